Background: an optimization exercise with open tools, aiming at small area. Do not read the settings as production practice. At most, simulation tests tie the RTL to the original design; equivalence was not proved. Order is by start time. A run may have started before the one above it ended, and the first run may already hold edits. Not every run is shown, and edits may drop behaviour that the tests do not exercise. No functional check of the RTL was part of runs 2 and 3. The clock cells of runs 6 to 20 come from the design's own scripts or RTL, not from TritonCTS. The clock port is modelled as an ideal driver, which makes a skipped or thinned clock tree look cheaper than it is; a real chip needs a root buffer or a tree. Power figures rest on the tool's default switching activity, not on a simulated workload.

===== flow/config.mk =====
export PLATFORM = sky130hd
export DESIGN_NAME = TopEntity
export DESIGN_NICKNAME = TopEntity
export VERILOG_FILES = /design/flow/design.v
export SDC_FILE = /design/flow/constraint.sdc
export NUM_CORES = 4
export LEC_CHECK = 0
export CAP_MARGIN = 20
export CORE_MARGIN = 2
export CORE_UTILIZATION = 40
export SLEW_MARGIN = 20

===== flow/constraint.sdc =====
create_clock -name core_clock -period 10.0 [get_ports {clk100khz}]
set_input_delay 2.0000 -clock core_clock [delete_from_list [all_inputs] [get_ports {clk100khz}]]
set_output_delay 2.0000 -clock core_clock [all_outputs]
set_load 0.01 [all_outputs]

===== flow/design.v =====
module CounterGrp
(
	input clk100khz,
	input rst,
	input mode_set,
	input inc,
	input dec,
	output [3: 0] msb_h,
	output [3: 0] lsb_h,
	output [3: 0] msb_m,
	output [3: 0] lsb_m,
	output [3: 0] msb_s,
	output [3: 0] lsb_s,
	output reg [1: 0] mode_flag
);
	reg clk1hz;
	reg [15: 0] clk1hz_cnt;
	reg mode_set_pre;
	wire c_m, c_s;
	wire inc_h_real = (mode_flag == 2'd3 && ~inc) | c_m;
	wire inc_m_real = (mode_flag == 2'd2 && ~inc) | c_s;
	wire inc_s_real = (mode_flag == 2'd1 && ~inc) | clk1hz;
	wire dec_h_real = mode_flag == 2'd3 && ~dec;
	wire dec_m_real = mode_flag == 2'd2 && ~dec;
	wire dec_s_real = mode_flag == 2'd1 && ~dec;
	Counter #(.max_num(23)) ch(.*, .inc(inc_h_real), .dec(dec_h_real), .msb(msb_h), .lsb(lsb_h), .c());
	Counter #(.max_num(59)) cm(.*, .inc(inc_m_real), .dec(dec_m_real), .msb(msb_m), .lsb(lsb_m), .c(c_m));
	Counter #(.max_num(59)) cs(.*, .inc(inc_s_real), .dec(dec_s_real), .msb(msb_s), .lsb(lsb_s), .c(c_s));
	always@(posedge clk100khz)
		if(rst)
		begin
			clk1hz_cnt <= 0;
			clk1hz <= 0;
		end
		else if(clk1hz_cnt == 16'd50000)
		begin
			clk1hz_cnt <= 0;
			clk1hz <= ~clk1hz;
		end
		else
			clk1hz_cnt <= clk1hz_cnt + 1'b1;
	always@(posedge clk100khz)
	begin
		if(rst)
			mode_flag <= 0;
		else if(mode_set_pre && !mode_set)   
			mode_flag <= mode_flag + 1'b1;
		mode_set_pre <= rst | mode_set;
	end
endmodule
module Counter
	#(parameter integer max_num = 59)
(
	input clk100khz,
	input rst,
	input inc,
	input dec,
	output reg [3: 0] msb,
	output reg [3: 0] lsb,
	output reg c
);
	localparam [3: 0] max_msb = max_num / 10;
	localparam [3: 0] max_lsb = max_num % 10;
	reg inc_pre;
	reg dec_pre;
	always@(posedge clk100khz)
	begin
		if(rst)
		begin
			msb <= 0;
			lsb <= 0;
			c <= 0;
		end
		else if(inc && !inc_pre)   
		begin
			if(msb == max_msb && lsb == max_lsb)
			begin
				msb <= 0;
				lsb <= 0;
				c <= 1;
			end
			else if(lsb == 4'd9)
			begin
				lsb <= 0;
				msb <= msb + 1'b1;
				c <= 0;
			end
			else
			begin
				lsb <= lsb + 1'b1;
				c <= 0;
			end
		end
		else if(dec && !dec_pre)   
		begin
			if(msb == 4'b0 && lsb == 4'b0)
			begin
				msb <= max_msb;
				lsb <= max_lsb;
			end
			else if(lsb == 4'b0)
			begin
				msb <= msb - 1'b1;
				lsb <= 4'd9;
			end
			else
				lsb <= lsb - 1'b1;
			c <= 0;
		end
		inc_pre <= rst ? 1'b0 : inc;
		dec_pre <= rst ? 1'b0 : dec;
	end
endmodule
module KeyFilter
(
	input clk100khz,
	input rst,
	input mode_set_o,
	input inc_o,
	input dec_o,
	output reg mode_set,
	output reg inc,
	output reg dec
);
	reg mode_set_buff;
	reg inc_buff;
	reg dec_buff;
	reg [8: 0] clk100hz_cnt;
	always@(posedge clk100khz)
	begin
		if(rst)
		begin
			clk100hz_cnt <= 0;
			mode_set <= 1;
			inc <= 1;
			dec <= 1;
			mode_set_buff <= 1;
			inc_buff <= 1;
			dec_buff <= 1;
		end
		else if(clk100hz_cnt == 9'd500)
		begin
			clk100hz_cnt <= 0;
			mode_set <= mode_set_buff;
			inc <= inc_buff;
			dec <= dec_buff;
			mode_set_buff <= 1;
			inc_buff <= 1;
			dec_buff <= 1;
		end
		else
		begin
			clk100hz_cnt <= clk100hz_cnt + 1'b1;
			mode_set_buff <= mode_set_buff & mode_set_o;
			inc_buff <= inc_buff & inc_o;
			dec_buff <= dec_buff & dec_o;
		end
	end
endmodule
module LedOutput
(
	input clk100khz,
	input rst,
	input [23: 0] digits,   
	input [1: 0] mode_flag,
	output wire [5: 0] scan,
	output wire [7: 0] dout
);
	function automatic [7: 0] led_num(input [3: 0] d);
		case(d)
			4'd0: led_num = 8'b00111111;   
			4'd1: led_num = 8'b00000110;
			4'd2: led_num = 8'b01011011;
			4'd3: led_num = 8'b01001111;
			4'd4: led_num = 8'b01100110;   
			4'd5: led_num = 8'b01101101;
			4'd6: led_num = 8'b01111101;
			4'd7: led_num = 8'b00000111;
			4'd8: led_num = 8'b01111111;   
			4'd9: led_num = 8'b01101111;
			default: led_num = 8'b0;
		endcase
	endfunction
	localparam [1: 0] SHOW_0 = 2'd0, SHOW_1 = 2'd1, HIDE = 2'd2;
	reg [2: 0] led_choice;
	reg [36: 0] state_cnt;
	reg [1: 0] state;
	wire [3: 0] curDigit =
		led_choice == 3'd0 ? digits[23: 20] :
		led_choice == 3'd1 ? digits[19: 16] :
		led_choice == 3'd2 ? digits[15: 12] :
		led_choice == 3'd3 ? digits[11: 8] :
		led_choice == 3'd4 ? digits[7: 4] :
		digits[3: 0];
	wire [7: 0] rawDigit = led_num(curDigit);
	wire shouldPutDot = led_choice == 3'd1 || led_choice == 3'd3;
	wire shouldHideDigit = state == HIDE && mode_flag == ~led_choice[2: 1];
	wire [7: 0] hidedDigit = shouldHideDigit ? 8'b0 : rawDigit;
	assign scan = 6'h20 >> led_choice;
	assign dout = shouldPutDot ? hidedDigit | 8'h80   : hidedDigit;
	always@(posedge clk100khz)
	if(rst)
	begin
		state <= SHOW_0;
		state_cnt <= 0;
		led_choice <= 0;
	end
	else
	begin
		if(state_cnt == 37'd33333)   
		begin
			state <=
				state == SHOW_0 ? SHOW_1 :
				state == SHOW_1 ? HIDE :
				SHOW_0;
			state_cnt <= 0;
		end
		else
			state_cnt <= state_cnt + 1'b1;
		led_choice <= led_choice == 3'd5 ? 3'b0 : led_choice + 1'b1;
	end
endmodule
module TopEntity
(
	input clk100khz,
	input rst,
	input mode_set_o,
	input inc_o,
	input dec_o,
	output wire [5: 0] scan,
	output wire [7: 0] dout
);
	wire mode_set, inc, dec;
	wire [3: 0] msb_h, lsb_h, msb_m, lsb_m, msb_s, lsb_s;
	wire [23: 0] digits;
	wire [1: 0] mode_flag;
	assign digits = {msb_h, lsb_h, msb_m, lsb_m, msb_s, lsb_s};
	KeyFilter keyFilter(.*);
	CounterGrp CounterGrp(.*);
	LedOutput ledOutput(.*);
endmodule

===== flow/run.sh =====
#!/bin/bash
# synth_recipe.tcl (not shown) runs the flow's synth.tcl, then flattens the netlist and writes it again
# the make line also repeats each setting of config.mk as NAME=value (left out here)
make -C /OpenROAD-flow-scripts/flow DESIGN_CONFIG=/design/flow/config.mk WORK_HOME=/design/flow/orfs CLKGATE_MAP_FILE= SYNTH_SCRIPT=/design/flow/synth_recipe.tcl finish

==> results.py, run 1 <==
metrics = {
    "placed_design": {
        "detailed_place_hpwl_um": 8775,
        "dp_slack_ps": 4944,
        "port_buffers": 18,
        "gpl.final_weighted_congestion": 0.8193,
        "placed_cells_incl_taps": 914,
    },
    "synth": {
        "yosys_warnings": 5,
        "synth.lib_cells_used.distinct": 64,
        "syn_std_cell_area_um2": 5989,
        "netlist_top_cells_count": "122 x sky130_fd_sc_hd__nor2_1, 109 x sky130_fd_sc_hd__dfxtp_1, 44 x sky130_fd_sc_hd__nand3_1, 43 x sky130_fd_sc_hd__nand2_1, 41 x sky130_fd_sc_hd__inv_1",
        "synth.largest_area_cell": "sky130_fd_sc_hd__dfxtp_1",
        "postSynthAreaPerCell_um2": 8.127,
        "synth_top_area_share_pct": 36.43,
        "synth-edff-count": 0,
        "synth-seq-area-share_pct": 36.43,
        "dominantRegCellSynth": "sky130_fd_sc_hd__dfxtp_1",
        "synth_top_cells_by_area": "sky130_fd_sc_hd__dfxtp_1 36%, sky130_fd_sc_hd__nor2_1 7.6%, sky130_fd_sc_hd__ha_1 6.9%, sky130_fd_sc_hd__xor2_1 5.3%, sky130_fd_sc_hd__nand3_1 3.7%",
        "asr_flop_ratio_synth_pct": 0,
        "ys_seq_elements": 109,
        "synth.net_count": 775,
        "syn_inst": 737,
        "synthMostInstantiatedCell": "sky130_fd_sc_hd__nor2_1",
    },
    "route": {
        "drcViolationCount": 0,
        "met3_wirelength_um": 444,
        "highest_layer": "met4",
        "detail_route.wirelength.met1_um": 6092,
        "firstDrtPassIters": 4,
        "met2_length_um": 5650,
        "drt-vias-per-instance": 5.365,
        "drt_total_wl_um": 12320,
        "detail_route.iter0.violations": 239,
        "antenna_left": 0,
        "route.detailed.wl_per_inst_um": 13.25,
        "dr_total_vias": 4989,
    },
    "setup_path": {
        "worst_r2r_startpoint": "ledOutput.state_cnt[0]",
        "critical_path.max_fanout": 17,
        "worst_path_cell_with_the_longest_stage_delay": "sky130_fd_sc_hd__dfxtp_1",
        "worstSetupPathType": "reg -> out",
        "timing.critical_path.from_type": "flip-flop",
        "critical_path.top_delay_family": "compound AO/OA/AOI/OAI gates",
        "critical_path.cell_chain": "inv_1 > ha_1 > a211o_1 > a22oi_1 > nor2_1 > or2_2 > o32ai_1 > clkdlybuf4s50_1",
        "crit_arrival_ps": 3450,
        "number_of_buffers_and_inverters_on_the_critical_path": 2,
        "delay_of_the_slowest_cell_on_the_worst_path_ps": 650,
        "worst-endpoint-required_ps": 8000,
        "critPathCaptureType": "output port",
        "timing.critical_path.from": "ledOutput.led_choice[2]",
    },
    "sta": {
        "report.final.hold_viol_count": 0,
        "clock.fmax_ghz": 0.1833,
        "clock_skew_ps": 7.983,
        "max-slew-margin-rel_pct": 48.39,
        "setup_viol_count_final": 0,
        "total_negative_setup_slack_ps": 0,
        "min_period_ps": 5454,
        "slew_viol_final": 0,
        "share_of_the_clock_period_used_by_the_worst_path_pct": 54.54,
        "rsz0062_at_grt": "no",
        "final.setup.worst_slack_ps": 4546,
        "worst_pin_slew_ps": 771.2,
    },
    "hold_path": {
        "class_of_the_worst_hold_path": "reg -> reg",
        "hold_path_startpoint": "keyFilter.inc_buff",
    },
    "final_layout": {
        "fin_nets": 779,
        "syn_to_final_growth_pct": 10.19,
        "num_antenna_cells": 0,
        "final-instance-count-excl-fill": 930,
        "drive_above_1_share_pct": 4.826,
    },
    "clock_tree": {
        "number_of_gates_resized_after_cts": 0,
        "clk_root_buffer_cell": "sky130_fd_sc_hd__clkbuf_16",
        "cts-buffers-inserted": 9,
        "holdBufCountCts": 0,
        "clkLatencyLatePin_ps": 350,
        "max-clock-path-buffers": 2,
        "total_clock_sinks": 109,
        "h-tree-depth": 3,
        "post_cts_buffers": 0,
        "cts.reportedPaths.clkPinSlew_ps": 80,
        "tritoncts": "done",
    },
    "global_routing": {
        "grt_start_max_net_pins": 41,
        "vias_in_the_first_global_route": 4658,
        "track_usage_pct": 15.99,
        "overflow": 0,
        "grt_first_pass_wirelength_um": 21580,
        "antenna_found_initial": 0,
    },
    "job": {
        "drv_cap": 0,
    },
    "pwr": {
        "p_leak_uw": 0.002395,
        "max-vdd-ir-drop_mv": 0.1083,
        "power.density_nw_per_um2": 140.7,
    },
    "floorplan": {
        "die_h_um": 126.4,
        "num_rows": 44,
        "fp.dieArea_um2": 15970,
        "fp.dieW_um": 126.4,
        "design.core.area_um2": 14590,
        "floorplan.initialDensity_pct": 41.05,
        "top_level_ports": 19,
    },
    "run_status": {
        "result_of_the_run": "no timing/DRC/antenna violations",
    },
}
==> area by class of cell <==
cell class / instances / area (um^2)
repair buffers: 22 / 210.2
well taps: 184 / 230.2
inverters: 41 / 153.9
multi-input cells: 558 / 3512
clock inverters: 4 / 55.05
flip-flops and latches: 109 / 2182
clock buffers: 12 / 256.5
fillers: 1428 / 7989
==> layout by cell type (no fill, tap or decap), types with 3 or more instances in the layout <==
master / count
sky130_fd_sc_hd__dfxtp_1: 109
sky130_fd_sc_hd__a31oi_1: 4
sky130_fd_sc_hd__ha_1: 33
sky130_fd_sc_hd__nand2_1: 43
sky130_fd_sc_hd__a21o_1: 6
sky130_fd_sc_hd__nand2b_1: 9
sky130_fd_sc_hd__nor2b_1: 5
sky130_fd_sc_hd__o32ai_1: 4
sky130_fd_sc_hd__or4_1: 4
sky130_fd_sc_hd__xor2_1: 36
sky130_fd_sc_hd__xnor2_1: 25
sky130_fd_sc_hd__inv_1: 41
sky130_fd_sc_hd__a21oi_1: 40
sky130_fd_sc_hd__a211oi_1: 9
sky130_fd_sc_hd__o21ai_0: 23
sky130_fd_sc_hd__or3_1: 9
sky130_fd_sc_hd__and4_1: 3
sky130_fd_sc_hd__clkdlybuf4s50_1: 18
sky130_fd_sc_hd__nor4b_1: 4
sky130_fd_sc_hd__o22ai_1: 9
sky130_fd_sc_hd__nand3_1: 44
sky130_fd_sc_hd__buf_4: 4
sky130_fd_sc_hd__mux2i_1: 12
sky130_fd_sc_hd__nor4_1: 8
sky130_fd_sc_hd__nor3_1: 18
sky130_fd_sc_hd__nor4bb_1: 3
sky130_fd_sc_hd__and3_1: 9
sky130_fd_sc_hd__and2_1: 10
sky130_fd_sc_hd__nand4_1: 14
sky130_fd_sc_hd__clkbuf_16: 9
sky130_fd_sc_hd__or2_2: 6
sky130_fd_sc_hd__a311oi_1: 6
sky130_fd_sc_hd__nand4b_1: 3
sky130_fd_sc_hd__nor2_1: 122
==> worst paths after layout <==
path              cells after the start  slack (ps)                 endpoint
setup / recovery                      8        4550                  dout[5]
hold / removal                        1         460       keyFilter.inc_buff
setup reg to reg                      7        7560  ledOutput.state_cnt[20]
hold reg to reg                       1         460       keyFilter.inc_buff
==> layer usage <==
layer / GRT usage, % / up-vias
li1: - / 2571
met4: 3.878 / 0
met2: 25.83 / 83
met3: 4.007 / 11
met1: 21.53 / 2324
met5: 0 / -
==> power breakdown <==
group / internal [uW] / total [uW] / switching, uW
Combinational: 55.3 / 113 / 57.3
Sequential: 439 / 445 / 6.54
Clock: 209 / 371 / 161
Total: 704 / 929 / 225
==> registers in the layout, summed over array words and instances (netlist names), 3 cells and up <==
register / flops
ledOutput.led_choice: 3
CounterGrp.ch.msb: 4
ledOutput.state_cnt: 37
CounterGrp.cm.msb: 4
CounterGrp.cm.lsb: 4
CounterGrp.cs.msb: 4
CounterGrp.ch.lsb: 4
CounterGrp.clk1hz_cnt: 16
CounterGrp.cs.lsb: 4
keyFilter.clk100hz_cnt: 9
==> cells by family (layout without fill, tap and decap cells) <==
group | count (synthesis) | count (layout) | share of synthesized area, %
flip-flops | 109 | 109 | 36.43
buffers and inverters | 70 | 79 | 4.930
adder cells (fa/ha/maj) | 33 | 33 | 6.894
multiplexers | 13 | 13 | 2.194
AO/OA/AOI/OAI | 124 | 124 | 13.16
AND/OR/NAND/NOR | 327 | 327 | 27.47
XOR/XNOR | 61 | 61 | 8.920
==> through the flow <==
stage	utilization [%]	hold WS (ps)	instance area [um^2]	total power [uW]
4_1_cts	45.24	469.2	6600	942.2
6_report	45.24	461.5	6600	929.0
3_3_place_gp	43.10	442.9	6289	564.8
5_1_grt	45.24	482.8	6600	971.1
3_5_place_dp	43.10	452.1	6289	568.3
2_1_floorplan	-	425.9	5989	525.8
==> inputs of run 2 (changes only) <==
==> flow/design.v (replaced) <==
module CounterGrp
(
	input clk100khz,
	input rst,
	input mode_set,
	input inc,
	input dec,
	input clk1hz,
	output [3: 0] msb_h,
	output [3: 0] lsb_h,
	output [3: 0] msb_m,
	output [3: 0] lsb_m,
	output [3: 0] msb_s,
	output [3: 0] lsb_s,
	output reg [1: 0] mode_flag
);
	reg mode_set_pre;
	wire c_m, c_s;
	wire inc_h_real = (mode_flag == 2'd3 && ~inc) | c_m;
	wire inc_m_real = (mode_flag == 2'd2 && ~inc) | c_s;
	wire inc_s_real = (mode_flag == 2'd1 && ~inc) | clk1hz;
	wire dec_h_real = mode_flag == 2'd3 && ~dec;
	wire dec_m_real = mode_flag == 2'd2 && ~dec;
	wire dec_s_real = mode_flag == 2'd1 && ~dec;
	Counter #(.max_num(23), .msb_w(2)) ch(.*, .inc(inc_h_real), .dec(dec_h_real), .msb(msb_h), .lsb(lsb_h), .c());
	Counter #(.max_num(59), .msb_w(3)) cm(.*, .inc(inc_m_real), .dec(dec_m_real), .msb(msb_m), .lsb(lsb_m), .c(c_m));
	Counter #(.max_num(59), .msb_w(3)) cs(.*, .inc(inc_s_real), .dec(dec_s_real), .msb(msb_s), .lsb(lsb_s), .c(c_s));
	always@(posedge clk100khz)
	begin
		if(rst)
			mode_flag <= 0;
		else if(mode_set_pre && !mode_set)   
			mode_flag <= mode_flag + 1'b1;
		mode_set_pre <= rst | mode_set;
	end
endmodule
module Counter
	#(parameter integer max_num = 59, parameter integer msb_w = 3)
(
	input clk100khz,
	input rst,
	input inc,
	input dec,
	output [3: 0] msb,
	output reg [3: 0] lsb,
	output reg c
);
	localparam [msb_w - 1: 0] max_msb = max_num / 10;
	localparam [3: 0] max_lsb = max_num % 10;
	reg [msb_w - 1: 0] m;
	reg inc_pre;
	reg dec_pre;
	assign msb = m;
	always@(posedge clk100khz)
	begin
		if(rst)
		begin
			m <= 0;
			lsb <= 0;
			c <= 0;
		end
		else if(inc && !inc_pre)   
		begin
			if(m == max_msb && lsb == max_lsb)
			begin
				m <= 0;
				lsb <= 0;
				c <= 1;
			end
			else if(lsb == 4'd9)
			begin
				lsb <= 0;
				m <= m + 1'b1;
				c <= 0;
			end
			else
			begin
				lsb <= lsb + 1'b1;
				c <= 0;
			end
		end
		else if(dec && !dec_pre)   
		begin
			if(m == 0 && lsb == 4'b0)
			begin
				m <= max_msb;
				lsb <= max_lsb;
			end
			else if(lsb == 4'b0)
			begin
				m <= m - 1'b1;
				lsb <= 4'd9;
			end
			else
				lsb <= lsb - 1'b1;
			c <= 0;
		end
		inc_pre <= rst ? 1'b0 : inc;
		dec_pre <= rst ? 1'b0 : dec;
	end
endmodule
module KeyFilter
(
	input clk100khz,
	input rst,
	input phase2,
	input mode_set_o,
	input inc_o,
	input dec_o,
	output reg mode_set,
	output reg inc,
	output reg dec
);
	reg mode_set_buff;
	reg inc_buff;
	reg dec_buff;
	reg [7: 0] lfsr;
	wire last167 = (lfsr & 8'hd3) == 8'h00;
	wire wrap = last167 & phase2;
	always@(posedge clk100khz)
	begin
		if(rst | last167)
			lfsr <= 8'h0e;
		else
			lfsr <= {lfsr[6: 0], ~(lfsr[7] ^ lfsr[2])};
		if(rst)
		begin
			mode_set <= 1;
			inc <= 1;
			dec <= 1;
			mode_set_buff <= 1;
			inc_buff <= 1;
			dec_buff <= 1;
		end
		else if(wrap)
		begin
			mode_set <= mode_set_buff;
			inc <= inc_buff;
			dec <= dec_buff;
			mode_set_buff <= 1;
			inc_buff <= 1;
			dec_buff <= 1;
		end
		else
		begin
			mode_set_buff <= mode_set_buff & mode_set_o;
			inc_buff <= inc_buff & inc_o;
			dec_buff <= dec_buff & dec_o;
		end
	end
endmodule
module LedOutput
(
	input clk100khz,
	input rst,
	input [23: 0] digits,   
	input [1: 0] mode_flag,
	output wire [5: 0] scan,
	output wire [7: 0] dout,
	output wire clk1hz,
	output wire phase2
);
	function automatic [6: 0] led_num(input [3: 0] d);
		case(d)
			4'd0: led_num = 7'b0111111;   
			4'd1: led_num = 7'b0000110;
			4'd2: led_num = 7'b1011011;
			4'd3: led_num = 7'b1001111;
			4'd4: led_num = 7'b1100110;   
			4'd5: led_num = 7'b1101101;
			4'd6: led_num = 7'b1111101;
			4'd7: led_num = 7'b0000111;
			4'd8: led_num = 7'b1111111;   
			4'd9: led_num = 7'b1101111;
			default: led_num = 7'bx;
		endcase
	endfunction
	reg [2: 0] ptr;
	reg [2: 0] tick;
	reg [14: 0] lfsr;
	wire [5: 0] p1h = {~ptr[1] & ptr[2], ~ptr[0] & ptr[1], ptr[0] & ptr[2],
		~ptr[2] & ptr[1], ptr[0] & ~ptr[1], ~ptr[0] & ~ptr[2]};
	wire last16667 = (lfsr & 15'h1e3f) == 15'h1e3e;
	assign phase2 = p1h[2] | p1h[5];
	assign clk1hz = tick[2];
	wire hide = tick[2] & ~tick[0];
	wire [3: 0] curDigit =
		({4{p1h[0]}} & digits[23: 20]) |
		({4{p1h[1]}} & digits[19: 16]) |
		({4{p1h[2]}} & digits[15: 12]) |
		({4{p1h[3]}} & digits[11: 8]) |
		({4{p1h[4]}} & digits[7: 4]) |
		({4{p1h[5]}} & digits[3: 0]);
	wire field =
		(mode_flag == 2'd3 & (p1h[0] | p1h[1])) |
		(mode_flag == 2'd2 & (p1h[2] | p1h[3])) |
		(mode_flag == 2'd1 & (p1h[4] | p1h[5]));
	assign scan = {p1h[0], p1h[1], p1h[2], p1h[3], p1h[4], p1h[5]};
	assign dout = {p1h[1] | p1h[3], (hide & field) ? 7'b0 : led_num(curDigit)};
	always@(posedge clk100khz)
	if(rst)
	begin
		ptr <= 0;
		tick <= 0;
		lfsr <= 15'h0849;
	end
	else
	begin
		ptr <= {ptr[1: 0], ~ptr[2]};
		if(last16667)
		begin
			lfsr <= 15'h0849;
			tick <= {tick[1: 0], ~tick[2]};
		end
		else
			lfsr <= {lfsr[13: 0], ~(lfsr[14] ^ lfsr[6])};
	end
endmodule
module TopEntity
(
	input clk100khz,
	input rst,
	input mode_set_o,
	input inc_o,
	input dec_o,
	output wire [5: 0] scan,
	output wire [7: 0] dout
);
	wire mode_set, inc, dec;
	wire [3: 0] msb_h, lsb_h, msb_m, lsb_m, msb_s, lsb_s;
	wire [23: 0] digits;
	wire [1: 0] mode_flag;
	wire clk1hz;      
	wire phase2;      
	assign digits = {msb_h, lsb_h, msb_m, lsb_m, msb_s, lsb_s};
	KeyFilter keyFilter(.*);
	CounterGrp CounterGrp(.*);
	LedOutput ledOutput(.*);
endmodule
==> results.py, run 2 <==
metrics = {
    "run_status": {
        "result_of_the_run": "no timing/DRC/antenna violations",
    },
    "synth": {
        "yosys_warnings": 5,
        "synth-seq-area-share_pct": 36.49,
        "synthMostInstantiatedCell": "sky130_fd_sc_hd__dfxtp_1",
        "synth_top_cells_by_area": "sky130_fd_sc_hd__dfxtp_1 36%, sky130_fd_sc_hd__ha_1 11%, sky130_fd_sc_hd__a21oi_1 4.0%, sky130_fd_sc_hd__nor2_1 3.8%, sky130_fd_sc_hd__nand2_1 3.2%",
        "ys_seq_elements": 66,
        "dominantRegCellSynth": "sky130_fd_sc_hd__dfxtp_1",
        "synth_top_area_share_pct": 36.49,
        "syn_std_cell_area_um2": 3621,
        "synth.net_count": 462,
        "synth.lib_cells_used.distinct": 65,
        "synth.largest_area_cell": "sky130_fd_sc_hd__dfxtp_1",
        "postSynthAreaPerCell_um2": 8.500,
        "syn_inst": 426,
        "netlist_top_cells_count": "66 x sky130_fd_sc_hd__dfxtp_1, 37 x sky130_fd_sc_hd__nor2_1, 31 x sky130_fd_sc_hd__ha_1, 31 x sky130_fd_sc_hd__nand2_1",
        "asr_flop_ratio_synth_pct": 0,
        "synth-edff-count": 0,
    },
    "setup_path": {
        "critPathCaptureType": "output port",
        "critical_path.max_fanout": 9,
        "worst-endpoint-required_ps": 8000,
        "timing.critical_path.from_type": "flip-flop",
        "crit_arrival_ps": 3270,
        "worstSetupPathType": "reg -> out",
    },
    "floorplan": {
        "fp.dieArea_um2": 9830,
        "num_rows": 34,
        "floorplan.initialDensity_pct": 41.32,
        "die_h_um": 99.15,
        "design.core.area_um2": 8763,
        "top_level_ports": 19,
        "fp.dieW_um": 99.15,
    },
    "sta": {
        "slew_viol_final": 0,
        "share_of_the_clock_period_used_by_the_worst_path_pct": 52.72,
        "max-slew-margin-rel_pct": 35.96,
        "total_negative_setup_slack_ps": 0,
        "worst_pin_slew_ps": 954.8,
        "report.final.hold_viol_count": 0,
        "rsz0062_at_grt": "no",
        "clock.fmax_ghz": 0.1897,
        "setup_viol_count_final": 0,
        "min_period_ps": 5272,
        "clock_skew_ps": 5.419,
    },
    "final_layout": {
        "multi_input_comb_area_um2": 2111,
        "syn_to_final_growth_pct": 11.96,
        "layout_fillers": 860,
        "sequential_cell_area_um2": 1321,
        "postLayoutCellArea_um2": 4054,
        "layout_commonest_cell": "sky130_fd_sc_hd__dfxtp_1",
        "num_antenna_cells": 0,
        "registers_with_the_highest_flip_flop_counts": "ledOutput.lfsr x15, keyFilter.lfsr x8",
        "drive_above_1_share_pct": 8.559,
        "max_flop_register": "ledOutput.lfsr",
        "fin_nets": 475,
        "finalCoreUtilization_pct": 46.26,
        "highest_count_cells_in_the_layout_ignoring_fill_and_taps": "66 x sky130_fd_sc_hd__dfxtp_1, 37 x sky130_fd_sc_hd__nor2_1, 31 x sky130_fd_sc_hd__nand2_1, 31 x sky130_fd_sc_hd__ha_1",
        "largest_reg_flops": 15,
    },
    "global_routing": {
        "overflow": 0,
        "track_usage_pct": 16.94,
        "grt_start_max_net_pins": 58,
        "grt_first_pass_wirelength_um": 13490,
        "vias_in_the_first_global_route": 2813,
        "antenna_found_initial": 0,
    },
    "pwr": {
        "power.switching_fraction_pct": 26.83,
        "p_int_uw": 389.1,
        "power_switching_uw": 142.7,
        "power.share.sequential_pct": 52.7,
        "max-vdd-ir-drop_mv": 0.08457,
        "comb_power_share_pct": 6.7,
        "pwr-share-clk_pct": 40.6,
        "power.density_nw_per_um2": 131.2,
        "p_leak_uw": 0.001524,
    },
    "route": {
        "drcViolationCount": 0,
        "firstDrtPassIters": 5,
        "dr_total_vias": 3020,
        "detail_route.iter0.violations": 102,
        "drt-vias-per-instance": 5.471,
        "route.detailed.wl_per_inst_um": 14.66,
        "antenna_left": 0,
        "drt_total_wl_um": 8095,
    },
    "clock_tree": {
        "holdBufCountCts": 0,
        "clkLatencyLatePin_ps": 340,
        "h-tree-depth": 3,
        "total_clock_sinks": 66,
        "number_of_gates_resized_after_cts": 0,
        "max-clock-path-buffers": 2,
        "post_cts_buffers": 0,
        "cts-buffers-inserted": 9,
        "clk_root_buffer_cell": "sky130_fd_sc_hd__clkbuf_8",
        "cts.reportedPaths.clkPinSlew_ps": 80,
        "tritoncts": "done",
    },
    "job": {
        "drv_cap": 0,
    },
    "hold_path": {
        "class_of_the_worst_hold_path": "reg -> reg",
    },
    "placed_design": {
        "placed_area_um2": 3866,
        "detailed_place_hpwl_um": 5731,
        "gpl.final_weighted_congestion": 0.8454,
        "port_buffers": 18,
    },
}
run 2: changes by cell type after synthesis, sizes merged, moves of 8 or more:
| cell | change |
|---|---|
| a21oi | -10 |
| clkbuf | -8 |
| dfxtp | -43 |
| inv | -12 |
| nand2 | -12 |
| nand3 | -31 |
| nand4 | -13 |
| nor2 | -84 |
| nor2b | +9 |
| nor4 | -10 |
| o21ai | -10 |
| xnor2 | -24 |
| xor2 | -34 |
run 2: final cells by class:
class,count,share of cell area [%]
Clock buffer,10,3.395
Timing Repair Buffer,20,4.691
Multi-Input combinational cell,313,52.07
Sequential cell,66,32.59
Tap cell,108,3.333
Clock inverter,6,1.235
Inverter,29,2.685
run 2: worst paths after layout:
check / from / end / slack, ps / cells after the start
setup / recovery: ledOutput.ptr[1] / dout[3] / 4730 / 11
hold / removal: ledOutput.lfsr[7] / ledOutput.lfsr[8] / 430 / 1
setup reg to reg: CounterGrp.mode_flag[0] / CounterGrp.cm.m[1] / 7730 / 7
hold reg to reg: ledOutput.lfsr[7] / ledOutput.lfsr[8] / 430 / 1
run 2: logic make-up (layout without fill, tap and decap cells):
| logic type | count (synthesis) | in the layout | synth area share (%) |
|---|---|---|---|
| XOR/XNOR | 3 | 3 | 0.7258 |
| adder cells (fa/ha/maj) | 31 | 31 | 10.71 |
| buffers and inverters | 47 | 65 | 5.217 |
| AO/OA/AOI/OAI | 108 | 108 | 20.97 |
| multiplexers | 6 | 6 | 1.659 |
| flip-flops | 66 | 66 | 36.49 |
| AND/OR/NAND/NOR | 165 | 165 | 24.22 |
run 2: metrics by stage:
step / setup slack (ps) / instances / total power [uW] / hold WS (ps)
finish: 4728 / 552 / 531.8 / 430.1
global route: 4448 / 552 / 552.8 / 452.0
CTS: 4714 / 552 / 536.7 / 435.5
detailed placement: 5114 / 536 / 322.1 / 415.9
global placement: 5241 / 536 / 321.5 / 409.0
floorplan: 5807 / 426 / 310.2 / 405.7
run 2: worst max-delay path, cell delays in order, from the launching register on:
cell                              delay, ps
sky130_fd_sc_hd__dfxtp_1                520
sky130_fd_sc_hd__inv_1                  110
sky130_fd_sc_hd__ha_1                   290
sky130_fd_sc_hd__a222oi_1               310
sky130_fd_sc_hd__nand2_1                120
sky130_fd_sc_hd__a21oi_1                330
sky130_fd_sc_hd__inv_1                  120
sky130_fd_sc_hd__ha_1                   290
sky130_fd_sc_hd__inv_1                   60
sky130_fd_sc_hd__o21ai_0                 80
sky130_fd_sc_hd__a21oi_1                150
sky130_fd_sc_hd__clkdlybuf4s50_1        550
run 2: layer usage:
layer / share of wire [%] / global-route usage, % / routed length, um / vias up
li1: - / - / - / 1545
met1: 50 / 22.36 / 4034 / 1418
met2: 45 / 27.13 / 3670 / 47
met3: 3.1 / 3.584 / 253 / 10
met4: 1.7 / 6.744 / 137 / 0
met5: 0 / 0 / 0 / -
run 2: power groups by stage:
stage	Combinational, uW	Clock, uW	Sequential (uW)
global placement	35.4	0	286
floorplan	27.3	0	283
CTS	36.0	220	280
global route	40.0	231	282
detailed placement	35.7	0	286
finish	35.9	216	280
==> inputs of run 3 (changes only) <==
--- a/flow/config.mk
+++ b/flow/config.mk
@@ -5,6 +5,7 @@
 export SDC_FILE = /design/flow/constraint.sdc
 export NUM_CORES = 4
 export LEC_CHECK = 0
+export ABC_AREA = 1
 export CAP_MARGIN = 20
 export CORE_MARGIN = 2
 export CORE_UTILIZATION = 40
==> results.py, run 3 <==
metrics = {
    "final_layout": {
        "drive_above_1_share_pct": 6.316,
        "max_flop_register": "ledOutput.lfsr",
        "layout_commonest_cell": "sky130_fd_sc_hd__nand2_1",
        "num_antenna_cells": 0,
        "largest_reg_flops": 15,
        "syn_to_final_growth_pct": 13.43,
        "highest_count_cells_in_the_layout_ignoring_fill_and_taps": "120 x sky130_fd_sc_hd__nand2_1, 95 x sky130_fd_sc_hd__inv_1, 75 x sky130_fd_sc_hd__nor2_1",
        "registers_with_the_highest_flip_flop_counts": "ledOutput.lfsr x15, keyFilter.lfsr x8",
        "fin_nets": 601,
    },
    "route": {
        "route.detailed.wl_per_inst_um": 11.66,
        "firstDrtPassIters": 4,
        "drt_total_wl_um": 7942,
        "drcViolationCount": 0,
        "drt-vias-per-instance": 4.752,
        "detail_route.iter0.violations": 173,
        "antenna_left": 0,
        "dr_total_vias": 3236,
    },
    "synth": {
        "synth-edff-count": 0,
        "synth-seq-area-share_pct": 35.56,
        "syn_inst": 544,
        "dominantRegCellSynth": "sky130_fd_sc_hd__dfxtp_1",
        "synth_top_cells_by_area": "sky130_fd_sc_hd__dfxtp_1 36%, sky130_fd_sc_hd__nand2_1 12%, sky130_fd_sc_hd__ha_1 10%, sky130_fd_sc_hd__inv_1 9.6%, sky130_fd_sc_hd__nor2_1 7.6%",
        "synth.net_count": 580,
        "netlist_top_cells_count": "120 x sky130_fd_sc_hd__nand2_1, 95 x sky130_fd_sc_hd__inv_1, 75 x sky130_fd_sc_hd__nor2_1, 66 x sky130_fd_sc_hd__dfxtp_1, 38 x sky130_fd_sc_hd__nand3_1",
        "synth.largest_area_cell": "sky130_fd_sc_hd__dfxtp_1",
        "synth.lib_cells_used.distinct": 31,
        "syn_std_cell_area_um2": 3716,
        "ys_seq_elements": 66,
        "synthMostInstantiatedCell": "sky130_fd_sc_hd__nand2_1",
        "asr_flop_ratio_synth_pct": 0,
        "yosys_warnings": 5,
        "synth_top_area_share_pct": 35.56,
        "postSynthAreaPerCell_um2": 6.831,
    },
    "global_routing": {
        "overflow": 0,
        "track_usage_pct": 16.69,
        "antenna_found_initial": 0,
        "vias_in_the_first_global_route": 3029,
        "grt_start_max_net_pins": 27,
        "grt_first_pass_wirelength_um": 13680,
    },
    "pwr": {
        "p_leak_uw": 0.002097,
        "max-vdd-ir-drop_mv": 0.1032,
        "power.density_nw_per_um2": 134.2,
    },
    "sta": {
        "share_of_the_clock_period_used_by_the_worst_path_pct": 49.48,
        "clock_skew_ps": 12.20,
        "max-slew-margin-rel_pct": 43.47,
        "report.final.hold_viol_count": 0,
        "rsz0062_at_grt": "no",
        "setup_viol_count_final": 0,
        "worst_pin_slew_ps": 847.0,
        "slew_viol_final": 0,
        "min_period_ps": 4948,
        "clock.fmax_ghz": 0.2021,
        "total_negative_setup_slack_ps": 0,
        "final.hold.worst_slack_ps": 413.7,
    },
    "clock_tree": {
        "total_clock_sinks": 66,
        "clk_root_buffer_cell": "sky130_fd_sc_hd__clkbuf_8",
        "holdBufCountCts": 0,
        "max-clock-path-buffers": 2,
        "cts.reportedPaths.clkPinSlew_ps": 80,
        "tritoncts": "done",
        "cts-buffers-inserted": 9,
        "clkLatencyLatePin_ps": 340,
        "post_cts_buffers": 0,
        "h-tree-depth": 3,
        "number_of_gates_resized_after_cts": 0,
    },
    "run_status": {
        "result_of_the_run": "no timing/DRC/antenna violations",
    },
    "setup_path": {
        "worstSetupPathType": "reg -> out",
        "worst_path_cell_with_the_longest_stage_delay": "sky130_fd_sc_hd__clkdlybuf4s50_1",
        "endpoint_of_the_worst_register_to_register_path": "CounterGrp.cm.m[1]",
        "critical_path.max_fanout": 6,
        "delay_of_the_slowest_cell_on_the_worst_path_ps": 560,
        "critPathCaptureType": "output port",
        "worst-endpoint-required_ps": 8000,
        "worst_r2r_path_depth": 10,
        "crit_arrival_ps": 2950,
        "regToRegSetupSlack_ps": 8310,
        "timing.critical_path.from_type": "flip-flop",
        "worst_r2r_startpoint": "CounterGrp.mode_flag[0]",
        "critical_path.cell_chain": "inv_1 > ha_1 > nand2_1 > nand3_1 > nor3_1 > inv_1 > ha_1 > inv_1 > nand2_1 > nand2_1 > nor2_1 > nor2_1 > clkdlybuf4s50_1",
    },
    "floorplan": {
        "die_h_um": 100.4,
        "floorplan.initialDensity_pct": 40.80,
        "num_rows": 35,
        "top_level_ports": 19,
        "fp.dieArea_um2": 10080,
        "design.core.area_um2": 9109,
        "fp.dieW_um": 100.4,
    },
    "placed_design": {
        "port_buffers": 18,
        "gpl.final_weighted_congestion": 0.8315,
        "detailed_place_hpwl_um": 5841,
    },
    "hold_path": {
        "hold_path_startpoint": "keyFilter.lfsr[3]",
        "class_of_the_worst_hold_path": "reg -> reg",
        "min_delay_worst_endpoint": "keyFilter.lfsr[4]",
        "holdPathStages": 2,
    },
    "job": {
        "drv_cap": 0,
    },
}
-- run 3: cells by family (layout without fill, tap and decap cells) --
family                   Yosys count  count (layout)  share of synthesized area, %
AO/OA/AOI/OAI                     64              64                         9.360
flip-flops                        66              66                         35.56
buffers and inverters            104             130                         10.71
XOR/XNOR                          10              10                         2.357
AND/OR/NAND/NOR                  269             269                         31.58
adder cells (fa/ha/maj)           31              31                         10.44
-- run 3: worst max path at each step --
stage               to  depth (start not counted)  slack (ps)             start
4_1_cts        dout[6]                         13        5030  ledOutput.ptr[1]
5_1_grt        dout[6]                         13        4790  ledOutput.ptr[1]
6_report       dout[6]                         13        5050  ledOutput.ptr[1]
2_1_floorplan  dout[6]                         12        6110  ledOutput.ptr[1]
3_3_place_gp   dout[0]                         13        5490  ledOutput.ptr[1]
3_5_place_dp   dout[6]                         13        5430  ledOutput.ptr[1]
-- run 3: routing by layer --
metal | vias to the layer above | GRT usage (%) | wire length (um)
met3 | 5 | 4.109 | 214
met1 | 1471 | 22.30 | 3961
met5 | - | 0 | 0
met2 | 30 | 27.67 | 3724
li1 | 1730 | - | -
met4 | 0 | 3.056 | 42
-- run 3: area by class of cell --
class,count,area [um^2]
Clock buffer,10,127.6
Clock inverter,6,90.09
Fill cell,949,4893
Inverter,96,360.3
Multi-Input combinational cell,374,1997
Sequential cell,66,1321
Tap cell,111,138.9
Timing Repair Buffer,18,180.2
-- run 3: stage by stage --
stage | instances | instance area, um^2 | util (%) | total power (uW) | setup WS, ps
2_1_floorplan | 544 | 3716 | - | 310.3 | 6112
3_3_place_gp | 665 | 3998 | 43.89 | 322.6 | 5493
3_5_place_dp | 665 | 3998 | 43.89 | 323.6 | 5434
4_1_cts | 681 | 4215 | 46.28 | 572.3 | 5031
5_1_grt | 681 | 4215 | 46.28 | 588.6 | 4795
6_report | 681 | 4215 | 46.28 | 565.6 | 5052
-- run 3: power by group --
| group | internal, uW | switching, uW | leakage [uW] | total, uW |
|---|---|---|---|---|
| combinational | 14.8 | 23.6 | 0.00145 | 38.5 |
| clock | 141 | 107 | 0.000107 | 248 |
| sequential | 273 | 6.34 | 0.000539 | 279 |
-- run 3: worst max-delay path: cells and delay by family, from the launching register on --
kind | cells | cell delay [ps]
adder cells (fa/ha/maj) | 2 | 510
buffers and inverters | 4 | 870
flip-flops | 1 | 380
AND/OR/NAND/NOR | 7 | 870
==> inputs of run 4 (changes only) <==
--- a/flow/design.v
+++ b/flow/design.v
@@ -45,12 +45,35 @@
 	output reg [3: 0] lsb,
 	output reg c
 );
-	localparam [msb_w - 1: 0] max_msb = max_num / 10;
-	localparam [3: 0] max_lsb = max_num % 10;
+	localparam hours = max_num == 23;
 	reg [msb_w - 1: 0] m;
 	reg inc_pre;
 	reg dec_pre;
 	assign msb = m;
+	wire [3: 0] l = lsb;
+	wire inc_e = inc & ~inc_pre;
+	wire dec_e = dec & ~dec_pre;
+	wire l9 = l[3] & l[0];
+	wire l0 = ~(l[3] | l[2] | l[1] | l[0]);
+	wire m0 = ~|m;
+	wire at_max = hours ? m[msb_w - 1] & l[1] & l[0] : m[2] & m[0] & l9;
+	wire [3: 0] l_up = {(l[3] & ~l[0]) | (l[2] & l[1] & l[0]), l[2] ^ (l[1] & l[0]),
+		(l[1] ^ l[0]) & ~l[3], ~l[0]};
+	wire [3: 0] l_dn = {(l[3] & l[0]) | l0, (l[2] & (l[1] | l[0])) | (l[3] & ~l[0]),
+		~(l[1] ^ l[0]) & ~l0, ~l[0]};
+	wire [msb_w - 1: 0] m_up, m_dn;
+	generate
+		if(hours)
+		begin : g_h
+			assign m_up = {m[0], ~m[1] & ~m[0]};
+			assign m_dn = {m0, m[1]};
+		end
+		else
+		begin : g_ms
+			assign m_up = {(m[2] & ~m[0]) | (m[1] & m[0]), (m[1] ^ m[0]) & ~m[2], ~m[0]};
+			assign m_dn = {(m[2] & m[0]) | m0, (m[1] & m[0]) | (m[2] & ~m[0]), ~m[0]};
+		end
+	endgenerate
 	always@(posedge clk100khz)
 	begin
 		if(rst)
@@ -59,40 +82,18 @@
 			lsb <= 0;
 			c <= 0;
 		end
-		else if(inc && !inc_pre)   
-		begin
-			if(m == max_msb && lsb == max_lsb)
-			begin
-				m <= 0;
-				lsb <= 0;
-				c <= 1;
-			end
-			else if(lsb == 4'd9)
-			begin
-				lsb <= 0;
-				m <= m + 1'b1;
-				c <= 0;
-			end
-			else
-			begin
-				lsb <= lsb + 1'b1;
-				c <= 0;
-			end
-		end
-		else if(dec && !dec_pre)   
-		begin
-			if(m == 0 && lsb == 4'b0)
-			begin
-				m <= max_msb;
-				lsb <= max_lsb;
-			end
-			else if(lsb == 4'b0)
-			begin
-				m <= m - 1'b1;
-				lsb <= 4'd9;
-			end
-			else
-				lsb <= lsb - 1'b1;
+		else if(inc_e)
+		begin
+			lsb <= (hours && at_max) ? 4'd0 : l_up;
+			if(l9 | at_max)
+				m <= m_up;
+			c <= at_max;
+		end
+		else if(dec_e)
+		begin
+			lsb <= (hours && m0 && l0) ? 4'd3 : l_dn;
+			if(l0)
+				m <= m_dn;
 			c <= 0;
 		end
 		inc_pre <= rst ? 1'b0 : inc;
--- a/flow/config.mk
+++ b/flow/config.mk
@@ -5,7 +5,6 @@
 export SDC_FILE = /design/flow/constraint.sdc
 export NUM_CORES = 4
 export LEC_CHECK = 0
-export ABC_AREA = 1
 export CAP_MARGIN = 20
 export CORE_MARGIN = 2
 export CORE_UTILIZATION = 40
==> results.py, run 4 <==
metrics = {
    "hold_path": {
        "class_of_the_worst_hold_path": "reg -> reg",
        "holdPathStages": 1,
        "hold_path_startpoint": "keyFilter.lfsr[5]",
        "min_delay_worst_endpoint": "keyFilter.lfsr[6]",
    },
    "clock_tree": {
        "cts-buffers-inserted": 9,
        "clk_root_buffer_cell": "sky130_fd_sc_hd__clkbuf_8",
        "post_cts_buffers": 0,
        "tritoncts": "done",
        "h-tree-depth": 3,
        "clkLatencyLatePin_ps": 340,
        "number_of_gates_resized_after_cts": 0,
        "holdBufCountCts": 0,
        "max-clock-path-buffers": 2,
        "cts.reportedPaths.clkPinSlew_ps": 70,
        "total_clock_sinks": 66,
    },
    "synth": {
        "dominantRegCellSynth": "sky130_fd_sc_hd__dfxtp_1",
        "synth-seq-area-share_pct": 41.20,
        "syn_std_cell_area_um2": 3207,
        "ys_seq_elements": 66,
        "synth_top_cells_by_area": "sky130_fd_sc_hd__dfxtp_1 41%, sky130_fd_sc_hd__ha_1 7.0%, sky130_fd_sc_hd__nor2_1 4.2%, sky130_fd_sc_hd__and2_1 3.7%, sky130_fd_sc_hd__a21oi_1 3.6%",
        "synth-edff-count": 0,
        "netlist_top_cells_count": "66 x sky130_fd_sc_hd__dfxtp_1, 36 x sky130_fd_sc_hd__nor2_1, 29 x sky130_fd_sc_hd__inv_1, 23 x sky130_fd_sc_hd__a21oi_1, 22 x sky130_fd_sc_hd__nand2_1",
        "synth.lib_cells_used.distinct": 54,
        "syn_inst": 361,
        "synthMostInstantiatedCell": "sky130_fd_sc_hd__dfxtp_1",
        "synth.largest_area_cell": "sky130_fd_sc_hd__dfxtp_1",
        "yosys_warnings": 5,
        "synth_top_area_share_pct": 41.20,
        "synth.net_count": 384,
        "asr_flop_ratio_synth_pct": 0,
        "postSynthAreaPerCell_um2": 8.883,
    },
    "route": {
        "dr_total_vias": 2530,
        "drt-vias-per-instance": 5.206,
        "detail_route.iter0.violations": 123,
        "route.detailed.wl_per_inst_um": 13.37,
        "drcViolationCount": 0,
        "antenna_left": 0,
        "firstDrtPassIters": 4,
        "drt_total_wl_um": 6500,
    },
    "final_layout": {
        "registers_with_the_highest_flip_flop_counts": "ledOutput.lfsr x15, keyFilter.lfsr x8, CounterGrp.ch.lsb x4",
        "final-instance-count-excl-fill": 486,
        "largest_reg_flops": 15,
        "num_antenna_cells": 0,
        "layout_fillers": 758,
        "sequential_cell_area_um2": 1321,
        "multi_input_comb_area_um2": 1718,
        "finalCoreUtilization_pct": 47.55,
        "max_flop_register": "ledOutput.lfsr",
        "syn_to_final_growth_pct": 15.18,
        "drive_above_1_share_pct": 8.594,
        "fin_nets": 402,
        "layout_commonest_cell": "sky130_fd_sc_hd__dfxtp_1",
        "highest_count_cells_in_the_layout_ignoring_fill_and_taps": "66 x sky130_fd_sc_hd__dfxtp_1, 36 x sky130_fd_sc_hd__nor2_1, 29 x sky130_fd_sc_hd__inv_1",
    },
    "placed_design": {
        "detailed_place_hpwl_um": 4475,
        "placed_cells_incl_taps": 470,
        "port_buffers": 18,
        "gpl.final_weighted_congestion": 0.7648,
    },
    "floorplan": {
        "top_level_ports": 19,
        "fp.dieArea_um2": 8750,
        "design.core.area_um2": 7767,
        "fp.dieW_um": 93.54,
        "floorplan.initialDensity_pct": 41.29,
        "die_h_um": 93.54,
        "num_rows": 32,
    },
    "setup_path": {
        "critical_path.max_fanout": 10,
        "regToRegSetupSlack_ps": 7710,
        "worst_r2r_startpoint": "CounterGrp.mode_flag[0]",
        "timing.critical_path.from_type": "flip-flop",
        "worstSetupPathType": "reg -> out",
        "crit_arrival_ps": 3320,
        "endpoint_of_the_worst_register_to_register_path": "CounterGrp.cs.m[2]",
        "worst-endpoint-required_ps": 8000,
        "critPathCaptureType": "output port",
        "timing.critical_path.from": "ledOutput.ptr[1]",
        "worst_r2r_path_depth": 6,
    },
    "sta": {
        "rsz0062_at_grt": "no",
        "share_of_the_clock_period_used_by_the_worst_path_pct": 53.23,
        "clock_skew_ps": 6.072,
        "slew_viol_final": 0,
        "max-slew-margin-rel_pct": 34.91,
        "setup_viol_count_final": 0,
        "clock.fmax_ghz": 0.1879,
        "total_negative_setup_slack_ps": 0,
        "report.final.hold_viol_count": 0,
        "min_period_ps": 5323,
        "worst_pin_slew_ps": 976.4,
    },
    "global_routing": {
        "overflow": 0,
        "track_usage_pct": 15.33,
        "vias_in_the_first_global_route": 2255,
        "grt_start_max_net_pins": 53,
        "antenna_found_initial": 0,
        "grt_first_pass_wirelength_um": 10650,
    },
    "pwr": {
        "power.density_nw_per_um2": 157.4,
        "power.share.sequential_pct": 48.1,
        "pwr-share-clk_pct": 46.7,
        "power_switching_uw": 127.8,
        "comb_power_share_pct": 5.2,
        "power.switching_fraction_pct": 21.97,
        "p_leak_uw": 0.001355,
        "max-vdd-ir-drop_mv": 0.1214,
        "p_int_uw": 453.6,
    },
    "run_status": {
        "result_of_the_run": "no timing/DRC/antenna violations",
    },
    "job": {
        "drv_cap": 0,
    },
}
## run 4: logic make-up after synthesis
family / after synthesis / share of synthesized area (%)
muxes: 9 / 3.199
adders and majority gates: 18 / 7.023
DFF: 66 / 41.20
buffers and inverters: 40 / 5.228
and+or+nand+nor: 134 / 22.90
xor gates and xnor gates: 8 / 2.185
AOI/OAI and AO/OA: 86 / 18.26
## run 4: through the flow
stage               cell area (um^2)  hold slack [ps]  setup slack (ps)  total power (uW)
finish                          3694            429.8              4677             581.4
global route                    3694            452.5              4386             604.1
CTS                             3694            435.9              4682             587.6
detailed placement              3451            416.4              5075             316.1
global placement                3451            410.4              5127             315.6
floorplan                       3207            405.7              5777             306.2
## run 4: layer usage
metal / part of all wire (%) / GRT usage [%] / up-vias
met5: 0 / 0 / -
met4: 0.97 / 3.623 / 0
met3: 5.2 / 4.674 / 9
met2: 43 / 23.98 / 55
met1: 51 / 20.78 / 1168
li1: - / - / 1298
## run 4: area by class of cell
| class | count | share of cell area [%] |
|---|---|---|
| well taps | 102 | 3.455 |
| inverters | 29 | 2.947 |
| repair buffers | 18 | 4.743 |
| clock inverters | 6 | 3.117 |
| multi-input cells | 255 | 46.51 |
| clock buffers | 10 | 3.455 |
| flip-flops and latches | 66 | 35.77 |
## run 4: worst max-delay path by stage
stage | to | slack [ps] | cells past startpoint
6_report | dout[3] | 4680 | 11
2_1_floorplan | dout[3] | 5780 | 11
4_1_cts | dout[3] | 4680 | 11
3_3_place_gp | dout[3] | 5130 | 11
3_5_place_dp | dout[3] | 5070 | 11
5_1_grt | dout[3] | 4390 | 11
## run 4: critical path, stage by stage (launching register included)
cell                              delay [ps]
sky130_fd_sc_hd__dfxtp_1                 540
sky130_fd_sc_hd__inv_1                   110
sky130_fd_sc_hd__ha_1                    290
sky130_fd_sc_hd__a222oi_1                350
sky130_fd_sc_hd__o21ai_0                 130
sky130_fd_sc_hd__a21oi_1                 340
sky130_fd_sc_hd__inv_1                   120
sky130_fd_sc_hd__ha_1                    290
sky130_fd_sc_hd__inv_1                    70
sky130_fd_sc_hd__o21ai_0                  80
sky130_fd_sc_hd__a21oi_1                 140
sky130_fd_sc_hd__clkdlybuf4s50_1         550
## run 4: power groups by stage
stage	clock network, uW	logic (uW)	registers [uW]
after floorplan	0	23.7	282
after global placement	0	30.2	285
after detailed placement	0	30.6	286
after CTS	277	30.8	280
after global routing	289	34.1	281
final	271	30.4	280
==> inputs of run 5 (changes only) <==
--- a/flow/config.mk
+++ b/flow/config.mk
@@ -8,4 +8,6 @@
 export CAP_MARGIN = 20
 export CORE_MARGIN = 2
 export CORE_UTILIZATION = 40
+export CTS_CLUSTER_DIAMETER = 300
+export CTS_CLUSTER_SIZE = 40
 export SLEW_MARGIN = 20
==> results.py, run 5 <==
metrics = {
    "run_status": {
        "result_of_the_run": "no timing/DRC/antenna violations",
    },
    "floorplan": {
        "design.core.area_um2": 7767,
        "fp.dieArea_um2": 8750,
        "die_h_um": 93.54,
        "top_level_ports": 19,
        "fp.dieW_um": 93.54,
        "floorplan.initialDensity_pct": 41.29,
        "num_rows": 32,
    },
    "clock_tree": {
        "number_of_gates_resized_after_cts": 0,
        "cts-buffers-inserted": 9,
        "holdBufCountCts": 0,
        "h-tree-depth": 3,
        "max-clock-path-buffers": 2,
        "cts.reportedPaths.clkPinSlew_ps": 70,
        "clk_root_buffer_cell": "sky130_fd_sc_hd__clkbuf_8",
        "total_clock_sinks": 66,
        "post_cts_buffers": 0,
        "tritoncts": "done",
        "clkLatencyLatePin_ps": 340,
    },
    "route": {
        "drcViolationCount": 0,
        "drt-vias-per-instance": 5.206,
        "route.detailed.wl_per_inst_um": 13.37,
        "firstDrtPassIters": 4,
        "dr_total_vias": 2530,
        "drt_total_wl_um": 6500,
        "detail_route.iter0.violations": 123,
        "antenna_left": 0,
    },
    "final_layout": {
        "highest_count_cells_in_the_layout_ignoring_fill_and_taps": "66 x sky130_fd_sc_hd__dfxtp_1, 36 x sky130_fd_sc_hd__nor2_1, 29 x sky130_fd_sc_hd__inv_1",
        "max_flop_register": "ledOutput.lfsr",
        "syn_to_final_growth_pct": 15.18,
        "largest_reg_flops": 15,
        "registers_with_the_highest_flip_flop_counts": "ledOutput.lfsr x15, keyFilter.lfsr x8, CounterGrp.ch.lsb x4",
        "layout_commonest_cell": "sky130_fd_sc_hd__dfxtp_1",
        "drive_above_1_share_pct": 8.594,
        "num_antenna_cells": 0,
        "fin_nets": 402,
        "finalCoreUtilization_pct": 47.55,
    },
    "setup_path": {
        "endpoint_of_the_worst_register_to_register_path": "CounterGrp.cs.m[2]",
        "worstSetupPathType": "reg -> out",
        "critical_path.max_fanout": 10,
        "worst_r2r_path_depth": 6,
        "worst_r2r_startpoint": "CounterGrp.mode_flag[0]",
        "delay_of_the_slowest_cell_on_the_worst_path_ps": 550,
        "critical_path.cell_chain": "inv_1 > ha_1 > a222oi_1 > o21ai_0 > a21oi_1 > inv_1 > ha_1 > inv_1 > o21ai_0 > a21oi_1 > clkdlybuf4s50_1",
        "crit_arrival_ps": 3320,
        "timing.critical_path.from_type": "flip-flop",
        "worst_path_cell_with_the_longest_stage_delay": "sky130_fd_sc_hd__clkdlybuf4s50_1",
        "critPathCaptureType": "output port",
        "worst-endpoint-required_ps": 8000,
        "critical-path-top-cell-by-count": "sky130_fd_sc_hd__inv_1",
        "regToRegSetupSlack_ps": 7710,
    },
    "synth": {
        "synth-edff-count": 0,
        "ys_seq_elements": 66,
        "yosys_warnings": 5,
        "yosys.area_share.adder_pct": 7.023,
        "synth-compound-area-share_pct": 18.26,
        "postSynthAreaPerCell_um2": 8.883,
        "netlist_top_cells_count": "66 x sky130_fd_sc_hd__dfxtp_1, 36 x sky130_fd_sc_hd__nor2_1, 29 x sky130_fd_sc_hd__inv_1, 23 x sky130_fd_sc_hd__a21oi_1, 22 x sky130_fd_sc_hd__nand2_1",
        "synth.net_count": 384,
        "synth-seq-area-share_pct": 41.20,
        "syn_inst": 361,
        "fraction_of_synthesized_cell_area_in_xor_and_xnor_cells_pct": 2.185,
        "synth.largest_area_cell": "sky130_fd_sc_hd__dfxtp_1",
        "dominantRegCellSynth": "sky130_fd_sc_hd__dfxtp_1",
        "synth.lib_cells_used.distinct": 54,
        "asr_flop_ratio_synth_pct": 0,
        "main_combinational_cell_family_by_area_after_synthesis": "simple AND/OR/NAND/NOR gates",
        "syn_std_cell_area_um2": 3207,
        "synth_simple_gate_area_share_pct": 22.90,
        "mux_share_of_post_synthesis_cell_area_pct": 3.199,
        "synthMostInstantiatedCell": "sky130_fd_sc_hd__dfxtp_1",
        "synth_top_cells_by_area": "sky130_fd_sc_hd__dfxtp_1 41%, sky130_fd_sc_hd__ha_1 7.0%, sky130_fd_sc_hd__nor2_1 4.2%, sky130_fd_sc_hd__and2_1 3.7%, sky130_fd_sc_hd__a21oi_1 3.6%",
        "synth_top_area_share_pct": 41.20,
    },
    "sta": {
        "total_negative_setup_slack_ps": 0,
        "final.hold.worst_slack_ps": 429.8,
        "slew_viol_final": 0,
        "clock.fmax_ghz": 0.1879,
        "setup_viol_count_final": 0,
        "rsz0062_at_grt": "no",
        "clock_skew_ps": 6.072,
        "worst_pin_slew_ps": 976.4,
        "min_period_ps": 5323,
        "share_of_the_clock_period_used_by_the_worst_path_pct": 53.23,
        "report.final.hold_viol_count": 0,
        "max-slew-margin-rel_pct": 34.91,
    },
    "hold_path": {
        "class_of_the_worst_hold_path": "reg -> reg",
        "hold_path_startpoint": "keyFilter.lfsr[5]",
        "holdPathStages": 1,
        "min_delay_worst_endpoint": "keyFilter.lfsr[6]",
    },
    "placed_design": {
        "port_buffers": 18,
        "gpl.final_weighted_congestion": 0.7648,
        "detailed_place_hpwl_um": 4475,
    },
    "global_routing": {
        "grt_first_pass_wirelength_um": 10650,
        "gr-usage-met2_pct": 23.98,
        "overflow": 0,
        "grt_util_met3_pct": 4.674,
        "grt_util_met1_pct": 20.78,
        "track_usage_pct": 15.33,
        "vias_in_the_first_global_route": 2255,
        "busiest_layer": "met2",
        "antenna_found_initial": 0,
        "grt_start_max_net_pins": 53,
    },
    "pwr": {
        "p_leak_uw": 0.001355,
        "max-vdd-ir-drop_mv": 0.1214,
        "power.density_nw_per_um2": 157.4,
    },
    "job": {
        "drv_cap": 0,
    },
}
[run 5: metrics by stage]
stage | total power [uW] | std cells | setup slack [ps] | cell area [um^2]
floorplan | 306.2 | 361 | 5777 | 3207
global placement | 315.6 | 470 | 5127 | 3451
detailed placement | 316.1 | 470 | 5075 | 3451
CTS | 587.6 | 486 | 4682 | 3694
global route | 604.1 | 486 | 4386 | 3694
finish | 581.4 | 486 | 4677 | 3694
[run 5: routing by layer]
layer / vias to the layer above / part of all wire (%)
met5: - / 0
met4: 0 / 0.97
met3: 9 / 5.2
met2: 55 / 43
met1: 1168 / 51
li1: 1298 / -
[run 5: worst max-delay path by stage]
stage / from / cells past startpoint / slack (ps) / to
after floorplan: ledOutput.ptr[1] / 11 / 5780 / dout[3]
after global placement: ledOutput.ptr[1] / 11 / 5130 / dout[3]
after detailed placement: ledOutput.ptr[1] / 11 / 5070 / dout[3]
after CTS: ledOutput.ptr[1] / 11 / 4680 / dout[3]
after global routing: ledOutput.ptr[1] / 11 / 4390 / dout[3]
final: ledOutput.ptr[1] / 11 / 4680 / dout[3]
[run 5: layout make-up]
class	instances	area (um^2)
clock buffer	10	127.6
clock inverter	6	115.1
fill	758	4074
inverter	29	108.9
multi-input combinational	255	1718
sequential	66	1321
tap	102	127.6
timing repair buffer	18	175.2
[run 5: critical path, delay by kind of cell (launching register included)]
family	cells	cell delay (ps)
flip-flops	1	540
AO/OA/AOI/OAI	5	1040
adder cells (fa/ha/maj)	2	580
buffers and inverters	4	850
[run 5: where the power goes]
group | total, uW | internal, uW | switching (uW)
combinational | 30.4 | 14.9 | 15.5
sequential | 280 | 272 | 7.29
clock | 271 | 167 | 105
[run 5: cells by family after synthesis]
logic type,Yosys count
AOI/OAI and AO/OA,86
xor gates and xnor gates,8
adders and majority gates,18
buffers and inverters,40
DFF,66
muxes,9
and+or+nand+nor,134
==> inputs of run 6 (changes only) <==
==> flow/flow/run.sh (new file) <==
#!/bin/bash
# Own layout flow: the standard flow (standard.sh) with three changes,
# made through ORFS's own hooks and variables:
#  - input/output ports are buffered with sky130_fd_sc_hd__buf_1;
#  - the clock tree is built by flow/manual_cts.tcl (a few clock buffers,
#    each driving one cluster of flip-flops) instead of TritonCTS;
#  - after global routing, repair_timing -recover_power downsizes gates
#    that have slack.
# Each tool's output is in the ORFS logs under orfs/logs/; make's own output
# is in standard.log here.
set -euo pipefail
here=$(pwd)
export BUFFER_PORTS_ARGS="-buffer_cell sky130_fd_sc_hd__buf_1"
export PRE_CTS_TCL="$here/flow/manual_cts.tcl"
export MCTS_K=${MCTS_K:-3}
export MCTS_CELL=${MCTS_CELL:-sky130_fd_sc_hd__clkbuf_16}
export RECOVER_POWER=${RECOVER_POWER:-100}
bash standard.sh > standard.log 2>&1
==> flow/flow/manual_cts.tcl (new file) <==
# Manual clock tree: the clock port drives a few clock buffers directly, each
# feeding one cluster of flip-flops (k-means on the flip-flop positions).
# Sourced as PRE_CTS_TCL; replaces TritonCTS for this small design.
proc mcts_build {k cell} {
  set block [ord::get_db_block]
  set clknet [$block findNet clk100khz]
  set pts {}
  foreach it [$clknet getITerms] {
    set inst [$it getInst]
    set bb [$inst getBBox]
    set x [expr {([$bb xMin] + [$bb xMax]) / 2.0}]
    set y [expr {([$bb yMin] + [$bb yMax]) / 2.0}]
    lappend pts [list [$inst getName] [$it getMTerm] $x $y]
  }
  set n [llength $pts]
  # initial centres: spread along the sorted x order
  set sorted [lsort -real -index 2 $pts]
  set cx {}; set cy {}
  for {set i 0} {$i < $k} {incr i} {
    set p [lindex $sorted [expr {int(($i + 0.5) * $n / $k)}]]
    lappend cx [lindex $p 2]; lappend cy [lindex $p 3]
  }
  for {set iter 0} {$iter < 50} {incr iter} {
    set assign {}
    foreach p $pts {
      set best 0; set bd 1e30
      for {set i 0} {$i < $k} {incr i} {
        set dx [expr {[lindex $p 2] - [lindex $cx $i]}]
        set dy [expr {[lindex $p 3] - [lindex $cy $i]}]
        set d [expr {abs($dx) + abs($dy)}]
        if {$d < $bd} { set bd $d; set best $i }
      }
      lappend assign $best
    }
    set ncx {}; set ncy {}
    for {set i 0} {$i < $k} {incr i} {
      set sx 0; set sy 0; set c 0
      foreach p $pts a $assign {
        if {$a == $i} { set sx [expr {$sx + [lindex $p 2]}]; set sy [expr {$sy + [lindex $p 3]}]; incr c }
      }
      if {$c > 0} { lappend ncx [expr {$sx / $c}]; lappend ncy [expr {$sy / $c}] } else { lappend ncx [lindex $cx $i]; lappend ncy [lindex $cy $i] }
    }
    set cx $ncx; set cy $ncy
  }
  set dbu [$block getDbUnitsPerMicron]
  for {set i 0} {$i < $k} {incr i} {
    set pins {}
    foreach p $pts a $assign {
      if {$a == $i} { lappend pins [get_pins "[lindex $p 0]/[[lindex $p 1] getName]"] }
    }
    if {[llength $pins] == 0} { continue }
    set lx [expr {[lindex $cx $i] / $dbu}]
    set ly [expr {[lindex $cy $i] / $dbu}]
    puts "mcts: buffer $i drives [llength $pins] sinks at ($lx, $ly)"
    insert_buffer -buffer_cell $cell -net clk100khz -load_pins $pins \
      -location [list $lx $ly] -buffer_name clkbuf_m$i -net_name clknet_m$i
    set nn [get_full_name [get_nets -of_objects [lindex $pins 0]]]
    [$block findNet $nn] setSigType CLOCK
  }
  [$block findNet clk100khz] setSigType CLOCK
  set_propagated_clock [all_clocks]
}

rename clock_tree_synthesis tritoncts_clock_tree_synthesis
proc clock_tree_synthesis {args} {
  set k 3
  set cell sky130_fd_sc_hd__clkbuf_8
  if {[info exists ::env(MCTS_K)]} { set k $::env(MCTS_K) }
  if {[info exists ::env(MCTS_CELL)]} { set cell $::env(MCTS_CELL) }
  mcts_build $k $cell
}
==> flow/standard.sh (new file) <==
#!/bin/bash
# synth_recipe.tcl (not shown) runs the flow's synth.tcl, then flattens the netlist and writes it again
# the make line also repeats each setting of config.mk as NAME=value (left out here)
make -C /OpenROAD-flow-scripts/flow DESIGN_CONFIG=/design/flow/config.mk WORK_HOME=/design/flow/orfs CLKGATE_MAP_FILE= SYNTH_SCRIPT=/design/flow/synth_recipe.tcl "${@:-finish}"
--- a/flow/config.mk
+++ b/flow/config.mk
@@ -8,6 +8,4 @@
 export CAP_MARGIN = 20
 export CORE_MARGIN = 2
 export CORE_UTILIZATION = 40
-export CTS_CLUSTER_DIAMETER = 300
-export CTS_CLUSTER_SIZE = 40
 export SLEW_MARGIN = 20
removed: flow/run.sh
==> results.py, run 6 <==
metrics = {
    "synth": {
        "synth_top_cells_by_area": "sky130_fd_sc_hd__dfxtp_1 41%, sky130_fd_sc_hd__ha_1 7.0%, sky130_fd_sc_hd__nor2_1 4.2%, sky130_fd_sc_hd__and2_1 3.7%, sky130_fd_sc_hd__a21oi_1 3.6%",
        "yosys_warnings": 5,
        "netlist_top_cells_count": "66 x sky130_fd_sc_hd__dfxtp_1, 36 x sky130_fd_sc_hd__nor2_1, 29 x sky130_fd_sc_hd__inv_1, 23 x sky130_fd_sc_hd__a21oi_1, 22 x sky130_fd_sc_hd__nand2_1",
        "ys_seq_elements": 66,
        "syn_std_cell_area_um2": 3207,
        "asr_flop_ratio_synth_pct": 0,
        "postSynthAreaPerCell_um2": 8.883,
        "synth-seq-area-share_pct": 41.20,
        "synthMostInstantiatedCell": "sky130_fd_sc_hd__dfxtp_1",
        "synth.lib_cells_used.distinct": 54,
        "syn_inst": 361,
        "synth.largest_area_cell": "sky130_fd_sc_hd__dfxtp_1",
        "dominantRegCellSynth": "sky130_fd_sc_hd__dfxtp_1",
        "synth_top_area_share_pct": 41.20,
        "synth-edff-count": 0,
        "synth.net_count": 384,
    },
    "setup_path": {
        "worst-endpoint-required_ps": 8000,
        "endpoint_of_the_worst_register_to_register_path": "CounterGrp.cs.m[2]",
        "critPathCaptureType": "output port",
        "critical_path.cell_chain": "inv_1 > ha_1 > a222oi_1 > o21ai_0 > a21oi_1 > inv_1 > ha_1 > inv_1 > o21ai_0 > a21oi_1 > buf_1",
        "critical_path_depth": 11,
        "worst_r2r_path_depth": 6,
        "delay_of_the_slowest_cell_on_the_worst_path_ps": 490,
        "worst_r2r_startpoint": "CounterGrp.mode_flag[0]",
        "worstSetupPathType": "reg -> out",
        "worst_path_cell_with_the_longest_stage_delay": "sky130_fd_sc_hd__dfxtp_1",
        "number_of_buffers_and_inverters_on_the_critical_path": 4,
        "critical-path-top-cell-by-count": "sky130_fd_sc_hd__inv_1",
        "regToRegSetupSlack_ps": 7690,
        "critical_path.top_delay_family": "compound AO/OA/AOI/OAI gates",
        "critical_path.max_fanout": 10,
        "crit_arrival_ps": 2750,
        "timing.critical_path.from_type": "flip-flop",
    },
    "final_layout": {
        "syn_to_final_growth_pct": 6.048,
        "num_antenna_cells": 0,
        "finalCoreUtilization_pct": 43.78,
        "max_flop_register": "ledOutput.lfsr",
        "largest_reg_flops": 15,
        "fin_nets": 396,
        "registers_with_the_highest_flip_flop_counts": "ledOutput.lfsr x15, keyFilter.lfsr x8, CounterGrp.ch.lsb x4",
        "layout_fillers": 787,
        "layout_commonest_cell": "sky130_fd_sc_hd__dfxtp_1",
        "highest_count_cells_in_the_layout_ignoring_fill_and_taps": "66 x sky130_fd_sc_hd__dfxtp_1, 36 x sky130_fd_sc_hd__nor2_1, 29 x sky130_fd_sc_hd__inv_1",
        "drive_above_1_share_pct": 4.582,
    },
    "run_status": {
        "violatedChecks": "max-capacitance violations, max-slew violations",
        "result_of_the_run": "failed layout checks",
    },
    "hold_path": {
        "min_delay_worst_endpoint": "ledOutput.lfsr[8]",
        "hold_path_startpoint": "ledOutput.lfsr[7]",
        "holdPathStages": 1,
        "class_of_the_worst_hold_path": "reg -> reg",
    },
    "route": {
        "detail_route.iter0.violations": 104,
        "antenna_left": 0,
        "drt_total_wl_um": 6132,
        "drt-vias-per-instance": 5.271,
        "route.detailed.wl_per_inst_um": 12.96,
        "dr_total_vias": 2493,
        "drcViolationCount": 0,
        "firstDrtPassIters": 5,
    },
    "global_routing": {
        "overflow": 0,
        "track_usage_pct": 13.88,
        "grt_start_max_net_pins": 53,
        "grt_util_met1_pct": 20.64,
        "busiest_layer": "met2",
        "vias_in_the_first_global_route": 2237,
        "antenna_found_initial": 0,
        "grt_util_met3_pct": 0.9670,
        "gr-usage-met2_pct": 23.14,
        "grt_first_pass_wirelength_um": 10400,
    },
    "sta": {
        "final.setup.worst_slack_ps": 5248,
        "rsz0062_at_grt": "no",
        "report.final.hold_viol_count": 0,
        "final.hold.worst_slack_ps": 428.8,
        "clock.fmax_ghz": 0.2104,
        "min_period_ps": 4752,
        "worst_pin_slew_ps": 2263,
        "clock_skew_ps": 9.859,
        "total_negative_setup_slack_ps": 0,
        "max-slew-margin-rel_pct": -50.88,
        "slew_viol_final": 53,
        "setup_viol_count_final": 0,
        "share_of_the_clock_period_used_by_the_worst_path_pct": 47.52,
    },
    "placed_design": {
        "detailed_place_hpwl_um": 4431,
        "port_buffers": 18,
        "dp_slack_ps": 5369,
        "gpl.final_weighted_congestion": 0.7901,
    },
    "clock_tree": {
        "number_of_gates_resized_after_cts": 0,
        "post_cts_buffers": 0,
        "clkLatencyLatePin_ps": 150,
        "holdBufCountCts": 0,
        "cts.reportedPaths.clkPinSlew_ps": 80,
    },
    "floorplan": {
        "fp.dieArea_um2": 8750,
        "design.core.area_um2": 7767,
        "floorplan.initialDensity_pct": 41.29,
        "top_level_ports": 19,
        "num_rows": 32,
        "fp.dieW_um": 93.54,
        "die_h_um": 93.54,
    },
    "job": {
        "drv_cap": 1,
    },
    "pwr": {
        "power.total_uw": 426.0,
        "max-vdd-ir-drop_mv": 0.1070,
        "power.density_nw_per_um2": 125.3,
        "p_leak_uw": 0.001213,
    },
}
## run 6: cell count changes in the layout (fill, tap and decap cells not counted), sizes merged
cell	delta
buf	+16
bufinv	-3
clkinv	-2
clkbuf	-6
clkinvlp	-1
clkdlybuf4s50	-17
## run 6: logic make-up (layout without fill, tap and decap cells)
| family | Yosys count | in the layout | share of synthesized area, % |
|---|---|---|---|
| compound gates | 86 | 86 | 18.26 |
| mux | 9 | 9 | 3.199 |
| fa+ha+maj | 18 | 18 | 7.023 |
| xor+xnor | 8 | 8 | 2.185 |
| buf+inv | 40 | 50 | 5.228 |
| flops | 66 | 66 | 41.20 |
| simple gates | 134 | 134 | 22.90 |
## run 6: cell type report, clock buffers not listed
cell class / instances / area, um^2 / area share [%]
Multi-Input combinational cell: 255 / 1700 / 50.00
Sequential cell: 66 / 1321 / 38.85
Tap cell: 102 / 127.6 / 3.753
Inverter: 29 / 108.9 / 3.201
Timing Repair Buffer: 18 / 67.56 / 1.987
## run 6: through the flow
stage               std cells  area [um^2]
global route              473         3401
CTS                       473         3420
floorplan                 361         3207
detailed placement        470         3344
finish                    473         3401
global placement          470         3344
## run 6: metal layers
layer / wire [um] / part of all wire, % / vias to the layer above
met5: 0 / 0 / -
met4: 46 / 0.75 / 0
met3: 275 / 4.5 / 5
met2: 2685 / 44 / 46
met1: 3124 / 51 / 1158
li1: - / - / 1284
## run 6: worst max path at each step
| stage | start | to | slack, ps |
|---|---|---|---|
| final | ledOutput.ptr[1] | dout[3] | 5250 |
| after global routing | ledOutput.ptr[1] | dout[3] | 5010 |
| after CTS | ledOutput.ptr[1] | dout[3] | 5180 |
| after detailed placement | ledOutput.ptr[1] | dout[3] | 5370 |
| after global placement | ledOutput.ptr[1] | dout[3] | 5500 |
| after floorplan | ledOutput.ptr[1] | dout[3] | 5780 |
## run 6: power by group
group / switching (uW) / internal, uW
combinational: 15.6 / 11.3
sequential: 6.91 / 272
clock: 65.2 / 54.8
==> inputs of run 7 (changes only) <==
--- a/flow/flow/run.sh
+++ b/flow/flow/run.sh
@@ -14,5 +14,5 @@
 export PRE_CTS_TCL="$here/flow/manual_cts.tcl"
 export MCTS_K=${MCTS_K:-3}
 export MCTS_CELL=${MCTS_CELL:-sky130_fd_sc_hd__clkbuf_16}
-export RECOVER_POWER=${RECOVER_POWER:-100}
+export RECOVER_POWER=${RECOVER_POWER:-0}
 bash standard.sh > standard.log 2>&1
==> results.py, run 7 <==
metrics = {
    "run_status": {
        "result_of_the_run": "no timing/DRC/antenna violations",
    },
    "synth": {
        "synth_top_cells_by_area": "sky130_fd_sc_hd__dfxtp_1 41%, sky130_fd_sc_hd__ha_1 7.0%, sky130_fd_sc_hd__nor2_1 4.2%, sky130_fd_sc_hd__and2_1 3.7%, sky130_fd_sc_hd__a21oi_1 3.6%",
        "syn_std_cell_area_um2": 3207,
        "mux_share_of_post_synthesis_cell_area_pct": 3.199,
        "synth_top_area_share_pct": 41.20,
        "synth-seq-area-share_pct": 41.20,
        "synth-compound-area-share_pct": 18.26,
        "synth.lib_cells_used.distinct": 54,
        "synth.largest_area_cell": "sky130_fd_sc_hd__dfxtp_1",
        "asr_flop_ratio_synth_pct": 0,
        "netlist_top_cells_count": "66 x sky130_fd_sc_hd__dfxtp_1, 36 x sky130_fd_sc_hd__nor2_1, 29 x sky130_fd_sc_hd__inv_1, 23 x sky130_fd_sc_hd__a21oi_1, 22 x sky130_fd_sc_hd__nand2_1",
        "yosys_warnings": 5,
        "postSynthAreaPerCell_um2": 8.883,
        "synth-edff-count": 0,
        "ys_seq_elements": 66,
        "dominantRegCellSynth": "sky130_fd_sc_hd__dfxtp_1",
        "yosys.area_share.adder_pct": 7.023,
        "fraction_of_synthesized_cell_area_in_xor_and_xnor_cells_pct": 2.185,
        "synthMostInstantiatedCell": "sky130_fd_sc_hd__dfxtp_1",
        "syn_inst": 361,
        "synth_simple_gate_area_share_pct": 22.90,
        "main_combinational_cell_family_by_area_after_synthesis": "simple AND/OR/NAND/NOR gates",
        "synth.net_count": 384,
    },
    "pwr": {
        "p_leak_uw": 0.001229,
        "max-vdd-ir-drop_mv": 0.1077,
        "power.density_nw_per_um2": 125.1,
    },
    "hold_path": {
        "min_delay_worst_endpoint": "ledOutput.lfsr[8]",
        "class_of_the_worst_hold_path": "reg -> reg",
        "holdPathStages": 1,
        "hold_path_startpoint": "ledOutput.lfsr[7]",
    },
    "sta": {
        "total_negative_setup_slack_ps": 0,
        "clock.fmax_ghz": 0.2074,
        "report.final.hold_viol_count": 0,
        "min_period_ps": 4821,
        "share_of_the_clock_period_used_by_the_worst_path_pct": 48.21,
        "clock_skew_ps": 8.754,
        "setup_viol_count_final": 0,
        "rsz0062_at_grt": "no",
        "slew_viol_final": 0,
        "max-slew-margin-rel_pct": 29.14,
        "worst_pin_slew_ps": 1063,
    },
    "final_layout": {
        "registers_with_the_highest_flip_flop_counts": "ledOutput.lfsr x15, keyFilter.lfsr x8, CounterGrp.ch.lsb x4",
        "max_flop_register": "ledOutput.lfsr",
        "largest_reg_flops": 15,
        "fin_nets": 396,
        "layout_fillers": 788,
        "drive_above_1_share_pct": 5.660,
        "num_antenna_cells": 0,
        "layout_commonest_cell": "sky130_fd_sc_hd__dfxtp_1",
        "highest_count_cells_in_the_layout_ignoring_fill_and_taps": "66 x sky130_fd_sc_hd__dfxtp_1, 36 x sky130_fd_sc_hd__nor2_1, 29 x sky130_fd_sc_hd__inv_1",
        "syn_to_final_growth_pct": 6.633,
        "postLayoutCellArea_um2": 3420,
    },
    "route": {
        "firstDrtPassIters": 4,
        "antenna_left": 0,
        "drcViolationCount": 0,
        "dr_total_vias": 2479,
        "route.detailed.wl_per_inst_um": 13.01,
        "drt_total_wl_um": 6152,
        "detail_route.iter0.violations": 107,
        "drt-vias-per-instance": 5.241,
    },
    "global_routing": {
        "grt_first_pass_wirelength_um": 10400,
        "vias_in_the_first_global_route": 2237,
        "antenna_found_initial": 0,
        "grt_start_max_net_pins": 53,
        "overflow": 0,
        "track_usage_pct": 13.88,
    },
    "job": {
        "drv_cap": 0,
    },
    "floorplan": {
        "num_rows": 32,
        "top_level_ports": 19,
        "fp.dieW_um": 93.54,
        "floorplan.initialDensity_pct": 41.29,
        "design.core.area_um2": 7767,
        "fp.dieArea_um2": 8750,
        "die_h_um": 93.54,
    },
    "placed_design": {
        "placed_area_um2": 3344,
        "port_buffers": 18,
        "gpl.final_weighted_congestion": 0.7901,
        "detailed_place_hpwl_um": 4431,
    },
    "setup_path": {
        "timing.critical_path.from_type": "flip-flop",
        "regToRegSetupSlack_ps": 7700,
        "worst_r2r_startpoint": "CounterGrp.mode_flag[0]",
        "endpoint_of_the_worst_register_to_register_path": "CounterGrp.cs.m[2]",
        "worst_r2r_path_depth": 6,
        "crit_arrival_ps": 2820,
        "worstSetupPathType": "reg -> out",
        "worst-endpoint-required_ps": 8000,
        "critPathCaptureType": "output port",
        "critical_path.max_fanout": 10,
    },
    "clock_tree": {
        "cts.reportedPaths.clkPinSlew_ps": 80,
        "clkLatencyLatePin_ps": 150,
        "post_cts_buffers": 0,
        "holdBufCountCts": 0,
        "number_of_gates_resized_after_cts": 0,
    },
}
## run 7: cell counts after synthesis
No cell type changed its count.
## run 7: worst max-delay path, cell delays in order (launching register included)
cell                       delay, ps
sky130_fd_sc_hd__dfxtp_1         550
sky130_fd_sc_hd__inv_1           110
sky130_fd_sc_hd__ha_1            280
sky130_fd_sc_hd__a222oi_1        390
sky130_fd_sc_hd__o21ai_0         140
sky130_fd_sc_hd__a21oi_1         320
sky130_fd_sc_hd__inv_1           110
sky130_fd_sc_hd__ha_1            290
sky130_fd_sc_hd__inv_1            80
sky130_fd_sc_hd__o21ai_0          80
sky130_fd_sc_hd__a21oi_1         140
sky130_fd_sc_hd__buf_1           170
## run 7: cell families after synthesis
logic type | Yosys count
compound gates | 86
xor+xnor | 8
mux | 9
buf+inv | 40
simple gates | 134
fa+ha+maj | 18
flops | 66
## run 7: worst max path at each step
stage	depth (start not counted)	to	from	slack [ps]
global route	11	dout[3]	ledOutput.ptr[1]	4940
floorplan	11	dout[3]	ledOutput.ptr[1]	5780
CTS	11	dout[3]	ledOutput.ptr[1]	5180
detailed placement	11	dout[3]	ledOutput.ptr[1]	5370
finish	11	dout[3]	ledOutput.ptr[1]	5180
global placement	11	dout[3]	ledOutput.ptr[1]	5500
## run 7: per-layer routing
metal  vias up  part of all wire [%]  GRT usage (%)
met5         -                     0              0
met4         0                  0.75         0.9662
met3         5                   3.8         0.9670
met2        39                    44          23.14
met1      1151                    51          20.64
li1       1284                     -              -
## run 7: layout make-up, clock buffers not listed
class | instances | area, um^2 | share of cell area, %
multi-input combinational | 255 | 1718 | 50.24
sequential | 66 | 1321 | 38.64
timing repair buffer | 18 | 68.82 | 2.012
tap | 102 | 127.6 | 3.732
inverter | 29 | 108.9 | 3.183
## run 7: stage by stage
step | instances | hold slack [ps] | worst slack [ps] | power, uW | utilization [%]
2_1_floorplan | 361 | 405.7 | 5777 | 306.2 | -
3_3_place_gp | 470 | 407.6 | 5500 | 312.7 | 43.06
3_5_place_dp | 470 | 412.9 | 5369 | 313.2 | 43.06
4_1_cts | 473 | 433.8 | 5184 | 433.0 | 44.02
5_1_grt | 473 | 443.7 | 4941 | 446.1 | 44.02
6_report | 473 | 430.4 | 5179 | 427.8 | 44.02
## run 7: where the power goes
part           total (uW)  internal [uW]  switching, uW  leakage (uW)
sequential            279            272           7.28      0.000539
clock                 121           54.8           66.0     0.0000370
combinational        27.6           12.0           15.7      0.000653
==> inputs of run 8 (changes only) <==
--- a/flow/design.v
+++ b/flow/design.v
@@ -15,16 +15,18 @@
 	output reg [1: 0] mode_flag
 );
 	reg mode_set_pre;
+	reg [1: 0] dec_pre;
 	wire c_m, c_s;
 	wire inc_h_real = (mode_flag == 2'd3 && ~inc) | c_m;
 	wire inc_m_real = (mode_flag == 2'd2 && ~inc) | c_s;
 	wire inc_s_real = (mode_flag == 2'd1 && ~inc) | clk1hz;
-	wire dec_h_real = mode_flag == 2'd3 && ~dec;
-	wire dec_m_real = mode_flag == 2'd2 && ~dec;
-	wire dec_s_real = mode_flag == 2'd1 && ~dec;
-	Counter #(.max_num(23), .msb_w(2)) ch(.*, .inc(inc_h_real), .dec(dec_h_real), .msb(msb_h), .lsb(lsb_h), .c());
-	Counter #(.max_num(59), .msb_w(3)) cm(.*, .inc(inc_m_real), .dec(dec_m_real), .msb(msb_m), .lsb(lsb_m), .c(c_m));
-	Counter #(.max_num(59), .msb_w(3)) cs(.*, .inc(inc_s_real), .dec(dec_s_real), .msb(msb_s), .lsb(lsb_s), .c(c_s));
+	wire dec_edge = ~dec & (dec_pre != mode_flag);   
+	wire dec_h_e = dec_edge && mode_flag == 2'd3;
+	wire dec_m_e = dec_edge && mode_flag == 2'd2;
+	wire dec_s_e = dec_edge && mode_flag == 2'd1;
+	Counter #(.max_num(23), .msb_w(2)) ch(.*, .inc(inc_h_real), .dec_e(dec_h_e), .msb(msb_h), .lsb(lsb_h), .c());
+	Counter #(.max_num(59), .msb_w(3)) cm(.*, .inc(inc_m_real), .dec_e(dec_m_e), .msb(msb_m), .lsb(lsb_m), .c(c_m));
+	Counter #(.max_num(59), .msb_w(3)) cs(.*, .inc(inc_s_real), .dec_e(dec_s_e), .msb(msb_s), .lsb(lsb_s), .c(c_s));
 	always@(posedge clk100khz)
 	begin
 		if(rst)
@@ -32,6 +34,7 @@
 		else if(mode_set_pre && !mode_set)   
 			mode_flag <= mode_flag + 1'b1;
 		mode_set_pre <= rst | mode_set;
+		dec_pre <= (rst | dec) ? 2'd0 : mode_flag;
 	end
 endmodule
 module Counter
@@ -40,26 +43,25 @@
 	input clk100khz,
 	input rst,
 	input inc,
-	input dec,
+	input dec_e,
 	output [3: 0] msb,
 	output reg [3: 0] lsb,
-	output reg c
+	output c
 );
 	localparam hours = max_num == 23;
 	reg [msb_w - 1: 0] m;
 	reg inc_pre;
-	reg dec_pre;
 	assign msb = m;
 	wire [3: 0] l = lsb;
 	wire inc_e = inc & ~inc_pre;
-	wire dec_e = dec & ~dec_pre;
 	wire l9 = l[3] & l[0];
-	wire l0 = ~(l[3] | l[2] | l[1] | l[0]);
+	wire l0 = ~l[2] & ~l[0] & ~(l[3] ^ l[1]);
 	wire m0 = ~|m;
+	assign c = l[3] & l[1];
 	wire at_max = hours ? m[msb_w - 1] & l[1] & l[0] : m[2] & m[0] & l9;
-	wire [3: 0] l_up = {(l[3] & ~l[0]) | (l[2] & l[1] & l[0]), l[2] ^ (l[1] & l[0]),
+	wire [3: 0] l_up = {(l[3] & ~l[0] & ~l[1]) | (l[2] & l[1] & l[0]), l[2] ^ (l[1] & l[0]),
 		(l[1] ^ l[0]) & ~l[3], ~l[0]};
-	wire [3: 0] l_dn = {(l[3] & l[0]) | l0, (l[2] & (l[1] | l[0])) | (l[3] & ~l[0]),
+	wire [3: 0] l_dn = {(l[3] & l[0]) | l0, (l[2] & (l[1] | l[0])) | (l[3] & ~l[0] & ~l[1]),
 		~(l[1] ^ l[0]) & ~l0, ~l[0]};
 	wire [msb_w - 1: 0] m_up, m_dn;
 	generate
@@ -80,24 +82,20 @@
 		begin
 			m <= 0;
 			lsb <= 0;
-			c <= 0;
 		end
 		else if(inc_e)
 		begin
-			lsb <= (hours && at_max) ? 4'd0 : l_up;
+			lsb <= at_max ? (hours ? 4'd0 : 4'b1010) : l_up;
 			if(l9 | at_max)
 				m <= m_up;
-			c <= at_max;
 		end
 		else if(dec_e)
 		begin
 			lsb <= (hours && m0 && l0) ? 4'd3 : l_dn;
 			if(l0)
 				m <= m_dn;
-			c <= 0;
 		end
 		inc_pre <= rst ? 1'b0 : inc;
-		dec_pre <= rst ? 1'b0 : dec;
 	end
 endmodule
 module KeyFilter
@@ -173,6 +171,7 @@
 			4'd7: led_num = 7'b0000111;
 			4'd8: led_num = 7'b1111111;   
 			4'd9: led_num = 7'b1101111;
+			4'd10: led_num = 7'b0111111;   
 			default: led_num = 7'bx;
 		endcase
 	endfunction
==> flow/flow/run.sh (replaced) <==
#!/bin/bash
# Own layout flow: the standard flow with these changes, made through
# ORFS's own variables and hooks:
#  - synthesis is the standard flow's synthesis script with an area-oriented ABC script
#    (flow/area.abc) and without Yosys's adder extraction (ADDER_MAP_FILE
#    empty), so ABC maps all the logic itself;
#  - input/output ports are buffered with sky130_fd_sc_hd__buf_1;
#  - the clock tree is built by flow/manual_cts.tcl (a few clock buffers,
#    each driving one cluster of flip-flops) instead of TritonCTS.
# The tools' own logs are in orfs/logs/; make's output is in synth.log and
# standard.log here.
set -euo pipefail
here=$(pwd)
export FLOW_WORK="$here"
export MY_ABC_SCRIPT="$here/flow/area.abc"
export BUFFER_PORTS_ARGS="-buffer_cell sky130_fd_sc_hd__buf_1"
export PRE_CTS_TCL="$here/flow/manual_cts.tcl"
export MCTS_K=${MCTS_K:-3}
export MCTS_CELL=${MCTS_CELL:-sky130_fd_sc_hd__buf_12}

# synthesis (same make call as standard.sh, with the synthesis script and
# adder mapping changed)
make -C "$FLOW_HOME" DESIGN_CONFIG="$here/config.mk" WORK_HOME="$here/orfs" \
  CLKGATE_MAP_FILE= ADDER_MAP_FILE= SYNTH_SCRIPT="$here/flow/synth_wrap.tcl" \
  synth > synth.log 2>&1
grep -q "area.abc" abc_script_used.txt

# the rest of the standard flow, from the synthesised netlist
bash standard.sh > standard.log 2>&1
==> flow/flow/area.abc (new file) <==
strash
balance
rewrite
refactor
balance
rewrite
rewrite -z
balance
refactor -z
rewrite -z
balance
balance
rewrite
refactor
balance
rewrite
rewrite -z
balance
refactor -z
rewrite -z
balance
balance
rewrite
refactor
balance
rewrite
rewrite -z
balance
refactor -z
rewrite -z
balance
&get -n
&dch -f
&nf -p -R 1000 -F 8 -A 4
&put
topo
dnsize
==> flow/flow/synth_wrap.tcl (new file) <==
# Synthesis for this flow: the standard flow's own synthesis script (synth_recipe.tcl, in
# the flow's work folder), with ABC's technology mapping run with the script
# given in MY_ABC_SCRIPT instead of ORFS's speed script. Everything else,
# including the flip-flop mapping and register names, is left as it is.
proc abc {args} {
  set i [lsearch -exact $args -script]
  if {$i >= 0 && [info exists ::env(MY_ABC_SCRIPT)]} {
    set args [lreplace $args [expr {$i + 1}] [expr {$i + 1}] $::env(MY_ABC_SCRIPT)]
    set f [open $::env(FLOW_WORK)/abc_script_used.txt w]
    puts $f $::env(MY_ABC_SCRIPT)
    close $f
  }
  yosys abc {*}$args
}
source $::env(FLOW_WORK)/synth_recipe.tcl
==> results.py, run 8 <==
metrics = {
    "synth": {
        "postSynthAreaPerCell_um2": 8.497,
        "dominantRegCellSynth": "sky130_fd_sc_hd__dfxtp_1",
        "synth.lib_cells_used.distinct": 34,
        "synth.net_count": 326,
        "asr_flop_ratio_synth_pct": 0,
        "synth-seq-area-share_pct": 46.24,
        "ys_seq_elements": 63,
        "syn_inst": 321,
        "synthMostInstantiatedCell": "sky130_fd_sc_hd__dfxtp_1",
        "synth_top_cells_by_area": "sky130_fd_sc_hd__dfxtp_1 46%, sky130_fd_sc_hd__nor2_1 6.5%, sky130_fd_sc_hd__nor2b_1 4.8%, sky130_fd_sc_hd__a21oi_1 4.6%, sky130_fd_sc_hd__nand2_1 4.0%",
        "syn_std_cell_area_um2": 2728,
        "synth_top_area_share_pct": 46.24,
        "netlist_top_cells_count": "63 x sky130_fd_sc_hd__dfxtp_1, 47 x sky130_fd_sc_hd__nor2_1, 29 x sky130_fd_sc_hd__nand2_1, 25 x sky130_fd_sc_hd__a21oi_1, 21 x sky130_fd_sc_hd__nor2b_1",
        "synth-edff-count": 0,
        "synth.largest_area_cell": "sky130_fd_sc_hd__dfxtp_1",
        "yosys_warnings": 5,
    },
    "setup_path": {
        "worst_r2r_startpoint": "CounterGrp.mode_flag[1]",
        "delay_of_the_slowest_cell_on_the_worst_path_ps": 650,
        "timing.critical_path.from": "ledOutput.ptr[2]",
        "worstSetupPathType": "reg -> out",
        "worst_path_cell_with_the_longest_stage_delay": "sky130_fd_sc_hd__a221oi_1",
        "critical-path-top-cell-by-count": "sky130_fd_sc_hd__nand2_1",
        "critical_path.cell_chain": "nor2b_1 > a22oi_1 > nand2_1 > a221oi_1 > o21ai_0 > clkinv_1 > nand2_1 > a21oi_1 > buf_1",
        "timing.critical_path.from_type": "flip-flop",
        "worst-endpoint-required_ps": 8000,
        "crit_arrival_ps": 2370,
        "critPathCaptureType": "output port",
        "critical_path.max_fanout": 8,
    },
    "route": {
        "drt_total_wl_um": 5618,
        "highest_layer": "met4",
        "drcViolationCount": 0,
        "detail_route.iter0.violations": 184,
        "firstDrtPassIters": 4,
        "met3_wirelength_um": 174,
        "antenna_left": 0,
        "met2_length_um": 2511,
        "detail_route.wirelength.met1_um": 2889,
        "drt-vias-per-instance": 5.391,
        "dr_total_vias": 2275,
        "route.detailed.wl_per_inst_um": 13.31,
    },
    "final_layout": {
        "layout_commonest_cell": "sky130_fd_sc_hd__dfxtp_1",
        "highest_count_cells_in_the_layout_ignoring_fill_and_taps": "63 x sky130_fd_sc_hd__dfxtp_1, 47 x sky130_fd_sc_hd__nor2_1, 29 x sky130_fd_sc_hd__nand2_1",
        "largest_reg_flops": 15,
        "registers_with_the_highest_flip_flop_counts": "ledOutput.lfsr x15, keyFilter.lfsr x8",
        "fin_nets": 349,
        "drive_above_1_share_pct": 1.170,
        "num_antenna_cells": 0,
        "final-instance-count-excl-fill": 422,
        "syn_to_final_growth_pct": 8.395,
        "max_flop_register": "ledOutput.lfsr",
        "layout_fillers": 673,
    },
    "clock_tree": {
        "holdBufCountCts": 0,
        "post_cts_buffers": 0,
        "clkLatencyLatePin_ps": 130,
        "cts.reportedPaths.clkPinSlew_ps": 80,
        "number_of_gates_resized_after_cts": 0,
    },
    "global_routing": {
        "overflow": 0,
        "grt_start_max_net_pins": 51,
        "vias_in_the_first_global_route": 2012,
        "track_usage_pct": 15.31,
        "grt_first_pass_wirelength_um": 9791,
        "antenna_found_initial": 0,
    },
    "pwr": {
        "p_leak_uw": 0.001068,
        "max-vdd-ir-drop_mv": 0.06566,
        "power.density_nw_per_um2": 135.2,
    },
    "floorplan": {
        "design.core.area_um2": 6681,
        "top_level_ports": 19,
        "floorplan.initialDensity_pct": 40.82,
        "fp.dieArea_um2": 7495,
        "num_rows": 30,
        "die_h_um": 86.58,
        "fp.dieW_um": 86.58,
    },
    "sta": {
        "worst_pin_slew_ps": 975.5,
        "share_of_the_clock_period_used_by_the_worst_path_pct": 43.66,
        "max-slew-margin-rel_pct": 34.05,
        "slew_viol_final": 0,
        "report.final.hold_viol_count": 0,
        "final.hold.worst_slack_ps": 430.5,
        "min_period_ps": 4366,
        "clock.fmax_ghz": 0.2291,
        "clock_skew_ps": 17.85,
        "setup_viol_count_final": 0,
        "total_negative_setup_slack_ps": 0,
        "rsz0062_at_grt": "no",
    },
    "placed_design": {
        "detailed_place_hpwl_um": 3906,
        "port_buffers": 18,
        "placed_cells_incl_taps": 419,
        "gpl.final_weighted_congestion": 0.8196,
    },
    "job": {
        "drv_cap": 0,
    },
    "hold_path": {
        "hold_path_startpoint": "keyFilter.lfsr[5]",
        "class_of_the_worst_hold_path": "reg -> reg",
    },
    "run_status": {
        "result_of_the_run": "no timing/DRC/antenna violations",
    },
}
## run 8: changes by cell type after synthesis, sizes merged, moves of 7 or more
cell and change:
and2 -7, xor2 +8, clkbuf -7, nor2 +10, nor3 +10, ha -18, inv -29, nand2 +7
## run 8: cell type report, clock buffers not listed
cell class,instances,area [um^2],share of cell area (%)
Multi-Input combinational cell,253,1448,48.96
Sequential cell,63,1261,42.66
Tap cell,80,100.1,3.386
Timing Repair Buffer,18,68.82,2.328
Inverter,5,18.77,0.6348
## run 8: power breakdown
part	internal [uW]	switching [uW]	leakage, uW	total, uW
clock	48.8	64.2	0.0000282	113
sequential	260	5.27	0.000515	265
combinational	8.01	13.6	0.000525	21.6
total	317	83.1	0.00107	400
## run 8: metrics by stage
stage,total power (uW),util (%),instance area (um^2),worst slack (ps)
floorplan,283.0,-,2728,6080
global placement,292.2,43.35,2897,5892
detailed placement,292.5,43.35,2897,5808
CTS,402.3,44.25,2957,5657
global route,417.4,44.25,2957,5405
finish,399.8,44.25,2957,5634
## run 8: cell families after synthesis
family | Yosys count | synth area share [%]
and+or+nand+nor | 155 | 27.71
AOI/OAI and AO/OA | 74 | 17.29
muxes | 7 | 2.615
xor gates and xnor gates | 17 | 5.459
DFF | 63 | 46.24
buffers and inverters | 5 | 0.6881
## run 8: worst paths after layout
path                        endpoint  slack [ps]  cells after the start
hold reg to reg    keyFilter.lfsr[6]         430                      1
setup reg to reg  CounterGrp.cm.m[2]        7230                      7
setup / recovery             dout[3]        5630                      9
hold / removal     keyFilter.lfsr[6]         430                      1
## run 8: worst max-delay path, delay by kind of cell (launching register included)
family | cells | cell delay (ps)
AO/OA/AOI/OAI | 4 | 1280
AND/OR/NAND/NOR | 3 | 350
flip-flops | 1 | 350
buffers and inverters | 2 | 270
## run 8: metal layers
layer | GRT usage [%] | vias up
met3 | 1.810 | 2
met1 | 23.05 | 1061
met2 | 24.55 | 26
met4 | 1.278 | 0
met5 | 0 | -
li1 | - | 1186
==> inputs of run 9 (changes only) <==
--- a/flow/design.v
+++ b/flow/design.v
@@ -114,14 +114,14 @@
 	reg inc_buff;
 	reg dec_buff;
 	reg [7: 0] lfsr;
-	wire last167 = (lfsr & 8'hd3) == 8'h00;
+	wire last167 = (lfsr & 8'hd7) == 8'h86;
 	wire wrap = last167 & phase2;
 	always@(posedge clk100khz)
 	begin
 		if(rst | last167)
-			lfsr <= 8'h0e;
-		else
-			lfsr <= {lfsr[6: 0], ~(lfsr[7] ^ lfsr[2])};
+			lfsr <= 8'h00;
+		else
+			lfsr <= {~lfsr[6: 0], ~(lfsr[7] ^ lfsr[2])};
 		if(rst)
 		begin
 			mode_set <= 1;
@@ -180,7 +180,7 @@
 	reg [14: 0] lfsr;
 	wire [5: 0] p1h = {~ptr[1] & ptr[2], ~ptr[0] & ptr[1], ptr[0] & ptr[2],
 		~ptr[2] & ptr[1], ptr[0] & ~ptr[1], ~ptr[0] & ~ptr[2]};
-	wire last16667 = (lfsr & 15'h1e3f) == 15'h1e3e;
+	wire last16667 = (lfsr & 15'h35ff) == 15'h25ac;
 	assign phase2 = p1h[2] | p1h[5];
 	assign clk1hz = tick[2];
 	wire hide = tick[2] & ~tick[0];
@@ -202,18 +202,18 @@
 	begin
 		ptr <= 0;
 		tick <= 0;
-		lfsr <= 15'h0849;
+		lfsr <= 15'h0000;
 	end
 	else
 	begin
 		ptr <= {ptr[1: 0], ~ptr[2]};
 		if(last16667)
 		begin
-			lfsr <= 15'h0849;
+			lfsr <= 15'h0000;
 			tick <= {tick[1: 0], ~tick[2]};
 		end
 		else
-			lfsr <= {lfsr[13: 0], ~(lfsr[14] ^ lfsr[6])};
+			lfsr <= {~lfsr[13: 0], ~(lfsr[14] ^ lfsr[0])};
 	end
 endmodule
 module TopEntity
==> flow/flow/area.abc (replaced) <==
strash
balance
rewrite
refactor
balance
rewrite
rewrite -z
balance
refactor -z
rewrite -z
balance
balance
rewrite
refactor
balance
rewrite
rewrite -z
balance
refactor -z
rewrite -z
balance
&get -n
&deepsyn -T 120 -S 4
&put
&get -n
&dch -f
&nf -p -R 1000 -F 8 -A 4
&put
topo
dnsize
==> results.py, run 9 <==
metrics = {
    "setup_path": {
        "regToRegSetupSlack_ps": 7450,
        "critical_path.max_fanout": 7,
        "worst_r2r_path_depth": 7,
        "critical_path.top_delay_family": "compound AO/OA/AOI/OAI gates",
        "timing.critical_path.from_type": "flip-flop",
        "worst-endpoint-required_ps": 8000,
        "worstSetupPathType": "reg -> out",
        "critical_path.cell_chain": "and2_0 > a22oi_1 > nand2_1 > a221oi_1 > xnor2_1 > a31oi_1 > o21ai_0 > a21boi_0 > buf_1",
        "worst_path_cell_with_the_longest_stage_delay": "sky130_fd_sc_hd__a221oi_1",
        "endpoint_of_the_worst_register_to_register_path": "CounterGrp.cs.m[2]",
        "crit_arrival_ps": 2420,
        "worst_r2r_startpoint": "CounterGrp.mode_flag[0]",
        "number_of_buffers_and_inverters_on_the_critical_path": 1,
        "delay_of_the_slowest_cell_on_the_worst_path_ps": 490,
        "critPathCaptureType": "output port",
    },
    "sta": {
        "total_negative_setup_slack_ps": 0,
        "max-slew-margin-rel_pct": 57.60,
        "worst_pin_slew_ps": 631.2,
        "min_period_ps": 4416,
        "final.setup.worst_slack_ps": 5584,
        "report.final.hold_viol_count": 0,
        "share_of_the_clock_period_used_by_the_worst_path_pct": 44.16,
        "clock.fmax_ghz": 0.2264,
        "final.hold.worst_slack_ps": 381.8,
        "slew_viol_final": 0,
        "clock_skew_ps": 15.66,
        "setup_viol_count_final": 0,
        "rsz0062_at_grt": "no",
    },
    "final_layout": {
        "largest_reg_flops": 15,
        "num_antenna_cells": 0,
        "highest_count_cells_in_the_layout_ignoring_fill_and_taps": "63 x sky130_fd_sc_hd__dfxtp_1, 63 x sky130_fd_sc_hd__nor2_1, 28 x sky130_fd_sc_hd__nand2_1",
        "syn_to_final_growth_pct": 9.122,
        "drive_above_1_share_pct": 1.553,
        "registers_with_the_highest_flip_flop_counts": "ledOutput.lfsr x15, keyFilter.lfsr x8",
        "max_flop_register": "ledOutput.lfsr",
        "fin_nets": 329,
    },
    "clock_tree": {
        "post_cts_buffers": 0,
        "holdBufCountCts": 0,
        "number_of_gates_resized_after_cts": 0,
        "cts.reportedPaths.clkPinSlew_ps": 80,
        "clkLatencyLatePin_ps": 130,
    },
    "floorplan": {
        "floorplan.initialDensity_pct": 40.88,
        "num_rows": 29,
        "fp.dieArea_um2": 7033,
        "fp.dieW_um": 83.86,
        "design.core.area_um2": 6241,
        "die_h_um": 83.86,
        "top_level_ports": 19,
    },
    "global_routing": {
        "overflow": 0,
        "vias_in_the_first_global_route": 1844,
        "grt_util_met1_pct": 21.26,
        "gr-usage-met2_pct": 22.40,
        "track_usage_pct": 14.09,
        "busiest_layer": "met2",
        "grt_first_pass_wirelength_um": 8611,
        "grt_start_max_net_pins": 46,
        "antenna_found_initial": 0,
        "grt_util_met3_pct": 0.9891,
    },
    "route": {
        "drcViolationCount": 0,
        "drt_total_wl_um": 5186,
        "drt-vias-per-instance": 5.343,
        "antenna_left": 0,
        "route.detailed.wl_per_inst_um": 13.00,
        "firstDrtPassIters": 4,
        "dr_total_vias": 2132,
        "detail_route.iter0.violations": 130,
    },
    "hold_path": {
        "min_delay_worst_endpoint": "keyFilter.lfsr[4]",
        "holdPathStages": 1,
        "hold_path_startpoint": "keyFilter.lfsr[3]",
        "class_of_the_worst_hold_path": "reg -> reg",
    },
    "synth": {
        "synth-edff-count": 0,
        "synth_top_area_share_pct": 49.44,
        "netlist_top_cells_count": "63 x sky130_fd_sc_hd__dfxtp_1, 63 x sky130_fd_sc_hd__nor2_1, 28 x sky130_fd_sc_hd__nand2_1, 16 x sky130_fd_sc_hd__a21oi_1, 16 x sky130_fd_sc_hd__o21ai_0",
        "synth_top_cells_by_area": "sky130_fd_sc_hd__dfxtp_1 49%, sky130_fd_sc_hd__nor2_1 9.3%, sky130_fd_sc_hd__nand2_1 4.1%, sky130_fd_sc_hd__a21oi_1 3.1%, sky130_fd_sc_hd__o21ai_0 3.1%",
        "yosys_warnings": 5,
        "syn_std_cell_area_um2": 2551,
        "postSynthAreaPerCell_um2": 8.504,
        "dominantRegCellSynth": "sky130_fd_sc_hd__dfxtp_1",
        "synth-seq-area-share_pct": 49.44,
        "synth.largest_area_cell": "sky130_fd_sc_hd__dfxtp_1",
        "synth.net_count": 305,
        "syn_inst": 300,
        "synth.lib_cells_used.distinct": 41,
        "ys_seq_elements": 63,
        "asr_flop_ratio_synth_pct": 0,
    },
    "pwr": {
        "power.density_nw_per_um2": 141.1,
        "p_leak_uw": 0.0009980,
        "max-vdd-ir-drop_mv": 0.1069,
    },
    "placed_design": {
        "detailed_place_hpwl_um": 3712,
        "gpl.final_weighted_congestion": 0.8346,
        "dp_slack_ps": 5735,
        "port_buffers": 18,
    },
    "job": {
        "drv_cap": 0,
    },
    "run_status": {
        "result_of_the_run": "no timing/DRC/antenna violations",
    },
}
## run 9: worst max path at each step
stage / endpoint / start / slack [ps] / depth (start not counted)
2_1_floorplan: dout[5] / ledOutput.ptr[2] / 5780 / 8
3_3_place_gp: dout[5] / ledOutput.ptr[2] / 5810 / 9
3_5_place_dp: dout[5] / ledOutput.ptr[2] / 5740 / 9
4_1_cts: dout[5] / ledOutput.ptr[2] / 5570 / 9
5_1_grt: dout[5] / ledOutput.ptr[2] / 5300 / 9
6_report: dout[5] / ledOutput.ptr[2] / 5580 / 9
## run 9: worst register-to-register path: stages, from the launching register on
cell                       delay (ps)
sky130_fd_sc_hd__dfxtp_1          520
sky130_fd_sc_hd__nand2b_1         120
sky130_fd_sc_hd__a211oi_1         400
sky130_fd_sc_hd__or3b_1           460
sky130_fd_sc_hd__or3_1            410
sky130_fd_sc_hd__mux2i_1          280
sky130_fd_sc_hd__nor2_1            70
sky130_fd_sc_hd__a211oi_1         210
## run 9: where the power goes
part	internal (uW)	switching [uW]
logic	6.24	11.5
registers	260	5.27
clock network	48.8	60.9
total	315	77.7
## run 9: final cells by class, clock buffers not listed
class	instances	area (um^2)
Multi-Input combinational cell	228	1256
Fill cell	630	3457
Inverter	9	33.78
Timing Repair Buffer	19	76.32
Sequential cell	63	1261
Tap cell	77	96.34
## run 9: kinds of logic after synthesis
logic type      after synthesis  synth area share (%)
simple gates                149                 27.56
buf+inv                       9                 1.324
xor+xnor                      7                 2.403
mux                           4                 1.618
flops                        63                 49.44
compound gates               68                 17.66
## run 9: routing by layer
metal | up-vias | part of all wire, %
li1 | 1114 | -
met1 | 981 | 51
met2 | 30 | 44
met3 | 7 | 2.5
met4 | 0 | 2.1
met5 | - | 0
## run 9: through the flow
step	instances	area, um^2	utilization (%)	total power, uW
floorplan	300	2551	-	280.2
global placement	396	2724	43.64	288.5
detailed placement	396	2724	43.64	288.7
CTS	399	2784	44.61	397.0
global route	399	2784	44.61	409.3
finish	399	2784	44.61	392.8
==> inputs of run 10 (changes only) <==
--- a/flow/design.v
+++ b/flow/design.v
@@ -172,7 +172,11 @@
 			4'd8: led_num = 7'b1111111;   
 			4'd9: led_num = 7'b1101111;
 			4'd10: led_num = 7'b0111111;   
-			default: led_num = 7'bx;
+			4'd11: led_num = 7'h07;
+			4'd12: led_num = 7'h27;
+			4'd13: led_num = 7'h2d;
+			4'd14: led_num = 7'h3d;
+			default: led_num = 7'h07;
 		endcase
 	endfunction
 	reg [2: 0] ptr;
--- a/flow/flow/run.sh
+++ b/flow/flow/run.sh
@@ -6,7 +6,8 @@
 #    empty), so ABC maps all the logic itself;
 #  - input/output ports are buffered with sky130_fd_sc_hd__buf_1;
 #  - the clock tree is built by flow/manual_cts.tcl (a few clock buffers,
-#    each driving one cluster of flip-flops) instead of TritonCTS.
+#    each driving one cluster of flip-flops and sized for its load) instead
+#    of TritonCTS.
 # The tools' own logs are in orfs/logs/; make's output is in synth.log and
 # standard.log here.
 set -euo pipefail
@@ -16,7 +17,11 @@
 export BUFFER_PORTS_ARGS="-buffer_cell sky130_fd_sc_hd__buf_1"
 export PRE_CTS_TCL="$here/flow/manual_cts.tcl"
 export MCTS_K=${MCTS_K:-3}
-export MCTS_CELL=${MCTS_CELL:-sky130_fd_sc_hd__buf_12}
+export MCTS_CELL=${MCTS_CELL:-sky130_fd_sc_hd__buf_16}
+# each clock buffer is then downsized to the smallest of these that keeps its
+# flip-flops' estimated clock slew within MCTS_SLEW ns
+export MCTS_SIZES="sky130_fd_sc_hd__buf_4 sky130_fd_sc_hd__buf_6 sky130_fd_sc_hd__buf_8 sky130_fd_sc_hd__buf_12 sky130_fd_sc_hd__buf_16"
+export MCTS_SLEW=0.100
 
 # synthesis (same make call as standard.sh, with the synthesis script and
 # adder mapping changed)
--- a/flow/flow/area.abc
+++ b/flow/flow/area.abc
@@ -20,7 +20,7 @@
 rewrite -z
 balance
 &get -n
-&deepsyn -T 120 -S 4
+&deepsyn -J 500 -S 4 -T 300
 &put
 &get -n
 &dch -f
--- a/flow/flow/manual_cts.tcl
+++ b/flow/flow/manual_cts.tcl
@@ -59,6 +59,33 @@
   }
   [$block findNet clk100khz] setSigType CLOCK
   set_propagated_clock [all_clocks]
+  if {[info exists ::env(MCTS_SIZES)]} { mcts_downsize $::env(MCTS_SIZES) $::env(MCTS_SLEW) }
+}
+
+# Swap each clock buffer for the smallest cell in sizes (smallest first) that
+# keeps the estimated slew at every flip-flop clock pin it drives within
+# target (ns), with placement-based parasitics.
+proc mcts_downsize {sizes target} {
+  foreach inst [get_cells clkbuf_m*] {
+    set name [get_full_name $inst]
+    set orig [get_property $inst ref_name]
+    set out [get_pins -of_objects $inst -filter "direction==output"]
+    set sinks [get_pins -of_objects [get_nets -of_objects $out] -filter "direction==input"]
+    set chosen $orig
+    foreach cell $sizes {
+      replace_cell $inst $cell
+      estimate_parasitics -placement
+      set worst 0
+      foreach p $sinks {
+        set sl [get_property $p slew_max]
+        if {$sl > $worst} { set worst $sl }
+      }
+      if {$worst <= $target} { set chosen $cell; break }
+    }
+    replace_cell $inst $chosen
+    puts "mcts: $name uses $chosen"
+  }
+  estimate_parasitics -placement
 }
 
 rename clock_tree_synthesis tritoncts_clock_tree_synthesis
==> results.py, run 10 <==
metrics = {
    "synth": {
        "synth_top_cells_by_area": "sky130_fd_sc_hd__dfxtp_1 49%, sky130_fd_sc_hd__nor2_1 9.8%, sky130_fd_sc_hd__a21oi_1 4.9%, sky130_fd_sc_hd__nand2_1 3.2%, sky130_fd_sc_hd__o21ai_0 2.7%",
        "synth_top_area_share_pct": 49.34,
        "synth_simple_gate_area_share_pct": 27.07,
        "synth.net_count": 309,
        "synth-seq-area-share_pct": 49.34,
        "syn_inst": 304,
        "postSynthAreaPerCell_um2": 8.409,
        "ys_seq_elements": 63,
        "synth.largest_area_cell": "sky130_fd_sc_hd__dfxtp_1",
        "synth.lib_cells_used.distinct": 40,
        "yosys.area_share.adder_pct": 0,
        "dominantRegCellSynth": "sky130_fd_sc_hd__dfxtp_1",
        "main_combinational_cell_family_by_area_after_synthesis": "simple AND/OR/NAND/NOR gates",
        "mux_share_of_post_synthesis_cell_area_pct": 0.3916,
        "synth-compound-area-share_pct": 19.63,
        "synthMostInstantiatedCell": "sky130_fd_sc_hd__nor2_1",
        "yosys_warnings": 5,
        "netlist_top_cells_count": "67 x sky130_fd_sc_hd__nor2_1, 63 x sky130_fd_sc_hd__dfxtp_1, 25 x sky130_fd_sc_hd__a21oi_1, 22 x sky130_fd_sc_hd__nand2_1, 14 x sky130_fd_sc_hd__o21ai_0",
        "syn_std_cell_area_um2": 2556,
        "asr_flop_ratio_synth_pct": 0,
        "synth-edff-count": 0,
        "fraction_of_synthesized_cell_area_in_xor_and_xnor_cells_pct": 2.398,
    },
    "global_routing": {
        "grt_start_max_net_pins": 46,
        "overflow": 0,
        "antenna_found_initial": 0,
        "grt_first_pass_wirelength_um": 9225,
        "vias_in_the_first_global_route": 1995,
        "track_usage_pct": 14.91,
    },
    "final_layout": {
        "max_flop_register": "ledOutput.lfsr",
        "drive_above_1_share_pct": 1.231,
        "fin_nets": 332,
        "registers_with_the_highest_flip_flop_counts": "ledOutput.lfsr x15, keyFilter.lfsr x8",
        "num_antenna_cells": 0,
        "syn_to_final_growth_pct": 8.811,
        "sequential_cell_area_um2": 1261,
        "multi_input_comb_area_um2": 1265,
        "layout_fillers": 627,
        "highest_count_cells_in_the_layout_ignoring_fill_and_taps": "67 x sky130_fd_sc_hd__nor2_1, 63 x sky130_fd_sc_hd__dfxtp_1, 25 x sky130_fd_sc_hd__a21oi_1",
        "largest_reg_flops": 15,
        "layout_commonest_cell": "sky130_fd_sc_hd__nor2_1",
    },
    "route": {
        "firstDrtPassIters": 4,
        "route.detailed.wl_per_inst_um": 13.44,
        "drcViolationCount": 0,
        "drt-vias-per-instance": 5.453,
        "drt_total_wl_um": 5404,
        "dr_total_vias": 2192,
        "antenna_left": 0,
        "detail_route.iter0.violations": 109,
    },
    "clock_tree": {
        "clkLatencyLatePin_ps": 120,
        "holdBufCountCts": 0,
        "number_of_gates_resized_after_cts": 0,
        "cts.reportedPaths.clkPinSlew_ps": 80,
        "post_cts_buffers": 0,
    },
    "setup_path": {
        "delay_of_the_slowest_cell_on_the_worst_path_ps": 420,
        "critPathCaptureType": "output port",
        "number_of_buffers_and_inverters_on_the_critical_path": 2,
        "critical-path-top-cell-by-count": "sky130_fd_sc_hd__nor2_1",
        "worst-endpoint-required_ps": 8000,
        "critical_path.cell_chain": "clkinv_1 > nor2_1 > a222oi_1 > and3_1 > nor2b_1 > a21oi_1 > nor2_1 > nor3_1 > a2bb2oi_1 > buf_1",
        "worst_path_cell_with_the_longest_stage_delay": "sky130_fd_sc_hd__dfxtp_1",
        "crit_arrival_ps": 2500,
        "worstSetupPathType": "reg -> out",
        "critical_path.top_delay_family": "simple AND/OR/NAND/NOR gates",
        "timing.critical_path.from_type": "flip-flop",
        "critical_path.max_fanout": 6,
    },
    "pwr": {
        "power.density_nw_per_um2": 141.6,
        "p_leak_uw": 0.001005,
        "power.total_uw": 393.8,
        "max-vdd-ir-drop_mv": 0.1400,
    },
    "sta": {
        "min_period_ps": 4501,
        "rsz0062_at_grt": "no",
        "share_of_the_clock_period_used_by_the_worst_path_pct": 45.01,
        "report.final.hold_viol_count": 0,
        "clock_skew_ps": 4.577,
        "setup_viol_count_final": 0,
        "clock.fmax_ghz": 0.2222,
        "max-slew-margin-rel_pct": 41.64,
        "slew_viol_final": 0,
        "total_negative_setup_slack_ps": 0,
        "worst_pin_slew_ps": 875.4,
    },
    "floorplan": {
        "floorplan.initialDensity_pct": 40.72,
        "fp.dieArea_um2": 7046,
        "die_h_um": 83.94,
        "num_rows": 29,
        "top_level_ports": 19,
        "design.core.area_um2": 6277,
        "fp.dieW_um": 83.94,
    },
    "placed_design": {
        "port_buffers": 18,
        "detailed_place_hpwl_um": 3933,
        "gpl.final_weighted_congestion": 0.8518,
    },
    "run_status": {
        "result_of_the_run": "no timing/DRC/antenna violations",
    },
    "hold_path": {
        "class_of_the_worst_hold_path": "reg -> reg",
    },
    "job": {
        "drv_cap": 0,
    },
}
[run 10: final timing paths]
check / end / slack (ps) / start / cells after the start
max: dout[3] / 5500 / ledOutput.ptr[2] / 10
min: keyFilter.lfsr[6] / 390 / keyFilter.lfsr[5] / 1
max reg2reg: CounterGrp.cs.m[2] / 7350 / CounterGrp.mode_flag[1] / 13
min reg2reg: keyFilter.lfsr[6] / 390 / keyFilter.lfsr[5] / 1
[run 10: layout make-up, clock buffers not listed]
cell class | count | area share (%)
inverters | 8 | 1.080
multi-input cells | 233 | 45.48
flip-flops and latches | 63 | 45.34
well taps | 77 | 3.464
repair buffers | 18 | 2.474
[run 10: where the power goes]
group / switching [uW] / internal, uW / leakage, uW
Clock: 62.3 / 48.8 / 0.0000282
Sequential: 5.18 / 260 / 0.000517
Combinational: 11.1 / 6.35 / 0.000460
Total: 78.6 / 315 / 0.00100
[run 10: cells by family (layout without fill, tap and decap cells)]
kind of cell | after synthesis | count (layout)
AO/OA/AOI/OAI | 77 | 77
XOR/XNOR | 7 | 7
buffers and inverters | 8 | 29
flip-flops | 63 | 63
multiplexers | 1 | 1
AND/OR/NAND/NOR | 148 | 148
[run 10: layer usage]
metal | track usage (%) | routed length (um)
met1 | 21.45 | 2663
met2 | 24.58 | 2429
met3 | 1.583 | 249
met4 | 2.493 | 61
met5 | 0 | 0
[run 10: worst register-to-register path: stages (launching register included)]
cell and delay [ps]:
sky130_fd_sc_hd__dfxtp_1 360, sky130_fd_sc_hd__clkinv_1 150, sky130_fd_sc_hd__nand2_1 150, sky130_fd_sc_hd__nor2_1 50
sky130_fd_sc_hd__nor2_1 220, sky130_fd_sc_hd__nor2_1 140, sky130_fd_sc_hd__or3_1 450, sky130_fd_sc_hd__nor3_1 220
sky130_fd_sc_hd__nor2_1 90, sky130_fd_sc_hd__nor2_1 120, sky130_fd_sc_hd__nor2_1 70, sky130_fd_sc_hd__a21oi_1 250
sky130_fd_sc_hd__nor2_1 70, sky130_fd_sc_hd__a211oi_1 220
[run 10: stage by stage]
step	hold slack, ps	worst slack, ps	utilization, %	instance area, um^2	std cells
after CTS	388.2	5492	44.31	2781	402
after global routing	399.1	5251	44.31	2781	402
after floorplan	368.2	5688	-	2556	304
final	385.6	5499	44.31	2781	402
after global placement	369.8	5805	43.35	2721	399
after detailed placement	373.9	5641	43.35	2721	399
==> inputs of run 11 (changes only) <==
--- a/flow/design.v
+++ b/flow/design.v
@@ -114,12 +114,12 @@
 	reg inc_buff;
 	reg dec_buff;
 	reg [7: 0] lfsr;
-	wire last167 = (lfsr & 8'hd7) == 8'h86;
+	wire last167 = (lfsr & 8'hd3) == 8'h51;
 	wire wrap = last167 & phase2;
 	always@(posedge clk100khz)
 	begin
 		if(rst | last167)
-			lfsr <= 8'h00;
+			lfsr <= 8'h5b;
 		else
 			lfsr <= {~lfsr[6: 0], ~(lfsr[7] ^ lfsr[2])};
 		if(rst)
@@ -184,7 +184,7 @@
 	reg [14: 0] lfsr;
 	wire [5: 0] p1h = {~ptr[1] & ptr[2], ~ptr[0] & ptr[1], ptr[0] & ptr[2],
 		~ptr[2] & ptr[1], ptr[0] & ~ptr[1], ~ptr[0] & ~ptr[2]};
-	wire last16667 = (lfsr & 15'h35ff) == 15'h25ac;
+	wire last16667 = (lfsr & 15'h1e3f) == 15'h1414;
 	assign phase2 = p1h[2] | p1h[5];
 	assign clk1hz = tick[2];
 	wire hide = tick[2] & ~tick[0];
@@ -206,18 +206,18 @@
 	begin
 		ptr <= 0;
 		tick <= 0;
-		lfsr <= 15'h0000;
+		lfsr <= 15'h22e3;
 	end
 	else
 	begin
 		ptr <= {ptr[1: 0], ~ptr[2]};
 		if(last16667)
 		begin
-			lfsr <= 15'h0000;
+			lfsr <= 15'h22e3;
 			tick <= {tick[1: 0], ~tick[2]};
 		end
 		else
-			lfsr <= {~lfsr[13: 0], ~(lfsr[14] ^ lfsr[0])};
+			lfsr <= {~lfsr[13: 0], ~(lfsr[14] ^ lfsr[6])};
 	end
 endmodule
 module TopEntity
==> results.py, run 11 <==
metrics = {
    "setup_path": {
        "critPathCaptureType": "output port",
        "regToRegSetupSlack_ps": 7330,
        "worst-endpoint-required_ps": 8000,
        "crit_arrival_ps": 2360,
        "critical_path.max_fanout": 7,
        "timing.critical_path.from_type": "flip-flop",
        "worstSetupPathType": "reg -> out",
    },
    "final_layout": {
        "registers_with_the_highest_flip_flop_counts": "ledOutput.lfsr x15, keyFilter.lfsr x8",
        "drive_above_1_share_pct": 1.582,
        "fin_nets": 323,
        "layout_commonest_cell": "sky130_fd_sc_hd__dfxtp_1",
        "highest_count_cells_in_the_layout_ignoring_fill_and_taps": "63 x sky130_fd_sc_hd__dfxtp_1, 48 x sky130_fd_sc_hd__nor2_1, 41 x sky130_fd_sc_hd__nand2_1",
        "finalCoreUtilization_pct": 44.55,
        "final-instance-count-excl-fill": 393,
        "max_flop_register": "ledOutput.lfsr",
        "num_antenna_cells": 0,
        "syn_to_final_growth_pct": 9.404,
        "largest_reg_flops": 15,
    },
    "route": {
        "firstDrtPassIters": 4,
        "antenna_left": 0,
        "route.detailed.wl_per_inst_um": 13.35,
        "detail_route.iter0.violations": 120,
        "drt_total_wl_um": 5246,
        "drcViolationCount": 0,
        "dr_total_vias": 2117,
        "drt-vias-per-instance": 5.387,
    },
    "sta": {
        "worst_pin_slew_ps": 589.4,
        "total_negative_setup_slack_ps": 0,
        "report.final.hold_viol_count": 0,
        "final.setup.worst_slack_ps": 5637,
        "clock.fmax_ghz": 0.2292,
        "clock_skew_ps": 14.50,
        "min_period_ps": 4363,
        "max-slew-margin-rel_pct": 60.15,
        "slew_viol_final": 0,
        "setup_viol_count_final": 0,
        "share_of_the_clock_period_used_by_the_worst_path_pct": 43.63,
        "rsz0062_at_grt": "no",
    },
    "placed_design": {
        "detailed_place_hpwl_um": 3800,
        "placed_cells_incl_taps": 390,
        "port_buffers": 18,
        "dp_slack_ps": 5800,
        "gpl.final_weighted_congestion": 0.8448,
    },
    "synth": {
        "asr_flop_ratio_synth_pct": 0,
        "netlist_top_cells_count": "63 x sky130_fd_sc_hd__dfxtp_1, 48 x sky130_fd_sc_hd__nor2_1, 41 x sky130_fd_sc_hd__nand2_1, 16 x sky130_fd_sc_hd__a21oi_1",
        "yosys.area_share.adder_pct": 0,
        "synth_top_area_share_pct": 49.63,
        "synth.largest_area_cell": "sky130_fd_sc_hd__dfxtp_1",
        "main_combinational_cell_family_by_area_after_synthesis": "simple AND/OR/NAND/NOR gates",
        "synth_top_cells_by_area": "sky130_fd_sc_hd__dfxtp_1 50%, sky130_fd_sc_hd__nor2_1 7.1%, sky130_fd_sc_hd__nand2_1 6.1%, sky130_fd_sc_hd__a21oi_1 3.2%, sky130_fd_sc_hd__nor2b_1 2.2%",
        "synthMostInstantiatedCell": "sky130_fd_sc_hd__dfxtp_1",
        "synth.lib_cells_used.distinct": 39,
        "syn_inst": 294,
        "synth-seq-area-share_pct": 49.63,
        "postSynthAreaPerCell_um2": 8.643,
        "yosys_warnings": 5,
        "synth_simple_gate_area_share_pct": 27.52,
        "synth-compound-area-share_pct": 19.10,
        "fraction_of_synthesized_cell_area_in_xor_and_xnor_cells_pct": 2.068,
        "mux_share_of_post_synthesis_cell_area_pct": 0.7878,
        "ys_seq_elements": 63,
        "synth.net_count": 299,
        "dominantRegCellSynth": "sky130_fd_sc_hd__dfxtp_1",
        "syn_std_cell_area_um2": 2541,
        "synth-edff-count": 0,
    },
    "floorplan": {
        "floorplan.initialDensity_pct": 40.72,
        "fp.dieW_um": 83.71,
        "top_level_ports": 19,
        "num_rows": 29,
        "die_h_um": 83.71,
        "design.core.area_um2": 6241,
        "fp.dieArea_um2": 7007,
    },
    "pwr": {
        "comb_power_share_pct": 4.7,
        "power.share.sequential_pct": 66.3,
        "power.switching_fraction_pct": 19.84,
        "power.density_nw_per_um2": 143.2,
        "p_int_uw": 319.0,
        "power.total_uw": 398.0,
        "pwr-share-clk_pct": 29.0,
        "p_leak_uw": 0.001032,
        "max-vdd-ir-drop_mv": 0.1401,
        "power_switching_uw": 78.96,
    },
    "clock_tree": {
        "post_cts_buffers": 0,
        "number_of_gates_resized_after_cts": 0,
        "holdBufCountCts": 0,
        "clkLatencyLatePin_ps": 130,
        "cts.reportedPaths.clkPinSlew_ps": 90,
    },
    "job": {
        "drv_cap": 0,
    },
    "global_routing": {
        "vias_in_the_first_global_route": 1805,
        "antenna_found_initial": 0,
        "grt_first_pass_wirelength_um": 8618,
        "overflow": 0,
        "grt_start_max_net_pins": 47,
        "track_usage_pct": 14.29,
    },
    "run_status": {
        "result_of_the_run": "no timing/DRC/antenna violations",
    },
    "hold_path": {
        "class_of_the_worst_hold_path": "reg -> reg",
    },
}
-- run 11: cell types whose count changed after synthesis, moves of 4 or more --
cell	delta
sky130_fd_sc_hd__nand2b_1	+5
sky130_fd_sc_hd__nor2_1	-19
sky130_fd_sc_hd__o21ai_0	-4
sky130_fd_sc_hd__nand2_1	+19
sky130_fd_sc_hd__o22ai_1	-5
sky130_fd_sc_hd__o21a_1	+4
sky130_fd_sc_hd__a21oi_1	-9
-- run 11: cell type report, clock buffers not listed --
class / count / area (um^2)
multi-input combinational: 225 / 1257
timing repair buffer: 19 / 76.32
tap: 77 / 96.34
inverter: 6 / 22.52
fill: 646 / 3461
sequential: 63 / 1261
-- run 11: through the flow --
step                hold slack, ps  instance area [um^2]
CTS                          377.4                  2780
floorplan                    343.4                  2541
global placement             345.0                  2714
detailed placement           352.6                  2714
finish                       376.2                  2780
global route                 391.9                  2780
-- run 11: metal layers --
layer	routed length [um]	up-vias	track usage [%]
li1	-	1105	-
met1	2692	970	21.84
met2	2247	36	22.47
met3	248	6	1.780
met4	57	0	1.320
met5	0	-	0
-- run 11: final timing paths --
check                          startpoint                 end  cells past startpoint
setup / recovery         ledOutput.ptr[1]             dout[0]                     10
hold / removal          ledOutput.lfsr[8]   ledOutput.lfsr[9]                      1
setup reg to reg  CounterGrp.mode_flag[0]  CounterGrp.cs.m[1]                     10
hold reg to reg         ledOutput.lfsr[8]   ledOutput.lfsr[9]                      1
-- run 11: power by group through the flow --
stage / logic, uW / clock network (uW) / registers (uW)
finish: 18.7 / 116 / 264
global route: 21.1 / 127 / 265
CTS: 18.9 / 119 / 264
detailed placement: 18.9 / 0 / 270
global placement: 18.7 / 0 / 270
floorplan: 11.6 / 0 / 268
-- run 11: kinds of logic after synthesis --
kind of cell    after synthesis
simple gates                148
compound gates               69
flops                        63
xor+xnor                      6
buf+inv                       6
mux                           2
-- run 11: critical path, cell delays in order, from the launching register on --
cell and delay, ps:
sky130_fd_sc_hd__dfxtp_1 370, sky130_fd_sc_hd__nor2b_1 210, sky130_fd_sc_hd__a222oi_1 370, sky130_fd_sc_hd__nand2_1 160, sky130_fd_sc_hd__nand2_1 130, sky130_fd_sc_hd__nand2_1 70, sky130_fd_sc_hd__o22a_1 210, sky130_fd_sc_hd__a211oi_1 300
sky130_fd_sc_hd__o21a_1 170, sky130_fd_sc_hd__or2_0 100, sky130_fd_sc_hd__buf_1 140
==> inputs of run 12 (changes only) <==
--- a/flow/config.mk
+++ b/flow/config.mk
@@ -7,5 +7,6 @@
 export LEC_CHECK = 0
 export CAP_MARGIN = 20
 export CORE_MARGIN = 2
-export CORE_UTILIZATION = 40
+export CORE_UTILIZATION = 65
+export PLACE_DENSITY = 0.85
 export SLEW_MARGIN = 20
==> results.py, run 12 <==
metrics = {
    "synth": {
        "syn_std_cell_area_um2": 2541,
        "synthMostInstantiatedCell": "sky130_fd_sc_hd__dfxtp_1",
        "yosys_warnings": 5,
        "postSynthAreaPerCell_um2": 8.643,
        "synth-seq-area-share_pct": 49.63,
        "synth_top_cells_by_area": "sky130_fd_sc_hd__dfxtp_1 50%, sky130_fd_sc_hd__nor2_1 7.1%, sky130_fd_sc_hd__nand2_1 6.1%, sky130_fd_sc_hd__a21oi_1 3.2%, sky130_fd_sc_hd__nor2b_1 2.2%",
        "synth-edff-count": 0,
        "syn_inst": 294,
        "synth_top_area_share_pct": 49.63,
        "netlist_top_cells_count": "63 x sky130_fd_sc_hd__dfxtp_1, 48 x sky130_fd_sc_hd__nor2_1, 41 x sky130_fd_sc_hd__nand2_1, 16 x sky130_fd_sc_hd__a21oi_1",
        "synth.largest_area_cell": "sky130_fd_sc_hd__dfxtp_1",
        "dominantRegCellSynth": "sky130_fd_sc_hd__dfxtp_1",
        "ys_seq_elements": 63,
        "synth.net_count": 299,
        "synth.lib_cells_used.distinct": 39,
        "asr_flop_ratio_synth_pct": 0,
    },
    "final_layout": {
        "largest_reg_flops": 15,
        "fin_nets": 323,
        "highest_count_cells_in_the_layout_ignoring_fill_and_taps": "63 x sky130_fd_sc_hd__dfxtp_1, 48 x sky130_fd_sc_hd__nor2_1, 41 x sky130_fd_sc_hd__nand2_1",
        "registers_with_the_highest_flip_flop_counts": "ledOutput.lfsr x15, keyFilter.lfsr x8",
        "layout_commonest_cell": "sky130_fd_sc_hd__dfxtp_1",
        "max_flop_register": "ledOutput.lfsr",
        "syn_to_final_growth_pct": 7.632,
        "postLayoutCellArea_um2": 2735,
        "final-instance-count-excl-fill": 364,
        "num_antenna_cells": 0,
        "drive_above_1_share_pct": 1.582,
    },
    "floorplan": {
        "die_h_um": 66.53,
        "design.core.area_um2": 3716,
        "fp.dieArea_um2": 4426,
        "floorplan.initialDensity_pct": 68.38,
        "num_rows": 22,
        "fp.dieW_um": 66.53,
        "top_level_ports": 19,
    },
    "clock_tree": {
        "number_of_gates_resized_after_cts": 0,
        "holdBufCountCts": 0,
        "post_cts_buffers": 0,
        "cts.reportedPaths.clkPinSlew_ps": 100,
        "clkLatencyLatePin_ps": 140,
    },
    "route": {
        "drt_total_wl_um": 5240,
        "firstDrtPassIters": 5,
        "antenna_left": 0,
        "dr_total_vias": 2205,
        "drt-vias-per-instance": 6.058,
        "detail_route.iter0.violations": 169,
        "drcViolationCount": 0,
        "route.detailed.wl_per_inst_um": 14.40,
    },
    "setup_path": {
        "critical_path.top_delay_family": "compound AO/OA/AOI/OAI gates",
        "worst_r2r_path_depth": 10,
        "worstSetupPathType": "reg -> out",
        "critical_path.max_fanout": 7,
        "critical_path.cell_chain": "nor2b_1 > a222oi_1 > nand2_1 > nand2_1 > nand2_1 > o22a_1 > a211oi_1 > o21a_1 > or2_0 > buf_1",
        "critical-path-top-cell-by-count": "sky130_fd_sc_hd__nand2_1",
        "timing.critical_path.from_type": "flip-flop",
        "worst_path_cell_with_the_longest_stage_delay": "sky130_fd_sc_hd__a222oi_1",
        "critPathCaptureType": "output port",
        "delay_of_the_slowest_cell_on_the_worst_path_ps": 400,
        "crit_arrival_ps": 2440,
        "number_of_buffers_and_inverters_on_the_critical_path": 1,
        "worst-endpoint-required_ps": 8000,
        "critical_path_depth": 10,
    },
    "placed_design": {
        "placed_cells_incl_taps": 361,
        "dp_slack_ps": 5797,
        "placed_area_um2": 2678,
        "port_buffers": 18,
        "gpl.final_weighted_congestion": 0.8839,
        "detailed_place_hpwl_um": 3777,
    },
    "pwr": {
        "pwr-share-clk_pct": 27.6,
        "power.density_nw_per_um2": 142.8,
        "p_int_uw": 311.3,
        "power.share.sequential_pct": 67.6,
        "power.switching_fraction_pct": 20.26,
        "comb_power_share_pct": 4.8,
        "p_leak_uw": 0.001028,
        "power_switching_uw": 79.12,
        "max-vdd-ir-drop_mv": 0.1197,
    },
    "hold_path": {
        "class_of_the_worst_hold_path": "reg -> reg",
        "holdPathStages": 1,
    },
    "global_routing": {
        "overflow": 0,
        "vias_in_the_first_global_route": 2041,
        "grt_start_max_net_pins": 47,
        "track_usage_pct": 24.61,
        "grt_first_pass_wirelength_um": 8825,
        "antenna_found_initial": 0,
    },
    "sta": {
        "rsz0062_at_grt": "no",
        "total_negative_setup_slack_ps": 0,
        "clock_skew_ps": 15.77,
        "share_of_the_clock_period_used_by_the_worst_path_pct": 44.35,
        "slew_viol_final": 0,
        "worst_pin_slew_ps": 679.5,
        "final.setup.worst_slack_ps": 5565,
        "clock.fmax_ghz": 0.2255,
        "report.final.hold_viol_count": 0,
        "min_period_ps": 4435,
        "max-slew-margin-rel_pct": 54.06,
        "setup_viol_count_final": 0,
    },
    "run_status": {
        "result_of_the_run": "no timing/DRC/antenna violations",
    },
    "job": {
        "drv_cap": 0,
    },
}
run 12: worst paths after layout:
| kind | from | to | slack (ps) |
|---|---|---|---|
| worst max-delay path | ledOutput.ptr[1] | dout[0] | 5560 |
| worst min-delay path | keyFilter.lfsr[5] | keyFilter.lfsr[6] | 370 |
| worst max register to register | CounterGrp.mode_flag[0] | CounterGrp.cs.m[1] | 7370 |
| worst min register to register | keyFilter.lfsr[5] | keyFilter.lfsr[6] | 370 |
run 12: through the flow:
stage	power, uW	util, %	hold WS [ps]
2_1_floorplan	279.8	-	343.4
3_3_place_gp	287.4	72.05	346.0
3_5_place_dp	288.2	72.05	351.0
4_1_cts	390.6	73.60	374.6
5_1_grt	401.9	73.60	385.2
6_report	390.5	73.60	372.5
run 12: area by class of cell, clock buffers not listed:
type                       count  area, um^2
multi-input combinational    225        1257
tap                           48       60.06
sequential                    63        1261
inverter                       6       22.52
timing repair buffer          19       76.32
fill                         305       980.9
run 12: metal layers:
layer | vias to the layer above | GRT usage, % | wire length, um
met2 | 76 | 42.75 | 2460
met1 | 1007 | 32.94 | 2403
met4 | 0 | 5.102 | 76
li1 | 1113 | - | -
met5 | - | 0 | 0
met3 | 9 | 3.041 | 299
run 12: cell families (layout without fill, tap and decap cells):
logic type / count (synthesis) / count (layout) / synth area share (%)
DFF: 63 / 63 / 49.63
muxes: 2 / 2 / 0.7878
AOI/OAI and AO/OA: 69 / 69 / 19.10
and+or+nand+nor: 148 / 148 / 27.52
buffers and inverters: 6 / 28 / 0.8862
xor gates and xnor gates: 6 / 6 / 2.068
run 12: power groups by stage:
| stage | clock, uW | combinational (uW) | sequential, uW |
|---|---|---|---|
| finish | 108 | 18.7 | 264 |
| global route | 115 | 21.5 | 265 |
| CTS | 108 | 18.7 | 264 |
| detailed placement | 0 | 18.7 | 270 |
| global placement | 0 | 18.1 | 269 |
| floorplan | 0 | 11.6 | 268 |
run 12: worst register-to-register path: cells and delay by family (launching register included):
family / cells / cell delay (ps)
AND/OR/NAND/NOR: 6 / 1280
AO/OA/AOI/OAI: 2 / 470
buffers and inverters: 1 / 150
flip-flops: 1 / 490
multiplexers: 1 / 120
==> inputs of run 13 (changes only) <==
--- a/flow/config.mk
+++ b/flow/config.mk
@@ -7,6 +7,6 @@
 export LEC_CHECK = 0
 export CAP_MARGIN = 20
 export CORE_MARGIN = 2
-export CORE_UTILIZATION = 65
-export PLACE_DENSITY = 0.85
+export CORE_UTILIZATION = 80
+export PLACE_DENSITY = 0.92
 export SLEW_MARGIN = 20
==> results.py, run 13 <==
metrics = {
    "sta": {
        "clock_skew_ps": 7.038,
        "final.hold.worst_slack_ps": 378.9,
        "clock.fmax_ghz": 0.2249,
        "report.final.hold_viol_count": 0,
        "total_negative_setup_slack_ps": 0,
        "slew_viol_final": 0,
        "max-slew-margin-rel_pct": 52.03,
        "share_of_the_clock_period_used_by_the_worst_path_pct": 44.46,
        "worst_pin_slew_ps": 709.5,
        "setup_viol_count_final": 0,
        "min_period_ps": 4446,
        "rsz0062_at_grt": "no",
    },
    "global_routing": {
        "overflow": 0,
        "vias_in_the_first_global_route": 2270,
        "grt_start_max_net_pins": 47,
        "antenna_found_initial": 0,
        "grt_first_pass_wirelength_um": 10250,
        "track_usage_pct": 36.96,
    },
    "final_layout": {
        "multi_input_comb_area_um2": 1257,
        "highest_count_cells_in_the_layout_ignoring_fill_and_taps": "63 x sky130_fd_sc_hd__dfxtp_1, 48 x sky130_fd_sc_hd__nor2_1, 41 x sky130_fd_sc_hd__nand2_1",
        "num_antenna_cells": 0,
        "final-instance-count-excl-fill": 360,
        "finalCoreUtilization_pct": 90.04,
        "max_flop_register": "ledOutput.lfsr",
        "largest_reg_flops": 15,
        "syn_to_final_growth_pct": 7.287,
        "registers_with_the_highest_flip_flop_counts": "ledOutput.lfsr x15, keyFilter.lfsr x8",
        "layout_fillers": 125,
        "drive_above_1_share_pct": 1.266,
        "layout_commonest_cell": "sky130_fd_sc_hd__dfxtp_1",
        "fin_nets": 323,
        "sequential_cell_area_um2": 1261,
    },
    "setup_path": {
        "worstSetupPathType": "reg -> out",
        "critical-path-top-cell-by-count": "sky130_fd_sc_hd__nand2_1",
        "crit_arrival_ps": 2450,
        "critical_path.max_fanout": 7,
        "delay_of_the_slowest_cell_on_the_worst_path_ps": 390,
        "critical_path.cell_chain": "nor2b_1 > a222oi_1 > nand2_1 > nand2_1 > nand2_1 > o22a_1 > a211oi_1 > o21a_1 > or2_0 > buf_1",
        "worst_path_cell_with_the_longest_stage_delay": "sky130_fd_sc_hd__a222oi_1",
        "worst-endpoint-required_ps": 8000,
        "timing.critical_path.from_type": "flip-flop",
        "worst_r2r_path_depth": 8,
        "critPathCaptureType": "output port",
    },
    "hold_path": {
        "holdPathStages": 1,
        "class_of_the_worst_hold_path": "reg -> reg",
    },
    "synth": {
        "synth.largest_area_cell": "sky130_fd_sc_hd__dfxtp_1",
        "yosys_warnings": 5,
        "synth-edff-count": 0,
        "synth_top_cells_by_area": "sky130_fd_sc_hd__dfxtp_1 50%, sky130_fd_sc_hd__nor2_1 7.1%, sky130_fd_sc_hd__nand2_1 6.1%, sky130_fd_sc_hd__a21oi_1 3.2%, sky130_fd_sc_hd__nor2b_1 2.2%",
        "syn_inst": 294,
        "ys_seq_elements": 63,
        "synth-seq-area-share_pct": 49.63,
        "netlist_top_cells_count": "63 x sky130_fd_sc_hd__dfxtp_1, 48 x sky130_fd_sc_hd__nor2_1, 41 x sky130_fd_sc_hd__nand2_1, 16 x sky130_fd_sc_hd__a21oi_1",
        "dominantRegCellSynth": "sky130_fd_sc_hd__dfxtp_1",
        "synthMostInstantiatedCell": "sky130_fd_sc_hd__dfxtp_1",
        "synth.net_count": 299,
        "syn_std_cell_area_um2": 2541,
        "postSynthAreaPerCell_um2": 8.643,
        "synth.lib_cells_used.distinct": 39,
        "asr_flop_ratio_synth_pct": 0,
        "synth_top_area_share_pct": 49.63,
    },
    "clock_tree": {
        "holdBufCountCts": 0,
        "cts.reportedPaths.clkPinSlew_ps": 80,
        "post_cts_buffers": 0,
        "clkLatencyLatePin_ps": 130,
        "number_of_gates_resized_after_cts": 0,
    },
    "floorplan": {
        "fp.dieArea_um2": 3643,
        "fp.dieW_um": 60.36,
        "design.core.area_um2": 3028,
        "floorplan.initialDensity_pct": 83.93,
        "top_level_ports": 19,
        "num_rows": 20,
        "die_h_um": 60.36,
    },
    "route": {
        "route.detailed.wl_per_inst_um": 17.06,
        "firstDrtPassIters": 8,
        "antenna_left": 0,
        "drcViolationCount": 0,
        "drt_total_wl_um": 6141,
        "dr_total_vias": 2351,
        "drt-vias-per-instance": 6.531,
        "detail_route.iter0.violations": 347,
    },
    "job": {
        "drv_cap": 0,
    },
    "placed_design": {
        "gpl.final_weighted_congestion": 0.9216,
        "port_buffers": 18,
        "detailed_place_hpwl_um": 4374,
        "placed_cells_incl_taps": 357,
    },
    "pwr": {
        "max-vdd-ir-drop_mv": 0.1891,
        "power.density_nw_per_um2": 142.8,
        "p_leak_uw": 0.001024,
    },
    "run_status": {
        "result_of_the_run": "no timing/DRC/antenna violations",
    },
}
-- run 13: cell counts after synthesis --
No cell type changed its count.
-- run 13: cell families after synthesis --
group | Yosys count | share of synthesized area, %
multiplexers | 2 | 0.7878
flip-flops | 63 | 49.63
XOR/XNOR | 6 | 2.068
AO/OA/AOI/OAI | 69 | 19.10
buffers and inverters | 6 | 0.8862
AND/OR/NAND/NOR | 148 | 27.52
-- run 13: layout make-up, clock buffers not listed --
| type | instances | share of cell area (%) |
|---|---|---|
| Inverter | 6 | 0.8261 |
| Multi-Input combinational cell | 225 | 46.12 |
| Sequential cell | 63 | 46.26 |
| Tap cell | 44 | 2.019 |
| Timing Repair Buffer | 19 | 2.754 |
-- run 13: final timing paths --
kind	startpoint	to	slack (ps)
worst max-delay path	ledOutput.ptr[1]	dout[0]	5550
worst min-delay path	keyFilter.lfsr[5]	keyFilter.lfsr[6]	380
worst max register to register	CounterGrp.mode_flag[1]	CounterGrp.cs.m[1]	7160
worst min register to register	keyFilter.lfsr[5]	keyFilter.lfsr[6]	380
-- run 13: report_power, final --
part	internal, uW	switching (uW)	total (uW)
registers	259	5.65	265
logic	6.61	13.1	19.7
clock network	44.0	60.9	105
-- run 13: metrics by stage --
| stage | cell area [um^2] | total power (uW) | setup slack [ps] |
|---|---|---|---|
| finish | 2726 | 389.4 | 5554 |
| global route | 2726 | 400.2 | 5267 |
| CTS | 2726 | 386.9 | 5589 |
| detailed placement | 2671 | 289.1 | 5753 |
| global placement | 2671 | 287.1 | 5907 |
| floorplan | 2541 | 279.8 | 5799 |
-- run 13: critical path: cells and delay by family, from the launching register on --
kind	cells	cell delay [ps]
and+or+nand+nor	5	730
buffers and inverters	1	150
DFF	1	380
AOI/OAI and AO/OA	4	1060
-- run 13: layer usage --
layer	vias up	GRT usage [%]	wire, um	part of all wire, %
met3	31	6.183	521	8.5
met1	1078	44.58	2379	39
met2	132	64.44	2974	48
met5	-	0	0	0
li1	1110	-	-	-
met4	0	17.14	266	4.3
==> inputs of run 14 (changes only) <==
--- a/flow/flow/run.sh
+++ b/flow/flow/run.sh
@@ -6,8 +6,8 @@
 #    empty), so ABC maps all the logic itself;
 #  - input/output ports are buffered with sky130_fd_sc_hd__buf_1;
 #  - the clock tree is built by flow/manual_cts.tcl (a few clock buffers,
-#    each driving one cluster of flip-flops and sized for its load) instead
-#    of TritonCTS.
+#    each driving one cluster of flip-flops and sized for its load; the
+#    cluster count with the least buffer area is kept) instead of TritonCTS.
 # The tools' own logs are in orfs/logs/; make's output is in synth.log and
 # standard.log here.
 set -euo pipefail
@@ -16,8 +16,7 @@
 export MY_ABC_SCRIPT="$here/flow/area.abc"
 export BUFFER_PORTS_ARGS="-buffer_cell sky130_fd_sc_hd__buf_1"
 export PRE_CTS_TCL="$here/flow/manual_cts.tcl"
-export MCTS_K=${MCTS_K:-3}
-export MCTS_CELL=${MCTS_CELL:-sky130_fd_sc_hd__buf_16}
+export MCTS_K=${MCTS_K:-"2 3 4"}
 # each clock buffer is then downsized to the smallest of these that keeps its
 # flip-flops' estimated clock slew within MCTS_SLEW ns
 export MCTS_SIZES="sky130_fd_sc_hd__buf_4 sky130_fd_sc_hd__buf_6 sky130_fd_sc_hd__buf_8 sky130_fd_sc_hd__buf_12 sky130_fd_sc_hd__buf_16"
--- a/flow/flow/area.abc
+++ b/flow/flow/area.abc
@@ -26,5 +26,13 @@
 &dch -f
 &nf -p -R 1000 -F 8 -A 4
 &put
+strash
+&get -n
+&deepsyn -J 500 -S 4 -T 300
+&put
+&get -n
+&dch -f
+&nf -p -R 1000 -F 8 -A 4
+&put
 topo
 dnsize
==> flow/flow/manual_cts.tcl (replaced) <==
# Manual clock tree, sourced as PRE_CTS_TCL: it replaces TritonCTS for this
# small design. The clock port drives a few clock buffers directly; each
# buffer drives one cluster of flip-flops (k-means on their positions) and is
# the smallest cell in MCTS_SIZES that keeps the estimated slew at its
# flip-flops' clock pins within MCTS_SLEW ns. Each cluster count in MCTS_K,
# with four k-means starts, is tried in a child OpenROAD run on a copy of the
# design (logged in the ORFS log folder, mcts_trial_*.log); the tree with
# the least buffer area
# is then built here.

# flip-flop clock pins on the clock net: {inst mterm x y}, sorted by name
proc mcts_sinks {} {
  set block [ord::get_db_block]
  set pts {}
  foreach it [[$block findNet clk100khz] getITerms] {
    set inst [$it getInst]
    set bb [$inst getBBox]
    lappend pts [list [$inst getName] [[$it getMTerm] getName] \
      [expr {([$bb xMin] + [$bb xMax]) / 2.0}] [expr {([$bb yMin] + [$bb yMax]) / 2.0}]]
  }
  return [lsort -index 0 $pts]
}

# k-means with centres started at quantiles of the points sorted by key
# (0: x, 1: y, 2: x + y, 3: x - y); returns a list of lists of points
proc mcts_kmeans {pts k key} {
  set n [llength $pts]
  set keyed {}
  foreach p $pts {
    set x [lindex $p 2]; set y [lindex $p 3]
    set v [lindex [list $x $y [expr {$x + $y}] [expr {$x - $y}]] $key]
    lappend keyed [list $v $p]
  }
  set keyed [lsort -real -index 0 $keyed]
  set cx {}; set cy {}
  for {set i 0} {$i < $k} {incr i} {
    set p [lindex [lindex $keyed [expr {int(($i + 0.5) * $n / $k)}]] 1]
    lappend cx [lindex $p 2]; lappend cy [lindex $p 3]
  }
  for {set iter 0} {$iter < 50} {incr iter} {
    set assign {}
    foreach p $pts {
      set best 0; set bd 1e30
      for {set i 0} {$i < $k} {incr i} {
        set d [expr {abs([lindex $p 2] - [lindex $cx $i]) + abs([lindex $p 3] - [lindex $cy $i])}]
        if {$d < $bd} { set bd $d; set best $i }
      }
      lappend assign $best
    }
    set ncx {}; set ncy {}
    for {set i 0} {$i < $k} {incr i} {
      set sx 0; set sy 0; set c 0
      foreach p $pts a $assign {
        if {$a == $i} { set sx [expr {$sx + [lindex $p 2]}]; set sy [expr {$sy + [lindex $p 3]}]; incr c }
      }
      if {$c > 0} { lappend ncx [expr {$sx / $c}]; lappend ncy [expr {$sy / $c}] } else { lappend ncx [lindex $cx $i]; lappend ncy [lindex $cy $i] }
    }
    set cx $ncx; set cy $ncy
  }
  set groups {}
  for {set i 0} {$i < $k} {incr i} {
    set g {}
    foreach p $pts a $assign { if {$a == $i} { lappend g $p } }
    if {[llength $g] > 0} { lappend groups $g }
  }
  return $groups
}

# Insert one buffer per group at the group's centre and size it. Returns
# {area feasible}; feasible is 0 when a group misses the slew target even
# with the largest cell.
proc mcts_insert {groups sizes target} {
  set block [ord::get_db_block]
  set dbu [$block getDbUnitsPerMicron]
  set i 0
  set bufs {}
  foreach g $groups {
    set pins {}
    set sx 0; set sy 0
    foreach p $g {
      lappend pins [get_pins "[lindex $p 0]/[lindex $p 1]"]
      set sx [expr {$sx + [lindex $p 2]}]; set sy [expr {$sy + [lindex $p 3]}]
    }
    set lx [expr {$sx / [llength $g] / $dbu}]
    set ly [expr {$sy / [llength $g] / $dbu}]
    insert_buffer -buffer_cell [lindex $sizes end] -net clk100khz -load_pins $pins \
      -location [list $lx $ly] -buffer_name clkbuf_m$i -net_name clknet_m$i
    set nn [get_full_name [get_nets -of_objects [lindex $pins 0]]]
    [$block findNet $nn] setSigType CLOCK
    set drv [get_pins -of_objects [get_nets $nn] -filter "direction==output"]
    lappend bufs [list [get_cells -of_objects $drv] $pins]
    incr i
  }
  [$block findNet clk100khz] setSigType CLOCK
  set_propagated_clock [all_clocks]
  set area 0
  set feasible 1
  foreach b $bufs {
    lassign $b inst sinks
    set chosen ""
    foreach cell $sizes {
      replace_cell $inst $cell
      estimate_parasitics -placement
      set worst 0
      foreach p $sinks {
        set sl [get_property $p slew_max]
        if {$sl > $worst} { set worst $sl }
      }
      if {$worst <= $target} { set chosen $cell; break }
    }
    if {$chosen eq ""} { set chosen [lindex $sizes end]; set feasible 0 }
    replace_cell $inst $chosen
    puts "mcts: [get_full_name $inst] $chosen drives [llength $sinks] sinks"
    set area [expr {$area + [get_property [get_lib_cells $chosen] area]}]
  }
  estimate_parasitics -placement
  return [list $area $feasible]
}

if {[info exists ::env(MCTS_TRIAL)]} {
  # child run: one trial on the saved copy of the design
  lassign $::env(MCTS_TRIAL) k key
  set groups [mcts_kmeans [mcts_sinks] $k $key]
  lassign [mcts_insert $groups $::env(MCTS_SIZES) $::env(MCTS_SLEW)] a ok
  puts "MCTS_RESULT $k $key $a $ok"
} else {
  rename clock_tree_synthesis tritoncts_clock_tree_synthesis
  proc clock_tree_synthesis {args} {
    set here $::env(OBJECTS_DIR)
    set logs $::env(LOG_DIR)
    set odb $here/mcts_place.odb
    set sdc $here/mcts_place.sdc
    write_db $odb
    write_sdc $sdc
    set tcl $here/mcts_trial.tcl
    set f [open $tcl w]
    puts $f "read_db $odb"
    foreach lib $::env(LIB_FILES) { puts $f "read_liberty $lib" }
    puts $f "read_sdc $sdc"
    puts $f "source $::env(PLATFORM_DIR)/setRC.tcl"
    puts $f "source $::env(PRE_CTS_TCL)"
    close $f
    set best {}
    set best_a 1e30
    foreach k $::env(MCTS_K) {
      foreach key {0 1 2 3} {
        set log $logs/mcts_trial_${k}_${key}.log
        set ::env(MCTS_TRIAL) "$k $key"
        catch {exec openroad -no_init -exit $tcl > $log 2>@1}
        unset ::env(MCTS_TRIAL)
        set res ""
        set fh [open $log r]
        foreach line [split [read $fh] "\n"] {
          if {[string match "MCTS_RESULT *" $line]} { set res $line }
        }
        close $fh
        puts "mcts: trial $k clusters, start $key: $res"
        if {$res eq ""} { continue }
        lassign $res tag rk rkey a ok
        if {$ok && $a < $best_a} { set best_a $a; set best [list $k $key] }
      }
    }
    if {$best eq {}} { error "mcts: no clock tree meets the slew target" }
    lassign $best k key
    puts "mcts: building $k clusters, start $key"
    set groups [mcts_kmeans [mcts_sinks] $k $key]
    lassign [mcts_insert $groups $::env(MCTS_SIZES) $::env(MCTS_SLEW)] a ok
    puts "mcts: kept [llength $groups] buffers, $a um2, feasible $ok"
  }
}
==> results.py, run 14 <==
metrics = {
    "final_layout": {
        "highest_count_cells_in_the_layout_ignoring_fill_and_taps": "63 x sky130_fd_sc_hd__dfxtp_1, 56 x sky130_fd_sc_hd__nor2_1, 34 x sky130_fd_sc_hd__nand2_1",
        "largest_reg_flops": 15,
        "syn_to_final_growth_pct": 7.460,
        "drive_above_1_share_pct": 1.577,
        "layout_commonest_cell": "sky130_fd_sc_hd__dfxtp_1",
        "finalCoreUtilization_pct": 89.88,
        "multi_input_comb_area_um2": 1245,
        "num_antenna_cells": 0,
        "fin_nets": 324,
        "max_flop_register": "ledOutput.lfsr",
        "sequential_cell_area_um2": 1261,
        "layout_fillers": 145,
        "registers_with_the_highest_flip_flop_counts": "ledOutput.lfsr x15, keyFilter.lfsr x8",
    },
    "synth": {
        "synth_top_area_share_pct": 49.80,
        "ys_seq_elements": 63,
        "netlist_top_cells_count": "63 x sky130_fd_sc_hd__dfxtp_1, 56 x sky130_fd_sc_hd__nor2_1, 34 x sky130_fd_sc_hd__nand2_1, 19 x sky130_fd_sc_hd__a21oi_1, 11 x sky130_fd_sc_hd__nor2b_1",
        "dominantRegCellSynth": "sky130_fd_sc_hd__dfxtp_1",
        "synth-seq-area-share_pct": 49.80,
        "yosys_warnings": 5,
        "synth.largest_area_cell": "sky130_fd_sc_hd__dfxtp_1",
        "syn_std_cell_area_um2": 2532,
        "synth-edff-count": 0,
        "synth_top_cells_by_area": "sky130_fd_sc_hd__dfxtp_1 50%, sky130_fd_sc_hd__nor2_1 8.3%, sky130_fd_sc_hd__nand2_1 5.0%, sky130_fd_sc_hd__a21oi_1 3.8%, sky130_fd_sc_hd__nor2b_1 2.7%",
        "synthMostInstantiatedCell": "sky130_fd_sc_hd__dfxtp_1",
        "asr_flop_ratio_synth_pct": 0,
        "syn_inst": 294,
        "synth.net_count": 299,
        "synth.lib_cells_used.distinct": 40,
        "postSynthAreaPerCell_um2": 8.614,
    },
    "floorplan": {
        "num_rows": 20,
        "die_h_um": 60.27,
        "floorplan.initialDensity_pct": 83.64,
        "fp.dieW_um": 60.27,
        "fp.dieArea_um2": 3632,
        "top_level_ports": 19,
        "design.core.area_um2": 3028,
    },
    "placed_design": {
        "gpl.final_weighted_congestion": 0.8570,
        "port_buffers": 18,
        "detailed_place_hpwl_um": 4175,
    },
    "sta": {
        "clock.fmax_ghz": 0.2100,
        "worst_pin_slew_ps": 662.8,
        "report.final.hold_viol_count": 0,
        "setup_viol_count_final": 0,
        "total_negative_setup_slack_ps": 0,
        "max-slew-margin-rel_pct": 55.19,
        "share_of_the_clock_period_used_by_the_worst_path_pct": 47.62,
        "slew_viol_final": 0,
        "clock_skew_ps": 11.05,
        "rsz0062_at_grt": "no",
        "min_period_ps": 4762,
    },
    "route": {
        "dr_total_vias": 2335,
        "drt-vias-per-instance": 6.468,
        "detail_route.iter0.violations": 237,
        "route.detailed.wl_per_inst_um": 17.09,
        "drcViolationCount": 0,
        "antenna_left": 0,
        "drt_total_wl_um": 6168,
        "firstDrtPassIters": 5,
    },
    "pwr": {
        "power.total_uw": 385.0,
        "p_leak_uw": 0.001025,
        "power.density_nw_per_um2": 141.5,
        "max-vdd-ir-drop_mv": 0.2228,
    },
    "setup_path": {
        "worst_path_cell_with_the_longest_stage_delay": "sky130_fd_sc_hd__a221oi_1",
        "worstSetupPathType": "reg -> out",
        "worst-endpoint-required_ps": 8000,
        "critPathCaptureType": "output port",
        "crit_arrival_ps": 2760,
        "timing.critical_path.from_type": "flip-flop",
        "critical_path.cell_chain": "nor2b_1 > a22o_1 > a221o_1 > a221oi_1 > nand2_1 > and3_1 > nor3_1 > nor2_1 > o22ai_1 > buf_1",
        "delay_of_the_slowest_cell_on_the_worst_path_ps": 480,
        "number_of_buffers_and_inverters_on_the_critical_path": 1,
        "critical_path.max_fanout": 7,
        "critical_path.top_delay_family": "compound AO/OA/AOI/OAI gates",
    },
    "global_routing": {
        "track_usage_pct": 35.14,
        "overflow": 0,
        "grt_start_max_net_pins": 45,
        "grt_first_pass_wirelength_um": 9708,
        "antenna_found_initial": 0,
        "vias_in_the_first_global_route": 2125,
    },
    "job": {
        "drv_cap": 0,
    },
    "hold_path": {
        "class_of_the_worst_hold_path": "reg -> reg",
    },
    "clock_tree": {
        "post_cts_buffers": 0,
        "clkLatencyLatePin_ps": 130,
        "holdBufCountCts": 0,
        "cts.reportedPaths.clkPinSlew_ps": 100,
        "number_of_gates_resized_after_cts": 0,
    },
    "run_status": {
        "result_of_the_run": "no timing/DRC/antenna violations",
    },
}
[run 14: per-layer routing]
metal | up-vias | wire (um) | GRT usage, % | part of all wire [%]
met5 | - | 0 | 0 | 0
met3 | 23 | 436 | 2.814 | 7.1
met2 | 142 | 3094 | 63.98 | 50
met4 | 0 | 221 | 12.70 | 3.6
li1 | 1099 | - | - | -
met1 | 1071 | 2415 | 42.92 | 39
[run 14: final timing paths]
check | from | to | slack [ps] | cells after the start
worst max-delay path | ledOutput.ptr[1] | dout[0] | 5240 | 10
worst min-delay path | keyFilter.lfsr[3] | keyFilter.lfsr[4] | 380 | 1
worst max register to register | CounterGrp.mode_flag[0] | CounterGrp.cm.m[1] | 7220 | 12
worst min register to register | keyFilter.lfsr[3] | keyFilter.lfsr[4] | 380 | 1
[run 14: final cells by class, clock buffers not listed]
| class | count | share of cell area (%) |
|---|---|---|
| sequential | 63 | 46.34 |
| multi-input combinational | 224 | 45.75 |
| timing repair buffer | 20 | 3.034 |
| tap | 44 | 2.023 |
| inverter | 7 | 0.9655 |
[run 14: power breakdown]
group          internal (uW)  switching, uW
Sequential               259           5.96
Combinational           6.46           13.4
Clock                   40.6           59.6
[run 14: stage by stage]
step / worst slack [ps] / hold WS, ps / instances / instance area [um^2]
after global placement: 5597 / 349.6 / 358 / 2670
after CTS: 5301 / 376.5 / 361 / 2721
final: 5238 / 375.6 / 361 / 2721
after floorplan: 5534 / 343.4 / 294 / 2532
after global routing: 5049 / 388.9 / 361 / 2721
after detailed placement: 5482 / 357.0 / 358 / 2670
[run 14: kinds of logic (layout without fill, tap and decap cells)]
| kind of cell | count (synthesis) | after routing | share of synthesized area, % |
|---|---|---|---|
| flops | 63 | 63 | 49.80 |
| simple gates | 146 | 146 | 27.22 |
| mux | 1 | 1 | 0.3953 |
| xor+xnor | 8 | 8 | 2.767 |
| buf+inv | 7 | 30 | 1.038 |
| compound gates | 69 | 69 | 18.78 |
==> inputs of run 15 (changes only) <==
--- a/flow/design.v
+++ b/flow/design.v
@@ -55,13 +55,13 @@
 	wire [3: 0] l = lsb;
 	wire inc_e = inc & ~inc_pre;
 	wire l9 = l[3] & l[0];
-	wire l0 = ~l[2] & ~l[0] & ~(l[3] ^ l[1]);
+	wire l0 = hours ? ~|l : ~l[2] & ~l[0] & ~(l[3] ^ l[1]);
 	wire m0 = ~|m;
 	assign c = l[3] & l[1];
 	wire at_max = hours ? m[msb_w - 1] & l[1] & l[0] : m[2] & m[0] & l9;
-	wire [3: 0] l_up = {(l[3] & ~l[0] & ~l[1]) | (l[2] & l[1] & l[0]), l[2] ^ (l[1] & l[0]),
+	wire [3: 0] l_up = {(l[3] & ~l[0] & (hours | ~l[1])) | (l[2] & l[1] & l[0]), l[2] ^ (l[1] & l[0]),
 		(l[1] ^ l[0]) & ~l[3], ~l[0]};
-	wire [3: 0] l_dn = {(l[3] & l[0]) | l0, (l[2] & (l[1] | l[0])) | (l[3] & ~l[0] & ~l[1]),
+	wire [3: 0] l_dn = {(l[3] & l[0]) | l0, (l[2] & (l[1] | l[0])) | (l[3] & ~l[0] & (hours | ~l[1])),
 		~(l[1] ^ l[0]) & ~l0, ~l[0]};
 	wire [msb_w - 1: 0] m_up, m_dn;
 	generate
==> results.py, run 15 <==
metrics = {
    "clock_tree": {
        "cts.reportedPaths.clkPinSlew_ps": 100,
        "holdBufCountCts": 0,
        "post_cts_buffers": 0,
        "number_of_gates_resized_after_cts": 0,
        "clkLatencyLatePin_ps": 130,
    },
    "placed_design": {
        "gpl.final_weighted_congestion": 0.9150,
        "port_buffers": 18,
        "detailed_place_hpwl_um": 4198,
        "dp_slack_ps": 5890,
    },
    "synth": {
        "postSynthAreaPerCell_um2": 8.603,
        "syn_std_cell_area_um2": 2555,
        "mux_share_of_post_synthesis_cell_area_pct": 0,
        "ys_seq_elements": 63,
        "fraction_of_synthesized_cell_area_in_xor_and_xnor_cells_pct": 2.742,
        "synth.net_count": 302,
        "yosys_warnings": 5,
        "asr_flop_ratio_synth_pct": 0,
        "synth-seq-area-share_pct": 49.36,
        "dominantRegCellSynth": "sky130_fd_sc_hd__dfxtp_1",
        "synth_simple_gate_area_share_pct": 27.08,
        "main_combinational_cell_family_by_area_after_synthesis": "simple AND/OR/NAND/NOR gates",
        "netlist_top_cells_count": "63 x sky130_fd_sc_hd__dfxtp_1, 47 x sky130_fd_sc_hd__nor2_1, 39 x sky130_fd_sc_hd__nand2_1, 19 x sky130_fd_sc_hd__a21oi_1, 12 x sky130_fd_sc_hd__o21ai_0",
        "synth_top_cells_by_area": "sky130_fd_sc_hd__dfxtp_1 49%, sky130_fd_sc_hd__nor2_1 6.9%, sky130_fd_sc_hd__nand2_1 5.7%, sky130_fd_sc_hd__a21oi_1 3.7%, sky130_fd_sc_hd__nor2b_1 2.7%",
        "synth-edff-count": 0,
        "synth-compound-area-share_pct": 20.08,
        "synthMostInstantiatedCell": "sky130_fd_sc_hd__dfxtp_1",
        "syn_inst": 297,
        "synth.lib_cells_used.distinct": 39,
        "yosys.area_share.adder_pct": 0,
        "synth.largest_area_cell": "sky130_fd_sc_hd__dfxtp_1",
        "synth_top_area_share_pct": 49.36,
    },
    "global_routing": {
        "track_usage_pct": 37.09,
        "grt_start_max_net_pins": 46,
        "vias_in_the_first_global_route": 2157,
        "grt_first_pass_wirelength_um": 10270,
        "overflow": 0,
        "antenna_found_initial": 0,
    },
    "run_status": {
        "result_of_the_run": "no timing/DRC/antenna violations",
    },
    "pwr": {
        "p_leak_uw": 0.001026,
        "p_int_uw": 301.0,
        "max-vdd-ir-drop_mv": 0.1843,
        "comb_power_share_pct": 5.4,
        "power_switching_uw": 83.94,
        "power.density_nw_per_um2": 141.1,
        "pwr-share-clk_pct": 25.7,
        "power.share.sequential_pct": 68.9,
        "power.switching_fraction_pct": 21.81,
    },
    "setup_path": {
        "critical_path.max_fanout": 6,
        "critical_path.top_delay_family": "simple AND/OR/NAND/NOR gates",
        "critical_path.cell_chain": "nor2b_1 > a222oi_1 > nand2_1 > or2_0 > a211oi_1 > nor2_1 > nor2_1 > a21o_1 > buf_1",
        "number_of_buffers_and_inverters_on_the_critical_path": 1,
        "worst_path_cell_with_the_longest_stage_delay": "sky130_fd_sc_hd__dfxtp_1",
        "worstSetupPathType": "reg -> out",
        "delay_of_the_slowest_cell_on_the_worst_path_ps": 470,
        "critPathCaptureType": "output port",
        "critical-path-top-cell-by-count": "sky130_fd_sc_hd__nor2_1",
        "timing.critical_path.from_type": "flip-flop",
        "worst-endpoint-required_ps": 8000,
        "crit_arrival_ps": 2350,
    },
    "sta": {
        "rsz0062_at_grt": "no",
        "min_period_ps": 4353,
        "final.setup.worst_slack_ps": 5647,
        "slew_viol_final": 0,
        "total_negative_setup_slack_ps": 0,
        "max-slew-margin-rel_pct": 39.25,
        "clock_skew_ps": 7.656,
        "report.final.hold_viol_count": 0,
        "clock.fmax_ghz": 0.2297,
        "setup_viol_count_final": 0,
        "worst_pin_slew_ps": 911.2,
        "share_of_the_clock_period_used_by_the_worst_path_pct": 43.53,
    },
    "floorplan": {
        "die_h_um": 60.51,
        "num_rows": 20,
        "floorplan.initialDensity_pct": 83.69,
        "top_level_ports": 19,
        "design.core.area_um2": 3053,
        "fp.dieW_um": 60.51,
        "fp.dieArea_um2": 3661,
    },
    "route": {
        "firstDrtPassIters": 7,
        "drt-vias-per-instance": 6.733,
        "detail_route.iter0.violations": 397,
        "drcViolationCount": 0,
        "dr_total_vias": 2444,
        "antenna_left": 0,
        "drt_total_wl_um": 6708,
        "route.detailed.wl_per_inst_um": 18.48,
    },
    "final_layout": {
        "highest_count_cells_in_the_layout_ignoring_fill_and_taps": "63 x sky130_fd_sc_hd__dfxtp_1, 47 x sky130_fd_sc_hd__nor2_1, 39 x sky130_fd_sc_hd__nand2_1",
        "syn_to_final_growth_pct": 6.758,
        "num_antenna_cells": 0,
        "finalCoreUtilization_pct": 89.34,
        "registers_with_the_highest_flip_flop_counts": "ledOutput.lfsr x15, keyFilter.lfsr x8",
        "fin_nets": 326,
        "layout_commonest_cell": "sky130_fd_sc_hd__dfxtp_1",
        "max_flop_register": "ledOutput.lfsr",
        "largest_reg_flops": 15,
        "drive_above_1_share_pct": 1.567,
    },
    "hold_path": {
        "class_of_the_worst_hold_path": "reg -> reg",
    },
    "job": {
        "drv_cap": 0,
    },
}
run 15: cell types whose count changed in the layout (fill, tap and decap cells not counted), sizes merged, moves of 3 or more:
cell     change
or2          +4
a2111oi      -3
a222oi       +4
or3          -4
o21ai        +3
and3         -4
nand2        +5
nor2         -9
nand3        +3
run 15: area by class of cell, clock buffers not listed:
class | instances | area [um^2]
inverter | 5 | 18.77
multi-input combinational | 229 | 1275
tap | 44 | 55.05
timing repair buffer | 18 | 68.82
sequential | 63 | 1261
fill | 149 | 325.3
run 15: worst register-to-register path, stage by stage, from the launching register on:
cell and delay (ps):
sky130_fd_sc_hd__dfxtp_1 480, sky130_fd_sc_hd__nand2b_1 180, sky130_fd_sc_hd__nor2_1 50, sky130_fd_sc_hd__a21oi_1 250
sky130_fd_sc_hd__nor2_1 190, sky130_fd_sc_hd__or3_1 430, sky130_fd_sc_hd__or3_1 450, sky130_fd_sc_hd__nor3_1 220
sky130_fd_sc_hd__nand2b_1 90, sky130_fd_sc_hd__a211oi_1 190
run 15: power by group through the flow:
stage | Combinational, uW | Clock, uW | Sequential (uW)
finish | 20.9 | 98.8 | 265
global route | 22.1 | 104 | 266
CTS | 20.1 | 96.4 | 265
detailed placement | 18.8 | 0 | 270
global placement | 17.4 | 0 | 269
floorplan | 11.4 | 0 | 268
run 15: stage by stage:
step / total power (uW) / instance area, um^2 / hold slack (ps) / std cells
floorplan: 279.7 / 2555 / 343.4 / 297
detailed placement: 288.9 / 2679 / 355.7 / 359
CTS: 381.4 / 2728 / 384.5 / 363
finish: 384.9 / 2728 / 385.5 / 363
global route: 391.8 / 2728 / 398.9 / 363
global placement: 286.7 / 2679 / 345.0 / 359
run 15: cells by family (layout without fill, tap and decap cells):
| family | after synthesis | after routing |
|---|---|---|
| xor+xnor | 8 | 8 |
| simple gates | 146 | 146 |
| flops | 63 | 63 |
| buf+inv | 5 | 27 |
| compound gates | 75 | 75 |
run 15: final timing paths:
path	from	end	slack (ps)	cells after the start
max	ledOutput.ptr[2]	dout[0]	5650	9
min	ledOutput.lfsr[8]	ledOutput.lfsr[9]	390	1
max reg2reg	CounterGrp.mode_flag[0]	CounterGrp.cm.m[2]	7380	9
min reg2reg	ledOutput.lfsr[8]	ledOutput.lfsr[9]	390	1
run 15: routing by layer:
metal  share of wire (%)  vias to the layer above  track usage (%)
met1                  37                     1122            44.20
met5                   0                        -                0
met3                 8.9                       35            5.757
met2                  49                      172            65.99
met4                 4.6                        0            16.77
li1                    -                     1115                -
==> inputs of run 16 (changes only) <==
--- a/flow/config.mk
+++ b/flow/config.mk
@@ -5,8 +5,8 @@
 export SDC_FILE = /design/flow/constraint.sdc
 export NUM_CORES = 4
 export LEC_CHECK = 0
-export CAP_MARGIN = 20
+export CAP_MARGIN = 0
 export CORE_MARGIN = 2
 export CORE_UTILIZATION = 80
 export PLACE_DENSITY = 0.92
-export SLEW_MARGIN = 20
+export SLEW_MARGIN = 0
==> results.py, run 16 <==
metrics = {
    "final_layout": {
        "highest_count_cells_in_the_layout_ignoring_fill_and_taps": "63 x sky130_fd_sc_hd__dfxtp_1, 47 x sky130_fd_sc_hd__nor2_1, 39 x sky130_fd_sc_hd__nand2_1",
        "registers_with_the_highest_flip_flop_counts": "ledOutput.lfsr x15, keyFilter.lfsr x8",
        "syn_to_final_growth_pct": 6.758,
        "fin_nets": 326,
        "num_antenna_cells": 0,
        "largest_reg_flops": 15,
        "drive_above_1_share_pct": 1.567,
        "postLayoutCellArea_um2": 2728,
        "max_flop_register": "ledOutput.lfsr",
        "layout_fillers": 149,
        "layout_commonest_cell": "sky130_fd_sc_hd__dfxtp_1",
    },
    "placed_design": {
        "detailed_place_hpwl_um": 4198,
        "placed_area_um2": 2679,
        "gpl.final_weighted_congestion": 0.9150,
        "port_buffers": 18,
    },
    "floorplan": {
        "top_level_ports": 19,
        "fp.dieArea_um2": 3661,
        "die_h_um": 60.51,
        "floorplan.initialDensity_pct": 83.69,
        "fp.dieW_um": 60.51,
        "design.core.area_um2": 3053,
        "num_rows": 20,
    },
    "route": {
        "route.detailed.wl_per_inst_um": 18.48,
        "dr_total_vias": 2444,
        "antenna_left": 0,
        "detail_route.iter0.violations": 397,
        "drcViolationCount": 0,
        "firstDrtPassIters": 7,
        "drt_total_wl_um": 6708,
        "drt-vias-per-instance": 6.733,
    },
    "setup_path": {
        "worstSetupPathType": "reg -> out",
        "timing.critical_path.from_type": "flip-flop",
        "critical_path.max_fanout": 6,
        "critical-path-top-cell-by-count": "sky130_fd_sc_hd__nor2_1",
        "endpoint_of_the_worst_register_to_register_path": "CounterGrp.cm.m[2]",
        "delay_of_the_slowest_cell_on_the_worst_path_ps": 470,
        "critPathCaptureType": "output port",
        "worst_r2r_path_depth": 9,
        "crit_arrival_ps": 2350,
        "worst-endpoint-required_ps": 8000,
        "worst_r2r_startpoint": "CounterGrp.mode_flag[0]",
        "critical_path.cell_chain": "nor2b_1 > a222oi_1 > nand2_1 > or2_0 > a211oi_1 > nor2_1 > nor2_1 > a21o_1 > buf_1",
        "worst_path_cell_with_the_longest_stage_delay": "sky130_fd_sc_hd__dfxtp_1",
        "regToRegSetupSlack_ps": 7380,
    },
    "clock_tree": {
        "post_cts_buffers": 0,
        "holdBufCountCts": 0,
        "clkLatencyLatePin_ps": 130,
        "number_of_gates_resized_after_cts": 0,
        "cts.reportedPaths.clkPinSlew_ps": 100,
    },
    "synth": {
        "syn_inst": 297,
        "syn_std_cell_area_um2": 2555,
        "ys_seq_elements": 63,
        "postSynthAreaPerCell_um2": 8.603,
        "asr_flop_ratio_synth_pct": 0,
        "synth.largest_area_cell": "sky130_fd_sc_hd__dfxtp_1",
        "synth-edff-count": 0,
        "dominantRegCellSynth": "sky130_fd_sc_hd__dfxtp_1",
        "yosys_warnings": 5,
        "netlist_top_cells_count": "63 x sky130_fd_sc_hd__dfxtp_1, 47 x sky130_fd_sc_hd__nor2_1, 39 x sky130_fd_sc_hd__nand2_1, 19 x sky130_fd_sc_hd__a21oi_1, 12 x sky130_fd_sc_hd__o21ai_0",
        "synth.lib_cells_used.distinct": 39,
        "synthMostInstantiatedCell": "sky130_fd_sc_hd__dfxtp_1",
        "synth_top_cells_by_area": "sky130_fd_sc_hd__dfxtp_1 49%, sky130_fd_sc_hd__nor2_1 6.9%, sky130_fd_sc_hd__nand2_1 5.7%, sky130_fd_sc_hd__a21oi_1 3.7%, sky130_fd_sc_hd__nor2b_1 2.7%",
        "synth_top_area_share_pct": 49.36,
        "synth-seq-area-share_pct": 49.36,
        "synth.net_count": 302,
    },
    "sta": {
        "slew_viol_final": 0,
        "report.final.hold_viol_count": 0,
        "worst_pin_slew_ps": 911.2,
        "clock_skew_ps": 7.656,
        "share_of_the_clock_period_used_by_the_worst_path_pct": 43.53,
        "min_period_ps": 4353,
        "rsz0062_at_grt": "no",
        "setup_viol_count_final": 0,
        "total_negative_setup_slack_ps": 0,
        "max-slew-margin-rel_pct": 39.25,
        "clock.fmax_ghz": 0.2297,
    },
    "global_routing": {
        "grt_start_max_net_pins": 46,
        "track_usage_pct": 37.09,
        "vias_in_the_first_global_route": 2157,
        "overflow": 0,
        "grt_first_pass_wirelength_um": 10270,
        "antenna_found_initial": 0,
    },
    "job": {
        "drv_cap": 0,
    },
    "run_status": {
        "result_of_the_run": "no timing/DRC/antenna violations",
    },
    "hold_path": {
        "hold_path_startpoint": "ledOutput.lfsr[8]",
        "class_of_the_worst_hold_path": "reg -> reg",
        "holdPathStages": 1,
        "min_delay_worst_endpoint": "ledOutput.lfsr[9]",
    },
    "pwr": {
        "max-vdd-ir-drop_mv": 0.1843,
        "power.density_nw_per_um2": 141.1,
        "p_leak_uw": 0.001026,
    },
}
[run 16: power by group]
group / total, uW / internal, uW / switching (uW)
clock network: 98.8 / 35.7 / 63.1
logic: 20.9 / 6.39 / 14.5
registers: 265 / 259 / 6.38
[run 16: worst max-delay path: cells and delay by family (launching register included)]
| family | cells | cell delay, ps |
|---|---|---|
| simple gates | 5 | 840 |
| flops | 1 | 470 |
| buf+inv | 1 | 150 |
| compound gates | 3 | 780 |
[run 16: per-layer routing]
metal | part of all wire [%] | global-route usage (%) | wire, um | vias to the layer above
li1 | - | - | - | 1115
met1 | 37 | 44.20 | 2508 | 1122
met4 | 4.6 | 16.77 | 306 | 0
met2 | 49 | 65.99 | 3297 | 172
met3 | 8.9 | 5.757 | 596 | 35
met5 | 0 | 0 | 0 | -
[run 16: final cells by class, clock buffers not listed]
type,count,area [um^2],area share [%]
multi-input cells,229,1275,46.74
inverters,5,18.77,0.6881
repair buffers,18,68.82,2.523
well taps,44,55.05,2.018
flip-flops and latches,63,1261,46.24
[run 16: logic make-up (layout without fill, tap and decap cells)]
kind of cell | count (synthesis) | in the layout | synth area share [%]
flip-flops | 63 | 63 | 49.36
XOR/XNOR | 8 | 8 | 2.743
AND/OR/NAND/NOR | 146 | 146 | 27.08
buffers and inverters | 5 | 27 | 0.7347
AO/OA/AOI/OAI | 75 | 75 | 20.08
[run 16: worst max-delay path by stage]
stage                      from      end  slack, ps  cells after the start
3_5_place_dp   ledOutput.ptr[0]  dout[0]       5890                     11
3_3_place_gp   ledOutput.ptr[0]  dout[0]       5950                      9
4_1_cts        ledOutput.ptr[0]  dout[0]       5730                     11
6_report       ledOutput.ptr[2]  dout[0]       5650                      9
2_1_floorplan  ledOutput.ptr[0]  dout[0]       5800                      8
5_1_grt        ledOutput.ptr[0]  dout[0]       5470                     11
[run 16: stage by stage]
step	hold slack [ps]	setup WS (ps)	utilization (%)	power, uW	cells
after floorplan	343.4	5804	-	279.7	297
after global placement	345.0	5953	87.75	286.7	359
after detailed placement	355.7	5890	87.75	288.9	359
after CTS	384.5	5726	89.34	381.4	363
after global routing	398.9	5474	89.34	391.8	363
final	385.5	5647	89.34	384.9	363
==> inputs of run 17 (changes only) <==
--- a/flow/config.mk
+++ b/flow/config.mk
@@ -5,8 +5,9 @@
 export SDC_FILE = /design/flow/constraint.sdc
 export NUM_CORES = 4
 export LEC_CHECK = 0
-export CAP_MARGIN = 0
+export CAP_MARGIN = 20
 export CORE_MARGIN = 2
 export CORE_UTILIZATION = 80
+export GPL_TIMING_DRIVEN = 0
 export PLACE_DENSITY = 0.92
-export SLEW_MARGIN = 0
+export SLEW_MARGIN = 20
==> results.py, run 17 <==
metrics = {
    "run_status": {
        "result_of_the_run": "no timing/DRC/antenna violations",
    },
    "sta": {
        "min_period_ps": 4441,
        "slew_viol_final": 0,
        "clock.fmax_ghz": 0.2252,
        "worst_pin_slew_ps": 807.2,
        "max-slew-margin-rel_pct": 46.19,
        "setup_viol_count_final": 0,
        "clock_skew_ps": 13.80,
        "total_negative_setup_slack_ps": 0,
        "share_of_the_clock_period_used_by_the_worst_path_pct": 44.41,
        "report.final.hold_viol_count": 0,
        "rsz0062_at_grt": "no",
    },
    "final_layout": {
        "registers_with_the_highest_flip_flop_counts": "ledOutput.lfsr x15, keyFilter.lfsr x8",
        "drive_above_1_share_pct": 1.567,
        "layout_commonest_cell": "sky130_fd_sc_hd__dfxtp_1",
        "fin_nets": 326,
        "final-instance-count-excl-fill": 363,
        "num_antenna_cells": 0,
        "syn_to_final_growth_pct": 6.758,
        "highest_count_cells_in_the_layout_ignoring_fill_and_taps": "63 x sky130_fd_sc_hd__dfxtp_1, 47 x sky130_fd_sc_hd__nor2_1, 39 x sky130_fd_sc_hd__nand2_1",
        "postLayoutCellArea_um2": 2728,
        "max_flop_register": "ledOutput.lfsr",
        "largest_reg_flops": 15,
        "finalCoreUtilization_pct": 89.34,
    },
    "placed_design": {
        "port_buffers": 18,
        "gpl.final_weighted_congestion": 0.9000,
        "placed_area_um2": 2679,
        "placed_cells_incl_taps": 359,
        "detailed_place_hpwl_um": 4278,
    },
    "synth": {
        "asr_flop_ratio_synth_pct": 0,
        "synth_top_area_share_pct": 49.36,
        "synth-seq-area-share_pct": 49.36,
        "synth.largest_area_cell": "sky130_fd_sc_hd__dfxtp_1",
        "syn_inst": 297,
        "synth.net_count": 302,
        "dominantRegCellSynth": "sky130_fd_sc_hd__dfxtp_1",
        "synthMostInstantiatedCell": "sky130_fd_sc_hd__dfxtp_1",
        "synth-edff-count": 0,
        "netlist_top_cells_count": "63 x sky130_fd_sc_hd__dfxtp_1, 47 x sky130_fd_sc_hd__nor2_1, 39 x sky130_fd_sc_hd__nand2_1, 19 x sky130_fd_sc_hd__a21oi_1, 12 x sky130_fd_sc_hd__o21ai_0",
        "syn_std_cell_area_um2": 2555,
        "yosys_warnings": 5,
        "ys_seq_elements": 63,
        "synth.lib_cells_used.distinct": 39,
        "postSynthAreaPerCell_um2": 8.603,
        "synth_top_cells_by_area": "sky130_fd_sc_hd__dfxtp_1 49%, sky130_fd_sc_hd__nor2_1 6.9%, sky130_fd_sc_hd__nand2_1 5.7%, sky130_fd_sc_hd__a21oi_1 3.7%, sky130_fd_sc_hd__nor2b_1 2.7%",
    },
    "job": {
        "drv_cap": 0,
    },
    "floorplan": {
        "design.core.area_um2": 3053,
        "die_h_um": 60.51,
        "top_level_ports": 19,
        "floorplan.initialDensity_pct": 83.69,
        "num_rows": 20,
        "fp.dieArea_um2": 3661,
        "fp.dieW_um": 60.51,
    },
    "global_routing": {
        "antenna_found_initial": 0,
        "vias_in_the_first_global_route": 2166,
        "grt_first_pass_wirelength_um": 9818,
        "overflow": 0,
        "grt_start_max_net_pins": 46,
        "track_usage_pct": 34.51,
    },
    "route": {
        "firstDrtPassIters": 6,
        "route.detailed.wl_per_inst_um": 17.34,
        "drt-vias-per-instance": 6.595,
        "detail_route.wirelength.met1_um": 2487,
        "drt_total_wl_um": 6293,
        "highest_layer": "met4",
        "drcViolationCount": 0,
        "met3_wirelength_um": 469,
        "dr_total_vias": 2394,
        "met2_length_um": 3176,
        "detail_route.iter0.violations": 360,
        "antenna_left": 0,
    },
    "pwr": {
        "power_switching_uw": 78.86,
        "power.switching_fraction_pct": 20.76,
        "power.density_nw_per_um2": 139.3,
        "max-vdd-ir-drop_mv": 0.1618,
        "power.share.sequential_pct": 69.8,
        "p_int_uw": 301.0,
        "pwr-share-clk_pct": 25.2,
        "comb_power_share_pct": 5.0,
        "p_leak_uw": 0.001026,
    },
    "clock_tree": {
        "cts.reportedPaths.clkPinSlew_ps": 100,
        "number_of_gates_resized_after_cts": 0,
        "holdBufCountCts": 0,
        "post_cts_buffers": 0,
        "clkLatencyLatePin_ps": 130,
    },
    "setup_path": {
        "timing.critical_path.from_type": "flip-flop",
        "crit_arrival_ps": 2440,
        "worst_r2r_startpoint": "CounterGrp.mode_flag[0]",
        "worst_path_cell_with_the_longest_stage_delay": "sky130_fd_sc_hd__a222oi_1",
        "critical_path.cell_chain": "and2_0 > a222oi_1 > nand2_1 > and2_0 > nor2_1 > nand2_1 > o22ai_1 > nor2_1 > nor2_1 > a21o_1 > buf_1",
        "delay_of_the_slowest_cell_on_the_worst_path_ps": 410,
        "critical-path-top-cell-by-count": "sky130_fd_sc_hd__nor2_1",
        "worst-endpoint-required_ps": 8000,
        "number_of_buffers_and_inverters_on_the_critical_path": 1,
        "timing.critical_path.from": "ledOutput.ptr[0]",
        "critical_path.max_fanout": 8,
        "worstSetupPathType": "reg -> out",
        "critPathCaptureType": "output port",
        "critical_path.top_delay_family": "simple AND/OR/NAND/NOR gates",
    },
    "hold_path": {
        "class_of_the_worst_hold_path": "reg -> reg",
        "hold_path_startpoint": "keyFilter.lfsr[3]",
    },
}
run 17: cell counts after synthesis:
Identical to the previous run, type by type.
run 17: cells by family after synthesis:
logic type	Yosys count	synth area share [%]
AND/OR/NAND/NOR	146	27.08
AO/OA/AOI/OAI	75	20.08
flip-flops	63	49.36
XOR/XNOR	8	2.743
buffers and inverters	5	0.7347
run 17: power groups by stage:
stage	logic (uW)	registers, uW	clock network, uW
after CTS	18.6	265	94.6
after detailed placement	18.5	270	0
after global routing	20.4	265	102
after global placement	17.3	269	0
final	19.0	265	95.9
after floorplan	11.4	268	0
run 17: through the flow:
stage | total power [uW] | worst slack [ps] | hold WS (ps)
after global routing | 388.2 | 5370 | 399.1
after global placement | 286.6 | 5754 | 345.5
after detailed placement | 288.6 | 5782 | 353.5
final | 379.9 | 5559 | 374.1
after CTS | 377.8 | 5600 | 376.4
after floorplan | 279.7 | 5804 | 343.4
run 17: worst paths after layout:
| kind | end | slack (ps) | depth (start not counted) |
|---|---|---|---|
| worst max-delay path | dout[0] | 5560 | 11 |
| worst min register to register | keyFilter.lfsr[4] | 370 | 1 |
| worst min-delay path | keyFilter.lfsr[4] | 370 | 1 |
| worst max register to register | CounterGrp.cm.m[2] | 7340 | 9 |
run 17: layout make-up, clock buffers not listed:
class / instances / area (um^2)
Sequential cell: 63 / 1261
Tap cell: 44 / 55.05
Timing Repair Buffer: 18 / 68.82
Multi-Input combinational cell: 229 / 1275
Inverter: 5 / 18.77
Fill cell: 152 / 325.3
run 17: metal layers:
| layer | vias to the layer above | GRT usage [%] |
|---|---|---|
| met5 | - | 0 |
| met4 | 0 | 11.80 |
| met3 | 23 | 3.198 |
| met2 | 142 | 63.04 |
| met1 | 1106 | 42.72 |
| li1 | 1123 | - |
==> inputs of run 18 (changes only) <==
--- a/flow/flow/area.abc
+++ b/flow/flow/area.abc
@@ -26,13 +26,5 @@
 &dch -f
 &nf -p -R 1000 -F 8 -A 4
 &put
-strash
-&get -n
-&deepsyn -J 500 -S 4 -T 300
-&put
-&get -n
-&dch -f
-&nf -p -R 1000 -F 8 -A 4
-&put
 topo
 dnsize
==> results.py, run 18 <==
metrics = {
    "route": {
        "drt-vias-per-instance": 6.983,
        "dr_total_vias": 2514,
        "drt_total_wl_um": 6436,
        "antenna_left": 0,
        "route.detailed.wl_per_inst_um": 17.88,
        "detail_route.iter0.violations": 479,
        "firstDrtPassIters": 10,
        "drcViolationCount": 0,
    },
    "global_routing": {
        "antenna_found_initial": 0,
        "grt_start_max_net_pins": 40,
        "track_usage_pct": 36.71,
        "vias_in_the_first_global_route": 2269,
        "grt_first_pass_wirelength_um": 10180,
        "overflow": 0,
    },
    "sta": {
        "slew_viol_final": 0,
        "worst_pin_slew_ps": 620.5,
        "share_of_the_clock_period_used_by_the_worst_path_pct": 44.64,
        "report.final.hold_viol_count": 0,
        "setup_viol_count_final": 0,
        "max-slew-margin-rel_pct": 58.55,
        "rsz0062_at_grt": "no",
        "total_negative_setup_slack_ps": 0,
        "clock_skew_ps": 16.71,
        "clock.fmax_ghz": 0.2240,
        "min_period_ps": 4464,
        "final.setup.worst_slack_ps": 5536,
    },
    "synth": {
        "asr_flop_ratio_synth_pct": 0,
        "synth-edff-count": 0,
        "synth.net_count": 299,
        "postSynthAreaPerCell_um2": 8.601,
        "syn_std_cell_area_um2": 2529,
        "synth.largest_area_cell": "sky130_fd_sc_hd__dfxtp_1",
        "synth.lib_cells_used.distinct": 37,
        "syn_inst": 294,
        "netlist_top_cells_count": "63 x sky130_fd_sc_hd__dfxtp_1, 54 x sky130_fd_sc_hd__nor2_1, 31 x sky130_fd_sc_hd__nand2_1, 17 x sky130_fd_sc_hd__a21oi_1, 17 x sky130_fd_sc_hd__nor3_1",
        "yosys_warnings": 5,
        "ys_seq_elements": 63,
        "synthMostInstantiatedCell": "sky130_fd_sc_hd__dfxtp_1",
        "synth-seq-area-share_pct": 49.88,
        "dominantRegCellSynth": "sky130_fd_sc_hd__dfxtp_1",
        "synth_top_cells_by_area": "sky130_fd_sc_hd__dfxtp_1 50%, sky130_fd_sc_hd__nor2_1 8.0%, sky130_fd_sc_hd__nand2_1 4.6%, sky130_fd_sc_hd__a21oi_1 3.4%, sky130_fd_sc_hd__nor3_1 3.4%",
        "synth_top_area_share_pct": 49.88,
    },
    "placed_design": {
        "gpl.final_weighted_congestion": 0.8910,
        "port_buffers": 18,
        "detailed_place_hpwl_um": 4446,
        "placed_cells_incl_taps": 357,
        "dp_slack_ps": 5803,
        "placed_area_um2": 2673,
    },
    "floorplan": {
        "top_level_ports": 19,
        "fp.dieArea_um2": 3626,
        "die_h_um": 60.22,
        "design.core.area_um2": 3028,
        "num_rows": 20,
        "fp.dieW_um": 60.22,
        "floorplan.initialDensity_pct": 83.51,
    },
    "clock_tree": {
        "holdBufCountCts": 0,
        "clkLatencyLatePin_ps": 140,
        "post_cts_buffers": 0,
        "number_of_gates_resized_after_cts": 0,
        "cts.reportedPaths.clkPinSlew_ps": 110,
    },
    "setup_path": {
        "critical_path_depth": 10,
        "timing.critical_path.from_type": "flip-flop",
        "critical_path.top_delay_family": "compound AO/OA/AOI/OAI gates",
        "number_of_buffers_and_inverters_on_the_critical_path": 1,
        "critical-path-top-cell-by-count": "sky130_fd_sc_hd__nand2_1",
        "worst_r2r_path_depth": 10,
        "delay_of_the_slowest_cell_on_the_worst_path_ps": 470,
        "critPathCaptureType": "output port",
        "worst_path_cell_with_the_longest_stage_delay": "sky130_fd_sc_hd__a222oi_1",
        "crit_arrival_ps": 2460,
        "critical_path.max_fanout": 6,
        "worst-endpoint-required_ps": 8000,
        "worstSetupPathType": "reg -> out",
        "critical_path.cell_chain": "and2_0 > a222oi_1 > nand2_1 > nand2_1 > nand2_1 > o22a_1 > a211oi_1 > nor2_1 > o21ai_0 > buf_1",
    },
    "pwr": {
        "power.density_nw_per_um2": 140.2,
        "p_leak_uw": 0.001002,
        "max-vdd-ir-drop_mv": 0.1588,
        "power.total_uw": 381.2,
    },
    "final_layout": {
        "registers_with_the_highest_flip_flop_counts": "ledOutput.lfsr x15, keyFilter.lfsr x8",
        "syn_to_final_growth_pct": 7.521,
        "layout_fillers": 144,
        "max_flop_register": "ledOutput.lfsr",
        "num_antenna_cells": 0,
        "layout_commonest_cell": "sky130_fd_sc_hd__dfxtp_1",
        "final-instance-count-excl-fill": 360,
        "postLayoutCellArea_um2": 2719,
        "fin_nets": 323,
        "largest_reg_flops": 15,
        "highest_count_cells_in_the_layout_ignoring_fill_and_taps": "63 x sky130_fd_sc_hd__dfxtp_1, 54 x sky130_fd_sc_hd__nor2_1, 31 x sky130_fd_sc_hd__nand2_1",
        "drive_above_1_share_pct": 1.582,
    },
    "hold_path": {
        "holdPathStages": 1,
        "class_of_the_worst_hold_path": "reg -> reg",
    },
    "job": {
        "drv_cap": 0,
    },
    "run_status": {
        "result_of_the_run": "no timing/DRC/antenna violations",
    },
}
[run 18: cell count changes after synthesis, moves of 2 or more]
cell,previous run,this run
sky130_fd_sc_hd__o21ai_0,12,9
sky130_fd_sc_hd__a41oi_1,2,0
sky130_fd_sc_hd__nor3_1,11,17
sky130_fd_sc_hd__xor2_1,7,4
sky130_fd_sc_hd__nor2_1,47,54
sky130_fd_sc_hd__a21oi_1,19,17
sky130_fd_sc_hd__a21o_1,2,0
sky130_fd_sc_hd__a211o_1,3,0
sky130_fd_sc_hd__nor3b_1,4,6
sky130_fd_sc_hd__or2_0,6,4
sky130_fd_sc_hd__nand2_1,39,31
[run 18: kinds of logic (layout without fill, tap and decap cells)]
group / Yosys count / after routing / share of synthesized area (%)
DFF: 63 / 63 / 49.88
xor gates and xnor gates: 5 / 5 / 1.732
AOI/OAI and AO/OA: 67 / 67 / 18.26
and+or+nand+nor: 154 / 154 / 29.39
buffers and inverters: 5 / 27 / 0.7423
[run 18: report_power, final]
| part | total (uW) | internal [uW] | switching, uW |
|---|---|---|---|
| registers | 264 | 259 | 5.51 |
| clock network | 96.1 | 35.9 | 60.2 |
| logic | 20.8 | 7.13 | 13.6 |
[run 18: final cells by class, clock buffers not listed]
cell class / count / area [um^2] / share of cell area [%]
sequential: 63 / 1261 / 46.39
multi-input combinational: 226 / 1249 / 45.93
tap: 44 / 55.05 / 2.025
timing repair buffer: 19 / 88.84 / 3.267
inverter: 5 / 18.77 / 0.6903
[run 18: final timing paths]
path	start	end	slack, ps
worst min-delay path	ledOutput.lfsr[8]	ledOutput.lfsr[9]	390
worst max register to register	CounterGrp.mode_flag[1]	CounterGrp.cs.m[2]	7290
worst min register to register	ledOutput.lfsr[8]	ledOutput.lfsr[9]	390
worst max-delay path	ledOutput.ptr[0]	dout[0]	5540
[run 18: through the flow]
stage	util, %	hold slack [ps]
floorplan	-	343.4
global placement	87.56	345.8
detailed placement	88.26	346.9
CTS	89.79	389.4
global route	89.79	406.9
finish	89.79	388.3
[run 18: metal layers]
metal	global-route usage [%]	part of all wire (%)
met1	43.68	37
met2	64.13	47
met3	4.329	9.5
met4	19.37	6.1
met5	0	0
==> inputs of run 19 (changes only) <==
--- a/flow/config.mk
+++ b/flow/config.mk
@@ -5,9 +5,9 @@
 export SDC_FILE = /design/flow/constraint.sdc
 export NUM_CORES = 4
 export LEC_CHECK = 0
-export CAP_MARGIN = 20
+export CAP_MARGIN = 0
 export CORE_MARGIN = 2
 export CORE_UTILIZATION = 80
 export GPL_TIMING_DRIVEN = 0
 export PLACE_DENSITY = 0.92
-export SLEW_MARGIN = 20
+export SLEW_MARGIN = 0
==> results.py, run 19 <==
metrics = {
    "run_status": {
        "result_of_the_run": "no timing/DRC/antenna violations",
    },
    "synth": {
        "synthMostInstantiatedCell": "sky130_fd_sc_hd__dfxtp_1",
        "dominantRegCellSynth": "sky130_fd_sc_hd__dfxtp_1",
        "synth.largest_area_cell": "sky130_fd_sc_hd__dfxtp_1",
        "netlist_top_cells_count": "63 x sky130_fd_sc_hd__dfxtp_1, 54 x sky130_fd_sc_hd__nor2_1, 31 x sky130_fd_sc_hd__nand2_1, 17 x sky130_fd_sc_hd__a21oi_1, 17 x sky130_fd_sc_hd__nor3_1",
        "syn_inst": 294,
        "synth.net_count": 299,
        "postSynthAreaPerCell_um2": 8.601,
        "synth.lib_cells_used.distinct": 37,
        "synth_top_cells_by_area": "sky130_fd_sc_hd__dfxtp_1 50%, sky130_fd_sc_hd__nor2_1 8.0%, sky130_fd_sc_hd__nand2_1 4.6%, sky130_fd_sc_hd__a21oi_1 3.4%, sky130_fd_sc_hd__nor3_1 3.4%",
        "yosys_warnings": 5,
        "synth-edff-count": 0,
        "synth_top_area_share_pct": 49.88,
        "ys_seq_elements": 63,
        "asr_flop_ratio_synth_pct": 0,
        "syn_std_cell_area_um2": 2529,
        "synth-seq-area-share_pct": 49.88,
    },
    "hold_path": {
        "holdPathStages": 1,
        "hold_path_startpoint": "ledOutput.lfsr[8]",
        "min_delay_worst_endpoint": "ledOutput.lfsr[9]",
        "class_of_the_worst_hold_path": "reg -> reg",
    },
    "sta": {
        "setup_viol_count_final": 0,
        "slew_viol_final": 0,
        "clock_skew_ps": 24.41,
        "clock.fmax_ghz": 0.2246,
        "final.setup.worst_slack_ps": 5548,
        "rsz0062_at_grt": "no",
        "share_of_the_clock_period_used_by_the_worst_path_pct": 44.52,
        "max-slew-margin-rel_pct": 46.99,
        "min_period_ps": 4452,
        "worst_pin_slew_ps": 795.2,
        "total_negative_setup_slack_ps": 0,
        "report.final.hold_viol_count": 0,
    },
    "final_layout": {
        "registers_with_the_highest_flip_flop_counts": "ledOutput.lfsr x15, keyFilter.lfsr x8",
        "drive_above_1_share_pct": 1.270,
        "max_flop_register": "ledOutput.lfsr",
        "layout_commonest_cell": "sky130_fd_sc_hd__dfxtp_1",
        "postLayoutCellArea_um2": 2700,
        "largest_reg_flops": 15,
        "final-instance-count-excl-fill": 359,
        "fin_nets": 322,
        "syn_to_final_growth_pct": 6.779,
        "num_antenna_cells": 0,
        "highest_count_cells_in_the_layout_ignoring_fill_and_taps": "63 x sky130_fd_sc_hd__dfxtp_1, 54 x sky130_fd_sc_hd__nor2_1, 31 x sky130_fd_sc_hd__nand2_1",
    },
    "global_routing": {
        "grt_first_pass_wirelength_um": 9722,
        "overflow": 0,
        "track_usage_pct": 35.28,
        "grt_start_max_net_pins": 47,
        "antenna_found_initial": 0,
        "vias_in_the_first_global_route": 2108,
    },
    "route": {
        "firstDrtPassIters": 6,
        "detail_route.iter0.violations": 329,
        "met3_wirelength_um": 528,
        "met2_length_um": 3132,
        "route.detailed.wl_per_inst_um": 17.48,
        "antenna_left": 0,
        "highest_layer": "met4",
        "drt-vias-per-instance": 6.691,
        "detail_route.wirelength.met1_um": 2419,
        "dr_total_vias": 2402,
        "drt_total_wl_um": 6274,
        "drcViolationCount": 0,
    },
    "placed_design": {
        "placed_area_um2": 2653,
        "placed_cells_incl_taps": 356,
        "port_buffers": 18,
        "gpl.final_weighted_congestion": 0.8910,
        "dp_slack_ps": 5785,
        "detailed_place_hpwl_um": 3907,
    },
    "floorplan": {
        "top_level_ports": 19,
        "fp.dieW_um": 60.22,
        "num_rows": 20,
        "design.core.area_um2": 3028,
        "fp.dieArea_um2": 3626,
        "die_h_um": 60.22,
        "floorplan.initialDensity_pct": 83.51,
    },
    "setup_path": {
        "regToRegSetupSlack_ps": 7420,
        "critical_path.max_fanout": 6,
        "endpoint_of_the_worst_register_to_register_path": "CounterGrp.cm.m[1]",
        "worstSetupPathType": "reg -> out",
        "timing.critical_path.from_type": "flip-flop",
        "worst-endpoint-required_ps": 8000,
        "worst_r2r_path_depth": 10,
        "worst_r2r_startpoint": "CounterGrp.mode_flag[0]",
        "critPathCaptureType": "output port",
        "crit_arrival_ps": 2450,
    },
    "pwr": {
        "power.density_nw_per_um2": 141.6,
        "pwr-share-clk_pct": 25.5,
        "comb_power_share_pct": 5.2,
        "p_int_uw": 303.3,
        "p_leak_uw": 0.0009930,
        "power.total_uw": 382.4,
        "power.switching_fraction_pct": 20.69,
        "max-vdd-ir-drop_mv": 0.1507,
        "power_switching_uw": 79.14,
        "power.share.sequential_pct": 69.3,
    },
    "clock_tree": {
        "post_cts_buffers": 0,
        "clkLatencyLatePin_ps": 150,
        "cts.reportedPaths.clkPinSlew_ps": 110,
        "number_of_gates_resized_after_cts": 0,
        "holdBufCountCts": 0,
    },
    "job": {
        "drv_cap": 0,
    },
}
run 19: cell counts after synthesis:
No cell type changed its count.
run 19: final cells by class, clock buffers not listed:
cell class / count / area (um^2)
Tap cell: 44 / 55.05
Sequential cell: 63 / 1261
Multi-Input combinational cell: 226 / 1249
Fill cell: 153 / 327.8
Timing Repair Buffer: 18 / 68.82
Inverter: 5 / 18.77
run 19: logic make-up (layout without fill, tap and decap cells):
kind of cell	after synthesis	count (layout)	share of synthesized area, %
buffers and inverters	5	26	0.7423
DFF	63	63	49.88
and+or+nand+nor	154	154	29.39
xor gates and xnor gates	5	5	1.732
AOI/OAI and AO/OA	67	67	18.26
run 19: power by group through the flow:
stage,Clock [uW],Combinational (uW),Sequential [uW]
4_1_cts,97.3,19.5,265
6_report,97.5,19.9,265
5_1_grt,105,21.4,265
3_5_place_dp,0,18.5,270
2_1_floorplan,0,11.6,268
3_3_place_gp,0,17.6,269
run 19: worst max-delay path by stage:
stage | startpoint | end | depth (start not counted)
finish | ledOutput.ptr[0] | dout[0] | 10
detailed placement | ledOutput.ptr[0] | dout[0] | 10
global route | ledOutput.ptr[0] | dout[0] | 10
global placement | rst | ledOutput.tick[1] | 3
floorplan | ledOutput.ptr[0] | dout[0] | 9
CTS | ledOutput.ptr[0] | dout[0] | 10
run 19: metal layers:
metal	global-route usage (%)	vias to the layer above
li1	-	1103
met1	43.29	1122
met2	62.42	148
met3	4.113	29
met4	13.97	0
met5	0	-
run 19: worst max-delay path: stages (launching register included):
cell                       delay (ps)
sky130_fd_sc_hd__dfxtp_1          360
sky130_fd_sc_hd__and2_0           280
sky130_fd_sc_hd__a222oi_1         440
sky130_fd_sc_hd__nand2_1          160
sky130_fd_sc_hd__nand2_1          110
sky130_fd_sc_hd__nand2_1           70
sky130_fd_sc_hd__o22a_1           190
sky130_fd_sc_hd__a211oi_1         280
sky130_fd_sc_hd__nor2_1            90
sky130_fd_sc_hd__o21ai_0          150
sky130_fd_sc_hd__buf_1            160
run 19: stage by stage:
stage	util (%)	hold WS (ps)
2_1_floorplan	-	343.4
6_report	89.17	376.6
3_5_place_dp	87.60	349.3
4_1_cts	89.17	377.8
5_1_grt	89.17	388.0
3_3_place_gp	87.56	345.8
==> inputs of run 20 (changes only) <==
--- a/flow/config.mk
+++ b/flow/config.mk
@@ -5,9 +5,9 @@
 export SDC_FILE = /design/flow/constraint.sdc
 export NUM_CORES = 4
 export LEC_CHECK = 0
-export CAP_MARGIN = 0
+export CAP_MARGIN = 10
 export CORE_MARGIN = 2
 export CORE_UTILIZATION = 80
 export GPL_TIMING_DRIVEN = 0
 export PLACE_DENSITY = 0.92
-export SLEW_MARGIN = 0
+export SLEW_MARGIN = 10
==> results.py, run 20 <==
metrics = {
    "run_status": {
        "result_of_the_run": "no timing/DRC/antenna violations",
    },
    "final_layout": {
        "max_flop_register": "ledOutput.lfsr",
        "drive_above_1_share_pct": 1.270,
        "registers_with_the_highest_flip_flop_counts": "ledOutput.lfsr x15, keyFilter.lfsr x8",
        "postLayoutCellArea_um2": 2700,
        "num_antenna_cells": 0,
        "fin_nets": 322,
        "syn_to_final_growth_pct": 6.779,
        "finalCoreUtilization_pct": 89.17,
        "final-instance-count-excl-fill": 359,
        "largest_reg_flops": 15,
        "highest_count_cells_in_the_layout_ignoring_fill_and_taps": "63 x sky130_fd_sc_hd__dfxtp_1, 54 x sky130_fd_sc_hd__nor2_1, 31 x sky130_fd_sc_hd__nand2_1",
        "layout_commonest_cell": "sky130_fd_sc_hd__dfxtp_1",
    },
    "synth": {
        "synthMostInstantiatedCell": "sky130_fd_sc_hd__dfxtp_1",
        "synth_top_cells_by_area": "sky130_fd_sc_hd__dfxtp_1 50%, sky130_fd_sc_hd__nor2_1 8.0%, sky130_fd_sc_hd__nand2_1 4.6%, sky130_fd_sc_hd__a21oi_1 3.4%, sky130_fd_sc_hd__nor3_1 3.4%",
        "netlist_top_cells_count": "63 x sky130_fd_sc_hd__dfxtp_1, 54 x sky130_fd_sc_hd__nor2_1, 31 x sky130_fd_sc_hd__nand2_1, 17 x sky130_fd_sc_hd__a21oi_1, 17 x sky130_fd_sc_hd__nor3_1",
        "synth.net_count": 299,
        "syn_inst": 294,
        "synth_top_area_share_pct": 49.88,
        "syn_std_cell_area_um2": 2529,
        "synth.largest_area_cell": "sky130_fd_sc_hd__dfxtp_1",
        "ys_seq_elements": 63,
        "asr_flop_ratio_synth_pct": 0,
        "yosys_warnings": 5,
        "dominantRegCellSynth": "sky130_fd_sc_hd__dfxtp_1",
        "synth-seq-area-share_pct": 49.88,
        "synth-edff-count": 0,
        "synth.lib_cells_used.distinct": 37,
        "postSynthAreaPerCell_um2": 8.601,
    },
    "route": {
        "dr_total_vias": 2402,
        "drt_total_wl_um": 6274,
        "drt-vias-per-instance": 6.691,
        "drcViolationCount": 0,
        "antenna_left": 0,
        "detail_route.iter0.violations": 329,
        "firstDrtPassIters": 6,
        "route.detailed.wl_per_inst_um": 17.48,
    },
    "clock_tree": {
        "post_cts_buffers": 0,
        "clkLatencyLatePin_ps": 150,
        "number_of_gates_resized_after_cts": 0,
        "holdBufCountCts": 0,
        "cts.reportedPaths.clkPinSlew_ps": 110,
    },
    "sta": {
        "max-slew-margin-rel_pct": 46.99,
        "worst_pin_slew_ps": 795.2,
        "rsz0062_at_grt": "no",
        "final.hold.worst_slack_ps": 376.6,
        "clock_skew_ps": 24.41,
        "report.final.hold_viol_count": 0,
        "total_negative_setup_slack_ps": 0,
        "slew_viol_final": 0,
        "clock.fmax_ghz": 0.2246,
        "min_period_ps": 4452,
        "share_of_the_clock_period_used_by_the_worst_path_pct": 44.52,
        "setup_viol_count_final": 0,
    },
    "placed_design": {
        "gpl.final_weighted_congestion": 0.8910,
        "detailed_place_hpwl_um": 3907,
        "port_buffers": 18,
        "placed_area_um2": 2653,
        "placed_cells_incl_taps": 356,
    },
    "setup_path": {
        "critical_path.max_fanout": 6,
        "worst_r2r_startpoint": "CounterGrp.mode_flag[0]",
        "endpoint_of_the_worst_register_to_register_path": "CounterGrp.cm.m[1]",
        "timing.critical_path.from": "ledOutput.ptr[0]",
        "worst_path_cell_with_the_longest_stage_delay": "sky130_fd_sc_hd__a222oi_1",
        "critical_path.cell_chain": "and2_0 > a222oi_1 > nand2_1 > nand2_1 > nand2_1 > o22a_1 > a211oi_1 > nor2_1 > o21ai_0 > buf_1",
        "regToRegSetupSlack_ps": 7420,
        "timing.critical_path.from_type": "flip-flop",
        "delay_of_the_slowest_cell_on_the_worst_path_ps": 440,
        "worst-endpoint-required_ps": 8000,
        "destination_of_the_critical_timing_path": "dout[0]",
        "critPathCaptureType": "output port",
        "critical-path-top-cell-by-count": "sky130_fd_sc_hd__nand2_1",
        "worst_r2r_path_depth": 10,
        "crit_arrival_ps": 2450,
        "worstSetupPathType": "reg -> out",
    },
    "global_routing": {
        "grt_first_pass_wirelength_um": 9722,
        "overflow": 0,
        "vias_in_the_first_global_route": 2108,
        "track_usage_pct": 35.28,
        "grt_start_max_net_pins": 47,
        "antenna_found_initial": 0,
    },
    "pwr": {
        "comb_power_share_pct": 5.2,
        "p_leak_uw": 0.0009930,
        "max-vdd-ir-drop_mv": 0.1507,
        "p_int_uw": 303.3,
        "power.density_nw_per_um2": 141.6,
        "power.share.sequential_pct": 69.3,
        "power.switching_fraction_pct": 20.69,
        "pwr-share-clk_pct": 25.5,
        "power_switching_uw": 79.14,
    },
    "floorplan": {
        "top_level_ports": 19,
        "num_rows": 20,
        "fp.dieArea_um2": 3626,
        "floorplan.initialDensity_pct": 83.51,
        "die_h_um": 60.22,
        "design.core.area_um2": 3028,
        "fp.dieW_um": 60.22,
    },
    "job": {
        "drv_cap": 0,
    },
    "hold_path": {
        "class_of_the_worst_hold_path": "reg -> reg",
    },
}
run 20: cell type report, clock buffers not listed:
class | instances | area [um^2]
multi-input combinational | 226 | 1249
timing repair buffer | 18 | 68.82
fill | 153 | 327.8
inverter | 5 | 18.77
sequential | 63 | 1261
tap | 44 | 55.05
run 20: how the worst min path moves through the flow:
stage | start | end | slack [ps] | cells past startpoint
floorplan | keyFilter.lfsr[3] | keyFilter.lfsr[4] | 340 | 1
global placement | ledOutput.lfsr[8] | ledOutput.lfsr[9] | 350 | 1
detailed placement | keyFilter.lfsr[5] | keyFilter.lfsr[6] | 350 | 1
CTS | ledOutput.lfsr[8] | ledOutput.lfsr[9] | 380 | 1
global route | ledOutput.lfsr[8] | ledOutput.lfsr[9] | 390 | 1
finish | ledOutput.lfsr[8] | ledOutput.lfsr[9] | 380 | 1
run 20: critical path: cells and delay by family, from the launching register on:
kind                   cells  cell delay [ps]
AOI/OAI and AO/OA          4             1060
and+or+nand+nor            5              710
DFF                        1              360
buffers and inverters      1              160
run 20: metrics by stage:
| step | power [uW] | setup WS [ps] |
|---|---|---|
| global route | 391.8 | 5332 |
| detailed placement | 288.1 | 5785 |
| CTS | 381.4 | 5583 |
| global placement | 286.6 | 5737 |
| finish | 382.4 | 5548 |
| floorplan | 279.6 | 5794 |
run 20: logic make-up after synthesis:
group | Yosys count | synth area share (%)
AO/OA/AOI/OAI | 67 | 18.26
XOR/XNOR | 5 | 1.732
buffers and inverters | 5 | 0.7423
flip-flops | 63 | 49.88
AND/OR/NAND/NOR | 154 | 29.39
run 20: power groups by stage:
stage                     logic, uW  registers, uW  clock network (uW)
after floorplan                11.6            268                   0
after global placement         17.6            269                   0
after detailed placement       18.5            270                   0
after CTS                      19.5            265                97.3
after global routing           21.4            265                 105
final                          19.9            265                97.5
run 20: metal layers:
| metal | vias up | track usage [%] | wire length, um |
|---|---|---|---|
| met5 | - | 0 | 0 |
| met4 | 0 | 13.97 | 193 |
| met3 | 29 | 4.113 | 528 |
| met2 | 148 | 62.42 | 3132 |
| met1 | 1122 | 43.29 | 2419 |
| li1 | 1103 | - | - |

## afterwards: timing with drivers on the ports
No port has a modelled driver above. Below, the same layouts with a new extraction and two added sets of constraints. Step 1 sets driving cells, clkbuf_16 on the clock port and buf_2 on the other inputs (assumed; they add their load-dependent delay and slew). Step 2, shift: input delay + t, output delay - t, t = (earliest + latest rising clock arrival at the registers) / 2. This alone moves slack from input paths to output paths. a / b / c = no drivers / after step 1 / after step 2; a / b = the first two.
run	t, ns	setup slack, ns	worst hold slack (ns)	latest minus earliest clock arrival (ns)
run 1	0.389	4.546 / 4.506 / 4.895	0.461 / 0.461 / 0.461	0.010 / 0.011
run 2	0.374	4.728 / 4.696 / 5.070	0.430 / 0.430 / 0.430	0.005 / 0.006
run 3	0.366	5.052 / 5.020 / 5.386	0.414 / 0.414 / 0.414	0.013 / 0.012
run 4	0.362	4.677 / 4.648 / 5.010	0.430 / 0.430 / 0.430	0.006 / 0.006
run 5	0.362	4.677 / 4.648 / 5.010	0.430 / 0.430 / 0.430	0.006 / 0.006
run 6	0.209	5.248 / 5.189 / 5.372	0.429 / 0.429 / 0.429	0.010 / 0.011
run 7	0.209	5.179 / 5.119 / 5.329	0.430 / 0.430 / 0.430	0.009 / 0.009
run 8	0.189	5.634 / 5.569 / 5.757	0.431 / 0.431 / 0.431	0.019 / 0.019
run 9	0.183	5.584 / 5.520 / 5.703	0.382 / 0.382 / 0.382	0.015 / 0.015
run 10	0.185	5.499 / 5.434 / 5.619	0.386 / 0.386 / 0.386	0.004 / 0.005
run 11	0.192	5.637 / 5.568 / 5.760	0.376 / 0.376 / 0.376	0.015 / 0.014
run 12	0.193	5.565 / 5.502 / 5.694	0.373 / 0.373 / 0.373	0.016 / 0.015
run 13	0.185	5.554 / 5.493 / 5.678	0.379 / 0.379 / 0.379	0.008 / 0.008
run 14	0.181	5.238 / 5.182 / 5.363	0.376 / 0.376 / 0.376	0.012 / 0.013
run 15	0.187	5.647 / 5.586 / 5.773	0.385 / 0.385 / 0.385	0.007 / 0.008
run 16	0.187	5.647 / 5.586 / 5.773	0.385 / 0.385 / 0.385	0.007 / 0.008
run 17	0.186	5.559 / 5.496 / 5.682	0.374 / 0.374 / 0.374	0.014 / 0.014
run 18	0.188	5.536 / 5.478 / 5.666	0.388 / 0.388 / 0.388	0.017 / 0.016
run 19	0.196	5.548 / 5.488 / 5.684	0.377 / 0.377 / 0.377	0.024 / 0.026
run 20	0.196	5.548 / 5.488 / 5.684	0.377 / 0.377 / 0.377	0.024 / 0.026
